This design comes from an exercise in tuning for small area on the open sky130 flow, not from production work.
RTL that was checked went through simulation tests only; none was proved equivalent to the original.
The runs stand in the order in which they began. Some may have run side by side, so a run need not build on the results above it, and the first need not be the original design.
Some runs may be left out. An edit can pass the tests and still lose a function that they never use.
For run 1, only the layout was checked, not whether the RTL still works.
Power is estimated from default activity; no workload was simulated.

[flow/run.sh]
#!/bin/bash
# synth_recipe.tcl (not shown) runs the flow's synth.tcl, then flattens the netlist and writes it again
# the make line also repeats each setting of config.mk as NAME=value (left out here)
make -C /OpenROAD-flow-scripts/flow DESIGN_CONFIG=/design/flow/config.mk WORK_HOME=/design/flow/orfs CLKGATE_MAP_FILE= SYNTH_SCRIPT=/design/flow/synth_recipe.tcl finish
[flow/constraint.sdc]
create_clock -name core_clock -period 10.0 [get_ports {iClk}]
set_input_delay 2.0000 -clock core_clock [delete_from_list [all_inputs] [get_ports {iClk}]]
set_output_delay 2.0000 -clock core_clock [all_outputs]
set_load 0.01 [all_outputs]
[flow/config.mk]
export PLATFORM = sky130hd
export DESIGN_NAME = systolic_cube_with_mc
export DESIGN_NICKNAME = systolic_cube_with_mc
export VERILOG_FILES = /design/flow/design.v
export SDC_FILE = /design/flow/constraint.sdc
export NUM_CORES = 4
export LEC_CHECK = 0
export CAP_MARGIN = 20
export CORE_MARGIN = 2
export CORE_UTILIZATION = 45
export SLEW_MARGIN = 20
[flow/design.v]
module appr_mult_basic_unit (
  input  wire [1:0]  iData1,
  input  wire [1:0]  iData2,
  output wire [2:0]  oResult
);
assign oResult[0] = iData1[0] & iData2[0];
assign oResult[1] = (iData1[1] & iData2[0]) | (iData1[0] & iData2[1]);
assign oResult[2] = iData1[1] & iData2[1];
endmodule
module appr_mult (
  input  wire        iClk,
  input  wire        iRst,
  input  wire [7:0]  iData1,
  input  wire [7:0]  iData2,
  output reg  [19:0] oResult
);
wire [19:0] result;
wire [8:0]  partial_result   [0:3];
wire [2:0]  appr_mult_result [0:15];
always @(posedge iClk) begin
  if (iRst) begin
    oResult <= 'd0;
  end else begin
    oResult <= result;
  end
end
assign result = partial_result[0] + (partial_result[1] << 2) + (partial_result[2] << 4) + (partial_result[3] << 6);
generate
  genvar i, j;
  for (j = 0; j < 4; j = j + 1) begin
    for (i = 0; i < 4; i = i + 1) begin
      appr_mult_basic_unit appr_mult_basic_unit_i (
        .iData1(iData1[2*(i+1)-1:2*i]),
        .iData2(iData2[2*(j+1)-1:2*j]),
        .oResult(appr_mult_result[4*j+i])
      );
    end
  end
  for (i = 0; i < 4; i = i + 1) begin
  	assign partial_result[i] = appr_mult_result[4*i] + (appr_mult_result[4*i+1] << 2) + (appr_mult_result[4*i+2] << 4) + (appr_mult_result[4*i+3] << 6);
  end
endgenerate
endmodule
module pe (
  input  wire        iClk,
  input  wire        iRst,
  input  wire [7:0]  iData,
  input  wire [7:0]  iWeight,
  input  wire        iClearAcc,
  output reg  [7:0]  oWeight,
  output reg  [19:0] oAcc,
  output reg         oClearAcc
);
wire [19:0] result;
always @(posedge iClk) begin
  if (iRst) begin
    oClearAcc <= 'd0;
  end else begin
    oClearAcc <= iClearAcc;
  end
end
always @(posedge iClk) begin
  if (iRst) begin
    oWeight <= 'd0;
  end else begin
    oWeight <= iWeight;
  end
end
always @(posedge iClk) begin
  if (iRst) begin
    oAcc <= 'd0;
  end else if (iClearAcc) begin
    oAcc <= 'd0;
  end else begin
    oAcc <= oAcc + result;
  end
end
appr_mult appr_mult_i(
  .iClk(iClk),
  .iRst(iRst),
  .iData1(iData),
  .iData2(oWeight),
  .oResult(result)
);
endmodule
module pe_array #(
  parameter ARRAY_NUM = 3
)(
  input  wire                    iClk,
  input  wire                    iRst,
  input  wire                    iClearAcc,
  input  wire [ARRAY_NUM-2:0]    iCfsPassDataLeft,
  input  wire [8*ARRAY_NUM-1:0]  iData,
  input  wire [7:0]              iWeight,
  input  wire [4:0]              iCfsOutputLeftShift,
  output wire [7:0]              oWeight,
  output reg  [8*ARRAY_NUM-1:0]  oResult,
  output wire                    oClearAcc,
  output wire [ARRAY_NUM-1:0]    oResultValid
);
reg  [7:0]  data_cache     [0:ARRAY_NUM-1];
reg  [7:0]  data_cache_dly [0:ARRAY_NUM-1];
wire [7:0]  data_to_pe     [0:ARRAY_NUM-1];
wire [7:0]  weight_to_pe   [0:ARRAY_NUM-1];
wire [7:0]  weight_from_pe [0:ARRAY_NUM-1];
wire [19:0] acc            [0:ARRAY_NUM-1];
wire        clear_acc_from_pe [0:ARRAY_NUM-1];
wire        clear_acc_to_pe   [0:ARRAY_NUM-1];
assign weight_to_pe[0] = iWeight;
assign oWeight = weight_from_pe[0];
assign clear_acc_to_pe[0] = iClearAcc;
assign oClearAcc = clear_acc_from_pe[0];
assign oResultValid[0] = clear_acc_from_pe[0];
always @(posedge iClk) begin
  if (iRst) begin
    data_cache[ARRAY_NUM-1] <= 'd0;
  end else begin
    data_cache[ARRAY_NUM-1] <= iData[(ARRAY_NUM)*8-1:(ARRAY_NUM-1)*8];
  end
end
generate
  genvar i;
  for (i = 1; i < ARRAY_NUM; i = i + 1) begin
    assign weight_to_pe[i] = weight_from_pe[i-1];
    assign oResultValid[i] = clear_acc_from_pe[i];
    assign clear_acc_to_pe[i] = clear_acc_from_pe[i-1];
  end
  for (i = 0; i < ARRAY_NUM; i = i + 1) begin : pe
    assign data_to_pe[i] = data_cache[i];
    pe pe_i(
      .iClk(iClk),
      .iRst(iRst),
      .iData(data_to_pe[i]),
      .iWeight(weight_to_pe[i]),
      .iClearAcc(clear_acc_to_pe[i]),
      .oWeight(weight_from_pe[i]),
      .oAcc(acc[i]),
      .oClearAcc(clear_acc_from_pe[i])
    );
  end
  for (i = 0; i < ARRAY_NUM; i = i + 1) begin
    always @(posedge iClk) begin
      if (iRst) begin
        data_cache_dly[i] <= 'd0;
      end else begin
        data_cache_dly[i] <= data_cache[i];
      end
    end
  end
  for (i = 0; i < ARRAY_NUM-1; i = i + 1) begin
    always @(posedge iClk) begin
      if (iRst) begin
        data_cache[i] <= 'd0; 
      end else begin
        if (iCfsPassDataLeft[i]) begin
          data_cache[i] <= data_cache_dly[i+1];
        end else begin
          data_cache[i] <= iData[(i+1)*8-1:i*8];
        end
      end
    end
  end
  for (i = 0; i < ARRAY_NUM; i = i + 1) begin
    always @(posedge iClk) begin
      if (iRst) begin
        oResult[(i+1)*8-1:i*8] <= 'd0;
      end else begin
        oResult[(i+1)*8-1:i*8] <= acc[i] >> iCfsOutputLeftShift;
      end
    end
  end
endgenerate
endmodule
module pe_block #(
  parameter ARRAY_NUM = 3,
  parameter BLOCK_NUM = 3
)(
  input  wire                    iClk,
  input  wire                    iRst,
  input  wire                    iClearAcc,
  input  wire [8*ARRAY_NUM*BLOCK_NUM-1:0] iData,
  input  wire [7:0]              iWeight,
  input  wire [ARRAY_NUM-2:0]    iCfsPassDataLeft,
  input  wire [4:0]              iCfsOutputLeftShift,
  output wire [8*ARRAY_NUM*BLOCK_NUM-1:0] oResult,
  output wire [ARRAY_NUM*BLOCK_NUM-1:0] oResultValid
);
wire [7:0] weight_to_pe_block   [0:BLOCK_NUM-1];
wire [7:0] weight_from_pe_block [0:BLOCK_NUM-1];
reg  [ARRAY_NUM-2:0]   cfs_pass_data_left_dly [0:BLOCK_NUM-2];
wire       clear_acc_to_pe_block   [0:BLOCK_NUM-1];
wire       clear_acc_from_pe_block [0:BLOCK_NUM-1];
assign weight_to_pe_block[0] = iWeight;
assign clear_acc_to_pe_block[0] = iClearAcc;
always @(posedge iClk) begin
  if (iRst) begin
    cfs_pass_data_left_dly[0] <= 'd0;
  end else begin
    cfs_pass_data_left_dly[0] <= iCfsPassDataLeft;
  end
end
pe_array #(
  .ARRAY_NUM(ARRAY_NUM)
) pe_array_first (
  .iClk(iClk),
  .iRst(iRst),
  .iClearAcc(clear_acc_to_pe_block[0]),
  .iCfsPassDataLeft(iCfsPassDataLeft),
  .iData(iData[8*ARRAY_NUM-1:0]),
  .iWeight(weight_to_pe_block[0]),
  .iCfsOutputLeftShift(iCfsOutputLeftShift),
  .oWeight(weight_from_pe_block[0]),
  .oResult(oResult[8*ARRAY_NUM-1:0]),
  .oClearAcc(clear_acc_from_pe_block[0]),
  .oResultValid(oResultValid[ARRAY_NUM-1:0])
);
generate
  genvar i;
  for (i = 1; i < BLOCK_NUM-1; i = i + 1) begin
    always @(posedge iClk) begin
      if (iRst) begin
        cfs_pass_data_left_dly[i] <= 'd0;
      end else begin
        cfs_pass_data_left_dly[i] <= cfs_pass_data_left_dly[i-1];
      end
    end
  end
  for (i = 1; i < BLOCK_NUM; i = i + 1) begin
    assign weight_to_pe_block[i] = weight_from_pe_block[i-1];
    assign clear_acc_to_pe_block[i] = clear_acc_from_pe_block[i-1];
  end
  for (i = 1; i < BLOCK_NUM; i = i + 1) begin
    pe_array #(
      .ARRAY_NUM(ARRAY_NUM)
    ) pe_array_i (
      .iClk(iClk),
      .iRst(iRst),
      .iClearAcc(clear_acc_to_pe_block[i]),
      .iCfsPassDataLeft(cfs_pass_data_left_dly[i-1]),
      .iData(iData[8*ARRAY_NUM*(i+1)-1:8*ARRAY_NUM*i]),
      .iWeight(weight_to_pe_block[i]),
      .iCfsOutputLeftShift(iCfsOutputLeftShift),
      .oWeight(weight_from_pe_block[i]),
      .oResult(oResult[8*ARRAY_NUM*(i+1)-1:8*ARRAY_NUM*i]),
      .oClearAcc(clear_acc_from_pe_block[i]),
      .oResultValid(oResultValid[ARRAY_NUM*(i+1)-1:ARRAY_NUM*i])
    );
  end
endgenerate
endmodule
module pe_cube #(
  parameter CUBE_NUM  = 3,
  parameter BLOCK_NUM = 3,
  parameter ARRAY_NUM = 3
)(
  input  wire                    iClk,
  input  wire                    iRst,
  input  wire                    iClearAcc,
  input  wire [8*CUBE_NUM-1:0]   iWeight,
  input  wire [8*ARRAY_NUM-1:0]  iData1,
  input  wire [7:0]              iData2,
  input  wire [3*ARRAY_NUM-1:0]  iCfsInputPattern,  
  input  wire [ARRAY_NUM-2:0]    iCfsPassDataLeft,
  input  wire [4:0]              iCfsOutputLeftShift,
  output wire [8*ARRAY_NUM*BLOCK_NUM*CUBE_NUM-1:0] oResult,
  output wire [ARRAY_NUM*BLOCK_NUM*CUBE_NUM-1:0] oResultValid
);
localparam PATTERN_1 = 3'd0,
           PATTERN_2 = 3'd1,
           PATTERN_3 = 3'd2,
           PATTERN_4 = 3'd3,
           PATTERN_5 = 3'd4;
wire [8*BLOCK_NUM-1:0]           data_after_mux [0:ARRAY_NUM-1];
wire [8*ARRAY_NUM*BLOCK_NUM-1:0] data_to_pe_block;
wire clear_acc_to_pe_block;
reg clear_acc_dly, clear_acc_dly2;
assign clear_acc_to_pe_block = clear_acc_dly2;
always @(posedge iClk) begin
  if (iRst) begin
    clear_acc_dly  <= 'd0;
    clear_acc_dly2 <= 'd0;
  end else begin
    clear_acc_dly  <= iClearAcc;
    clear_acc_dly2 <= clear_acc_dly;
  end
end
generate
  genvar i, j;
  for (i = 0; i < ARRAY_NUM; i = i + 1) begin
    for (j = 0; j < BLOCK_NUM; j = j + 1) begin
      assign data_to_pe_block[8*ARRAY_NUM*j+8*(i+1)-1:8*ARRAY_NUM*j+8*i] = data_after_mux[i][8*(j+1)-1:8*j];
    end
  end
  for (i = 0; i < ARRAY_NUM; i = i + 1) begin
    assign data_after_mux[i] = iCfsInputPattern[3*(i+1)-1:3*i] == PATTERN_1 ? {iData2, iData2, iData1[8*(i+1)-1:8*i]} : 
                               iCfsInputPattern[3*(i+1)-1:3*i] == PATTERN_2 ? {iData2, iData1[8*(i+1)-1:8*i], iData1[8*(i+1)-1:8*i]} : 
                               iCfsInputPattern[3*(i+1)-1:3*i] == PATTERN_3 ? {iData1[8*(i+1)-1:8*i], iData1[8*(i+1)-1:8*i], iData1[8*(i+1)-1:8*i]} : 
                               iCfsInputPattern[3*(i+1)-1:3*i] == PATTERN_4 ? {iData1[8*(i+1)-1:8*i], iData1[8*(i+1)-1:8*i], iData2} : 
                               iCfsInputPattern[3*(i+1)-1:3*i] == PATTERN_5 ? {iData1[8*(i+1)-1:8*i], iData2, iData2} : 'd0;
  end
  for (i = 0; i < CUBE_NUM; i = i + 1) begin
    pe_block #(
      .ARRAY_NUM(ARRAY_NUM),
      .BLOCK_NUM(BLOCK_NUM)
    ) pe_block_i (
      .iClk(iClk),
      .iRst(iRst),
      .iClearAcc(clear_acc_to_pe_block),
      .iData(data_to_pe_block),
      .iWeight(iWeight[8*(i+1)-1:8*i]),
      .iCfsPassDataLeft(iCfsPassDataLeft),
      .iCfsOutputLeftShift(iCfsOutputLeftShift),
      .oResult(oResult[8*ARRAY_NUM*BLOCK_NUM*(i+1)-1:8*ARRAY_NUM*BLOCK_NUM*i]),
      .oResultValid(oResultValid[ARRAY_NUM*BLOCK_NUM*(i+1)-1:ARRAY_NUM*BLOCK_NUM*i])
    );
  end
endgenerate
endmodule
module result_fifo (
  input  wire       clk,
  input  wire       srst,
  input  wire [7:0] din,
  input  wire       wr_en,
  input  wire       rd_en,
  output reg  [7:0] dout,
  output wire       full,
  output wire       empty,
  output wire       wr_rst_busy,
  output wire       rd_rst_busy
);
reg [7:0] mem [0:15];
reg [3:0] wr_ptr;
reg [3:0] rd_ptr;
reg [4:0] count;
wire do_wr = wr_en & ~full;
wire do_rd = rd_en & ~empty;
assign full        = (count == 5'd16);
assign empty       = (count == 5'd0);
assign wr_rst_busy = 1'b0;
assign rd_rst_busy = 1'b0;
always @(posedge clk) begin
  if (do_wr) begin
    mem[wr_ptr] <= din;
  end
end
always @(posedge clk) begin
  if (srst) begin
    wr_ptr <= 'd0;
    rd_ptr <= 'd0;
    count  <= 'd0;
    dout   <= 'd0;
  end else begin
    if (do_wr) begin
      wr_ptr <= wr_ptr + 4'd1;
    end
    if (do_rd) begin
      rd_ptr <= rd_ptr + 4'd1;
      dout   <= mem[rd_ptr];
    end
    count <= count + {4'd0, do_wr} - {4'd0, do_rd};
  end
end
endmodule
module micro_controller #(
    parameter ARRAY_NUM     = 3,
    parameter BLOCK_NUM     = 3,
    parameter CUBE_NUM      = 3,
    parameter RAM_DEPTH     = 2048
) (
    input  wire                     iClk,
    input  wire                     iRst,
    input  wire                     iStart,
    output wire                     oReady,
    output reg                      oClearAcc,
    output reg  [3*ARRAY_NUM-1:0]   oInputPattern,
    output reg  [ARRAY_NUM-2:0]     oPassDataLeft,
    output reg                      oDataRdValid,
    output wire [$clog2(RAM_DEPTH)-1:0] oAddrRd,
    input  wire                     iAllResultFifoHasData,
    output reg  [ARRAY_NUM*BLOCK_NUM*CUBE_NUM-1:0] oResultRdEn,
    output wire                     oWriteEn,
    output reg  [$clog2(RAM_DEPTH)-1:0] oAddrWr,
    output wire [2:0]               oResultFifoSel  
);
localparam IDLE   = 'd0,
           CONFIG = 'd1;
localparam PATTERN_1 = 3'd0,
           PATTERN_2 = 3'd1,
           PATTERN_3 = 3'd2,
           PATTERN_4 = 3'd3,
           PATTERN_5 = 3'd4,
           NOT_CARE  = 3'd5;
localparam CLEAR_ACC_LATENCY = 27,
           CLEAR_CNT_LATENCY = 30;
reg       state;
reg       nxt_state;
reg [4:0] counter;
wire      one_block_finish;
wire      addr_valid;
assign one_block_finish = (counter == CLEAR_CNT_LATENCY);
assign oAddrRd = counter * 4;
assign oReady = (state == IDLE);
assign addr_valid = (state == CONFIG);
always @(posedge iClk) begin
    if (iRst) begin
        oDataRdValid <= 'd0;
    end else begin
        oDataRdValid <= addr_valid;
    end
end
always @(*) begin
    case (state)
        IDLE :
            nxt_state = iStart;
        CONFIG :
            nxt_state = ~one_block_finish;
    endcase
end
always @(posedge iClk) begin
    if (iRst) begin
        state <= IDLE;
    end else begin
        state <= nxt_state;
    end
end
always @(posedge iClk) begin
    if (iRst) begin
        counter <= 'd0;
    end else begin
        if (state == CONFIG) begin
            if (one_block_finish) begin
                counter <= 'd0;
            end else begin
                counter <= counter + 'd1;
            end
        end
    end
end
always @(posedge iClk) begin
    if (iRst) begin
        oClearAcc <= 'd0;
    end else begin
        oClearAcc <= (counter == CLEAR_ACC_LATENCY);
    end
end
always @(posedge iClk) begin 
    if (iRst) begin
        oInputPattern <= 'd0;
    end else begin
        case (counter)
            'd0 : oInputPattern <= {NOT_CARE, NOT_CARE, PATTERN_1};
            'd1 : oInputPattern <= {NOT_CARE, PATTERN_1, PATTERN_2};
            'd2 : oInputPattern <= {PATTERN_1, PATTERN_2, PATTERN_3};
            'd3 : oInputPattern <= {PATTERN_2, PATTERN_3, PATTERN_4};
            'd4 : oInputPattern <= {PATTERN_3, PATTERN_4, PATTERN_5};
            'd5 : oInputPattern <= {PATTERN_4, PATTERN_5, NOT_CARE};
            'd6 : oInputPattern <= {PATTERN_5, NOT_CARE, NOT_CARE};
            'd7 : oInputPattern <= {PATTERN_3, NOT_CARE, NOT_CARE};
            'd8 : oInputPattern <= {PATTERN_4, NOT_CARE, NOT_CARE};
            'd9 : oInputPattern <= {PATTERN_5, NOT_CARE, PATTERN_1};
            'd10 : oInputPattern <= {PATTERN_3, PATTERN_1, PATTERN_2};
            'd11 : oInputPattern <= {PATTERN_4, PATTERN_2, PATTERN_3};
            'd12 : oInputPattern <= {PATTERN_5, PATTERN_3, PATTERN_4};
            'd13 : oInputPattern <= {PATTERN_3, PATTERN_4, PATTERN_5};
            'd14 : oInputPattern <= {PATTERN_4, PATTERN_5, NOT_CARE};
            'd15 : oInputPattern <= {PATTERN_5, NOT_CARE, NOT_CARE};
            'd16 : oInputPattern <= {PATTERN_3, NOT_CARE, NOT_CARE};
            'd17 : oInputPattern <= {PATTERN_4, NOT_CARE, NOT_CARE};
            'd18 : oInputPattern <= {PATTERN_5, NOT_CARE, PATTERN_1};
            'd19 : oInputPattern <= {PATTERN_3, PATTERN_1, PATTERN_2};
            'd20 : oInputPattern <= {PATTERN_4, PATTERN_2, PATTERN_3};
            'd21 : oInputPattern <= {PATTERN_5, PATTERN_3, PATTERN_4};
            'd22 : oInputPattern <= {PATTERN_3, PATTERN_4, PATTERN_5};
            'd23 : oInputPattern <= {PATTERN_4, PATTERN_5, NOT_CARE};
            'd24 : oInputPattern <= {PATTERN_5, NOT_CARE, NOT_CARE};
            'd25 : oInputPattern <= {PATTERN_3, NOT_CARE, NOT_CARE};
            'd26 : oInputPattern <= {PATTERN_4, NOT_CARE, NOT_CARE};
            'd27 : oInputPattern <= {PATTERN_5, NOT_CARE, PATTERN_1};
            'd28 : oInputPattern <= {PATTERN_3, PATTERN_1, PATTERN_2};
            'd29 : oInputPattern <= {PATTERN_4, PATTERN_2, PATTERN_3};
            'd30 : oInputPattern <= {PATTERN_5, PATTERN_3, PATTERN_4};
            default : oInputPattern <= {NOT_CARE, NOT_CARE, NOT_CARE};
        endcase
    end
end
always @(posedge iClk) begin 
    if (iRst) begin
        oPassDataLeft <= 'd0;
    end else begin
        case (counter)
            'd0 : oPassDataLeft <= 2'd0;
            'd1 : oPassDataLeft <= 2'd0;
            'd2 : oPassDataLeft <= 2'd0;
            'd3 : oPassDataLeft <= 2'd1;
            'd4 : oPassDataLeft <= 2'd3;
            'd5 : oPassDataLeft <= 2'd3;
            'd6 : oPassDataLeft <= 2'd3;
            'd7 : oPassDataLeft <= 2'd3;
            'd8 : oPassDataLeft <= 2'd3;
            'd9 : oPassDataLeft <= 2'd2;
            'd10 : oPassDataLeft <= 2'd0;
            'd11 : oPassDataLeft <= 2'd0;
            'd12 : oPassDataLeft <= 2'd1;
            'd13 : oPassDataLeft <= 2'd3;
            'd14 : oPassDataLeft <= 2'd3;
            'd15 : oPassDataLeft <= 2'd3;
            'd16 : oPassDataLeft <= 2'd3;
            'd17 : oPassDataLeft <= 2'd3;
            'd18 : oPassDataLeft <= 2'd2;
            'd19 : oPassDataLeft <= 2'd0;
            'd20 : oPassDataLeft <= 2'd0;
            'd21 : oPassDataLeft <= 2'd1;
            'd22 : oPassDataLeft <= 2'd3;
            'd23 : oPassDataLeft <= 2'd3;
            'd24 : oPassDataLeft <= 2'd3;
            'd25 : oPassDataLeft <= 2'd3;
            'd26 : oPassDataLeft <= 2'd3;
            'd27 : oPassDataLeft <= 2'd2;
            'd28 : oPassDataLeft <= 2'd0;
            'd29 : oPassDataLeft <= 2'd0;
            'd30 : oPassDataLeft <= 2'd1;
            default : oPassDataLeft <= 2'd0;
        endcase
    end
end
reg        state_wr;
reg        nxt_state_wr;
wire       one_block_finish_wr;
reg  [3:0] counter_wr;
reg        write_en_dly, write_en_dly2;
reg  [2:0] result_fifo_dly, result_fifo_dly2;
localparam CLEAR_CNT_LATENCY_WR = 6;
assign oResultFifoSel = result_fifo_dly2;
assign oWriteEn = write_en_dly2;
assign one_block_finish_wr = (counter_wr == CLEAR_CNT_LATENCY_WR);
always @(*) begin
    case (state_wr)
        IDLE : nxt_state_wr = iAllResultFifoHasData;
        CONFIG : nxt_state_wr = ~one_block_finish_wr;
    endcase
end
always @(posedge iClk) begin
    if (iRst) begin
        state_wr <= 'd0;
    end else begin
        state_wr <= nxt_state_wr;
    end
end
always @(posedge iClk) begin
    if (iRst) begin
        counter_wr <= 'd0;
    end else begin
        if (state_wr == CONFIG) begin
            if (one_block_finish_wr) begin
                counter_wr <= 'd0;
            end else begin
                counter_wr <= counter_wr + 'd1;
            end
        end
    end
end
always @(posedge iClk) begin
    if (iRst) begin
        oResultRdEn <= 'd0;
    end else if (state_wr == CONFIG) begin
        case (counter_wr)
            'd0 : oResultRdEn <= 27'h000_000f;
            'd1 : oResultRdEn <= 27'h000_00f0;
            'd2 : oResultRdEn <= 27'h000_0f00;
            'd3 : oResultRdEn <= 27'h000_f000;
            'd4 : oResultRdEn <= 27'h00f_0000;
            'd5 : oResultRdEn <= 27'h0f0_0000;
            'd6 : oResultRdEn <= 27'h700_0000;
            default : oResultRdEn <= 27'd0;
        endcase
    end else begin
        oResultRdEn <= 27'd0;
    end
end
always @(posedge iClk) begin
    if (iRst) begin
        result_fifo_dly <= 'd0;
    end else if (state_wr == CONFIG) begin
        result_fifo_dly <= counter_wr;
    end else begin
        result_fifo_dly <= 3'd0;
    end
end
always @(posedge iClk) begin
    if (iRst) begin
        result_fifo_dly2 <= 'd0;
    end else begin
        result_fifo_dly2 <= result_fifo_dly;
    end
end
always @(posedge iClk) begin
    if (iRst) begin
        write_en_dly <= 'd0;
        write_en_dly2 <= 'd0;
    end else begin
        write_en_dly <= (state_wr == CONFIG);
        write_en_dly2 <= write_en_dly;
    end
end
always @(posedge iClk) begin
    if (iRst) begin
        oAddrWr <= 'd0;
    end else begin
        if (write_en_dly2) begin
            oAddrWr <= oAddrWr + 'd4;
        end
    end
end
endmodule
module systolic_cube_with_mc #(
    parameter ARRAY_NUM = 3,
    parameter BLOCK_NUM = 3,
    parameter CUBE_NUM  = 3,  
    parameter RAM_DEPTH = 2048
) (
    input  wire                         iClk,
    input  wire                         iRst,
    input  wire                         iStart,
    output wire                         oReady,
    output wire [$clog2(RAM_DEPTH)-1:0] oAddrForDataWeightRam,
    input  wire [31:0]                  iDataFromDataRam,
    input  wire [31:0]                  iWeightFromWeightRam,
    output wire                         oWrEnForResultRam,
    output wire [$clog2(RAM_DEPTH)-1:0] oAddrForResultRam,
    output wire [31:0]                  oDataToResultRam
);
wire                                      clear_acc;
wire [ARRAY_NUM-2:0]                      pass_data_left;
wire [3*ARRAY_NUM-1:0]                    input_pattern;
wire [8*ARRAY_NUM*BLOCK_NUM*CUBE_NUM-1:0] result;
wire [ARRAY_NUM*BLOCK_NUM*CUBE_NUM-1:0]   result_valid;
wire                                    data_from_ram_valid;
wire [ARRAY_NUM*BLOCK_NUM*CUBE_NUM-1:0] result_fifo_empty;
wire [ARRAY_NUM*BLOCK_NUM*CUBE_NUM-1:0] result_fifo_rd_en;
wire [7:0] result_from_fifo [0:ARRAY_NUM*BLOCK_NUM*CUBE_NUM-1];
wire [2:0] result_fifo_sel;
assign oDataToResultRam = (result_fifo_sel == 'd0) ? {result_from_fifo[3], result_from_fifo[2], result_from_fifo[1], result_from_fifo[0]} :
                          (result_fifo_sel == 'd1) ? {result_from_fifo[7], result_from_fifo[6], result_from_fifo[5], result_from_fifo[4]} :
                          (result_fifo_sel == 'd2) ? {result_from_fifo[11], result_from_fifo[10], result_from_fifo[9], result_from_fifo[8]} :
                          (result_fifo_sel == 'd3) ? {result_from_fifo[15], result_from_fifo[14], result_from_fifo[13], result_from_fifo[12]} :
                          (result_fifo_sel == 'd4) ? {result_from_fifo[19], result_from_fifo[18], result_from_fifo[17], result_from_fifo[16]} :
                          (result_fifo_sel == 'd5) ? {result_from_fifo[23], result_from_fifo[22], result_from_fifo[21], result_from_fifo[20]} :
                          (result_fifo_sel == 'd6) ? {7'd0, result_from_fifo[26], result_from_fifo[25], result_from_fifo[24]} : 'd0;
generate
    genvar i;
    for (i = 0; i < ARRAY_NUM*BLOCK_NUM*CUBE_NUM; i = i + 1) begin
        result_fifo result_fifo_i (
            .clk(iClk),
            .srst(iRst),
            .din(result[8*(i+1)-1:8*i]),
            .wr_en(result_valid[i]),
            .rd_en(result_fifo_rd_en[i]),
            .dout(result_from_fifo[i]),
            .full(),
            .empty(result_fifo_empty[i]),
            .wr_rst_busy(),
            .rd_rst_busy()
        );
    end
endgenerate
micro_controller #(
    .ARRAY_NUM(ARRAY_NUM),
    .BLOCK_NUM(BLOCK_NUM),
    .CUBE_NUM(CUBE_NUM),
    .RAM_DEPTH(RAM_DEPTH)
) micro_controller_i (
    .iClk(iClk),
    .iRst(iRst),
    .iStart(iStart),
    .oReady(oReady),
    .oClearAcc(clear_acc),
    .oInputPattern(input_pattern),
    .oPassDataLeft(pass_data_left),
    .oDataRdValid(data_from_ram_valid),
    .oAddrRd(oAddrForDataWeightRam),
    .iAllResultFifoHasData(~(|result_fifo_empty)),
    .oResultRdEn(result_fifo_rd_en),
    .oWriteEn(oWrEnForResultRam),
    .oAddrWr(oAddrForResultRam),
    .oResultFifoSel(result_fifo_sel)
);
pe_cube #(
    .ARRAY_NUM(ARRAY_NUM),
    .BLOCK_NUM(BLOCK_NUM),
    .CUBE_NUM(CUBE_NUM)
) pe_cube_i (
    .iClk(iClk),
    .iRst(iRst),
    .iClearAcc(clear_acc),
    .iWeight(data_from_ram_valid ? iWeightFromWeightRam[23:0] : 24'd0),
    .iData1(data_from_ram_valid ? iDataFromDataRam[23:0] : 24'd0),
    .iData2(data_from_ram_valid ? iDataFromDataRam[31:24] : 8'd0),
    .iCfsInputPattern(input_pattern),
    .iCfsPassDataLeft(pass_data_left),
    .iCfsOutputLeftShift(data_from_ram_valid ? iWeightFromWeightRam[28:24] : 5'd0),
    .oResult(result),
    .oResultValid(result_valid)
);
endmodule
==> results.yml, run 1 <==
yosys:
  synth_top_cell_by_area: "edfxtp_1"
  syn_area_mm2: 0.2836
  synth_area_per_cell_um2: 12.18
  ys_ff_latch: 5510
  synth.top_cell.area_share: 0.3659
  ys_seq_area_frac: 0.5109
  async_flop_share: 0
  yosys-top-cells-count: "3456 x edfxtp_1, 2079 x nor2_1, 2054 x dfxtp_1"
  synth.most_common_cell: "edfxtp_1"
  synthTopCellsByArea: "edfxtp_1 37%, dfxtp_1 14%, mux4_2 9.6%, ha_1 7.7%, nor2_1 2.8%"
  synth_warnings: 14
  synth_edf_count: 3456
  synth.distinct_cells: 101
  syn_inst: 23290
  synth_top_flop_cell: "edfxtp_1"
flow_run:
  cap_viol_max_count: 0
setup_path:
  slowest_stage: "o21ai_0"
  critPathLaunchType: "flop"
  r2r_slack_ns: 4.09
  worst_path_largest_cell_delay_ns: 0.78
  worstPathArrival_ns: 4.78
  cp_cell_sequence: "buf_4 > mux2i_1 > o21ai_0 > a21oi_1 > o21ai_0 > clkdlybuf4s50_1"
  reg2reg_depth: 23
  cp_num_buf_inv: 2
  crit_path_start: "micro_controller_i.result_fifo_dly2[0]"
  cp-end-kind: "output port"
  cp_top_family: "compound AO/OA/AOI/OAI gates"
  path_class: "flop to output port"
  crit_fanout: 33
  path_depth: 6
  cpMostUsedCell: "o21ai_0"
  required_ns: 8.00
  cp-endpoint: "oDataToResultRam[2]"
floorplanning:
  initial_utilization: 0.4515
  coreArea_mm2: 0.6281
  die_w_um: 797.9
  dieHeight_um: 797.9
  rows: 291
  die_area_mm2: 0.6366
  top_level_ports: 123
layout:
  areaGrowthSynthToFinish_pct: 10.38
  final_util: 0.4984
  multi_input_area_mm2: 0.1291
  stdcell_count: 31970
  final_area_mm2: 0.3130
  nFillCells: 54420
  layout.nets: 25240
  drive_gt1_frac: 0.1159
  ff_latch_area_mm2: 0.1450
power:
  p_leak_nw: 118.0
  peakVddDrop_mv: 0.1902
  finalPower_mw: 46.73
  powerDensity_mw_per_mm2: 149.3
grt:
  grt_pass1_vias: 176600
  grt_usage: 0.2324
  grt_first_pass_wirelength_um: 1129000
  grt_max_degree: 176
  grt.overflow.total: 0
  antenna_found_initial: 74
routing:
  routed_wl_um: 757300
  drc: 0
  viasPerCell: 5.662
  dr_wl_met2_um: 338900
  detail_route.wl_per_cell_um: 23.69
  ant_nets: 0
  wl_met3_um: 52730
  vias: 181000
  top_layer: "met5"
  drt_iter0_markers: 16130
  dr.pass1.iters: 9
  met1Wirelength_um: 338800
timing:
  relSlewSlack: 0.1274
  finalCritPeriodShare: 0.6777
  slew_viol_final: 0
  setup_viol: 0
  min_period_ns: 6.777
  hold_viol_final: 0
  worst_pin_slew_ns: 1.295
  rsz0062_at_grt: "false"
  fmax_mhz: 147.6
  fin_tns_setup_ns: 0
  finClkSkew_ns: 0.07265
clock_tree:
  root_buffer: "clkbuf_16"
  cts_hold_buffers: 0
  postCtsSetupRepairBufs: 0
  post_cts_resize_count: 0
  cts.sinks: 5510
  cts_buffers: 584
  clkLatencyLatePin_ns: 1.13
  cts_tree: "yes"
  clock_path_buffers: 4
  clk_pin_slew_ns: 0.06
  cts_max_level: 6
placed_design:
  place_congestion: 0.8688
  placed_cells: 30820
  io_buffers: 111
  dpl.hpwl_um: 535900
  dpl_cell_area_mm2: 0.2933
hold_path:
  hold_class: "flop to flop"
run_status:
  status: "complete, no violations"
==> cell families after synthesis <==
logic type                 synth area share
and+or+nand+nor                     0.09813
DFF                                  0.5109
AOI/OAI and AO/OA                   0.08769
buffers and inverters               0.03479
adders and majority gates            0.1035
muxes                                0.1215
xor gates and xnor gates            0.04336
other                            0.00001322
==> placed cells by master, fill, tap and decap left out, types with 378 or more instances in the layout <==
cell	instances
a21o_1	425
a21oi_1	1253
and2_1	714
buf_4	389
clkbuf_16	592
dfxtp_1	2008
edfxtp_1	3456
fa_1	378
ha_1	1742
inv_1	1198
mux2i_1	632
mux4_2	1205
nand2_1	1572
nor2_1	2072
nor2b_1	431
nor3_1	395
o21ai_0	584
xnor2_1	767
xor2_1	637
==> metal layers <==
layer / global-route usage / vias to the layer above
met3: 0.03881 / 1091
met5: 0 / -
li1: - / 84440
met1: 0.3307 / 90220
met4: 0.07606 / 26
met2: 0.3636 / 5253
==> final cells by class <==
type / count / area share
antenna: 70 / 0.0005596
tap: 8350 / 0.03337
clock buffer: 801 / 0.05201
inverter: 1202 / 0.01441
multi-input combinational: 15240 / 0.4125
timing repair buffer: 513 / 0.01374
sequential: 5510 / 0.4631
clock inverter: 282 / 0.01032
==> power by group <==
part | internal [mW] | switching, mW | total [mW]
Clock | 12.5 | 9.35 | 21.8
Sequential | 24.0 | 0.105 | 24.1
Combinational | 0.224 | 0.600 | 0.824
==> per-stage QoR <==
stage / worst slack (ns) / hold slack [ns]
after global routing: 3.144 / 0.4540
after floorplan: 4.764 / 0.4138
after CTS: 3.101 / 0.4431
after global placement: 3.483 / 0.4175
final: 3.223 / 0.4418
after detailed placement: 3.530 / 0.4338
==> worst min path at each step <==
stage | from | slack [ns] | endpoint | cells past startpoint
CTS | micro_controller_i.result_fifo_dly[1] | 0.44 | micro_controller_i.result_fifo_dly2[1] | 1
detailed placement | micro_controller_i.result_fifo_dly[1] | 0.43 | micro_controller_i.result_fifo_dly2[1] | 1
global placement | micro_controller_i.result_fifo_dly[0] | 0.42 | micro_controller_i.result_fifo_dly2[0] | 1
floorplan | micro_controller_i.result_fifo_dly[0] | 0.41 | micro_controller_i.result_fifo_dly2[0] | 1
global route | micro_controller_i.result_fifo_dly[1] | 0.45 | micro_controller_i.result_fifo_dly2[1] | 1
finish | micro_controller_i.result_fifo_dly[1] | 0.44 | micro_controller_i.result_fifo_dly2[1] | 1
==> run 2: changes to the inputs <==
==> flow/design.v (replaced) <==
module appr_mult_basic_unit (
  input  wire [1:0] iDigit,
  input  wire [7:0] iData,
  input  wire [8:0] iTimes3,
  output wire [8:0] oPartial
);
assign oPartial = (iDigit == 2'd1) ? {1'b0, iData} :
                  (iDigit == 2'd2) ? {iData, 1'b0} :
                  (iDigit == 2'd3) ? iTimes3 : 9'd0;
endmodule
module appr_mult (
  input  wire [7:0] iData,
  output wire [8:0] oTimes3
);
wire [7:0] e;
generate
  genvar i;
  for (i = 0; i < 4; i = i + 1) begin : g
    assign e[2*i]   = iData[2*i] & iData[2*i+1];
    assign e[2*i+1] = 1'b0;
  end
endgenerate
assign oTimes3 = {1'b0, iData} + {iData, 1'b0} - {e, 1'b0};
endmodule
module pe (
  input  wire        iClk,
  input  wire        iClear,      
  input  wire [7:0]  iData,
  input  wire [8:0]  iTimes3,
  input  wire [7:0]  iWeight,
  input  wire [4:0]  iShift,
  output reg  [7:0]  oResult
);
reg  [19:0] acc;
wire [8:0]  partial [0:3];
wire [15:0] product;
generate
  genvar j;
  for (j = 0; j < 4; j = j + 1) begin : digit
    appr_mult_basic_unit u (
      .iDigit(iWeight[2*j+1:2*j]),
      .iData(iData),
      .iTimes3(iTimes3),
      .oPartial(partial[j])
    );
  end
endgenerate
assign product = partial[0] + (partial[1] << 2) + (partial[2] << 4) + (partial[3] << 6);
always @(posedge iClk) begin
  if (iClear) begin
    acc <= 20'd0;
  end else begin
    acc <= acc + {4'd0, product};
  end
end
wire [19:0] shifted = acc >> iShift;
always @(posedge iClk) begin
  if (iClear) begin
    oResult <= shifted[7:0];
  end
end
endmodule
module pe_cube (
  input  wire         iClk,
  input  wire         iRst,
  input  wire         iValid,
  input  wire [31:0]  iDataRam,
  input  wire [31:0]  iWeightRam,
  input  wire [8:0]   iPattern,
  input  wire [1:0]   iPassLeft,
  input  wire         iCap0,
  input  wire [3:0]   iPost,
  output wire [215:0] oResult
);
localparam PATTERN_1 = 3'd0,
           PATTERN_2 = 3'd1,
           PATTERN_3 = 3'd2,
           PATTERN_4 = 3'd3,
           PATTERN_5 = 3'd4;
wire [7:0] d2 = iValid ? iDataRam[31:24] : 8'd0;
wire [4:0] shift_in = iValid ? iWeightRam[28:24] : 5'd0;
reg  [1:0] pass_dly [0:1];
wire [1:0] pass [0:2];
assign pass[0] = iPassLeft;
assign pass[1] = pass_dly[0];
assign pass[2] = pass_dly[1];
always @(posedge iClk) begin
  if (iRst) begin
    pass_dly[0] <= 2'd0;
    pass_dly[1] <= 2'd0;
  end else begin
    pass_dly[0] <= iPassLeft;
    pass_dly[1] <= pass_dly[0];
  end
end
wire [4:0] cap;
assign cap[0] = iCap0;
assign cap[1] = (iPost == 4'd1);
assign cap[2] = (iPost == 4'd2);
assign cap[3] = (iPost == 4'd3);
assign cap[4] = (iPost == 4'd4);
wire [4:0] shift [0:4];
assign shift[0] = iWeightRam[28:24];    
assign shift[1] = iWeightRam[28:24];
assign shift[2] = 5'd0;                 
assign shift[3] = shift_in;
assign shift[4] = shift_in;
reg  [7:0] cache [0:8];
reg  [7:0] dly   [0:8];
wire [7:0] x     [0:8];
wire [8:0] t3    [0:8];
reg  [7:0] w     [0:2][1:6];
generate
  genvar k, a, c;
  for (c = 0; c < 3; c = c + 1) begin : col
    wire [2:0] p  = iPattern[3*c+2:3*c];
    wire [7:0] d1 = iValid ? iDataRam[8*c+7:8*c] : 8'd0;
    assign x[c]   = (p == PATTERN_1 || p == PATTERN_2 || p == PATTERN_3) ? d1 :
                    (p == PATTERN_4 || p == PATTERN_5) ? d2 : 8'd0;
    assign x[3+c] = (p == PATTERN_2 || p == PATTERN_3 || p == PATTERN_4) ? d1 :
                    (p == PATTERN_1 || p == PATTERN_5) ? d2 : 8'd0;
    assign x[6+c] = (p == PATTERN_3 || p == PATTERN_4 || p == PATTERN_5) ? d1 :
                    (p == PATTERN_1 || p == PATTERN_2) ? d2 : 8'd0;
  end
  for (a = 0; a < 3; a = a + 1) begin : arr
    for (c = 0; c < 3; c = c + 1) begin : col
      always @(posedge iClk) begin
        if (c < 2 && pass[a][c % 2]) begin
          cache[3*a+c] <= dly[3*a+(c+1)%3];
        end else begin
          cache[3*a+c] <= x[3*a+c];
        end
        dly[3*a+c] <= cache[3*a+c];
      end
      appr_mult m (.iData(dly[3*a+c]), .oTimes3(t3[3*a+c]));
    end
  end
  for (k = 0; k < 3; k = k + 1) begin : blk
    always @(posedge iClk) begin
      if (iRst) begin
        w[k][1] <= 8'd0;
        w[k][2] <= 8'd0;
        w[k][3] <= 8'd0;
        w[k][4] <= 8'd0;
        w[k][5] <= 8'd0;
        w[k][6] <= 8'd0;
      end else begin
        w[k][1] <= iValid ? iWeightRam[8*k+7:8*k] : 8'd0;
        w[k][2] <= w[k][1];
        w[k][3] <= w[k][2];
        w[k][4] <= w[k][3];
        w[k][5] <= w[k][4];
        w[k][6] <= w[k][5];
      end
    end
    for (a = 0; a < 3; a = a + 1) begin : arr
      for (c = 0; c < 3; c = c + 1) begin : col
        pe u (
          .iClk(iClk),
          .iClear(iRst | cap[a+c]),
          .iData(dly[3*a+c]),
          .iTimes3(t3[3*a+c]),
          .iWeight(w[k][a+c+2]),
          .iShift(shift[a+c]),
          .oResult(oResult[8*(9*k+3*a+c)+7:8*(9*k+3*a+c)])
        );
      end
    end
  end
endgenerate
endmodule
module micro_controller (
    input  wire        iClk,
    input  wire        iRst,
    input  wire        iStart,
    output wire        oReady,
    output wire [10:0] oAddrRd,
    output reg         oDataRdValid,
    output reg  [8:0]  oInputPattern,
    output reg  [1:0]  oPassDataLeft,
    output wire        oCap0,         
    output reg  [3:0]  oPost,         
    output wire        oWriteEn,
    output wire [10:0] oAddrWr
);
localparam PATTERN_1 = 3'd0,
           PATTERN_2 = 3'd1,
           PATTERN_3 = 3'd2,
           PATTERN_4 = 3'd3,
           PATTERN_5 = 3'd4,
           NOT_CARE  = 3'd5;
reg       state;
reg [4:0] counter;
reg [8:0] addr_wr;
wire      finish = (counter == 5'd30);
assign oReady   = ~state;
assign oAddrRd  = {4'd0, counter, 2'd0};
assign oCap0    = finish;
assign oWriteEn = oPost[3] & (|oPost[2:0]);
assign oAddrWr  = {addr_wr, 2'd0};
always @(posedge iClk) begin
    if (iRst) begin
        state        <= 1'b0;
        counter      <= 5'd0;
        oDataRdValid <= 1'b0;
    end else begin
        oDataRdValid <= state;
        if (state) begin
            state   <= ~finish;
            counter <= finish ? 5'd0 : counter + 5'd1;
        end else begin
            state   <= iStart;
        end
    end
end
always @(posedge iClk) begin
    if (iRst) begin
        oPost <= 4'd0;
    end else if (finish) begin
        oPost <= 4'd1;
    end else if (oPost != 4'd0) begin
        oPost <= oPost + 4'd1;
    end
end
always @(posedge iClk) begin
    if (iRst) begin
        addr_wr <= 9'd0;
    end else if (oWriteEn) begin
        addr_wr <= addr_wr + 9'd1;
    end
end
always @(posedge iClk) begin
    if (iRst) begin
        oInputPattern <= 'd0;
    end else begin
        case (counter)
            'd0 : oInputPattern <= {NOT_CARE, NOT_CARE, PATTERN_1};
            'd1 : oInputPattern <= {NOT_CARE, PATTERN_1, PATTERN_2};
            'd2 : oInputPattern <= {PATTERN_1, PATTERN_2, PATTERN_3};
            'd3 : oInputPattern <= {PATTERN_2, PATTERN_3, PATTERN_4};
            'd4 : oInputPattern <= {PATTERN_3, PATTERN_4, PATTERN_5};
            'd5 : oInputPattern <= {PATTERN_4, PATTERN_5, NOT_CARE};
            'd6 : oInputPattern <= {PATTERN_5, NOT_CARE, NOT_CARE};
            'd7, 'd16, 'd25 : oInputPattern <= {PATTERN_3, NOT_CARE, NOT_CARE};
            'd8, 'd17, 'd26 : oInputPattern <= {PATTERN_4, NOT_CARE, NOT_CARE};
            'd9, 'd18, 'd27 : oInputPattern <= {PATTERN_5, NOT_CARE, PATTERN_1};
            'd10, 'd19, 'd28 : oInputPattern <= {PATTERN_3, PATTERN_1, PATTERN_2};
            'd11, 'd20, 'd29 : oInputPattern <= {PATTERN_4, PATTERN_2, PATTERN_3};
            'd12, 'd21, 'd30 : oInputPattern <= {PATTERN_5, PATTERN_3, PATTERN_4};
            'd13, 'd22 : oInputPattern <= {PATTERN_3, PATTERN_4, PATTERN_5};
            'd14, 'd23 : oInputPattern <= {PATTERN_4, PATTERN_5, NOT_CARE};
            'd15, 'd24 : oInputPattern <= {PATTERN_5, NOT_CARE, NOT_CARE};
            default : oInputPattern <= {NOT_CARE, NOT_CARE, NOT_CARE};
        endcase
    end
end
always @(posedge iClk) begin
    if (iRst) begin
        oPassDataLeft <= 'd0;
    end else begin
        case (counter)
            'd3, 'd12, 'd21, 'd30 : oPassDataLeft <= 2'd1;
            'd4, 'd5, 'd6, 'd7, 'd8,
            'd13, 'd14, 'd15, 'd16, 'd17,
            'd22, 'd23, 'd24, 'd25, 'd26 : oPassDataLeft <= 2'd3;
            'd9, 'd18, 'd27 : oPassDataLeft <= 2'd2;
            default : oPassDataLeft <= 2'd0;
        endcase
    end
end
endmodule
module systolic_cube_with_mc #(
    parameter ARRAY_NUM = 3,
    parameter BLOCK_NUM = 3,
    parameter CUBE_NUM  = 3,  
    parameter RAM_DEPTH = 2048
) (
    input  wire                         iClk,
    input  wire                         iRst,
    input  wire                         iStart,
    output wire                         oReady,
    output wire [$clog2(RAM_DEPTH)-1:0] oAddrForDataWeightRam,
    input  wire [31:0]                  iDataFromDataRam,
    input  wire [31:0]                  iWeightFromWeightRam,
    output wire                         oWrEnForResultRam,
    output wire [$clog2(RAM_DEPTH)-1:0] oAddrForResultRam,
    output wire [31:0]                  oDataToResultRam
);
wire         valid;
wire [8:0]   pattern;
wire [1:0]   pass_left;
wire         cap0;
wire [3:0]   post;
wire [215:0] result;
micro_controller micro_controller_i (
    .iClk(iClk),
    .iRst(iRst),
    .iStart(iStart),
    .oReady(oReady),
    .oAddrRd(oAddrForDataWeightRam),
    .oDataRdValid(valid),
    .oInputPattern(pattern),
    .oPassDataLeft(pass_left),
    .oCap0(cap0),
    .oPost(post),
    .oWriteEn(oWrEnForResultRam),
    .oAddrWr(oAddrForResultRam)
);
pe_cube pe_cube_i (
    .iClk(iClk),
    .iRst(iRst),
    .iValid(valid),
    .iDataRam(iDataFromDataRam),
    .iWeightRam(iWeightFromWeightRam),
    .iPattern(pattern),
    .iPassLeft(pass_left),
    .iCap0(cap0),
    .iPost(post),
    .oResult(result)
);
reg [31:0] word;
always @(*) begin
    case (post)
        4'd9  : word = result[31:0];
        4'd10 : word = result[63:32];
        4'd11 : word = result[95:64];
        4'd12 : word = result[127:96];
        4'd13 : word = result[159:128];
        4'd14 : word = result[191:160];
        4'd15 : word = {8'd0, result[215:192]};
        default : word = 32'd0;
    endcase
end
assign oDataToResultRam = word;
endmodule
==> results.yml, run 2 <==
run_status:
  status: "complete, no violations"
yosys:
  synth_warnings: 12
  synth.top_cell.area_share: 0.1665
  ys_ff_latch: 971
  synthTopCellsByArea: "dfxtp_1 17%, ha_1 13%, fa_1 11%, edfxtp_1 7.1%, nand2_1 5.2%"
  synth.most_common_cell: "nand2_1"
  syn_area_mm2: 0.09080
  yosys-top-cells-count: "1250 x nand2_1, 915 x ha_1, 782 x inv_1"
  synth_top_cell_by_area: "dfxtp_1"
  synth_top_flop_cell: "dfxtp_1"
  async_flop_share: 0
  syn_inst: 10770
  ys_seq_area_frac: 0.2379
  synth_area_per_cell_um2: 8.431
  synth.distinct_cells: 90
  synth_edf_count: 216
setup_path:
  path_class: "flop to flop"
  cp_top_family: "adder cells"
  worst_path_largest_cell_delay_ns: 0.82
  cp_num_buf_inv: 6
  crit_fanout: 23
  required_ns: 10.64
  slowest_stage: "ha_1"
  worstPathArrival_ns: 8.01
  critPathLaunchType: "flop"
  cp-end-kind: "flop"
timing:
  fin_tns_setup_ns: 0
  fmax_mhz: 135.7
  hold_viol_final: 0
  finalCritPeriodShare: 0.7370
  slew_viol_final: 0
  min_period_ns: 7.370
  relSlewSlack: 0.2345
  worst_pin_slew_ns: 1.146
  worst_slack_ns: 2.630
  finClkSkew_ns: 0.05935
  setup_viol: 0
  rsz0062_at_grt: "false"
placed_design:
  place_congestion: 0.9593
  io_buffers: 111
  placed_cells: 12920
  place_ws_ns: 2.855
  dpl.hpwl_um: 247000
layout:
  areaGrowthSynthToFinish_pct: 8.056
  final_cell_mix: "1248 x nand2_1, 915 x ha_1, 778 x inv_1"
  stdcell_count: 13170
  final_common_cell: "nand2_1"
  drive_gt1_frac: 0.06643
  largest_register_ffs: 432
  top_register: "pe_cube_i.blk.arr.col.u.acc"
  top_regs: "pe_cube_i.blk.arr.col.u.acc: 432 flops, pe_cube_i.blk.arr.col.u.oResult: 216 flops, pe_cube_i.w: 144 flops"
  layout.nets: 11860
routing:
  ant_nets: 0
  viasPerCell: 6.157
  drt_iter0_markers: 9063
  dr.pass1.iters: 11
  routed_wl_um: 333400
  detail_route.wl_per_cell_um: 25.32
  vias: 81070
  drc: 0
clock_tree:
  root_buffer: "clkbuf_16"
  cts_buffers: 118
  post_cts_resize_count: 0
  cts_max_level: 3
  cts.sinks: 971
  clk_pin_slew_ns: 0.07
  clock_path_buffers: 3
  cts_tree: "yes"
  clkLatencyLatePin_ns: 0.82
  cts_hold_buffers: 0
  postCtsSetupRepairBufs: 0
flow_run:
  cap_viol_max_count: 0
grt:
  antenna_found_initial: 27
  grt_usage: 0.3165
  grt.overflow.total: 0
  grt_max_degree: 102
  grt_pass1_vias: 77010
  grt_first_pass_wirelength_um: 493600
floorplanning:
  initial_utilization: 0.4538
  dieHeight_um: 453.2
  die_area_mm2: 0.2054
  rows: 164
  die_w_um: 453.2
  coreArea_mm2: 0.2001
  top_level_ports: 123
power:
  powerDensity_mw_per_mm2: 108.2
  finalPower_mw: 10.61
  p_leak_nw: 44.03
  peakVddDrop_mv: 0.1630
hold_path:
  hold_class: "flop to flop"
==> run 2: layer usage <==
layer | GRT usage | share of wire | up-vias
li1 | - | - | 37140
met4 | 0.1470 | 0.051 | 14
met1 | 0.4313 | 0.42 | 39290
met3 | 0.07067 | 0.10 | 667
met2 | 0.4754 | 0.43 | 3960
met5 | 0 | 0.00028 | -
==> run 2: cell families after synthesis <==
logic type	share of synthesized area
AOI/OAI and AO/OA	0.2108
muxes	0.05949
adders and majority gates	0.2339
DFF	0.2379
other	0.00004130
xor gates and xnor gates	0.02932
buffers and inverters	0.06977
and+or+nand+nor	0.1588
==> run 2: area by class of cell <==
class                           count  area [µm²]
Antenna cell                       18       45.04
Clock buffer                      143        3277
Clock inverter                     82        1094
Fill cell                       18830      102000
Inverter                          800        3015
Multi-Input combinational cell   8171       63010
Sequential cell                   971       21600
Tap cell                         2656        3323
Timing Repair Buffer              326        2739
==> run 2: metrics by stage <==
step	hold slack [ns]	cell area, µm²	util
after detailed placement	0.3121	93680	0.4683
after CTS	0.3268	98060	0.4901
final	0.3263	98110	0.4904
after floorplan	0.3096	90820	-
after global routing	0.3283	98070	0.4902
after global placement	0.3103	93670	0.4682
==> run 2: worst paths after layout <==
check / start / to / slack (ns) / cells past startpoint
setup / recovery: pe_cube_i.dly[1][1] / pe_cube_i.blk[2].arr[0].col[1].u.acc[17] / 2.63 / 25
hold / removal: pe_cube_i.cache[2][5] / pe_cube_i.dly[2][5] / 0.33 / 0
setup reg to reg: pe_cube_i.dly[1][1] / pe_cube_i.blk[2].arr[0].col[1].u.acc[17] / 2.63 / 25
hold reg to reg: pe_cube_i.cache[2][5] / pe_cube_i.dly[2][5] / 0.33 / 0
==> run 2: power breakdown <==
group	switching (mW)	total (mW)	internal [mW]	leakage (nW)
logic	1.08	1.52	0.431	33.6
clock network	2.01	4.84	2.83	2.10
registers	0.134	4.26	4.13	8.32
total	3.23	10.6	7.39	44.0
==> run 3: changes to the inputs <==
--- a/flow/design.v
+++ b/flow/design.v
@@ -4,9 +4,11 @@
   input  wire [8:0] iTimes3,
   output wire [8:0] oPartial
 );
-assign oPartial = (iDigit == 2'd1) ? {1'b0, iData} :
-                  (iDigit == 2'd2) ? {iData, 1'b0} :
-                  (iDigit == 2'd3) ? iTimes3 : 9'd0;
+wire s1 = iDigit[0] & ~iDigit[1];
+wire s2 = iDigit[1] & ~iDigit[0];
+wire s3 = iDigit[1] & iDigit[0];
+assign oPartial[0]   = iDigit[0] & iData[0];
+assign oPartial[8:1] = ({8{s1}} & {1'b0, iData[7:1]}) | ({8{s2}} & iData) | ({8{s3}} & iTimes3[8:1]);
 endmodule
 module appr_mult (
   input  wire [7:0] iData,
@@ -32,26 +34,202 @@
   output reg  [7:0]  oResult
 );
 reg  [19:0] acc;
-wire [8:0]  partial [0:3];
-wire [15:0] product;
-generate
-  genvar j;
-  for (j = 0; j < 4; j = j + 1) begin : digit
-    appr_mult_basic_unit u (
-      .iDigit(iWeight[2*j+1:2*j]),
-      .iData(iData),
-      .iTimes3(iTimes3),
-      .oPartial(partial[j])
-    );
-  end
-endgenerate
-assign product = partial[0] + (partial[1] << 2) + (partial[2] << 4) + (partial[3] << 6);
+wire [19:0] accg = iClear ? 20'd0 : acc;
+wire [8:0]  p0, p1, p2, p3;
+wire [19:0] sum;
+appr_mult_basic_unit u0 (.iDigit(iWeight[1:0]), .iData(iData), .iTimes3(iTimes3), .oPartial(p0));
+appr_mult_basic_unit u1 (.iDigit(iWeight[3:2]), .iData(iData), .iTimes3(iTimes3), .oPartial(p1));
+appr_mult_basic_unit u2 (.iDigit(iWeight[5:4]), .iData(iData), .iTimes3(iTimes3), .oPartial(p2));
+appr_mult_basic_unit u3 (.iDigit(iWeight[7:6]), .iData(iData), .iTimes3(iTimes3), .oPartial(p3));
+wire s1;
+wire c2;
+wire s3;
+wire c4;
+wire s5;
+wire c6;
+wire s7;
+wire c8;
+wire s9;
+wire c10;
+wire s11;
+wire c12;
+wire s13;
+wire c14;
+wire s15;
+wire c16;
+wire s17;
+wire c18;
+wire s19;
+wire c20;
+wire s21;
+wire c22;
+wire s23;
+wire c24;
+wire s25;
+wire c26;
+wire s27;
+wire c28;
+wire s29;
+wire c30;
+wire s31;
+wire c32;
+wire s33;
+wire c34;
+wire s35;
+wire c36;
+wire s37;
+wire c38;
+wire s39;
+wire c40;
+wire s41;
+wire c42;
+wire s43;
+wire c44;
+wire s45;
+wire c46;
+wire s47;
+wire c48;
+wire s49;
+wire c50;
+wire s51;
+wire c52;
+wire s53;
+wire c54;
+wire s55;
+wire c56;
+wire s57;
+wire c58;
+wire s59;
+wire c60;
+wire s61;
+wire c62;
+wire s63;
+wire c64;
+wire s65;
+wire c66;
+wire s67;
+wire c68;
+wire s69;
+wire c70;
+wire s71;
+wire c72;
+wire s73;
+wire c74;
+wire s75;
+wire c76;
+wire s77;
+wire c78;
+wire s79;
+wire c80;
+wire s81;
+wire c82;
+wire s83;
+wire c84;
+wire s85;
+wire c86;
+wire s87;
+wire c88;
+wire s89;
+wire c90;
+wire s91;
+wire c92;
+wire s93;
+assign s1 = accg[6] ^ p0[6];
+assign c2 = accg[6] & p0[6];
+assign s3 = accg[7] ^ p0[7] ^ p1[5];
+assign c4 = (accg[7] & p0[7]) | (p1[5] & (accg[7] ^ p0[7]));
+assign s5 = accg[8] ^ p0[8] ^ p1[6];
+assign c6 = (accg[8] & p0[8]) | (p1[6] & (accg[8] ^ p0[8]));
+assign s7 = accg[9] ^ p1[7];
+assign c8 = accg[9] & p1[7];
+assign s9 = accg[10] ^ p1[8];
+assign c10 = accg[10] & p1[8];
+assign s11 = accg[4] ^ p0[4];
+assign c12 = accg[4] & p0[4];
+assign s13 = accg[5] ^ p0[5] ^ p1[3];
+assign c14 = (accg[5] & p0[5]) | (p1[3] & (accg[5] ^ p0[5]));
+assign s15 = p1[4] ^ p2[2] ^ p3[0];
+assign c16 = (p1[4] & p2[2]) | (p3[0] & (p1[4] ^ p2[2]));
+assign s17 = p2[3] ^ p3[1] ^ c2;
+assign c18 = (p2[3] & p3[1]) | (c2 & (p2[3] ^ p3[1]));
+assign s19 = p2[4] ^ p3[2] ^ c4;
+assign c20 = (p2[4] & p3[2]) | (c4 & (p2[4] ^ p3[2]));
+assign s21 = p2[5] ^ p3[3] ^ c6;
+assign c22 = (p2[5] & p3[3]) | (c6 & (p2[5] ^ p3[3]));
+assign s23 = p2[6] ^ p3[4] ^ c8;
+assign c24 = (p2[6] & p3[4]) | (c8 & (p2[6] ^ p3[4]));
+assign s25 = accg[11] ^ p2[7] ^ p3[5];
+assign c26 = (accg[11] & p2[7]) | (p3[5] & (accg[11] ^ p2[7]));
+assign s27 = accg[12] ^ p2[8];
+assign c28 = accg[12] & p2[8];
+assign s29 = accg[2] ^ p0[2];
+assign c30 = accg[2] & p0[2];
+assign s31 = accg[3] ^ p0[3] ^ p1[1];
+assign c32 = (accg[3] & p0[3]) | (p1[1] & (accg[3] ^ p0[3]));
+assign s33 = p1[2] ^ p2[0] ^ s11;
+assign c34 = (p1[2] & p2[0]) | (s11 & (p1[2] ^ p2[0]));
+assign s35 = p2[1] ^ c12 ^ s13;
+assign c36 = (p2[1] & c12) | (s13 & (p2[1] ^ c12));
+assign s37 = s1 ^ c14 ^ s15;
+assign c38 = (s1 & c14) | (s15 & (s1 ^ c14));
+assign s39 = s3 ^ c16 ^ s17;
+assign c40 = (s3 & c16) | (s17 & (s3 ^ c16));
+assign s41 = s5 ^ c18 ^ s19;
+assign c42 = (s5 & c18) | (s19 & (s5 ^ c18));
+assign s43 = s7 ^ c20 ^ s21;
+assign c44 = (s7 & c20) | (s21 & (s7 ^ c20));
+assign s45 = s9 ^ c22 ^ s23;
+assign c46 = (s9 & c22) | (s23 & (s9 ^ c22));
+assign s47 = c10 ^ c24 ^ s25;
+assign c48 = (c10 & c24) | (s25 & (c10 ^ c24));
+assign s49 = p3[6] ^ c26 ^ s27;
+assign c50 = (p3[6] & c26) | (s27 & (p3[6] ^ c26));
+assign s51 = accg[13] ^ p3[7] ^ c28;
+assign c52 = (accg[13] & p3[7]) | (c28 & (accg[13] ^ p3[7]));
+assign s53 = accg[14] ^ p3[8];
+assign c54 = accg[14] & p3[8];
+assign s55 = accg[0] ^ p0[0];
+assign c56 = accg[0] & p0[0];
+assign s57 = accg[1] ^ p0[1] ^ c56;
+assign c58 = (accg[1] & p0[1]) | (c56 & (accg[1] ^ p0[1]));
+assign s59 = p1[0] ^ s29 ^ c58;
+assign c60 = (p1[0] & s29) | (c58 & (p1[0] ^ s29));
+assign s61 = c30 ^ s31 ^ c60;
+assign c62 = (c30 & s31) | (c60 & (c30 ^ s31));
+assign s63 = c32 ^ s33 ^ c62;
+assign c64 = (c32 & s33) | (c62 & (c32 ^ s33));
+assign s65 = c34 ^ s35 ^ c64;
+assign c66 = (c34 & s35) | (c64 & (c34 ^ s35));
+assign s67 = c36 ^ s37 ^ c66;
+assign c68 = (c36 & s37) | (c66 & (c36 ^ s37));
+assign s69 = c38 ^ s39 ^ c68;
+assign c70 = (c38 & s39) | (c68 & (c38 ^ s39));
+assign s71 = c40 ^ s41 ^ c70;
+assign c72 = (c40 & s41) | (c70 & (c40 ^ s41));
+assign s73 = c42 ^ s43 ^ c72;
+assign c74 = (c42 & s43) | (c72 & (c42 ^ s43));
+assign s75 = c44 ^ s45 ^ c74;
+assign c76 = (c44 & s45) | (c74 & (c44 ^ s45));
+assign s77 = c46 ^ s47 ^ c76;
+assign c78 = (c46 & s47) | (c76 & (c46 ^ s47));
+assign s79 = c48 ^ s49 ^ c78;
+assign c80 = (c48 & s49) | (c78 & (c48 ^ s49));
+assign s81 = c50 ^ s51 ^ c80;
+assign c82 = (c50 & s51) | (c80 & (c50 ^ s51));
+assign s83 = c52 ^ s53 ^ c82;
+assign c84 = (c52 & s53) | (c82 & (c52 ^ s53));
+assign s85 = accg[15] ^ c54 ^ c84;
+assign c86 = (accg[15] & c54) | (c84 & (accg[15] ^ c54));
+assign s87 = accg[16] ^ c86;
+assign c88 = accg[16] & c86;
+assign s89 = accg[17] ^ c88;
+assign c90 = accg[17] & c88;
+assign s91 = accg[18] ^ c90;
+assign c92 = accg[18] & c90;
+assign s93 = accg[19] ^ c92;
+assign sum = {s93, s91, s89, s87, s85, s83, s81, s79, s77, s75, s73, s71, s69, s67, s65, s63, s61, s59, s57, s55};
 always @(posedge iClk) begin
-  if (iClear) begin
-    acc <= 20'd0;
-  end else begin
-    acc <= acc + {4'd0, product};
-  end
+  acc <= sum;
 end
 wire [19:0] shifted = acc >> iShift;
 always @(posedge iClk) begin
@@ -68,6 +246,7 @@
   input  wire [31:0]  iWeightRam,
   input  wire [8:0]   iPattern,
   input  wire [1:0]   iPassLeft,
+  input  wire         iHold0,
   input  wire         iCap0,
   input  wire [3:0]   iPost,
   output wire [215:0] oResult
@@ -99,6 +278,9 @@
 assign cap[2] = (iPost == 4'd2);
 assign cap[3] = (iPost == 4'd3);
 assign cap[4] = (iPost == 4'd4);
+wire [4:0] hold;
+assign hold[0] = iHold0;
+assign hold[4:1] = cap[3:0];
 wire [4:0] shift [0:4];
 assign shift[0] = iWeightRam[28:24];    
 assign shift[1] = iWeightRam[28:24];
@@ -109,7 +291,7 @@
 reg  [7:0] dly   [0:8];
 wire [7:0] x     [0:8];
 wire [8:0] t3    [0:8];
-reg  [7:0] w     [0:2][1:6];
+reg  [7:0] w     [0:2][1:5];
 generate
   genvar k, a, c;
   for (c = 0; c < 3; c = c + 1) begin : col
@@ -132,7 +314,7 @@
         end
         dly[3*a+c] <= cache[3*a+c];
       end
-      appr_mult m (.iData(dly[3*a+c]), .oTimes3(t3[3*a+c]));
+      appr_mult m (.iData(cache[3*a+c]), .oTimes3(t3[3*a+c]));
     end
   end
   for (k = 0; k < 3; k = k + 1) begin : blk
@@ -143,24 +325,26 @@
         w[k][3] <= 8'd0;
         w[k][4] <= 8'd0;
         w[k][5] <= 8'd0;
-        w[k][6] <= 8'd0;
       end else begin
         w[k][1] <= iValid ? iWeightRam[8*k+7:8*k] : 8'd0;
         w[k][2] <= w[k][1];
         w[k][3] <= w[k][2];
         w[k][4] <= w[k][3];
         w[k][5] <= w[k][4];
-        w[k][6] <= w[k][5];
       end
     end
+    wire [7:0] wd [0:4];
+    for (a = 0; a < 5; a = a + 1) begin : tap
+      assign wd[a] = (iRst | hold[a]) ? 8'd0 : w[k][a+1];
+    end
     for (a = 0; a < 3; a = a + 1) begin : arr
       for (c = 0; c < 3; c = c + 1) begin : col
         pe u (
           .iClk(iClk),
           .iClear(iRst | cap[a+c]),
-          .iData(dly[3*a+c]),
+          .iData(cache[3*a+c]),
           .iTimes3(t3[3*a+c]),
-          .iWeight(w[k][a+c+2]),
+          .iWeight(wd[a+c]),
           .iShift(shift[a+c]),
           .oResult(oResult[8*(9*k+3*a+c)+7:8*(9*k+3*a+c)])
         );
@@ -178,6 +362,7 @@
     output reg         oDataRdValid,
     output reg  [8:0]  oInputPattern,
     output reg  [1:0]  oPassDataLeft,
+    output wire        oHold0,        
     output wire        oCap0,         
     output reg  [3:0]  oPost,         
     output wire        oWriteEn,
@@ -196,6 +381,7 @@
 assign oReady   = ~state;
 assign oAddrRd  = {4'd0, counter, 2'd0};
 assign oCap0    = finish;
+assign oHold0   = (counter == 5'd29);
 assign oWriteEn = oPost[3] & (|oPost[2:0]);
 assign oAddrWr  = {addr_wr, 2'd0};
 always @(posedge iClk) begin
@@ -289,6 +475,7 @@
 wire         valid;
 wire [8:0]   pattern;
 wire [1:0]   pass_left;
+wire         hold0;
 wire         cap0;
 wire [3:0]   post;
 wire [215:0] result;
@@ -301,6 +488,7 @@
     .oDataRdValid(valid),
     .oInputPattern(pattern),
     .oPassDataLeft(pass_left),
+    .oHold0(hold0),
     .oCap0(cap0),
     .oPost(post),
     .oWriteEn(oWrEnForResultRam),
@@ -314,6 +502,7 @@
     .iWeightRam(iWeightFromWeightRam),
     .iPattern(pattern),
     .iPassLeft(pass_left),
+    .iHold0(hold0),
     .iCap0(cap0),
     .iPost(post),
     .oResult(result)
--- a/flow/config.mk
+++ b/flow/config.mk
@@ -5,6 +5,7 @@
 export SDC_FILE = /design/flow/constraint.sdc
 export NUM_CORES = 4
 export LEC_CHECK = 0
+export ABC_AREA = 1
 export CAP_MARGIN = 20
 export CORE_MARGIN = 2
 export CORE_UTILIZATION = 45
==> results.yml, run 3 <==
yosys:
  synth.most_common_cell: "nand2_1"
  ys_seq_area_frac: 0.2673
  async_flop_share: 0
  synthTopCellsByArea: "fa_1 19%, dfxtp_1 18%, nand2_1 10%, inv_1 8.7%, edfxtp_1 8.4%"
  syn_inst: 10130
  synth.top_cell.area_share: 0.1921
  synth_top_flop_cell: "dfxtp_1"
  synth_area_per_cell_um2: 7.621
  synth_top_cell_by_area: "fa_1"
  yosys-top-cells-count: "2075 x nand2_1, 1786 x inv_1, 789 x nor2_1"
  synth_edf_count: 216
  ys_ff_latch: 923
  synth_warnings: 12
  syn_area_mm2: 0.07721
  synth.distinct_cells: 48
setup_path:
  worst_path_largest_cell_delay_ns: 0.56
  slowest_stage: "fa_1"
  reg2reg_depth: 27
  required_ns: 10.66
  path_depth: 27
  reg2reg_from: "micro_controller_i.oPost[0]"
  path_class: "input port to flop"
  cp-endpoint: "pe_cube_i.blk[0].arr[2].col[1].u.acc[19]"
  cpMostUsedCell: "fa_1"
  critPathLaunchType: "input port"
  cp_top_family: "adder cells"
  crit_fanout: 10
  r2r_slack_ns: 0.84
  reg2reg_to: "pe_cube_i.blk[1].arr[2].col[1].u.acc[19]"
  cp-end-kind: "flop"
  cp_num_buf_inv: 5
  crit_path_start: "iRst"
  worstPathArrival_ns: 10.27
placed_design:
  placed_cells: 12510
  io_buffers: 111
  dpl.hpwl_um: 256600
  place_congestion: 1.028
  place_ws_ns: -0.3451
routing:
  routed_wl_um: 329900
  drc: 0
  viasPerCell: 5.725
  dr_wl_met2_um: 142800
  vias: 72850
  top_layer: "met5"
  drt_iter0_markers: 8549
  wl_met3_um: 28570
  dr.pass1.iters: 7
  detail_route.wl_per_cell_um: 25.92
  ant_nets: 0
  met1Wirelength_um: 128600
floorplanning:
  top_level_ports: 123
  die_w_um: 418.2
  dieHeight_um: 418.2
  die_area_mm2: 0.1749
  coreArea_mm2: 0.1710
  rows: 152
  initial_utilization: 0.4516
clock_tree:
  clkLatencyLatePin_ns: 0.78
  root_buffer: "clkbuf_16"
  clk_pin_slew_ns: 0.07
  cts_buffers: 111
  cts.sinks: 923
  cts_max_level: 3
  postCtsSetupRepairBufs: 0
  cts_hold_buffers: 0
  cts_tree: "yes"
  clock_path_buffers: 3
  post_cts_resize_count: 0
grt:
  grt.overflow.total: 0
  grt_usage: 0.3726
  antenna_found_initial: 19
  grt_first_pass_wirelength_um: 477000
  grt_pass1_vias: 70090
  grt_max_degree: 147
power:
  p_comb_frac: 0.264
  swShare: 0.3684
  p_leak_nw: 39.29
  powerDensity_mw_per_mm2: 132.5
  peakVddDrop_mv: 0.2098
  pwr-share-clk: 0.370
  p_seq_frac: 0.366
  internal_power_mw: 7.285
  switchingPower_mw: 4.249
timing:
  finalCritPeriodShare: 0.9614
  fmax_mhz: 104.0
  worst_slack_ns: 0.3857
  slew_viol_final: 0
  fin_tns_setup_ns: 0
  whs_ns: 0.4061
  setup_viol: 0
  relSlewSlack: 0.07426
  worst_pin_slew_ns: 1.374
  hold_viol_final: 0
  rsz0062_at_grt: "false"
  finClkSkew_ns: 0.03999
  min_period_ns: 9.614
layout:
  drive_gt1_frac: 0.09627
  areaGrowthSynthToFinish_pct: 12.72
  top_regs: "pe_cube_i.blk.arr.col.u.acc: 432 flops, pe_cube_i.blk.arr.col.u.oResult: 216 flops, pe_cube_i.w: 120 flops"
  ff_latch_area_mm2: 0.02064
  final_cell_mix: "2071 x nand2_1, 1784 x inv_1, 782 x nor2_1"
  largest_register_ffs: 432
  layout.nets: 11520
  nFillCells: 16710
  stdcell_count: 12730
  final_common_cell: "nand2_1"
  multi_input_area_mm2: 0.04710
  top_register: "pe_cube_i.blk.arr.col.u.acc"
  final_util: 0.5090
run_status:
  status: "complete, no violations"
flow_run:
  cap_viol_max_count: 0
hold_path:
  hold_class: "flop to flop"
run 3: cell type report:
cell class | instances | area share
Multi-Input combinational cell | 6771 | 0.5411
Tap cell | 2233 | 0.03210
Sequential cell | 923 | 0.2372
Timing Repair Buffer | 689 | 0.06422
Clock buffer | 143 | 0.03590
Inverter | 1890 | 0.08160
Antenna cell | 11 | 0.0003163
Clock inverter | 65 | 0.007562
run 3: metrics by stage:
step	instance area, µm²	total power [mW]
global placement	83200	7.213
detailed placement	83200	7.219
global route	87020	11.87
finish	87030	11.53
CTS	86990	11.48
floorplan	77250	5.721
run 3: power by group through the flow:
stage	Sequential (mW)	Combinational [mW]	Clock, mW
after floorplan	4.16	1.56	0
after global placement	4.29	2.93	0
after detailed placement	4.28	2.93	0
after CTS	4.21	2.95	4.33
after global routing	4.22	3.19	4.46
final	4.22	3.04	4.27
run 3: logic make-up after synthesis:
family | Yosys count | share of synthesized area
mux | 50 | 0.006482
fa+ha+maj | 1069 | 0.2453
other cells | 1 | 0.00004857
xor+xnor | 70 | 0.007940
compound gates | 2140 | 0.1673
buf+inv | 2445 | 0.1241
flops | 923 | 0.2673
simple gates | 3434 | 0.1816
run 3: worst min path at each step:
stage                     slack, ns                               startpoint  cells after the start                                     endpoint
after floorplan                0.33                    pe_cube_i.cache[1][3]                      0                          pe_cube_i.dly[1][3]
after global placement         0.41                    pe_cube_i.cache[5][5]                      0                          pe_cube_i.dly[5][5]
after detailed placement       0.41                    pe_cube_i.cache[5][5]                      0                          pe_cube_i.dly[5][5]
after CTS                      0.40  pe_cube_i.blk[1].arr[0].col[2].u.acc[2]                      0  pe_cube_i.blk[1].arr[0].col[2].u.oResult[2]
after global routing           0.43                    pe_cube_i.cache[5][5]                      0                          pe_cube_i.dly[5][5]
final                          0.41  pe_cube_i.blk[1].arr[0].col[2].u.acc[2]                      0  pe_cube_i.blk[1].arr[0].col[2].u.oResult[2]
run 3: layer usage:
metal	vias up	global-route usage
li1	33180	-
met1	34840	0.4734
met2	3859	0.5691
met3	966	0.06596
met4	8	0.2752
met5	-	0
==> run 4: changes to the inputs <==
--- a/flow/design.v
+++ b/flow/design.v
@@ -278,6 +278,20 @@
 assign cap[2] = (iPost == 4'd2);
 assign cap[3] = (iPost == 4'd3);
 assign cap[4] = (iPost == 4'd4);
+reg  [2:0] since_rst;    
+always @(posedge iClk) begin
+  if (iRst) begin
+    since_rst <= 3'd1;
+  end else if (since_rst != 3'd6) begin
+    since_rst <= since_rst + 3'd1;
+  end
+end
+wire [4:0] young;
+assign young[0] = (since_rst <= 3'd1);
+assign young[1] = (since_rst <= 3'd2);
+assign young[2] = (since_rst <= 3'd3);
+assign young[3] = (since_rst <= 3'd4);
+assign young[4] = (since_rst <= 3'd5);
 wire [4:0] hold;
 assign hold[0] = iHold0;
 assign hold[4:1] = cap[3:0];
@@ -319,23 +333,15 @@
   end
   for (k = 0; k < 3; k = k + 1) begin : blk
     always @(posedge iClk) begin
-      if (iRst) begin
-        w[k][1] <= 8'd0;
-        w[k][2] <= 8'd0;
-        w[k][3] <= 8'd0;
-        w[k][4] <= 8'd0;
-        w[k][5] <= 8'd0;
-      end else begin
-        w[k][1] <= iValid ? iWeightRam[8*k+7:8*k] : 8'd0;
-        w[k][2] <= w[k][1];
-        w[k][3] <= w[k][2];
-        w[k][4] <= w[k][3];
-        w[k][5] <= w[k][4];
-      end
+      w[k][1] <= iValid ? iWeightRam[8*k+7:8*k] : 8'd0;
+      w[k][2] <= w[k][1];
+      w[k][3] <= w[k][2];
+      w[k][4] <= w[k][3];
+      w[k][5] <= w[k][4];
     end
     wire [7:0] wd [0:4];
     for (a = 0; a < 5; a = a + 1) begin : tap
-      assign wd[a] = (iRst | hold[a]) ? 8'd0 : w[k][a+1];
+      assign wd[a] = (iRst | hold[a] | young[a]) ? 8'd0 : w[k][a+1];
     end
     for (a = 0; a < 3; a = a + 1) begin : arr
       for (c = 0; c < 3; c = c + 1) begin : col
--- a/flow/config.mk
+++ b/flow/config.mk
@@ -9,4 +9,5 @@
 export CAP_MARGIN = 20
 export CORE_MARGIN = 2
 export CORE_UTILIZATION = 45
+export CTS_BUF_LIST = sky130_fd_sc_hd__clkbuf_4
 export SLEW_MARGIN = 20
==> results.yml, run 4 <==
flow_run:
  cap_viol_max_count: 0
setup_path:
  cp-end-kind: "flop"
  cpMostUsedCell: "fa_1"
  worstPathArrival_ns: 10.46
  required_ns: 11.21
  cp_top_family: "adder cells"
  reg2reg_to: "pe_cube_i.blk[2].arr[2].col[2].u.acc[19]"
  crit_fanout: 6
  cp_num_buf_inv: 8
  r2r_slack_ns: 0.77
  critPathLaunchType: "input port"
  worst_path_largest_cell_delay_ns: 0.53
  slowest_stage: "fa_1"
  reg2reg_depth: 27
  path_class: "input port to flop"
  reg2reg_from: "pe_cube_i.cache[8][4]"
timing:
  finClkSkew_ns: 0.1163
  min_period_ns: 9.250
  finalCritPeriodShare: 0.9250
  whs_ns: 0.3646
  rsz0062_at_grt: "false"
  slew_viol_final: 0
  worst_slack_ns: 0.7499
  worst_pin_slew_ns: 1.302
  relSlewSlack: 0.1227
  hold_viol_final: 0
  fmax_mhz: 108.1
  setup_viol: 0
layout:
  layout.nets: 11410
  top_regs: "pe_cube_i.blk.arr.col.u.acc: 432 flops, pe_cube_i.blk.arr.col.u.oResult: 216 flops, pe_cube_i.w: 120 flops"
  largest_register_ffs: 432
  final_cell_mix: "1758 x nand2_1, 1723 x inv_1, 814 x o21ai_0"
  stdcell_count: 12700
  nFillCells: 16350
  final_common_cell: "nand2_1"
  top_register: "pe_cube_i.blk.arr.col.u.acc"
  drive_gt1_frac: 0.1148
  ff_latch_area_mm2: 0.02070
  final_util: 0.5152
  multi_input_area_mm2: 0.04604
  areaGrowthSynthToFinish_pct: 13.97
grt:
  grt.overflow.total: 0
  antenna_found_initial: 18
  grt_usage: 0.3832
  grt_max_degree: 119
  grt_pass1_vias: 71480
  grt_first_pass_wirelength_um: 474800
clock_tree:
  cts_hold_buffers: 0
  clkLatencyLatePin_ns: 1.43
  postCtsSetupRepairBufs: 0
  cts_buffers: 291
  root_buffer: "clkbuf_4"
  clock_path_buffers: 4
  post_cts_resize_count: 0
  cts.sinks: 926
  clk_pin_slew_ns: 0.07
  cts_tree: "yes"
  cts_max_level: 5
power:
  p_seq_frac: 0.381
  swShare: 0.3961
  p_comb_frac: 0.286
  p_leak_nw: 38.86
  finalPower_mw: 11.57
  peakVddDrop_mv: 0.1656
  pwr-share-clk: 0.334
  powerDensity_mw_per_mm2: 134.6
  switchingPower_mw: 4.583
  internal_power_mw: 6.987
placed_design:
  place_ws_ns: -0.5710
  place_congestion: 1.021
  dpl.hpwl_um: 252000
  io_buffers: 111
  placed_cells: 12180
yosys:
  async_flop_share: 0
  syn_area_mm2: 0.07542
  synth_top_flop_cell: "dfxtp_1"
  ys_ff_latch: 926
  yosys-top-cells-count: "1763 x nand2_1, 1727 x inv_1, 814 x o21ai_0"
  synth.top_cell.area_share: 0.1970
  ys_seq_area_frac: 0.2745
  synth.most_common_cell: "nand2_1"
  synth.distinct_cells: 50
  synth_top_cell_by_area: "fa_1"
  synthTopCellsByArea: "fa_1 20%, dfxtp_1 19%, nand2_1 8.8%, edfxtp_1 8.6%, inv_1 8.6%"
  syn_inst: 9727
  synth_warnings: 12
  synth_area_per_cell_um2: 7.754
  synth_edf_count: 216
routing:
  drt_iter0_markers: 7901
  ant_nets: 0
  detail_route.wl_per_cell_um: 25.99
  vias: 72990
  drc: 0
  viasPerCell: 5.750
  routed_wl_um: 329900
  dr.pass1.iters: 7
floorplanning:
  top_level_ports: 123
  initial_utilization: 0.4520
  die_area_mm2: 0.1709
  dieHeight_um: 413.4
  coreArea_mm2: 0.1668
  rows: 150
  die_w_um: 413.4
hold_path:
  hold_class: "flop to flop"
  hp-start: "pe_cube_i.blk[1].arr[2].col[0].u.acc[0]"
  whs_endpoint: "pe_cube_i.blk[1].arr[2].col[0].u.oResult[0]"
  holdPathStages: 0
run_status:
  status: "complete, no violations"
[run 4: cell count changes after synthesis, moves of 64 or more]
cell      before   now
nand2_1     2075  1763
o21ai_0      681   814
buf_2        149    23
clkbuf_1     306   427
nand3_1      310   204
a21oi_1      454   550
a22oi_1       80   144
[run 4: area by class of cell]
class | instances | area share
inverters | 1810 | 0.07925
multi-input cells | 6479 | 0.5356
flip-flops and latches | 926 | 0.2408
clock buffers | 419 | 0.03660
repair buffers | 762 | 0.07067
well taps | 2204 | 0.03208
clock inverters | 73 | 0.004323
diodes | 22 | 0.0006405
[run 4: cells by family (layout without fill, tap and decap cells)]
kind of cell / after synthesis / count (layout) / share of synthesized area
mux: 50 / 50 / 0.006636
fa+ha+maj: 1074 / 1074 / 0.2520
buf+inv: 2329 / 3064 / 0.1168
other cells: 1 / 30 / 0.00004972
xor+xnor: 79 / 79 / 0.009174
compound gates: 2388 / 2388 / 0.1895
flops: 926 / 926 / 0.2745
simple gates: 2880 / 2880 / 0.1514
[run 4: metal layers]
layer | share of wire | vias to the layer above | routed length (µm) | track usage
met1 | 0.38 | 35060 | 126000 | 0.4715
met4 | 0.082 | 8 | 26950 | 0.2673
met3 | 0.093 | 1039 | 30670 | 0.08195
met5 | 0.00015 | - | 49 | 0
li1 | - | 32950 | - | -
met2 | 0.44 | 3941 | 146200 | 0.5994
[run 4: worst max path at each step]
stage,from,end,slack [ns],depth (start not counted)
after floorplan,iRst,pe_cube_i.blk[0].arr[0].col[1].u.acc[19],-0.02,27
after global placement,iRst,pe_cube_i.blk[1].arr[1].col[0].u.acc[19],-0.51,31
after detailed placement,iRst,pe_cube_i.blk[2].arr[1].col[2].u.acc[19],-0.57,35
after CTS,iRst,pe_cube_i.blk[2].arr[1].col[2].u.acc[19],0.87,35
after global routing,iRst,pe_cube_i.blk[2].arr[2].col[2].u.acc[19],0.49,32
final,iRst,pe_cube_i.blk[2].arr[2].col[2].u.acc[19],0.75,32
[run 4: worst reg2reg max path: stages, from the launching register on]
cell     delay, ns
dfxtp_1       0.51
inv_1         0.44
ha_1          0.45
inv_1         0.05
ha_1          0.34
a21oi_1       0.25
xor2_1        0.17
buf_4         0.27
o22ai_1       0.13
a21oi_1       0.22
fa_1          0.46
inv_1         0.08
fa_1          0.44
fa_1          0.43
fa_1          0.40
fa_1          0.40
fa_1          0.40
fa_1          0.41
fa_1          0.40
fa_1          0.41
fa_1          0.42
fa_1          0.42
fa_1          0.41
fa_1          0.42
ha_1          0.21
ha_1          0.19
ha_1          0.19
xnor2_1       0.12
[run 4: per-stage QoR]
step	setup TNS (ns)	cell area (µm²)
2_1_floorplan	-0.02286	75460
3_3_place_gp	-17.15	82380
3_5_place_dp	-19.60	82380
4_1_cts	0	85900
5_1_grt	0	85920
6_report	0	85950
[run 4: power groups by stage]
| stage | clock network [mW] | registers, mW | logic [mW] |
|---|---|---|---|
| floorplan | 0 | 4.29 | 1.60 |
| global placement | 0 | 4.46 | 3.16 |
| detailed placement | 0 | 4.46 | 3.17 |
| CTS | 3.94 | 4.39 | 3.18 |
| global route | 4.12 | 4.40 | 3.44 |
| finish | 3.86 | 4.41 | 3.30 |
==> run 5: changes to the inputs <==
--- a/flow/design.v
+++ b/flow/design.v
@@ -247,8 +247,7 @@
   input  wire [8:0]   iPattern,
   input  wire [1:0]   iPassLeft,
   input  wire         iHold0,
-  input  wire         iCap0,
-  input  wire [3:0]   iPost,
+  input  wire [4:0]   iCap,
   output wire [215:0] oResult
 );
 localparam PATTERN_1 = 3'd0,
@@ -272,12 +271,7 @@
     pass_dly[1] <= pass_dly[0];
   end
 end
-wire [4:0] cap;
-assign cap[0] = iCap0;
-assign cap[1] = (iPost == 4'd1);
-assign cap[2] = (iPost == 4'd2);
-assign cap[3] = (iPost == 4'd3);
-assign cap[4] = (iPost == 4'd4);
+wire [4:0] cap = iCap;
 reg  [2:0] since_rst;    
 always @(posedge iClk) begin
   if (iRst) begin
@@ -286,6 +280,10 @@
     since_rst <= since_rst + 3'd1;
   end
 end
+reg rst_q;
+always @(posedge iClk) begin
+  rst_q <= iRst;
+end
 wire [4:0] young;
 assign young[0] = (since_rst <= 3'd1);
 assign young[1] = (since_rst <= 3'd2);
@@ -341,13 +339,13 @@
     end
     wire [7:0] wd [0:4];
     for (a = 0; a < 5; a = a + 1) begin : tap
-      assign wd[a] = (iRst | hold[a] | young[a]) ? 8'd0 : w[k][a+1];
+      assign wd[a] = (hold[a] | young[a]) ? 8'd0 : w[k][a+1];
     end
     for (a = 0; a < 3; a = a + 1) begin : arr
       for (c = 0; c < 3; c = c + 1) begin : col
         pe u (
           .iClk(iClk),
-          .iClear(iRst | cap[a+c]),
+          .iClear(rst_q | cap[a+c]),
           .iData(cache[3*a+c]),
           .iTimes3(t3[3*a+c]),
           .iWeight(wd[a+c]),
@@ -368,8 +366,8 @@
     output reg         oDataRdValid,
     output reg  [8:0]  oInputPattern,
     output reg  [1:0]  oPassDataLeft,
-    output wire        oHold0,        
-    output wire        oCap0,         
+    output reg         oHold0,        
+    output reg  [4:0]  oCap,          
     output reg  [3:0]  oPost,         
     output wire        oWriteEn,
     output wire [10:0] oAddrWr
@@ -386,8 +384,6 @@
 wire      finish = (counter == 5'd30);
 assign oReady   = ~state;
 assign oAddrRd  = {4'd0, counter, 2'd0};
-assign oCap0    = finish;
-assign oHold0   = (counter == 5'd29);
 assign oWriteEn = oPost[3] & (|oPost[2:0]);
 assign oAddrWr  = {addr_wr, 2'd0};
 always @(posedge iClk) begin
@@ -407,6 +403,15 @@
 end
 always @(posedge iClk) begin
     if (iRst) begin
+        oHold0 <= 1'b0;
+        oCap   <= 5'd0;
+    end else begin
+        oHold0 <= state & (counter == 5'd28);
+        oCap   <= {oCap[3:0], state & (counter == 5'd29)};
+    end
+end
+always @(posedge iClk) begin
+    if (iRst) begin
         oPost <= 4'd0;
     end else if (finish) begin
         oPost <= 4'd1;
@@ -482,7 +487,7 @@
 wire [8:0]   pattern;
 wire [1:0]   pass_left;
 wire         hold0;
-wire         cap0;
+wire [4:0]   cap;
 wire [3:0]   post;
 wire [215:0] result;
 micro_controller micro_controller_i (
@@ -495,7 +500,7 @@
     .oInputPattern(pattern),
     .oPassDataLeft(pass_left),
     .oHold0(hold0),
-    .oCap0(cap0),
+    .oCap(cap),
     .oPost(post),
     .oWriteEn(oWrEnForResultRam),
     .oAddrWr(oAddrForResultRam)
@@ -509,8 +514,7 @@
     .iPattern(pattern),
     .iPassLeft(pass_left),
     .iHold0(hold0),
-    .iCap0(cap0),
-    .iPost(post),
+    .iCap(cap),
     .oResult(result)
 );
 reg [31:0] word;
--- a/flow/config.mk
+++ b/flow/config.mk
@@ -9,5 +9,4 @@
 export CAP_MARGIN = 20
 export CORE_MARGIN = 2
 export CORE_UTILIZATION = 45
-export CTS_BUF_LIST = sky130_fd_sc_hd__clkbuf_4
 export SLEW_MARGIN = 20
==> results.yml, run 5 <==
setup_path:
  reg2reg_from: "pe_cube_i.since_rst[0]"
  crit_fanout: 8
  r2r_slack_ns: 0.79
  reg2reg_to: "pe_cube_i.blk[1].arr[0].col[1].u.acc[19]"
  critPathLaunchType: "flop"
  required_ns: 10.63
  path_class: "flop to flop"
  cp-end-kind: "flop"
  reg2reg_depth: 27
  worstPathArrival_ns: 9.84
yosys:
  synth_top_flop_cell: "dfxtp_1"
  ys_seq_area_frac: 0.2756
  synth_warnings: 12
  synth_area_per_cell_um2: 7.741
  syn_area_mm2: 0.07562
  synth_top_cell_by_area: "fa_1"
  synth.most_common_cell: "nand2_1"
  async_flop_share: 0
  synth.distinct_cells: 46
  synth.top_cell.area_share: 0.1962
  yosys-top-cells-count: "1820 x nand2_1, 1657 x inv_1, 896 x o21ai_0"
  ys_ff_latch: 933
  syn_inst: 9769
  synthTopCellsByArea: "fa_1 20%, dfxtp_1 19%, nand2_1 9.0%, edfxtp_1 8.6%, inv_1 8.2%"
  synth_edf_count: 216
routing:
  vias: 69890
  drt_iter0_markers: 8158
  detail_route.wl_per_cell_um: 25.52
  viasPerCell: 5.821
  ant_nets: 0
  dr.pass1.iters: 8
  routed_wl_um: 306400
  drc: 0
floorplanning:
  dieHeight_um: 413.9
  initial_utilization: 0.4527
  coreArea_mm2: 0.1670
  rows: 150
  die_area_mm2: 0.1713
  die_w_um: 413.9
  top_level_ports: 123
clock_tree:
  clk_pin_slew_ns: 0.06
  cts.sinks: 933
  root_buffer: "clkbuf_16"
  clock_path_buffers: 3
  cts_tree: "yes"
  cts_buffers: 111
  post_cts_resize_count: 0
  cts_hold_buffers: 0
  postCtsSetupRepairBufs: 0
  cts_max_level: 3
  clkLatencyLatePin_ns: 0.78
hold_path:
  hp-start: "pe_cube_i.w[0][6]"
  hold_class: "flop to flop"
  holdPathStages: 0
  whs_endpoint: "pe_cube_i.w[1][6]"
placed_design:
  io_buffers: 111
  place_congestion: 1.043
  placed_cells: 11790
  dpl.hpwl_um: 232200
grt:
  antenna_found_initial: 14
  grt_pass1_vias: 66810
  grt.overflow.total: 0
  grt_max_degree: 170
  grt_usage: 0.3541
  grt_first_pass_wirelength_um: 446000
layout:
  drive_gt1_frac: 0.05430
  top_regs: "pe_cube_i.blk.arr.col.u.acc: 432 flops, pe_cube_i.blk.arr.col.u.oResult: 216 flops, pe_cube_i.w: 120 flops"
  stdcell_count: 12010
  layout.nets: 10840
  final_common_cell: "nand2_1"
  largest_register_ffs: 432
  final_cell_mix: "1814 x nand2_1, 1649 x inv_1, 896 x o21ai_0"
  nFillCells: 16440
  areaGrowthSynthToFinish_pct: 9.953
  top_register: "pe_cube_i.blk.arr.col.u.acc"
timing:
  finClkSkew_ns: 0.04564
  setup_viol: 0
  hold_viol_final: 0
  rsz0062_at_grt: "false"
  worst_pin_slew_ns: 1.075
  fin_tns_setup_ns: 0
  relSlewSlack: 0.2828
  finalCritPeriodShare: 0.9210
  min_period_ns: 9.210
  slew_viol_final: 0
  fmax_mhz: 108.6
power:
  powerDensity_mw_per_mm2: 125.4
  peakVddDrop_mv: 0.1440
  p_leak_nw: 36.51
run_status:
  status: "complete, no violations"
flow_run:
  cap_viol_max_count: 0
-- run 5: metal layers --
metal	vias up	GRT usage	wire length, µm
met5	-	0	22
met4	4	0.2011	20820
met3	741	0.06916	27710
met2	3624	0.5418	133800
met1	33710	0.4685	124000
li1	31800	-	-
-- run 5: cells by family (layout without fill, tap and decap cells) --
group,count (synthesis),count (layout),synth area share
XOR/XNOR,72,72,0.008339
AND/OR/NAND/NOR,2938,2938,0.1553
multiplexers,52,52,0.006883
other,1,12,0.00004959
flip-flops,933,933,0.2756
AO/OA/AOI/OAI,2444,2444,0.1895
adder cells (fa/ha/maj),1075,1075,0.2514
buffers and inverters,2254,2275,0.1129
-- run 5: power breakdown --
group	switching (mW)	internal, mW	leakage (nW)	total (mW)
Combinational	1.48	0.501	26.6	1.98
Clock	1.85	2.42	1.86	4.26
Sequential	0.167	4.02	8.03	4.18
Total	3.49	6.93	36.5	10.4
-- run 5: final cells by class --
class,count,area [µm²],share of cell area
Antenna cell,4,10.01,0.0001204
Clock buffer,160,3291,0.03958
Clock inverter,51,534.3,0.006426
Inverter,1731,6511,0.07831
Multi-Input combinational cell,6589,46410,0.5582
Sequential cell,933,20840,0.2507
Tap cell,2204,2758,0.03317
Timing Repair Buffer,333,2781,0.03345
-- run 5: how the worst max path moves through the flow --
stage,from,to,slack (ns),cells past startpoint
after floorplan,pe_cube_i.rst_q,pe_cube_i.blk[0].arr[1].col[2].u.acc[19],1.13,27
after global placement,pe_cube_i.since_rst[1],pe_cube_i.blk[2].arr[1].col[2].u.acc[19],0.94,29
after detailed placement,pe_cube_i.since_rst[0],pe_cube_i.blk[2].arr[1].col[2].u.acc[19],0.92,29
final,pe_cube_i.since_rst[0],pe_cube_i.blk[1].arr[0].col[1].u.acc[19],0.79,27
after CTS,pe_cube_i.since_rst[0],pe_cube_i.blk[2].arr[1].col[2].u.acc[19],0.91,29
after global routing,pe_cube_i.since_rst[0],pe_cube_i.blk[1].arr[0].col[1].u.acc[19],0.43,27
-- run 5: worst max-delay path, cell delays in order (launching register included) --
cell      delay (ns)
dfxtp_1         0.36
inv_1           0.11
ha_1            0.26
a211oi_4        0.65
nand2_1         0.28
nor2_1          0.44
inv_1           0.23
o22ai_1         0.16
a21oi_1         0.08
fa_1            0.52
inv_1           0.05
fa_1            0.40
fa_1            0.40
fa_1            0.39
fa_1            0.39
fa_1            0.39
fa_1            0.41
fa_1            0.40
fa_1            0.39
fa_1            0.39
fa_1            0.40
fa_1            0.40
fa_1            0.42
fa_1            0.45
ha_1            0.22
ha_1            0.18
ha_1            0.18
xnor2_1         0.12
-- run 5: through the flow --
step	power, mW	hold slack (ns)	utilization	cell area [µm²]	setup slack, ns
after floorplan	5.239	0.3258	-	75640	1.128
after global placement	6.136	0.3613	0.4748	79310	0.9434
after detailed placement	6.148	0.3683	0.4748	79310	0.9159
after CTS	10.40	0.3763	0.4977	83130	0.9083
after global routing	10.74	0.3894	0.4977	83130	0.4255
final	10.43	0.3709	0.4978	83140	0.7902
==> run 6: changes to the inputs <==
==> flow/flow/run.sh (new file) <==
#!/bin/bash
# The standard layout (standard.sh), with one change to synthesis: the final
# technology mapping runs ABC with flow/abc_area.script (two rounds of
# choice-based area mapping with don't-care resubstitution, and no buffering
# or sizing, which placement repairs later) instead of ORFS's ABC script.
# Everything else, including the registers, is the standard synthesis.
set -euo pipefail
W=$(pwd)
cat > "$W/synth_abc.tcl" <<EOT
proc abc {args} {
  set i [lsearch -exact \$args -script]
  if { \$i >= 0 } { set args [lreplace \$args [expr {\$i + 1}] [expr {\$i + 1}] {$W/flow/abc_area.script}] }
  yosys abc {*}\$args
}
source {$W/synth_recipe.tcl}
EOT
bash "$W/standard.sh" "SYNTH_SCRIPT=$W/synth_abc.tcl" finish > "$W/standard.log" 2>&1
==> flow/flow/abc_area.script (new file) <==
strash
&get -n
&st
&dch -f
&nf -a -R 1000
&put
mfs2
strash
&get -n
&st
&dch -f
&nf -a -R 1000
&put
topo
==> flow/standard.sh (new file) <==
#!/bin/bash
# synth_recipe.tcl (not shown) runs the flow's synth.tcl, then flattens the netlist and writes it again
# the make line also repeats each setting of config.mk as NAME=value (left out here)
make -C /OpenROAD-flow-scripts/flow DESIGN_CONFIG=/design/flow/config.mk WORK_HOME=/design/flow/orfs CLKGATE_MAP_FILE= SYNTH_SCRIPT=/design/flow/synth_recipe.tcl "${@:-finish}"
removed: flow/run.sh
==> results.yml, run 6 <==
routing:
  viasPerCell: 6.095
  dr.pass1.iters: 9
  routed_wl_um: 266800
  drc: 0
  drt_iter0_markers: 7310
  vias: 63550
  ant_nets: 0
  detail_route.wl_per_cell_um: 25.59
run_status:
  status: "complete, no violations"
setup_path:
  path_class: "flop to flop"
  slowest_stage: "xnor2_1"
  critPathLaunchType: "flop"
  cp-end-kind: "flop"
  worstPathArrival_ns: 9.95
  crit_fanout: 11
  crit_path_start: "pe_cube_i.cache[5][3]"
  required_ns: 10.64
  worst_path_largest_cell_delay_ns: 0.76
  cpMostUsedCell: "fa_1"
  reg2reg_from: "pe_cube_i.cache[5][3]"
  reg2reg_depth: 28
floorplanning:
  initial_utilization: 0.4530
  top_level_ports: 123
  rows: 146
  coreArea_mm2: 0.1582
  die_area_mm2: 0.1625
  dieHeight_um: 403.1
  die_w_um: 403.1
timing:
  fmax_mhz: 107.4
  relSlewSlack: 0.2134
  finalCritPeriodShare: 0.9307
  slew_viol_final: 0
  hold_viol_final: 0
  finClkSkew_ns: 0.03635
  fin_tns_setup_ns: 0
  setup_viol: 0
  worst_pin_slew_ns: 1.176
  min_period_ns: 9.307
  rsz0062_at_grt: "false"
power:
  p_leak_nw: 31.62
  powerDensity_mw_per_mm2: 129.0
  peakVddDrop_mv: 0.1601
yosys:
  synth_edf_count: 216
  async_flop_share: 0
  synth.most_common_cell: "nand2_1"
  synth_top_cell_by_area: "fa_1"
  syn_area_mm2: 0.07166
  synth_top_flop_cell: "dfxtp_1"
  ys_ff_latch: 933
  yosys-top-cells-count: "894 x nand2_1, 880 x clkinv_1, 802 x nor2_1"
  synth_warnings: 12
  syn_inst: 7780
  synth.distinct_cells: 57
  ys_seq_area_frac: 0.2908
  synth_area_per_cell_um2: 9.211
  synthTopCellsByArea: "fa_1 21%, dfxtp_1 20%, edfxtp_1 9.1%, ha_1 5.8%, nand2_1 4.7%"
  synth.top_cell.area_share: 0.2070
placed_design:
  dpl.hpwl_um: 197400
  place_congestion: 1.018
  placed_cells: 10210
  io_buffers: 111
grt:
  antenna_found_initial: 20
  grt_max_degree: 138
  grt_pass1_vias: 61980
  grt_first_pass_wirelength_um: 399800
  grt_usage: 0.3266
  grt.overflow.total: 0
layout:
  multi_input_area_mm2: 0.04763
  largest_register_ffs: 432
  stdcell_count: 10430
  ff_latch_area_mm2: 0.02084
  top_regs: "pe_cube_i.blk.arr.col.u.acc: 432 flops, pe_cube_i.blk.arr.col.u.oResult: 216 flops, pe_cube_i.w: 120 flops"
  layout.nets: 9392
  final_cell_mix: "890 x nand2_1, 878 x clkinv_1, 794 x nor2_1"
  top_register: "pe_cube_i.blk.arr.col.u.acc"
  areaGrowthSynthToFinish_pct: 13.68
  drive_gt1_frac: 0.05868
  final_common_cell: "nand2_1"
  nFillCells: 14830
hold_path:
  hp-start: "pe_cube_i.w[0][1]"
  hold_class: "flop to flop"
  holdPathStages: 0
clock_tree:
  cts_max_level: 3
  cts_hold_buffers: 0
  clkLatencyLatePin_ns: 0.78
  cts_buffers: 112
  cts.sinks: 933
  clock_path_buffers: 3
  cts_tree: "yes"
  postCtsSetupRepairBufs: 0
  post_cts_resize_count: 0
  clk_pin_slew_ns: 0.06
  root_buffer: "clkbuf_16"
flow_run:
  cap_viol_max_count: 0
[run 6: cell count changes in the layout (fill, tap and decap cells not counted), sizes merged, moves of 273 or more]
cell | before | now
clkinv | 71 | 911
inv | 1699 | 17
o22ai | 458 | 185
and2 | 6 | 336
nand2 | 1821 | 894
o21ai | 914 | 581
[run 6: final cells by class]
cell class              instances  area share
inverters                     880     0.04056
multi-input cells            5966      0.5847
clock buffers                 141     0.03850
repair buffers                357     0.03709
flip-flops and latches        933      0.2559
diodes                          5   0.0001536
clock inverters                73     0.01135
well taps                    2072     0.03182
[run 6: power by group]
| group | total, mW | switching [mW] | internal (mW) |
|---|---|---|---|
| registers | 4.20 | 0.190 | 4.01 |
| clock network | 4.50 | 1.86 | 2.64 |
| logic | 1.81 | 1.30 | 0.514 |
[run 6: logic make-up after synthesis]
logic type               after synthesis  share of synthesized area
flip-flops                           933                     0.2908
buffers and inverters                888                    0.04693
adder cells (fa/ha/maj)             1075                     0.2653
multiplexers                         287                    0.04304
XOR/XNOR                             143                    0.01748
AND/OR/NAND/NOR                     2323                     0.1410
AO/OA/AOI/OAI                       2130                     0.1954
other                                  1                 0.00005233
[run 6: worst paths after layout]
check / end / slack [ns]
worst min register to register: pe_cube_i.w[1][1] / 0.40
worst max register to register: pe_cube_i.blk[0].arr[1].col[2].u.acc[19] / 0.69
worst max-delay path: pe_cube_i.blk[0].arr[1].col[2].u.acc[19] / 0.69
worst min-delay path: pe_cube_i.w[1][1] / 0.40
[run 6: layer usage]
layer	share of wire	track usage	vias to the layer above
li1	-	-	28470
met1	0.41	0.4357	31020
met2	0.44	0.5019	3378
met3	0.099	0.07347	664
met4	0.058	0.1589	16
met5	0.00034	0	-
[run 6: through the flow]
stage	total power, mW	utilization	setup slack, ns	hold slack, ns	area [µm²]
detailed placement	6.013	0.4890	0.7246	0.3922	77370
global route	10.84	0.5149	0.2451	0.4097	81460
floorplan	5.098	-	0.01903	0.3560	71710
global placement	5.995	0.4890	0.8093	0.3907	77370
CTS	10.51	0.5147	0.6845	0.4013	81430
finish	10.51	0.5150	0.6928	0.3966	81470
[run 6: worst max-delay path, delay by kind of cell, from the launching register on]
kind,cells,cell delay [ns]
xor gates and xnor gates,2,0.88
DFF,1,0.59
and+or+nand+nor,1,0.05
adders and majority gates,18,6.43
AOI/OAI and AO/OA,3,0.61
buffers and inverters,4,0.59
==> run 7: changes to the inputs <==
==> flow/run.sh (new file) <==
#!/bin/bash
# synth_recipe.tcl (not shown) runs the flow's synth.tcl, then flattens the netlist and writes it again
# the make line also repeats each setting of config.mk as NAME=value (left out here)
make -C /OpenROAD-flow-scripts/flow DESIGN_CONFIG=/design/flow/config.mk WORK_HOME=/design/flow/orfs CLKGATE_MAP_FILE= SYNTH_SCRIPT=/design/flow/synth_recipe.tcl finish
--- a/flow/config.mk
+++ b/flow/config.mk
@@ -9,4 +9,6 @@
 export CAP_MARGIN = 20
 export CORE_MARGIN = 2
 export CORE_UTILIZATION = 45
+export CTS_CLUSTER_DIAMETER = 100
+export CTS_CLUSTER_SIZE = 22
 export SLEW_MARGIN = 20
removed: flow/flow/run.sh
removed: flow/flow/abc_area.script
removed: flow/standard.sh
==> results.yml, run 7 <==
yosys:
  synth_top_flop_cell: "dfxtp_1"
  yosys-top-cells-count: "1820 x nand2_1, 1657 x inv_1, 896 x o21ai_0"
  syn_area_mm2: 0.07562
  synth.most_common_cell: "nand2_1"
  synth.distinct_cells: 46
  synth_edf_count: 216
  synth_area_per_cell_um2: 7.741
  synthTopCellsByArea: "fa_1 20%, dfxtp_1 19%, nand2_1 9.0%, edfxtp_1 8.6%, inv_1 8.2%"
  synth_top_cell_by_area: "fa_1"
  synth.top_cell.area_share: 0.1962
  async_flop_share: 0
  ys_ff_latch: 933
  ys_seq_area_frac: 0.2756
  syn_inst: 9769
  synth_warnings: 12
floorplanning:
  coreArea_mm2: 0.1670
  rows: 150
  die_area_mm2: 0.1713
  dieHeight_um: 413.9
  die_w_um: 413.9
  initial_utilization: 0.4527
  top_level_ports: 123
layout:
  final_common_cell: "nand2_1"
  drive_gt1_frac: 0.04515
  top_regs: "pe_cube_i.blk.arr.col.u.acc: 432 flops, pe_cube_i.blk.arr.col.u.oResult: 216 flops, pe_cube_i.w: 120 flops"
  areaGrowthSynthToFinish_pct: 7.502
  top_register: "pe_cube_i.blk.arr.col.u.acc"
  final_cell_mix: "1814 x nand2_1, 1649 x inv_1, 896 x o21ai_0"
  final_area_mm2: 0.08129
  largest_register_ffs: 432
  layout.nets: 10790
timing:
  whs_ns: 0.3763
  min_period_ns: 9.253
  rsz0062_at_grt: "false"
  hold_viol_final: 0
  finalCritPeriodShare: 0.9253
  fin_tns_setup_ns: 0
  worst_pin_slew_ns: 1.065
  slew_viol_final: 0
  fmax_mhz: 108.1
  finClkSkew_ns: 0.03006
  relSlewSlack: 0.2900
  setup_viol: 0
setup_path:
  cpMostUsedCell: "fa_1"
  required_ns: 10.63
  worst_path_largest_cell_delay_ns: 0.53
  crit_fanout: 17
  worstPathArrival_ns: 9.89
  cp_num_buf_inv: 4
  cp-end-kind: "flop"
  cp_top_family: "adder cells"
  path_class: "flop to flop"
  critPathLaunchType: "flop"
  slowest_stage: "fa_1"
clock_tree:
  cts_max_level: 2
  cts_buffers: 60
  post_cts_resize_count: 0
  postCtsSetupRepairBufs: 0
  clk_pin_slew_ns: 0.09
  cts_hold_buffers: 0
  cts.sinks: 933
  cts_tree: "yes"
  clkLatencyLatePin_ns: 0.74
  root_buffer: "clkbuf_16"
  clock_path_buffers: 3
routing:
  dr.pass1.iters: 7
  ant_nets: 0
  vias: 69760
  drc: 0
  viasPerCell: 5.860
  routed_wl_um: 305100
  detail_route.wl_per_cell_um: 25.63
  drt_iter0_markers: 8077
power:
  powerDensity_mw_per_mm2: 110.3
  peakVddDrop_mv: 0.1465
  p_leak_nw: 35.61
  finalPower_mw: 8.965
placed_design:
  dpl_cell_area_mm2: 0.07931
  dpl.hpwl_um: 232200
  io_buffers: 111
  place_congestion: 1.043
grt:
  grt_pass1_vias: 66310
  grt_max_degree: 170
  grt_usage: 0.3517
  grt.overflow.total: 0
  antenna_found_initial: 10
  grt_first_pass_wirelength_um: 443900
run_status:
  status: "complete, no violations"
hold_path:
  hold_class: "flop to flop"
flow_run:
  cap_viol_max_count: 0
## run 7: final timing paths
path                                                                  to                   start  slack, ns  depth (start not counted)
worst max-delay path            pe_cube_i.blk[2].arr[1].col[2].u.acc[19]  pe_cube_i.since_rst[0]       0.75                         29
worst min-delay path                                   pe_cube_i.w[1][6]       pe_cube_i.w[0][6]       0.38                          0
worst max register to register  pe_cube_i.blk[2].arr[1].col[2].u.acc[19]  pe_cube_i.since_rst[0]       0.75                         29
worst min register to register                         pe_cube_i.w[1][6]       pe_cube_i.w[0][6]       0.38                          0
## run 7: stage by stage
step	setup slack, ns	instances	util
final	0.7474	11910	0.4867
after global routing	0.4297	11900	0.4867
after CTS	0.9032	11900	0.4867
after detailed placement	0.9159	11790	0.4748
after global placement	0.9434	11790	0.4748
after floorplan	1.128	9776	-
## run 7: report_power, final
group	internal [mW]	total [mW]	leakage, nW	switching (mW)
Clock	1.21	2.80	0.959	1.60
Sequential	4.01	4.18	8.03	0.167
Combinational	0.501	1.98	26.6	1.48
## run 7: final cells by class
cell class                      count  area (µm²)
Fill cell                       16640       85740
Sequential cell                   933       20840
Tap cell                         2204        2758
Multi-Input combinational cell   6589       46410
Clock buffer                       85        1627
Inverter                         1731        6511
Timing Repair Buffer              333        2781
Antenna cell                        1       2.502
Clock inverter                     29       352.8
## run 7: per-layer routing
layer  wire [µm]  track usage
met2      133200       0.5418
met3       28470      0.06334
met5          48            0
met4       20970       0.1945
met1      122500       0.4675
## run 7: kinds of logic after synthesis
group / after synthesis / synth area share
multiplexers: 52 / 0.006883
AND/OR/NAND/NOR: 2938 / 0.1553
other: 1 / 0.00004959
adder cells (fa/ha/maj): 1075 / 0.2514
flip-flops: 933 / 0.2756
AO/OA/AOI/OAI: 2444 / 0.1895
buffers and inverters: 2254 / 0.1129
XOR/XNOR: 72 / 0.008339
==> run 8: changes to the inputs <==
--- a/flow/design.v
+++ b/flow/design.v
@@ -27,6 +27,7 @@
 module pe (
   input  wire        iClk,
   input  wire        iClear,      
+  input  wire        iCapture,    
   input  wire [7:0]  iData,
   input  wire [8:0]  iTimes3,
   input  wire [7:0]  iWeight,
@@ -233,7 +234,7 @@
 end
 wire [19:0] shifted = acc >> iShift;
 always @(posedge iClk) begin
-  if (iClear) begin
+  if (iCapture) begin
     oResult <= shifted[7:0];
   end
 end
@@ -346,6 +347,7 @@
         pe u (
           .iClk(iClk),
           .iClear(rst_q | cap[a+c]),
+          .iCapture(cap[a+c]),
           .iData(cache[3*a+c]),
           .iTimes3(t3[3*a+c]),
           .iWeight(wd[a+c]),
==> flow/flow/run.sh (new file) <==
#!/bin/bash
# The standard layout (standard.sh), with two changes to synthesis, neither
# of which touches the registers:
#  - Yosys's synth skips its quick ABC pass (synth -noabc), so the full
#    adders that extract_fa finds are the ones the RTL writes, without the
#    inverters the quick mapping leaves around them;
#  - the final technology mapping runs ABC with flow/abc_area.script (two
#    rounds of choice-based area mapping with don't-care resubstitution, and
#    no buffering or sizing, which placement repairs later).
set -euo pipefail
W=$(pwd)
sed 's/yosys synth -nofsm -noshare /yosys synth -nofsm -noshare -noabc /' "$W/synth_recipe.tcl" > "$W/synth_noabc.tcl"
grep -q -- '-noabc' "$W/synth_noabc.tcl"
cat > "$W/synth_abc.tcl" <<EOT
proc abc {args} {
  set i [lsearch -exact \$args -script]
  if { \$i >= 0 } { set args [lreplace \$args [expr {\$i + 1}] [expr {\$i + 1}] {$W/flow/abc_area.script}] }
  yosys abc {*}\$args
}
source {$W/synth_noabc.tcl}
EOT
bash "$W/standard.sh" "SYNTH_SCRIPT=$W/synth_abc.tcl" finish > "$W/standard.log" 2>&1
==> flow/flow/abc_area.script (new file) <==
strash
&get -n
&st
&dch -f
&nf -a -R 1000
&put
mfs2
strash
&get -n
&st
&dch -f
&nf -a -R 1000
&put
topo
==> flow/standard.sh (new file) <==
#!/bin/bash
# synth_recipe.tcl (not shown) runs the flow's synth.tcl, then flattens the netlist and writes it again
# the make line also repeats each setting of config.mk as NAME=value (left out here)
make -C /OpenROAD-flow-scripts/flow DESIGN_CONFIG=/design/flow/config.mk WORK_HOME=/design/flow/orfs CLKGATE_MAP_FILE= SYNTH_SCRIPT=/design/flow/synth_recipe.tcl "${@:-finish}"
--- a/flow/config.mk
+++ b/flow/config.mk
@@ -9,6 +9,4 @@
 export CAP_MARGIN = 20
 export CORE_MARGIN = 2
 export CORE_UTILIZATION = 45
-export CTS_CLUSTER_DIAMETER = 100
-export CTS_CLUSTER_SIZE = 22
 export SLEW_MARGIN = 20
removed: flow/run.sh
==> results.yml, run 8 <==
run_status:
  status: "complete, no violations"
clock_tree:
  cts_tree: "yes"
  clkLatencyLatePin_ns: 0.77
  root_buffer: "clkbuf_16"
  cts_max_level: 3
  cts_hold_buffers: 0
  post_cts_resize_count: 0
  clk_pin_slew_ns: 0.06
  cts.sinks: 933
  clock_path_buffers: 3
  cts_buffers: 110
  postCtsSetupRepairBufs: 0
layout:
  nFillCells: 14690
  layout.nets: 9079
  final_cell_mix: "1273 x nand2_1, 780 x fa_1, 713 x dfxtp_1"
  largest_register_ffs: 432
  top_register: "pe_cube_i.blk.arr.col.u.acc"
  multi_input_area_mm2: 0.04945
  areaGrowthSynthToFinish_pct: 13.87
  ff_latch_area_mm2: 0.02085
  drive_gt1_frac: 0.06536
  final_common_cell: "nand2_1"
  top_regs: "pe_cube_i.blk.arr.col.u.acc: 432 flops, pe_cube_i.blk.arr.col.u.oResult: 216 flops, pe_cube_i.w: 120 flops"
yosys:
  synth_top_cell_by_area: "fa_1"
  synth.top_cell.area_share: 0.2191
  syn_inst: 7411
  async_flop_share: 0
  yosys-top-cells-count: "1279 x nand2_1, 780 x fa_1, 717 x dfxtp_1"
  synthTopCellsByArea: "fa_1 22%, dfxtp_1 20%, edfxtp_1 9.1%, nand2_1 6.7%, a22oi_1 6.0%"
  synth_edf_count: 216
  ys_ff_latch: 933
  syn_area_mm2: 0.07127
  ys_seq_area_frac: 0.2924
  synth.distinct_cells: 52
  synth.most_common_cell: "nand2_1"
  synth_top_flop_cell: "dfxtp_1"
  synth_area_per_cell_um2: 9.616
  synth_warnings: 12
placed_design:
  place_congestion: 0.9966
  place_ws_ns: 0.5150
  io_buffers: 111
  dpl.hpwl_um: 199800
setup_path:
  cp-end-kind: "flop"
  crit_path_start: "pe_cube_i.since_rst[1]"
  path_depth: 25
  critPathLaunchType: "flop"
  crit_fanout: 16
  worstPathArrival_ns: 10.31
  reg2reg_from: "pe_cube_i.since_rst[1]"
  reg2reg_to: "pe_cube_i.blk[1].arr[2].col[1].u.acc[19]"
  r2r_slack_ns: 0.33
  cp_num_buf_inv: 2
  cp_top_family: "adder cells"
  slowest_stage: "o21ai_0"
  path_class: "flop to flop"
  reg2reg_depth: 25
  required_ns: 10.64
  cp-endpoint: "pe_cube_i.blk[1].arr[2].col[1].u.acc[19]"
  cpMostUsedCell: "fa_1"
  worst_path_largest_cell_delay_ns: 0.86
grt:
  antenna_found_initial: 17
  grt_max_degree: 169
  grt_first_pass_wirelength_um: 403100
  grt.overflow.total: 0
  grt_usage: 0.3317
  grt_pass1_vias: 61900
timing:
  worst_pin_slew_ns: 1.287
  finClkSkew_ns: 0.02943
  rsz0062_at_grt: "false"
  setup_viol: 0
  min_period_ns: 9.670
  worst_slack_ns: 0.3303
  fin_tns_setup_ns: 0
  slew_viol_final: 0
  whs_ns: 0.3763
  relSlewSlack: 0.1385
  finalCritPeriodShare: 0.9670
  hold_viol_final: 0
  fmax_mhz: 103.4
power:
  peakVddDrop_mv: 0.1400
  p_comb_frac: 0.202
  p_leak_nw: 36.10
  pwr-share-clk: 0.414
  p_seq_frac: 0.384
  internal_power_mw: 7.095
  switchingPower_mw: 3.525
  swShare: 0.3320
  powerDensity_mw_per_mm2: 130.9
routing:
  wl_met3_um: 27360
  top_layer: "met5"
  routed_wl_um: 272500
  ant_nets: 0
  viasPerCell: 6.312
  drt_iter0_markers: 8506
  drc: 0
  vias: 63640
  detail_route.wl_per_cell_um: 27.03
  dr.pass1.iters: 9
  dr_wl_met2_um: 119700
  met1Wirelength_um: 110300
floorplanning:
  dieHeight_um: 402.0
  top_level_ports: 123
  die_area_mm2: 0.1616
  initial_utilization: 0.4515
  die_w_um: 402.0
  coreArea_mm2: 0.1578
  rows: 146
hold_path:
  hold_class: "flop to flop"
flow_run:
  cap_viol_max_count: 0
==> run 8: changes by cell type after synthesis, moves of 142 or more <==
cell,before,now
inv_1,1657,0
and2_0,0,438
nand3_1,256,78
o221ai_1,152,10
nor2_1,715,554
mux2i_1,52,196
o22ai_1,458,135
a222oi_1,0,143
a21oi_1,544,391
nand2_1,1820,1279
o21ai_0,896,503
clkbuf_1,434,0
a22oi_1,198,574
clkinv_1,45,293
==> run 8: cell type report <==
type,count,area share
Antenna cell,9,0.0002775
Clock buffer,139,0.03859
Clock inverter,71,0.009914
Inverter,293,0.01355
Multi-Input combinational cell,6184,0.6094
Sequential cell,933,0.2569
Tap cell,2072,0.03195
Timing Repair Buffer,382,0.03939
==> run 8: power by group through the flow <==
| stage | combinational (mW) | clock [mW] | sequential, mW |
|---|---|---|---|
| 6_report | 2.14 | 4.39 | 4.08 |
| 5_1_grt | 2.25 | 4.60 | 4.09 |
| 4_1_cts | 2.06 | 4.46 | 4.08 |
| 3_5_place_dp | 2.05 | 0 | 4.16 |
| 3_3_place_gp | 2.04 | 0 | 4.15 |
| 2_1_floorplan | 1.00 | 0 | 4.13 |
==> run 8: routing by layer <==
layer | up-vias | GRT usage
met3 | 670 | 0.07440
met2 | 3674 | 0.5057
li1 | 27940 | -
met1 | 31340 | 0.4470
met5 | - | 0
met4 | 16 | 0.1588
==> run 8: worst min-delay path by stage <==
| stage | from | endpoint | slack [ns] | depth (start not counted) |
|---|---|---|---|---|
| floorplan | pe_cube_i.w[12][6] | pe_cube_i.w[13][6] | 0.33 | 0 |
| global placement | pe_cube_i.w[10][4] | pe_cube_i.w[11][4] | 0.38 | 0 |
| detailed placement | pe_cube_i.w[5][7] | pe_cube_i.w[6][7] | 0.37 | 0 |
| CTS | pe_cube_i.w[5][7] | pe_cube_i.w[6][7] | 0.38 | 0 |
| global route | pe_cube_i.w[10][2] | pe_cube_i.w[11][2] | 0.40 | 0 |
| finish | pe_cube_i.w[6][4] | pe_cube_i.w[7][4] | 0.38 | 0 |
==> run 8: cell families after synthesis <==
| kind of cell | Yosys count | synth area share |
|---|---|---|
| compound gates | 2087 | 0.1948 |
| buf+inv | 301 | 0.01628 |
| mux | 276 | 0.04286 |
| other cells | 1 | 0.00005262 |
| fa+ha+maj | 1108 | 0.2767 |
| simple gates | 2549 | 0.1577 |
| flops | 933 | 0.2924 |
| xor+xnor | 156 | 0.01917 |
==> run 8: stage by stage <==
stage / power (mW) / cells / utilization / area (µm²)
after global routing: 10.93 / 10070 / 0.5140 / 81130
final: 10.62 / 10080 / 0.5142 / 81150
after detailed placement: 6.209 / 9863 / 0.4888 / 77160
after CTS: 10.59 / 10070 / 0.5138 / 81090
after global placement: 6.194 / 9863 / 0.4888 / 77150
after floorplan: 5.136 / 7418 / - / 71300
==> run 9: changes to the inputs <==
--- a/flow/design.v
+++ b/flow/design.v
@@ -429,9 +429,7 @@
     end
 end
 always @(posedge iClk) begin
-    if (iRst) begin
-        oInputPattern <= 'd0;
-    end else begin
+    begin
         case (counter)
             'd0 : oInputPattern <= {NOT_CARE, NOT_CARE, PATTERN_1};
             'd1 : oInputPattern <= {NOT_CARE, PATTERN_1, PATTERN_2};
@@ -521,15 +519,14 @@
 );
 reg [31:0] word;
 always @(*) begin
-    case (post)
-        4'd9  : word = result[31:0];
-        4'd10 : word = result[63:32];
-        4'd11 : word = result[95:64];
-        4'd12 : word = result[127:96];
-        4'd13 : word = result[159:128];
-        4'd14 : word = result[191:160];
-        4'd15 : word = {8'd0, result[215:192]};
-        default : word = 32'd0;
+    case (post[2:0])
+        3'd2 : word = result[63:32];
+        3'd3 : word = result[95:64];
+        3'd4 : word = result[127:96];
+        3'd5 : word = result[159:128];
+        3'd6 : word = result[191:160];
+        3'd7 : word = {8'd0, result[215:192]};
+        default : word = result[31:0];
     endcase
 end
 assign oDataToResultRam = word;
--- a/flow/config.mk
+++ b/flow/config.mk
@@ -9,4 +9,6 @@
 export CAP_MARGIN = 20
 export CORE_MARGIN = 2
 export CORE_UTILIZATION = 45
+export CTS_CLUSTER_DIAMETER = 100
+export CTS_CLUSTER_SIZE = 22
 export SLEW_MARGIN = 20
==> results.yml, run 9 <==
run_status:
  status: "complete, no violations"
clock_tree:
  clkLatencyLatePin_ns: 0.74
  post_cts_resize_count: 0
  clock_path_buffers: 3
  clk_pin_slew_ns: 0.09
  root_buffer: "clkbuf_16"
  cts_hold_buffers: 0
  cts_tree: "yes"
  cts_max_level: 2
  cts_buffers: 58
  postCtsSetupRepairBufs: 0
  cts.sinks: 933
yosys:
  synth.most_common_cell: "nand2_1"
  ys_seq_area_frac: 0.2916
  yosys-top-cells-count: "1416 x nand2_1, 780 x fa_1, 717 x dfxtp_1"
  synth.distinct_cells: 57
  syn_area_mm2: 0.07147
  synth.top_cell.area_share: 0.2185
  synth_edf_count: 216
  synthTopCellsByArea: "fa_1 22%, dfxtp_1 20%, edfxtp_1 9.1%, nand2_1 7.4%, ha_1 5.7%"
  synth_warnings: 12
  ys_ff_latch: 933
  synth_area_per_cell_um2: 9.526
  synth_top_flop_cell: "dfxtp_1"
  syn_inst: 7502
  synth_top_cell_by_area: "fa_1"
  async_flop_share: 0
floorplanning:
  top_level_ports: 123
  coreArea_mm2: 0.1580
  dieHeight_um: 402.5
  die_w_um: 402.5
  initial_utilization: 0.4523
  die_area_mm2: 0.1620
  rows: 146
timing:
  finalCritPeriodShare: 0.9462
  worst_slack_ns: 0.5380
  slew_viol_final: 0
  worst_pin_slew_ns: 1.170
  fin_tns_setup_ns: 0
  hold_viol_final: 0
  fmax_mhz: 105.7
  finClkSkew_ns: 0.02970
  min_period_ns: 9.462
  rsz0062_at_grt: "false"
  relSlewSlack: 0.2172
  setup_viol: 0
layout:
  layout.nets: 9087
  drive_gt1_frac: 0.04839
  stdcell_count: 10040
  top_register: "pe_cube_i.blk.arr.col.u.acc"
  final_area_mm2: 0.07906
  areaGrowthSynthToFinish_pct: 10.63
  final_cell_mix: "1410 x nand2_1, 780 x fa_1, 713 x dfxtp_1"
  largest_register_ffs: 432
  top_regs: "pe_cube_i.blk.arr.col.u.acc: 432 flops, pe_cube_i.blk.arr.col.u.oResult: 216 flops, pe_cube_i.w: 120 flops"
  final_common_cell: "nand2_1"
routing:
  top_layer: "met5"
  drc: 0
  vias: 62560
  drt_iter0_markers: 7557
  viasPerCell: 6.234
  dr_wl_met2_um: 117600
  wl_met3_um: 26220
  dr.pass1.iters: 10
  detail_route.wl_per_cell_um: 26.39
  ant_nets: 0
  routed_wl_um: 264800
  met1Wirelength_um: 107300
power:
  p_leak_nw: 35.16
  p_comb_frac: 0.260
  switchingPower_mw: 3.300
  powerDensity_mw_per_mm2: 115.1
  pwr-share-clk: 0.295
  internal_power_mw: 5.798
  swShare: 0.3627
  p_seq_frac: 0.444
  peakVddDrop_mv: 0.1553
placed_design:
  placed_cells: 9923
  place_congestion: 0.9755
  place_ws_ns: 0.6241
  io_buffers: 111
  dpl.hpwl_um: 194100
  dpl_cell_area_mm2: 0.07713
setup_path:
  critPathLaunchType: "flop"
  path_class: "flop to flop"
  cp-end-kind: "flop"
  worstPathArrival_ns: 10.09
  crit_fanout: 16
  required_ns: 10.63
grt:
  grt_max_degree: 97
  grt_pass1_vias: 61140
  grt.overflow.total: 0
  antenna_found_initial: 14
  grt_usage: 0.3216
  grt_first_pass_wirelength_um: 393400
flow_run:
  cap_viol_max_count: 0
hold_path:
  hold_class: "flop to flop"
-- run 9: path summary, 6_finish.rpt --
check / from / end / slack [ns] / depth (start not counted)
worst min-delay path: pe_cube_i.w[0][3] / pe_cube_i.w[1][3] / 0.37 / 0
worst max-delay path: pe_cube_i.since_rst[0] / pe_cube_i.blk[0].arr[1].col[0].u.acc[19] / 0.54 / 27
worst max register to register: pe_cube_i.since_rst[0] / pe_cube_i.blk[0].arr[1].col[0].u.acc[19] / 0.54 / 27
worst min register to register: pe_cube_i.w[0][3] / pe_cube_i.w[1][3] / 0.37 / 0
-- run 9: layer usage --
metal  vias to the layer above  track usage
li1                      27870            -
met1                     30640       0.4350
met2                      3445       0.4994
met3                       603      0.06329
met4                         6       0.1457
met5                         -            0
-- run 9: critical path, cell delays in order, from the launching register on --
cell and delay (ns):
dfxtp_1 0.47, clkinv_1 0.15, ha_1 0.22, nand2b_1 0.18, a21oi_4 0.51, nand2_1 0.13, nor2_1 0.83, a22oi_1 0.21
nand2_1 0.12, ha_1 0.24, fa_1 0.41, fa_1 0.40, fa_1 0.41, fa_1 0.39, fa_1 0.41, fa_1 0.41
fa_1 0.40, fa_1 0.39, fa_1 0.40, fa_1 0.40, fa_1 0.40, fa_1 0.40, fa_1 0.40, fa_1 0.38
ha_1 0.19, ha_1 0.18, ha_1 0.18, xnor2_1 0.12
-- run 9: cell type report --
cell class              count  area [µm²]
diodes                      6       15.01
clock buffers              80        1575
clock inverters            25       310.3
fillers                 14790       78950
inverters                 298        1119
multi-input cells        6270       49650
flip-flops and latches    933       20850
well taps                2072        2592
repair buffers            351        2949
-- run 9: cell families (layout without fill, tap and decap cells) --
family          after synthesis  in the layout  share of synthesized area
simple gates               2719           2719                     0.1671
mux                         289            289                    0.04384
xor+xnor                    159            159                    0.01949
fa+ha+maj                  1108           1108                     0.2759
other cells                   1             14                 0.00005247
flops                       933            933                     0.2916
compound gates             1987           1987                     0.1855
buf+inv                     306            754                    0.01649
-- run 9: metrics by stage --
step / hold WS [ns] / power, mW / util
global route: 0.3819 / 9.401 / 0.5003
detailed placement: 0.3566 / 6.416 / 0.4881
CTS: 0.3692 / 9.083 / 0.5001
finish: 0.3712 / 9.098 / 0.5004
floorplan: 0.3306 / 5.172 / -
global placement: 0.3584 / 6.402 / 0.4881
-- run 9: power groups by stage --
stage               clock network [mW]  logic, mW  registers (mW)
detailed placement                   0       2.29            4.12
CTS                               2.74       2.30            4.04
global placement                     0       2.28            4.12
floorplan                            0       1.07            4.10
finish                            2.69       2.37            4.04
global route                      2.87       2.48            4.05
==> run 10: changes to the inputs <==
==> flow/run.sh (new file) <==
#!/bin/bash
# synth_recipe.tcl (not shown) runs the flow's synth.tcl, then flattens the netlist and writes it again
# the make line also repeats each setting of config.mk as NAME=value (left out here)
make -C /OpenROAD-flow-scripts/flow DESIGN_CONFIG=/design/flow/config.mk WORK_HOME=/design/flow/orfs CLKGATE_MAP_FILE= SYNTH_SCRIPT=/design/flow/synth_recipe.tcl finish
removed: flow/flow/run.sh
removed: flow/flow/abc_area.script
removed: flow/standard.sh
==> results.yml, run 10 <==
clock_tree:
  cts_max_level: 2
  postCtsSetupRepairBufs: 0
  post_cts_resize_count: 0
  clock_path_buffers: 3
  root_buffer: "clkbuf_16"
  cts_tree: "yes"
  cts_buffers: 60
  cts.sinks: 933
  clk_pin_slew_ns: 0.10
  cts_hold_buffers: 0
  clkLatencyLatePin_ns: 0.76
timing:
  setup_viol: 0
  fmax_mhz: 107.0
  finClkSkew_ns: 0.03229
  fin_tns_setup_ns: 0
  worst_pin_slew_ns: 1.139
  worst_slack_ns: 0.6566
  rsz0062_at_grt: "false"
  slew_viol_final: 0
  relSlewSlack: 0.2328
  finalCritPeriodShare: 0.9343
  min_period_ns: 9.343
  hold_viol_final: 0
placed_design:
  io_buffers: 111
  place_congestion: 1.055
  dpl.hpwl_um: 236400
  place_ws_ns: 0.8342
setup_path:
  worst_path_largest_cell_delay_ns: 0.81
  slowest_stage: "nor3_4"
  crit_path_start: "pe_cube_i.since_rst[2]"
  required_ns: 10.64
  path_class: "flop to flop"
  reg2reg_to: "pe_cube_i.blk[2].arr[2].col[1].u.acc[19]"
  reg2reg_from: "pe_cube_i.since_rst[2]"
  cp-endpoint: "pe_cube_i.blk[2].arr[2].col[1].u.acc[19]"
  cpMostUsedCell: "fa_1"
  crit_fanout: 8
  cp-end-kind: "flop"
  r2r_slack_ns: 0.66
  worstPathArrival_ns: 9.98
  reg2reg_depth: 28
  critPathLaunchType: "flop"
routing:
  routed_wl_um: 311100
  vias: 70680
  viasPerCell: 5.798
  ant_nets: 0
  dr.pass1.iters: 8
  drc: 0
  detail_route.wl_per_cell_um: 25.52
  drt_iter0_markers: 8688
power:
  peakVddDrop_mv: 0.1702
  powerDensity_mw_per_mm2: 112.1
  p_leak_nw: 35.90
floorplanning:
  coreArea_mm2: 0.1691
  die_area_mm2: 0.1733
  dieHeight_um: 416.3
  die_w_um: 416.3
  top_level_ports: 123
  initial_utilization: 0.4523
  rows: 151
yosys:
  syn_inst: 9989
  synth_warnings: 12
  syn_area_mm2: 0.07649
  ys_seq_area_frac: 0.2725
  synth.top_cell.area_share: 0.1939
  synth.distinct_cells: 48
  synthTopCellsByArea: "fa_1 19%, dfxtp_1 19%, nand2_1 9.7%, inv_1 9.0%, edfxtp_1 8.5%"
  synth_edf_count: 216
  synth_top_flop_cell: "dfxtp_1"
  ys_ff_latch: 933
  synth.most_common_cell: "nand2_1"
  synth_top_cell_by_area: "fa_1"
  synth_area_per_cell_um2: 7.657
  async_flop_share: 0
  yosys-top-cells-count: "1981 x nand2_1, 1832 x inv_1, 868 x o21ai_0"
flow_run:
  cap_viol_max_count: 0
layout:
  top_regs: "pe_cube_i.blk.arr.col.u.acc: 432 flops, pe_cube_i.blk.arr.col.u.oResult: 216 flops, pe_cube_i.w: 120 flops"
  drive_gt1_frac: 0.04963
  layout.nets: 11050
  areaGrowthSynthToFinish_pct: 7.744
  final_common_cell: "nand2_1"
  final_cell_mix: "1978 x nand2_1, 1823 x inv_1, 868 x o21ai_0"
  largest_register_ffs: 432
  top_register: "pe_cube_i.blk.arr.col.u.acc"
grt:
  grt_first_pass_wirelength_um: 449500
  antenna_found_initial: 22
  grt_usage: 0.3524
  grt.overflow.total: 0
  grt_max_degree: 95
  grt_pass1_vias: 67560
hold_path:
  hold_class: "flop to flop"
run_status:
  status: "complete, no violations"
==> run 10: worst min-delay path by stage <==
stage / end / slack (ns) / start / cells after the start
6_report: pe_cube_i.dly[4][0] / 0.36 / pe_cube_i.cache[4][0] / 0
5_1_grt: pe_cube_i.w[1][4] / 0.37 / pe_cube_i.w[0][4] / 0
4_1_cts: pe_cube_i.dly[4][0] / 0.36 / pe_cube_i.cache[4][0] / 0
3_5_place_dp: pe_cube_i.dly[4][0] / 0.35 / pe_cube_i.cache[4][0] / 0
3_3_place_gp: pe_cube_i.dly[4][0] / 0.34 / pe_cube_i.cache[4][0] / 0
2_1_floorplan: pe_cube_i.dly[1][0] / 0.33 / pe_cube_i.cache[1][0] / 0
==> run 10: cells by family after synthesis <==
kind of cell | count (synthesis) | share of synthesized area
AND/OR/NAND/NOR | 3119 | 0.1636
buffers and inverters | 2431 | 0.1210
AO/OA/AOI/OAI | 2315 | 0.1804
adder cells (fa/ha/maj) | 1076 | 0.2487
flip-flops | 933 | 0.2725
XOR/XNOR | 72 | 0.008244
multiplexers | 42 | 0.005496
other | 1 | 0.00004903
==> run 10: power by group <==
group	total [mW]	internal, mW	switching, mW
Combinational	2.41	0.675	1.73
Clock	2.78	1.18	1.61
Sequential	4.04	3.93	0.114
==> run 10: critical path: cells and delay by family (launching register included) <==
family | cells | cell delay (ns)
AO/OA/AOI/OAI | 2 | 0.28
XOR/XNOR | 1 | 0.12
adder cells (fa/ha/maj) | 17 | 6.57
buffers and inverters | 5 | 0.64
flip-flops | 1 | 0.40
AND/OR/NAND/NOR | 3 | 1.17
==> run 10: per-stage QoR <==
step                instance area (µm²)    util  hold slack [ns]  cells  power, mW
CTS                               82300  0.4867           0.3626  12170      9.183
detailed placement                80370  0.4753           0.3467  12060      6.436
floorplan                         76510       -           0.3258   9996      5.259
global route                      82380  0.4872           0.3734  12180      9.494
finish                            82410  0.4874           0.3643  12190      9.235
global placement                  80360  0.4753           0.3443  12060      6.418
==> run 10: final cells by class <==
cell class / instances / area (µm²)
sequential: 933 / 20850
antenna: 19 / 47.55
multi-input combinational: 6632 / 46530
inverter: 1913 / 7189
fill: 16810 / 86680
clock inverter: 28 / 350.3
tap: 2218 / 2775
timing repair buffer: 367 / 3089
clock buffer: 80 / 1577
==> run 10: metal layers <==
| metal | vias to the layer above | wire, µm | global-route usage |
|---|---|---|---|
| li1 | 32090 | - | - |
| met1 | 33870 | 117500 | 0.4376 |
| met2 | 3791 | 135400 | 0.5421 |
| met3 | 930 | 30080 | 0.06966 |
| met4 | 8 | 28130 | 0.2667 |
| met5 | - | 46 | 0 |
==> run 11: changes to the inputs <==
--- a/flow/design.v
+++ b/flow/design.v
@@ -35,7 +35,10 @@
   output reg  [7:0]  oResult
 );
 reg  [19:0] acc;
+reg         cdef;
+wire        cnext;
 wire [19:0] accg = iClear ? 20'd0 : acc;
+wire        cdefg = iClear ? 1'b0 : cdef;
 wire [8:0]  p0, p1, p2, p3;
 wire [19:0] sum;
 appr_mult_basic_unit u0 (.iDigit(iWeight[1:0]), .iData(iData), .iTimes3(iTimes3), .oPartial(p0));
@@ -209,8 +212,9 @@
 assign c72 = (c40 & s41) | (c70 & (c40 ^ s41));
 assign s73 = c42 ^ s43 ^ c72;
 assign c74 = (c42 & s43) | (c72 & (c42 ^ s43));
-assign s75 = c44 ^ s45 ^ c74;
-assign c76 = (c44 & s45) | (c74 & (c44 ^ s45));
+assign cnext = c74;
+assign s75 = c44 ^ s45 ^ cdefg;
+assign c76 = (c44 & s45) | (cdefg & (c44 ^ s45));
 assign s77 = c46 ^ s47 ^ c76;
 assign c78 = (c46 & s47) | (c76 & (c46 ^ s47));
 assign s79 = c48 ^ s49 ^ c78;
@@ -230,7 +234,8 @@
 assign s93 = accg[19] ^ c92;
 assign sum = {s93, s91, s89, s87, s85, s83, s81, s79, s77, s75, s73, s71, s69, s67, s65, s63, s61, s59, s57, s55};
 always @(posedge iClk) begin
-  acc <= sum;
+  acc  <= sum;
+  cdef <= cnext;
 end
 wire [19:0] shifted = acc >> iShift;
 always @(posedge iClk) begin
@@ -273,24 +278,15 @@
   end
 end
 wire [4:0] cap = iCap;
-reg  [2:0] since_rst;    
+reg  [4:0] young;
 always @(posedge iClk) begin
   if (iRst) begin
-    since_rst <= 3'd1;
-  end else if (since_rst != 3'd6) begin
-    since_rst <= since_rst + 3'd1;
+    young <= 5'b11111;
+  end else begin
+    young <= {young[3:0], 1'b0};
   end
 end
-reg rst_q;
-always @(posedge iClk) begin
-  rst_q <= iRst;
-end
-wire [4:0] young;
-assign young[0] = (since_rst <= 3'd1);
-assign young[1] = (since_rst <= 3'd2);
-assign young[2] = (since_rst <= 3'd3);
-assign young[3] = (since_rst <= 3'd4);
-assign young[4] = (since_rst <= 3'd5);
+wire rst_q = young[0];
 wire [4:0] hold;
 assign hold[0] = iHold0;
 assign hold[4:1] = cap[3:0];
==> flow/flow/run.sh (new file) <==
#!/bin/bash
# The standard layout (standard.sh), with two changes to synthesis, neither
# of which touches the registers:
#  - Yosys's synth skips its quick ABC pass (synth -noabc), so the full
#    adders that extract_fa finds are the ones the RTL writes, without the
#    inverters the quick mapping leaves around them;
#  - the final technology mapping runs ABC with flow/abc_area.script (two
#    rounds of choice-based area mapping with don't-care resubstitution, and
#    no buffering or sizing, which placement repairs later).
set -euo pipefail
W=$(pwd)
sed 's/yosys synth -nofsm -noshare /yosys synth -nofsm -noshare -noabc /' "$W/synth_recipe.tcl" > "$W/synth_noabc.tcl"
grep -q -- '-noabc' "$W/synth_noabc.tcl"
cat > "$W/synth_abc.tcl" <<EOT
proc abc {args} {
  set i [lsearch -exact \$args -script]
  if { \$i >= 0 } { set args [lreplace \$args [expr {\$i + 1}] [expr {\$i + 1}] {$W/flow/abc_area.script}] }
  yosys abc {*}\$args
}
source {$W/synth_noabc.tcl}
EOT
bash "$W/standard.sh" "SYNTH_SCRIPT=$W/synth_abc.tcl" finish > "$W/standard.log" 2>&1
==> flow/flow/abc_area.script (new file) <==
strash
&get -n
&st
&dch -f
&nf -a -R 1000
&put
mfs2
strash
&get -n
&st
&dch -f
&nf -a -R 1000
&put
topo
==> flow/standard.sh (new file) <==
#!/bin/bash
# synth_recipe.tcl (not shown) runs the flow's synth.tcl, then flattens the netlist and writes it again
# the make line also repeats each setting of config.mk as NAME=value (left out here)
make -C /OpenROAD-flow-scripts/flow DESIGN_CONFIG=/design/flow/config.mk WORK_HOME=/design/flow/orfs CLKGATE_MAP_FILE= SYNTH_SCRIPT=/design/flow/synth_recipe.tcl "${@:-finish}"
removed: flow/run.sh
==> results.yml, run 11 <==
clock_tree:
  cts_hold_buffers: 0
  clkLatencyLatePin_ns: 0.74
  cts_tree: "yes"
  cts.sinks: 952
  cts_max_level: 2
  postCtsSetupRepairBufs: 0
  cts_buffers: 55
  post_cts_resize_count: 0
  root_buffer: "clkbuf_16"
  clock_path_buffers: 3
  clk_pin_slew_ns: 0.09
layout:
  final_cell_mix: "1011 x nand2_1, 780 x fa_1, 756 x o21ai_0"
  areaGrowthSynthToFinish_pct: 10.17
  top_regs: "pe_cube_i.blk.arr.col.u.acc: 432 flops, pe_cube_i.blk.arr.col.u.oResult: 216 flops, pe_cube_i.w: 120 flops"
  drive_gt1_frac: 0.04357
  final_common_cell: "nand2_1"
  largest_register_ffs: 432
  layout.nets: 8954
  top_register: "pe_cube_i.blk.arr.col.u.acc"
timing:
  rsz0062_at_grt: "false"
  relSlewSlack: 0.1902
  setup_viol: 0
  fin_tns_setup_ns: 0
  worst_pin_slew_ns: 1.202
  slew_viol_final: 0
  fmax_mhz: 122.0
  min_period_ns: 8.196
  hold_viol_final: 0
  finClkSkew_ns: 0.02909
  finalCritPeriodShare: 0.8196
grt:
  grt_usage: 0.3190
  grt_pass1_vias: 60240
  grt_first_pass_wirelength_um: 391500
  grt.overflow.total: 0
  grt_max_degree: 147
  antenna_found_initial: 25
yosys:
  synth_xor_area_frac: 0.01937
  synth_warnings: 12
  synth_top_flop_cell: "dfxtp_1"
  syn_area_mm2: 0.07142
  synth.distinct_cells: 53
  yosys-top-cells-count: "1016 x nand2_1, 780 x fa_1, 757 x o21ai_0"
  synthTopCellsByArea: "fa_1 22%, dfxtp_1 21%, edfxtp_1 9.1%, a22oi_1 5.7%, ha_1 5.7%"
  synth_compound_area_frac: 0.1992
  async_flop_share: 0
  synth_top_family_by_area: "adder cells"
  synth_top_cell_by_area: "fa_1"
  synth_area_per_cell_um2: 9.647
  synth_edf_count: 216
  synth-simple-area-share: 0.1510
  synth.most_common_cell: "nand2_1"
  ys_seq_area_frac: 0.2971
  ys_ff_latch: 952
  synth.top_cell.area_share: 0.2186
  muxShareOfSynthArea: 0.04273
  syn_inst: 7404
  synth_fa_ha_area_frac: 0.2752
run_status:
  status: "complete, no violations"
setup_path:
  cp-end-kind: "flop"
  slowest_stage: "fa_1"
  critPathLaunchType: "flop"
  required_ns: 10.63
  crit_fanout: 25
  cpMostUsedCell: "fa_1"
  worstPathArrival_ns: 8.83
  reg2reg_depth: 27
  path_class: "flop to flop"
  worst_path_largest_cell_delay_ns: 0.54
power:
  p_comb_frac: 0.237
  powerDensity_mw_per_mm2: 111.4
  finalPower_mw: 8.764
  internal_power_mw: 5.749
  switchingPower_mw: 3.015
  p_leak_nw: 33.62
  pwr-share-clk: 0.297
  swShare: 0.3440
  peakVddDrop_mv: 0.1561
  p_seq_frac: 0.466
flow_run:
  cap_viol_max_count: 0
routing:
  dr.pass1.iters: 10
  viasPerCell: 6.243
  drt_iter0_markers: 8106
  ant_nets: 0
  detail_route.wl_per_cell_um: 26.44
  drc: 0
  vias: 61850
  routed_wl_um: 261900
floorplanning:
  rows: 146
  die_w_um: 402.4
  dieHeight_um: 402.4
  die_area_mm2: 0.1619
  top_level_ports: 123
  initial_utilization: 0.4520
  coreArea_mm2: 0.1580
placed_design:
  dpl.hpwl_um: 193600
  io_buffers: 111
  place_congestion: 0.9933
hold_path:
  holdPathStages: 0
  hold_class: "flop to flop"
run 11: through the flow:
stage | std cells | hold WS (ns) | worst slack (ns) | utilization | area [µm²]
after floorplan | 7411 | 0.3445 | 1.780 | - | 71450
after global placement | 9799 | 0.3713 | 1.911 | 0.4866 | 76890
after detailed placement | 9799 | 0.3785 | 1.857 | 0.4867 | 76900
after CTS | 9899 | 0.3898 | 1.808 | 0.4979 | 78670
after global routing | 9899 | 0.4087 | 1.411 | 0.4979 | 78670
final | 9906 | 0.3984 | 1.804 | 0.4980 | 78690
run 11: cells by family (layout without fill, tap and decap cells):
kind of cell	after synthesis	count (layout)
AOI/OAI and AO/OA	2224	2224
xor gates and xnor gates	158	158
adders and majority gates	1103	1103
buffers and inverters	284	700
DFF	952	952
muxes	288	288
other	1	15
and+or+nand+nor	2394	2394
run 11: path summary, 6_finish.rpt:
| kind | start | endpoint | slack, ns |
|---|---|---|---|
| hold / removal | pe_cube_i.w[6][4] | pe_cube_i.w[7][4] | 0.40 |
| setup reg to reg | pe_cube_i.cache[3][3] | pe_cube_i.blk[2].arr[1].col[0].u.acc[19] | 1.80 |
| setup / recovery | pe_cube_i.cache[3][3] | pe_cube_i.blk[2].arr[1].col[0].u.acc[19] | 1.80 |
| hold reg to reg | pe_cube_i.w[6][4] | pe_cube_i.w[7][4] | 0.40 |
run 11: area by class of cell:
cell class	instances	area, µm²
clock inverter	19	261.5
inverter	276	1036
multi-input combinational	6175	49310
sequential	952	21230
fill	14820	79320
timing repair buffer	324	2731
tap	2072	2592
clock buffer	81	1506
antenna	7	17.52
run 11: power groups by stage:
stage	logic (mW)	registers, mW	clock network, mW
final	2.08	4.08	2.61
after CTS	2.04	4.07	2.66
after global placement	2.03	4.16	0
after floorplan	0.925	4.15	0
after detailed placement	2.03	4.16	0
after global routing	2.19	4.08	2.78
run 11: metal layers:
| metal | GRT usage | vias to the layer above | wire (µm) |
|---|---|---|---|
| met1 | 0.4338 | 30360 | 107000 |
| met3 | 0.07566 | 541 | 27010 |
| li1 | - | 27730 | - |
| met2 | 0.4822 | 3202 | 114400 |
| met5 | 0 | - | 88 |
| met4 | 0.1456 | 12 | 13390 |
run 11: critical path, delay by kind of cell, from the launching register on:
| kind | cells | cell delay, ns |
|---|---|---|
| compound gates | 6 | 0.98 |
| xor+xnor | 2 | 0.58 |
| fa+ha+maj | 14 | 5.20 |
| buf+inv | 4 | 0.89 |
| flops | 1 | 0.32 |
| simple gates | 1 | 0.06 |
==> run 12: changes to the inputs <==
--- a/flow/config.mk
+++ b/flow/config.mk
@@ -11,4 +11,5 @@
 export CORE_UTILIZATION = 45
 export CTS_CLUSTER_DIAMETER = 100
 export CTS_CLUSTER_SIZE = 22
+export GPL_TIMING_DRIVEN = 0
 export SLEW_MARGIN = 20
==> results.yml, run 12 <==
run_status:
  status: "complete, no violations"
floorplanning:
  die_w_um: 402.4
  dieHeight_um: 402.4
  rows: 146
  initial_utilization: 0.4520
  top_level_ports: 123
  coreArea_mm2: 0.1580
  die_area_mm2: 0.1619
yosys:
  yosys-top-cells-count: "1016 x nand2_1, 780 x fa_1, 757 x o21ai_0"
  syn_inst: 7404
  synth_warnings: 12
  synth_edf_count: 216
  ys_seq_area_frac: 0.2971
  synth_top_cell_by_area: "fa_1"
  synth_top_flop_cell: "dfxtp_1"
  synth_area_per_cell_um2: 9.647
  ys_ff_latch: 952
  synth.top_cell.area_share: 0.2186
  syn_area_mm2: 0.07142
  synth.most_common_cell: "nand2_1"
  synth.distinct_cells: 53
  synthTopCellsByArea: "fa_1 22%, dfxtp_1 21%, edfxtp_1 9.1%, a22oi_1 5.7%, ha_1 5.7%"
  async_flop_share: 0
routing:
  detail_route.wl_per_cell_um: 26.51
  routed_wl_um: 259400
  dr_wl_met2_um: 113800
  top_layer: "met5"
  drc: 0
  wl_met3_um: 26660
  drt_iter0_markers: 8291
  vias: 62110
  ant_nets: 0
  dr.pass1.iters: 14
  met1Wirelength_um: 106200
  viasPerCell: 6.349
timing:
  slew_viol_final: 0
  worst_slack_ns: 0.3586
  setup_viol: 0
  worst_pin_slew_ns: 1.248
  fmax_mhz: 103.7
  rsz0062_at_grt: "false"
  min_period_ns: 9.641
  finalCritPeriodShare: 0.9641
  finClkSkew_ns: 0.03100
  relSlewSlack: 0.1650
  hold_viol_final: 0
clock_tree:
  clk_pin_slew_ns: 0.09
  cts_hold_buffers: 0
  clkLatencyLatePin_ns: 0.73
  clock_path_buffers: 3
  cts_max_level: 2
  postCtsSetupRepairBufs: 0
  cts.sinks: 952
  cts_buffers: 55
  root_buffer: "clkbuf_16"
  cts_tree: "yes"
placed_design:
  place_congestion: 0.9811
  io_buffers: 111
  placed_cells: 9672
  place_ws_ns: -0.07307
  dpl.hpwl_um: 191300
grt:
  grt_first_pass_wirelength_um: 386700
  grt_max_degree: 144
  grt_pass1_vias: 60400
  antenna_found_initial: 16
  grt.overflow.total: 0
  grt_usage: 0.3139
layout:
  top_register: "pe_cube_i.blk.arr.col.u.acc"
  areaGrowthSynthToFinish_pct: 10.63
  stdcell_count: 9783
  top_regs: "pe_cube_i.blk.arr.col.u.acc: 432 flops, pe_cube_i.blk.arr.col.u.oResult: 216 flops, pe_cube_i.w: 120 flops"
  largest_register_ffs: 432
  nFillCells: 14690
  final_util: 0.5001
  drive_gt1_frac: 0.04102
  final_common_cell: "nand2_1"
  final_cell_mix: "1007 x nand2_1, 780 x fa_1, 756 x o21ai_0"
  layout.nets: 8829
setup_path:
  path_class: "flop to flop"
  crit_fanout: 14
  critPathLaunchType: "flop"
  worstPathArrival_ns: 10.25
  cp-end-kind: "flop"
  required_ns: 10.61
hold_path:
  hold_class: "flop to flop"
power:
  peakVddDrop_mv: 0.1602
  p_leak_nw: 33.44
  finalPower_mw: 8.794
  powerDensity_mw_per_mm2: 111.3
flow_run:
  cap_viol_max_count: 0
[run 12: changes by cell type in the layout (fill, tap and decap cells not counted), moves of 18 or more]
cell	delta
xnor2_2	+18
buf_4	-193
dfxtp_1	-44
dfxtp_2	+42
buf_16	+26
xnor2_1	-18
buf_12	+25
[run 12: repair_timing]
item,in CTS,in global routing
endpoints found under the hold margin,0,0
pin swaps,0,0
endpoints found under the setup margin,6,30
gates resized for setup,1,8
[run 12: worst paths after layout]
check                        start                                        to  slack [ns]  depth (start not counted)
min reg2reg      pe_cube_i.w[0][5]                         pe_cube_i.w[1][5]        0.39                          0
max          pe_cube_i.cache[8][0]  pe_cube_i.blk[0].arr[2].col[2].u.acc[19]        0.36                         23
max reg2reg  pe_cube_i.cache[8][0]  pe_cube_i.blk[0].arr[2].col[2].u.acc[19]        0.36                         23
min              pe_cube_i.w[0][5]                         pe_cube_i.w[1][5]        0.39                          0
[run 12: worst max-delay path, stage by stage (launching register included)]
cell and delay [ns]:
dfxtp_1 0.99, clkinvlp_4 0.72, fa_1 0.72, clkinv_1 0.46, fa_1 0.66, nand3_1 0.09, nand2_1 0.10, a21o_1 0.19
a21oi_1 0.23, xor2_2 0.64, o21ai_0 0.33, fa_1 0.48, fa_1 0.40, fa_1 0.42, fa_1 0.43, fa_1 0.40
fa_1 0.39, fa_1 0.39, fa_1 0.40, fa_1 0.38, ha_1 0.20, ha_1 0.19, ha_1 0.19, xnor2_1 0.12
[run 12: layout make-up]
cell class,count,area (µm²),share of cell area
antenna,7,17.52,0.0002217
buffer,8,60.06,0.0007601
clock buffer,83,1524,0.01929
clock inverter,19,207.7,0.002629
inverter,276,1057,0.01338
multi-input combinational,6175,49640,0.6282
sequential,952,21290,0.2694
tap,2072,2592,0.03281
timing repair buffer,191,2629,0.03327
[run 12: kinds of logic after synthesis]
group                    Yosys count  share of synthesized area
AO/OA/AOI/OAI                   2224                     0.1992
XOR/XNOR                         158                    0.01937
adder cells (fa/ha/maj)         1103                     0.2752
buffers and inverters            284                    0.01535
flip-flops                       952                     0.2971
multiplexers                     288                    0.04273
other                              1                 0.00005250
AND/OR/NAND/NOR                 2394                     0.1510
[run 12: report_power, final]
| part | switching [mW] | internal [mW] |
|---|---|---|
| combinational | 1.40 | 0.663 |
| clock | 1.47 | 1.09 |
| sequential | 0.183 | 3.98 |
[run 12: stage by stage]
stage | instance area, µm² | TNS, ns | hold WS, ns
2_1_floorplan | 71450 | 0 | 0.3445
3_3_place_gp | 75150 | -1420.32 | 0.3700
3_5_place_dp | 77190 | -0.1876 | 0.3750
4_1_cts | 78930 | 0 | 0.3895
5_1_grt | 79000 | 0 | 0.4006
6_report | 79020 | 0 | 0.3903
[run 12: metal layers]
metal	up-vias	track usage
li1	27470	-
met1	30560	0.4263
met2	3491	0.4783
met3	579	0.07510
met4	12	0.1359
met5	-	0
==> run 13: changes to the inputs <==
--- a/flow/design.v
+++ b/flow/design.v
@@ -27,12 +27,10 @@
 module pe (
   input  wire        iClk,
   input  wire        iClear,      
-  input  wire        iCapture,    
   input  wire [7:0]  iData,
   input  wire [8:0]  iTimes3,
   input  wire [7:0]  iWeight,
-  input  wire [4:0]  iShift,
-  output reg  [7:0]  oResult
+  output wire [19:0] oAcc
 );
 reg  [19:0] acc;
 reg         cdef;
@@ -237,12 +235,7 @@
   acc  <= sum;
   cdef <= cnext;
 end
-wire [19:0] shifted = acc >> iShift;
-always @(posedge iClk) begin
-  if (iCapture) begin
-    oResult <= shifted[7:0];
-  end
-end
+assign oAcc = acc;
 endmodule
 module pe_cube (
   input  wire         iClk,
@@ -290,12 +283,6 @@
 wire [4:0] hold;
 assign hold[0] = iHold0;
 assign hold[4:1] = cap[3:0];
-wire [4:0] shift [0:4];
-assign shift[0] = iWeightRam[28:24];    
-assign shift[1] = iWeightRam[28:24];
-assign shift[2] = 5'd0;                 
-assign shift[3] = shift_in;
-assign shift[4] = shift_in;
 reg  [7:0] cache [0:8];
 reg  [7:0] dly   [0:8];
 wire [7:0] x     [0:8];
@@ -338,20 +325,39 @@
     for (a = 0; a < 5; a = a + 1) begin : tap
       assign wd[a] = (hold[a] | young[a]) ? 8'd0 : w[k][a+1];
     end
+    wire [19:0] acc [0:8];
     for (a = 0; a < 3; a = a + 1) begin : arr
       for (c = 0; c < 3; c = c + 1) begin : col
         pe u (
           .iClk(iClk),
           .iClear(rst_q | cap[a+c]),
-          .iCapture(cap[a+c]),
           .iData(cache[3*a+c]),
           .iTimes3(t3[3*a+c]),
           .iWeight(wd[a+c]),
-          .iShift(shift[a+c]),
-          .oResult(oResult[8*(9*k+3*a+c)+7:8*(9*k+3*a+c)])
+          .oAcc(acc[3*a+c])
         );
       end
     end
+    wire [19:0] sh0_in = ({20{cap[0]}} & acc[0]) | ({20{cap[1]}} & acc[1]) |
+                         ({20{cap[3]}} & acc[5]) | ({20{cap[4]}} & acc[8]);
+    wire [19:0] sh1_in = ({20{cap[1]}} & acc[3]) | ({20{cap[3]}} & acc[7]);
+    wire [19:0] sh0    = sh0_in >> shift_in;
+    wire [19:0] sh1    = sh1_in >> shift_in;
+    reg  [7:0] res [0:8];
+    always @(posedge iClk) begin
+      if (cap[0]) res[0] <= sh0[7:0];
+      if (cap[1]) res[1] <= sh0[7:0];
+      if (cap[2]) res[2] <= acc[2][7:0];
+      if (cap[1]) res[3] <= sh1[7:0];
+      if (cap[2]) res[4] <= acc[4][7:0];
+      if (cap[3]) res[5] <= sh0[7:0];
+      if (cap[2]) res[6] <= acc[6][7:0];
+      if (cap[3]) res[7] <= sh1[7:0];
+      if (cap[4]) res[8] <= sh0[7:0];
+    end
+    for (a = 0; a < 9; a = a + 1) begin : out
+      assign oResult[8*(9*k+a)+7:8*(9*k+a)] = res[a];
+    end
   end
 endgenerate
 endmodule
--- a/flow/config.mk
+++ b/flow/config.mk
@@ -11,5 +11,4 @@
 export CORE_UTILIZATION = 45
 export CTS_CLUSTER_DIAMETER = 100
 export CTS_CLUSTER_SIZE = 22
-export GPL_TIMING_DRIVEN = 0
 export SLEW_MARGIN = 20
==> results.yml, run 13 <==
floorplanning:
  coreArea_mm2: 0.1452
  top_level_ports: 123
  dieHeight_um: 386.1
  die_area_mm2: 0.1491
  die_w_um: 386.1
  rows: 140
  initial_utilization: 0.4524
setup_path:
  worstPathArrival_ns: 9.16
  path_class: "flop to flop"
  cp-end-kind: "flop"
  required_ns: 10.64
  crit_fanout: 9
  critPathLaunchType: "flop"
yosys:
  synth_top_flop_cell: "dfxtp_1"
  synthTopCellsByArea: "fa_1 24%, dfxtp_1 22%, edfxtp_1 9.9%, a22oi_1 6.6%, ha_1 6.2%"
  async_flop_share: 0
  synth_top_cell_by_area: "fa_1"
  synth.distinct_cells: 52
  yosys-top-cells-count: "841 x nand2_1, 780 x fa_1, 736 x dfxtp_1"
  synth_edf_count: 216
  synth_warnings: 18
  synth.most_common_cell: "nand2_1"
  synth_area_per_cell_um2: 10.18
  synth.top_cell.area_share: 0.2377
  syn_area_mm2: 0.06569
  ys_seq_area_frac: 0.3230
  ys_ff_latch: 952
  syn_inst: 6451
timing:
  relSlewSlack: 0.1097
  fin_tns_setup_ns: 0
  worst_slack_ns: 1.476
  fmax_mhz: 117.3
  finClkSkew_ns: 0.07346
  min_period_ns: 8.524
  rsz0062_at_grt: "false"
  hold_viol_final: 0
  worst_pin_slew_ns: 1.336
  setup_viol: 0
  finalCritPeriodShare: 0.8524
  slew_viol_final: 0
layout:
  top_regs: "pe_cube_i.blk.arr.col.u.acc: 432 flops, pe_cube_i.blk.res: 216 flops, pe_cube_i.w: 120 flops"
  drive_gt1_frac: 0.04833
  layout.nets: 8000
  areaGrowthSynthToFinish_pct: 10.93
  nFillCells: 13470
  top_register: "pe_cube_i.blk.arr.col.u.acc"
  final_common_cell: "nand2_1"
  largest_register_ffs: 432
  final_cell_mix: "839 x nand2_1, 780 x fa_1, 727 x dfxtp_1"
clock_tree:
  clkLatencyLatePin_ns: 0.75
  cts.sinks: 952
  post_cts_resize_count: 0
  clk_pin_slew_ns: 0.10
  cts_hold_buffers: 0
  cts_buffers: 57
  root_buffer: "clkbuf_16"
  clock_path_buffers: 3
  cts_max_level: 2
  cts_tree: "yes"
  postCtsSetupRepairBufs: 0
hold_path:
  hold_class: "flop to flop"
grt:
  grt.overflow.total: 0
  grt_pass1_vias: 53210
  grt_max_degree: 127
  antenna_found_initial: 16
  grt_usage: 0.3621
  grt_first_pass_wirelength_um: 388900
placed_design:
  dpl.hpwl_um: 204700
  place_ws_ns: 1.670
  io_buffers: 111
  place_congestion: 1.024
power:
  p_leak_nw: 31.51
  powerDensity_mw_per_mm2: 121.2
  peakVddDrop_mv: 0.1779
routing:
  ant_nets: 0
  dr.pass1.iters: 12
  dr_wl_met2_um: 110800
  met1Wirelength_um: 111200
  vias: 56550
  drc: 0
  wl_met3_um: 35900
  viasPerCell: 6.428
  routed_wl_um: 273100
  top_layer: "met5"
  detail_route.wl_per_cell_um: 31.04
  drt_iter0_markers: 9238
flow_run:
  cap_viol_max_count: 0
run_status:
  status: "complete, no violations"
==> run 13: power breakdown <==
group / total [mW] / internal, mW / switching (mW)
clock network: 2.72 / 1.18 / 1.54
registers: 4.12 / 3.99 / 0.130
logic: 1.99 / 0.596 / 1.39
==> run 13: metrics by stage <==
stage / instance area [µm²] / util / power [mW] / instances / hold WS, ns
2_1_floorplan: 65720 / - / 5.022 / 6458 / 0.3509
3_3_place_gp: 70980 / 0.4888 / 6.115 / 8688 / 0.3729
3_5_place_dp: 70980 / 0.4888 / 6.126 / 8688 / 0.3740
4_1_cts: 72840 / 0.5016 / 8.798 / 8786 / 0.3803
5_1_grt: 72850 / 0.5017 / 9.069 / 8787 / 0.3900
6_report: 72870 / 0.5018 / 8.831 / 8798 / 0.3863
==> run 13: area by class of cell <==
cell class	instances	area, µm²	share of cell area
flip-flops and latches	952	21240	0.2915
well taps	1917	2399	0.03291
multi-input cells	5228	43590	0.5981
clock inverters	25	371.6	0.005099
repair buffers	321	2745	0.03767
inverters	270	1013	0.01391
clock buffers	73	1486	0.02040
diodes	12	30.03	0.0004121
==> run 13: per-layer routing <==
layer	GRT usage	vias to the layer above
li1	-	24210
met1	0.5107	28100
met2	0.5039	3681
met3	0.1174	559
met4	0.1579	6
met5	0.01332	-
==> run 13: cell families (layout without fill, tap and decap cells) <==
kind of cell,after synthesis,count (layout),synth area share
AOI/OAI and AO/OA,1878,1878,0.1909
other,1,20,0.00005708
and+or+nand+nor,2044,2044,0.1436
muxes,35,35,0.005542
adders and majority gates,1103,1103,0.2992
xor gates and xnor gates,160,160,0.02133
buffers and inverters,278,689,0.01634
DFF,952,952,0.3230
==> run 13: final timing paths <==
check,from,endpoint,slack [ns],cells past startpoint
max,pe_cube_i.cache[8][2],pe_cube_i.blk[2].arr[2].col[2].u.acc[19],1.48,25
min,pe_cube_i.w[3][3],pe_cube_i.w[4][3],0.39,0
max reg2reg,pe_cube_i.cache[8][2],pe_cube_i.blk[2].arr[2].col[2].u.acc[19],1.48,25
min reg2reg,pe_cube_i.w[3][3],pe_cube_i.w[4][3],0.39,0
==> run 13: worst max-delay path, cell delays in order, from the launching register on <==
cell      delay (ns)
dfxtp_1         0.34
clkinv_1        0.13
fa_1            0.55
clkinv_1        0.06
ha_1            0.34
nand2_1         0.06
o21ai_0         0.29
a21o_1          0.17
a21o_1          0.14
a21o_1          0.11
a21oi_1         0.07
xnor2_1         0.94
o21ai_0         0.32
fa_1            0.50
fa_1            0.46
fa_1            0.40
fa_1            0.42
fa_1            0.40
fa_1            0.41
fa_1            0.42
fa_1            0.42
fa_1            0.65
ha_1            0.31
ha_1            0.18
ha_1            0.19
xnor2_1         0.12
==> run 14: changes to the inputs <==
--- a/flow/config.mk
+++ b/flow/config.mk
@@ -6,9 +6,9 @@
 export NUM_CORES = 4
 export LEC_CHECK = 0
 export ABC_AREA = 1
-export CAP_MARGIN = 20
+export CAP_MARGIN = 5
 export CORE_MARGIN = 2
 export CORE_UTILIZATION = 45
 export CTS_CLUSTER_DIAMETER = 100
 export CTS_CLUSTER_SIZE = 22
-export SLEW_MARGIN = 20
+export SLEW_MARGIN = 5
==> results.yml, run 14 <==
setup_path:
  path_class: "flop to flop"
  reg2reg_to: "pe_cube_i.blk[2].arr[0].col[1].u.acc[19]"
  r2r_slack_ns: 1.53
  worstPathArrival_ns: 9.06
  reg2reg_depth: 26
  critPathLaunchType: "flop"
  required_ns: 10.60
  cp-end-kind: "flop"
  crit_fanout: 12
  reg2reg_from: "pe_cube_i.cache[1][0]"
timing:
  hold_viol_final: 0
  rsz0062_at_grt: "false"
  worst_pin_slew_ns: 1.341
  relSlewSlack: 0.09622
  finClkSkew_ns: 0.07436
  fin_tns_setup_ns: 0
  min_period_ns: 8.468
  slew_viol_final: 0
  finalCritPeriodShare: 0.8468
  fmax_mhz: 118.1
  setup_viol: 0
routing:
  drc: 0
  vias: 56700
  dr.pass1.iters: 12
  viasPerCell: 6.447
  drt_iter0_markers: 9214
  detail_route.wl_per_cell_um: 31.06
  ant_nets: 0
  routed_wl_um: 273200
power:
  switchingPower_mw: 3.072
  finalPower_mw: 8.836
  p_comb_frac: 0.225
  pwr-share-clk: 0.308
  peakVddDrop_mv: 0.1833
  p_seq_frac: 0.466
  internal_power_mw: 5.764
  p_leak_nw: 31.51
  powerDensity_mw_per_mm2: 121.3
  swShare: 0.3477
flow_run:
  cap_viol_max_count: 0
layout:
  nFillCells: 13470
  largest_register_ffs: 432
  top_regs: "pe_cube_i.blk.arr.col.u.acc: 432 flops, pe_cube_i.blk.res: 216 flops, pe_cube_i.w: 120 flops"
  final_cell_mix: "839 x nand2_1, 780 x fa_1, 727 x dfxtp_1"
  final_common_cell: "nand2_1"
  layout.nets: 8001
  top_register: "pe_cube_i.blk.arr.col.u.acc"
  drive_gt1_frac: 0.04833
  areaGrowthSynthToFinish_pct: 10.92
floorplanning:
  die_area_mm2: 0.1491
  coreArea_mm2: 0.1452
  rows: 140
  top_level_ports: 123
  initial_utilization: 0.4524
  die_w_um: 386.1
  dieHeight_um: 386.1
hold_path:
  whs_endpoint: "pe_cube_i.w[4][3]"
  holdPathStages: 0
  hold_class: "flop to flop"
  hp-start: "pe_cube_i.w[3][3]"
clock_tree:
  clkLatencyLatePin_ns: 0.76
  clock_path_buffers: 3
  cts_max_level: 2
  cts.sinks: 952
  postCtsSetupRepairBufs: 0
  clk_pin_slew_ns: 0.10
  cts_tree: "yes"
  cts_hold_buffers: 0
  cts_buffers: 57
  root_buffer: "clkbuf_16"
  post_cts_resize_count: 0
yosys:
  synth_area_per_cell_um2: 10.18
  yosys-top-cells-count: "841 x nand2_1, 780 x fa_1, 736 x dfxtp_1"
  synth.distinct_cells: 52
  ys_seq_area_frac: 0.3230
  synthTopCellsByArea: "fa_1 24%, dfxtp_1 22%, edfxtp_1 9.9%, a22oi_1 6.6%, ha_1 6.2%"
  synth_warnings: 18
  synth_top_cell_by_area: "fa_1"
  async_flop_share: 0
  ys_ff_latch: 952
  syn_inst: 6451
  synth.top_cell.area_share: 0.2377
  syn_area_mm2: 0.06569
  synth_edf_count: 216
  synth.most_common_cell: "nand2_1"
  synth_top_flop_cell: "dfxtp_1"
placed_design:
  dpl.hpwl_um: 204700
  place_congestion: 1.024
  io_buffers: 111
grt:
  grt_usage: 0.3621
  grt.overflow.total: 0
  antenna_found_initial: 16
  grt_max_degree: 127
  grt_pass1_vias: 53210
  grt_first_pass_wirelength_um: 388900
run_status:
  status: "complete, no violations"
-- run 14: changes by cell type in the layout (fill, tap and decap cells not counted) --
cell,change
o21ai_0,+4
diode_2,-4
nor2_1,+1
nor2_2,-1
o21ai_1,-4
clkbuf_4,+1
-- run 14: cell type report --
| cell class | count | area [µm²] | share of cell area |
|---|---|---|---|
| Inverter | 270 | 1013 | 0.01391 |
| Antenna cell | 8 | 20.02 | 0.0002747 |
| Clock inverter | 25 | 371.6 | 0.005100 |
| Timing Repair Buffer | 322 | 2753 | 0.03777 |
| Multi-Input combinational cell | 5228 | 43580 | 0.5981 |
| Tap cell | 1917 | 2399 | 0.03292 |
| Clock buffer | 73 | 1486 | 0.02040 |
| Sequential cell | 952 | 21240 | 0.2915 |
-- run 14: logic make-up after synthesis --
group | Yosys count | synth area share
buf+inv | 278 | 0.01634
xor+xnor | 160 | 0.02133
other cells | 1 | 0.00005708
compound gates | 1878 | 0.1909
mux | 35 | 0.005542
simple gates | 2044 | 0.1436
flops | 952 | 0.3230
fa+ha+maj | 1103 | 0.2992
-- run 14: metal layers --
metal | wire, µm | vias to the layer above | track usage
met4 | 14730 | 8 | 0.1579
met1 | 111000 | 28170 | 0.5107
met3 | 36060 | 534 | 0.1174
met2 | 111100 | 3770 | 0.5039
li1 | - | 24220 | -
met5 | 319 | - | 0.01332
-- run 14: worst max path at each step --
stage / start / to / slack, ns / cells past startpoint
after floorplan: micro_controller_i.oCap[1] / pe_cube_i.blk[0].arr[0].col[1].u.acc[19] / 1.17 / 15
after global placement: pe_cube_i.cache[8][2] / pe_cube_i.blk[2].arr[2].col[2].u.acc[19] / 1.75 / 25
after detailed placement: pe_cube_i.cache[8][2] / pe_cube_i.blk[0].arr[2].col[2].u.acc[19] / 1.67 / 25
after CTS: pe_cube_i.cache[8][2] / pe_cube_i.blk[0].arr[2].col[2].u.acc[19] / 1.65 / 25
after global routing: pe_cube_i.cache[8][2] / pe_cube_i.blk[2].arr[2].col[2].u.acc[19] / 1.23 / 25
final: pe_cube_i.cache[1][0] / pe_cube_i.blk[2].arr[0].col[1].u.acc[19] / 1.53 / 26
-- run 14: per-stage QoR --
step / cells / util / instance area (µm²) / worst slack, ns / hold slack (ns)
6_report: 8795 / 0.5018 / 72870 / 1.532 / 0.3831
4_1_cts: 8786 / 0.5016 / 72840 / 1.655 / 0.3803
3_3_place_gp: 8688 / 0.4888 / 70980 / 1.751 / 0.3729
5_1_grt: 8788 / 0.5017 / 72850 / 1.227 / 0.3900
2_1_floorplan: 6458 / - / 65720 / 1.173 / 0.3509
3_5_place_dp: 8688 / 0.4888 / 70980 / 1.670 / 0.3740
-- run 14: worst max-delay path, stage by stage, from the launching register on --
cell and delay (ns):
dfxtp_1 0.33, clkinv_1 0.13, buf_4 0.21, nor2_1 0.07, fa_1 0.53, clkinv_1 0.49, fa_1 0.64, a21o_1 0.19
a21oi_1 0.26, o21bai_1 0.10, a21oi_1 0.18, xor2_1 0.15, buf_4 0.26, o21ai_0 0.15, fa_1 0.44, fa_1 0.41
fa_1 0.43, fa_1 0.44, fa_1 0.40, fa_1 0.39, fa_1 0.39, fa_1 0.39, fa_1 0.57, ha_1 0.27
ha_1 0.18, ha_1 0.18, xnor2_1 0.12
-- run 14: power by group through the flow --
stage                     clock network (mW)  registers, mW  logic [mW]
after floorplan                            0           4.17       0.854
after global placement                     0           4.20        1.91
after detailed placement                   0           4.20        1.92
after CTS                               2.75           4.11        1.93
after global routing                    2.87           4.12        2.08
final                                   2.72           4.12        1.99
==> run 15: changes to the inputs <==
--- a/flow/config.mk
+++ b/flow/config.mk
@@ -6,9 +6,10 @@
 export NUM_CORES = 4
 export LEC_CHECK = 0
 export ABC_AREA = 1
-export CAP_MARGIN = 5
+export CAP_MARGIN = 20
 export CORE_MARGIN = 2
 export CORE_UTILIZATION = 45
 export CTS_CLUSTER_DIAMETER = 100
 export CTS_CLUSTER_SIZE = 22
-export SLEW_MARGIN = 5
+export PLACE_DENSITY = 0.75
+export SLEW_MARGIN = 20
==> results.yml, run 15 <==
layout:
  nFillCells: 13090
  layout.nets: 8005
  final_cell_mix: "839 x nand2_1, 780 x fa_1, 730 x dfxtp_1"
  multi_input_area_mm2: 0.04363
  top_regs: "pe_cube_i.blk.arr.col.u.acc: 432 flops, pe_cube_i.blk.res: 216 flops, pe_cube_i.w: 120 flops"
  drive_gt1_frac: 0.04948
  top_register: "pe_cube_i.blk.arr.col.u.acc"
  final_common_cell: "nand2_1"
  areaGrowthSynthToFinish_pct: 10.91
  ff_latch_area_mm2: 0.02124
  stdcell_count: 8802
  largest_register_ffs: 432
clock_tree:
  cts.sinks: 952
  clkLatencyLatePin_ns: 0.75
  cts_tree: "yes"
  cts_buffers: 56
  cts_hold_buffers: 0
  clk_pin_slew_ns: 0.09
  postCtsSetupRepairBufs: 0
  cts_max_level: 2
  post_cts_resize_count: 0
  clock_path_buffers: 3
  root_buffer: "clkbuf_16"
floorplanning:
  die_area_mm2: 0.1491
  rows: 140
  coreArea_mm2: 0.1452
  die_w_um: 386.1
  initial_utilization: 0.4524
  dieHeight_um: 386.1
  top_level_ports: 123
power:
  p_seq_frac: 0.467
  switchingPower_mw: 3.097
  pwr-share-clk: 0.295
  internal_power_mw: 5.692
  p_leak_nw: 31.50
  powerDensity_mw_per_mm2: 120.6
  finalPower_mw: 8.789
  swShare: 0.3524
  p_comb_frac: 0.238
  peakVddDrop_mv: 0.1493
yosys:
  synth_area_per_cell_um2: 10.18
  async_flop_share: 0
  ys_ff_latch: 952
  synth.distinct_cells: 52
  yosys-top-cells-count: "841 x nand2_1, 780 x fa_1, 736 x dfxtp_1"
  synth_edf_count: 216
  synth_top_flop_cell: "dfxtp_1"
  ys_seq_area_frac: 0.3230
  synth.top_cell.area_share: 0.2377
  synth_warnings: 18
  synth.most_common_cell: "nand2_1"
  synthTopCellsByArea: "fa_1 24%, dfxtp_1 22%, edfxtp_1 9.9%, a22oi_1 6.6%, ha_1 6.2%"
  syn_area_mm2: 0.06569
  syn_inst: 6451
  synth_top_cell_by_area: "fa_1"
grt:
  grt.overflow.total: 0
  met2_usage: 0.5062
  grt_usage: 0.3524
  grt_most_used_layer: "met2"
  grt_util_met3: 0.1199
  grt_first_pass_wirelength_um: 380900
  grtUsageMet1: 0.4656
  antenna_found_initial: 24
  grt_pass1_vias: 54310
  grt_max_degree: 127
setup_path:
  reg2reg_depth: 26
  required_ns: 10.58
  worstPathArrival_ns: 9.19
  r2r_slack_ns: 1.39
  reg2reg_from: "pe_cube_i.cache[5][0]"
  cp-end-kind: "flop"
  reg2reg_to: "pe_cube_i.blk[1].arr[1].col[2].u.acc[19]"
  path_class: "flop to flop"
  crit_fanout: 12
  cp-endpoint: "pe_cube_i.blk[1].arr[1].col[2].u.acc[19]"
  crit_path_start: "pe_cube_i.cache[5][0]"
  critPathLaunchType: "flop"
routing:
  routed_wl_um: 265900
  viasPerCell: 6.507
  vias: 57270
  drc: 0
  dr.pass1.iters: 11
  ant_nets: 0
  detail_route.wl_per_cell_um: 30.21
  drt_iter0_markers: 10210
flow_run:
  cap_viol_max_count: 0
timing:
  finalCritPeriodShare: 0.8606
  slew_viol_final: 0
  rsz0062_at_grt: "false"
  fmax_mhz: 116.2
  worst_pin_slew_ns: 1.336
  worst_slack_ns: 1.394
  fin_tns_setup_ns: 0
  hold_viol_final: 0
  setup_viol: 0
  finClkSkew_ns: 0.09367
  relSlewSlack: 0.1094
  min_period_ns: 8.606
hold_path:
  hold_class: "flop to flop"
run_status:
  status: "complete, no violations"
placed_design:
  place_congestion: 1.067
  io_buffers: 111
  placed_cells: 8685
  dpl.hpwl_um: 198700
  place_ws_ns: 1.584
[run 15: cell counts after synthesis]
No cell type changed its count.
[run 15: per-layer routing]
metal | part of all wire | vias up | wire length [µm]
met2 | 0.41 | 4133 | 110300
met3 | 0.14 | 783 | 36150
li1 | - | 24250 | -
met4 | 0.073 | 18 | 19440
met5 | 0.0012 | - | 309
met1 | 0.37 | 28090 | 99670
[run 15: through the flow]
step	hold WS, ns	utilization	area, µm²
after floorplan	0.3509	-	65720
after global placement	0.3771	0.4885	70930
after detailed placement	0.3782	0.4885	70940
after CTS	0.3842	0.5008	72720
after global routing	0.3943	0.5015	72830
final	0.3901	0.5017	72860
[run 15: worst min-delay path by stage]
stage | startpoint | endpoint | depth (start not counted)
floorplan | pe_cube_i.w[12][6] | pe_cube_i.w[13][6] | 0
global placement | pe_cube_i.w[2][3] | pe_cube_i.w[3][3] | 0
detailed placement | pe_cube_i.w[2][2] | pe_cube_i.w[3][2] | 0
CTS | pe_cube_i.w[0][2] | pe_cube_i.w[1][2] | 0
global route | pe_cube_i.w[0][2] | pe_cube_i.w[1][2] | 0
finish | pe_cube_i.w[0][1] | pe_cube_i.w[1][1] | 0
[run 15: logic make-up after synthesis]
| family | synth area share |
|---|---|
| simple gates | 0.1436 |
| compound gates | 0.1909 |
| fa+ha+maj | 0.2992 |
| flops | 0.3230 |
| buf+inv | 0.01634 |
| xor+xnor | 0.02133 |
| mux | 0.005542 |
| other cells | 0.00005708 |
[run 15: worst max-delay path, stage by stage (launching register included)]
cell and delay (ns):
dfxtp_1 0.32, clkinv_1 0.07, buf_4 0.22, nor2_1 0.08, fa_1 0.76, clkinv_1 0.52
fa_1 0.59, nand3_1 0.10, nand2_1 0.08, a21o_1 0.18, a21oi_1 0.16, xor2_1 0.17
buf_4 0.28, o21ai_0 0.17, fa_1 0.44, fa_1 0.45, fa_1 0.45, fa_1 0.43
fa_1 0.40, fa_1 0.39, fa_1 0.47, fa_1 0.53, fa_1 0.47, ha_1 0.21
ha_1 0.18, ha_1 0.19, xnor2_1 0.12
[run 15: cell type report]
class / instances / share of cell area
multi-input combinational: 5228 / 0.5988
sequential: 952 / 0.2915
timing repair buffer: 327 / 0.03805
tap: 1917 / 0.03292
clock buffer: 73 / 0.02025
inverter: 270 / 0.01391
clock inverter: 22 / 0.004121
antenna: 13 / 0.0004465
[run 15: power groups by stage]
stage / logic [mW] / clock network [mW] / registers [mW]
2_1_floorplan: 0.854 / 0 / 4.17
3_3_place_gp: 1.96 / 0 / 4.18
3_5_place_dp: 1.98 / 0 / 4.19
4_1_cts: 1.99 / 2.62 / 4.10
5_1_grt: 2.15 / 2.74 / 4.11
6_report: 2.09 / 2.60 / 4.10
==> run 16: changes to the inputs <==
==> flow/run.sh (new file) <==
#!/bin/bash
# synth_recipe.tcl (not shown) runs the flow's synth.tcl, then flattens the netlist and writes it again
# the make line also repeats each setting of config.mk as NAME=value (left out here)
make -C /OpenROAD-flow-scripts/flow DESIGN_CONFIG=/design/flow/config.mk WORK_HOME=/design/flow/orfs CLKGATE_MAP_FILE= SYNTH_SCRIPT=/design/flow/synth_recipe.tcl finish
--- a/flow/config.mk
+++ b/flow/config.mk
@@ -11,5 +11,4 @@
 export CORE_UTILIZATION = 45
 export CTS_CLUSTER_DIAMETER = 100
 export CTS_CLUSTER_SIZE = 22
-export PLACE_DENSITY = 0.75
 export SLEW_MARGIN = 20
removed: flow/flow/run.sh
removed: flow/flow/abc_area.script
removed: flow/standard.sh
==> results.yml, run 16 <==
yosys:
  synth_area_per_cell_um2: 7.901
  synth_top_cell_by_area: "fa_1"
  synth.top_cell.area_share: 0.2036
  syn_area_mm2: 0.07267
  ys_seq_area_frac: 0.2920
  async_flop_share: 0
  syn_inst: 9198
  yosys-top-cells-count: "2103 x inv_1, 1685 x nand2_1, 799 x nor2_1"
  synth_top_flop_cell: "dfxtp_1"
  synth.most_common_cell: "inv_1"
  synth_warnings: 18
  synth_edf_count: 216
  synth.distinct_cells: 48
  synthTopCellsByArea: "fa_1 20%, dfxtp_1 20%, inv_1 11%, edfxtp_1 8.9%, nand2_1 8.7%"
  ys_ff_latch: 952
clock_tree:
  post_cts_resize_count: 0
  cts_hold_buffers: 0
  cts_buffers: 57
  cts_tree: "yes"
  clk_pin_slew_ns: 0.10
  clkLatencyLatePin_ns: 0.77
  root_buffer: "clkbuf_16"
  cts.sinks: 952
  postCtsSetupRepairBufs: 0
  clock_path_buffers: 3
  cts_max_level: 2
placed_design:
  dpl.hpwl_um: 225000
  place_congestion: 1.037
  io_buffers: 111
  dpl_cell_area_mm2: 0.07603
setup_path:
  worstPathArrival_ns: 8.82
  reg2reg_to: "pe_cube_i.blk[1].arr[0].col[1].u.acc[19]"
  reg2reg_from: "micro_controller_i.oCap[0]"
  path_class: "flop to flop"
  required_ns: 10.58
  r2r_slack_ns: 1.76
  reg2reg_depth: 21
  crit_fanout: 24
  cp-end-kind: "flop"
  critPathLaunchType: "flop"
hold_path:
  holdPathStages: 0
  whs_endpoint: "pe_cube_i.w[13][7]"
  hold_class: "flop to flop"
  hp-start: "pe_cube_i.w[12][7]"
layout:
  final_area_mm2: 0.07794
  final_cell_mix: "2098 x inv_1, 1682 x nand2_1, 794 x nor2_1"
  top_register: "pe_cube_i.blk.arr.col.u.acc"
  largest_register_ffs: 432
  drive_gt1_frac: 0.03403
  layout.nets: 10240
  areaGrowthSynthToFinish_pct: 7.248
  top_regs: "pe_cube_i.blk.arr.col.u.acc: 432 flops, pe_cube_i.blk.res: 216 flops, pe_cube_i.w: 120 flops"
  final_common_cell: "inv_1"
floorplanning:
  rows: 147
  dieHeight_um: 405.9
  coreArea_mm2: 0.1604
  top_level_ports: 123
  die_area_mm2: 0.1647
  die_w_um: 405.9
  initial_utilization: 0.4531
grt:
  grt_usage: 0.3465
  grt_max_degree: 93
  grt_pass1_vias: 60990
  grt.overflow.total: 0
  grt_first_pass_wirelength_um: 415300
  antenna_found_initial: 26
timing:
  min_period_ns: 8.242
  finalCritPeriodShare: 0.8242
  finClkSkew_ns: 0.09426
  hold_viol_final: 0
  slew_viol_final: 0
  relSlewSlack: 0.2142
  worst_pin_slew_ns: 1.166
  setup_viol: 0
  fin_tns_setup_ns: 0
  rsz0062_at_grt: "false"
  fmax_mhz: 121.3
power:
  peakVddDrop_mv: 0.1596
  powerDensity_mw_per_mm2: 106.3
  p_leak_nw: 33.75
routing:
  vias: 63820
  routed_wl_um: 286400
  ant_nets: 0
  drc: 0
  detail_route.wl_per_cell_um: 25.30
  viasPerCell: 5.638
  drt_iter0_markers: 7308
  dr.pass1.iters: 9
run_status:
  status: "complete, no violations"
flow_run:
  cap_viol_max_count: 0
[run 16: cell types whose count changed after synthesis, moves of 217 or more]
cell,change
o221ai_1,+317
inv_1,+2103
clkbuf_1,+312
nand3_1,+378
o21ai_0,-395
o22ai_1,+425
nand2_1,+844
and2_0,-462
clkinv_1,-217
a22oi_1,-570
nor2_1,+357
[run 16: final cells by class]
| cell class | instances | area, µm² |
|---|---|---|
| Clock inverter | 24 | 367.9 |
| Sequential cell | 952 | 21240 |
| Antenna cell | 20 | 50.05 |
| Clock buffer | 73 | 1496 |
| Fill cell | 15800 | 82440 |
| Multi-Input combinational cell | 5662 | 41700 |
| Inverter | 2168 | 8142 |
| Timing Repair Buffer | 261 | 2250 |
| Tap cell | 2160 | 2703 |
[run 16: cell families (layout without fill, tap and decap cells)]
family	after synthesis	in the layout	share of synthesized area
compound gates	1439	1439	0.1318
xor+xnor	79	79	0.009521
fa+ha+maj	1071	1071	0.2607
buf+inv	2591	2526	0.1354
flops	952	952	0.2920
other cells	1	28	0.00005160
simple gates	3065	3065	0.1705
[run 16: how the worst max path moves through the flow]
| stage | start | to | slack [ns] | depth (start not counted) |
|---|---|---|---|---|
| after floorplan | micro_controller_i.oCap[2] | pe_cube_i.blk[2].arr[1].col[2].u.acc[19] | 2.85 | 24 |
| after global placement | pe_cube_i.cache[1][2] | pe_cube_i.blk[2].arr[0].col[1].u.acc[19] | 2.22 | 26 |
| after detailed placement | pe_cube_i.cache[3][3] | pe_cube_i.blk[0].arr[1].col[0].u.acc[19] | 2.19 | 25 |
| after CTS | pe_cube_i.cache[3][3] | pe_cube_i.blk[0].arr[1].col[0].u.acc[19] | 2.11 | 25 |
| after global routing | micro_controller_i.oCap[0] | pe_cube_i.blk[2].arr[0].col[1].u.acc[19] | 1.61 | 23 |
| final | micro_controller_i.oCap[0] | pe_cube_i.blk[1].arr[0].col[1].u.acc[19] | 1.76 | 21 |
[run 16: power by group]
group / switching [mW] / leakage [nW] / total, mW / internal [mW]
combinational: 1.09 / 24.9 / 1.52 / 0.430
sequential: 0.0862 / 7.93 / 4.07 / 3.98
clock: 1.53 / 0.899 / 2.69 / 1.16
[run 16: worst max-delay path, stage by stage, from the launching register on]
cell and delay, ns:
dfxtp_2 0.39, nor2_1 0.61, inv_1 0.57, nor2_1 0.35, inv_1 0.13, nor2_1 0.66, clkinv_1 0.68, o22ai_1 0.28
a21oi_1 0.10, fa_1 0.47, fa_1 0.57, fa_1 0.19, inv_1 0.05, fa_1 0.40, fa_1 0.41, fa_1 0.40
fa_1 0.41, fa_1 0.59, ha_1 0.29, ha_1 0.19, ha_1 0.19, xnor2_1 0.12
[run 16: per-stage QoR]
step	setup WS (ns)	hold WS [ns]	power, mW	utilization	cells
floorplan	2.854	0.3258	4.946	-	9205
global route	1.607	0.3784	8.550	0.4859	11310
global placement	2.219	0.3659	5.616	0.4740	11200
detailed placement	2.193	0.3668	5.627	0.4740	11200
CTS	2.111	0.3540	8.277	0.4856	11300
finish	1.758	0.3485	8.282	0.4860	11320
[run 16: routing by layer]
metal / share of wire / vias up / track usage
met5: 0.00028 / - / 0
met4: 0.066 / 12 / 0.1920
met3: 0.10 / 602 / 0.07812
met2: 0.42 / 3281 / 0.5131
met1: 0.41 / 31070 / 0.4683
li1: - / 28860 / -
==> run 17: changes to the inputs <==
--- a/flow/design.v
+++ b/flow/design.v
@@ -14,15 +14,31 @@
   input  wire [7:0] iData,
   output wire [8:0] oTimes3
 );
-wire [7:0] e;
+wire [7:0] lo;
+wire [8:2] hi;
 generate
   genvar i;
   for (i = 0; i < 4; i = i + 1) begin : g
-    assign e[2*i]   = iData[2*i] & iData[2*i+1];
-    assign e[2*i+1] = 1'b0;
+    assign lo[2*i]   = iData[2*i];
+    assign lo[2*i+1] = iData[2*i] | iData[2*i+1];
+    assign hi[2*i+2] = iData[2*i+1];
   end
 endgenerate
-assign oTimes3 = {1'b0, iData} + {iData, 1'b0} - {e, 1'b0};
+wire c3 = lo[2] & hi[2];
+wire c4 = lo[3] & c3;
+wire c5 = (lo[4] & hi[4]) | (c4 & (lo[4] ^ hi[4]));
+wire c6 = lo[5] & c5;
+wire c7 = (lo[6] & hi[6]) | (c6 & (lo[6] ^ hi[6]));
+wire c8 = lo[7] & c7;
+assign oTimes3 = {hi[8] ^ c8,
+                  lo[7] ^ c7,
+                  lo[6] ^ hi[6] ^ c6,
+                  lo[5] ^ c5,
+                  lo[4] ^ hi[4] ^ c4,
+                  lo[3] ^ c3,
+                  lo[2] ^ hi[2],
+                  lo[1],
+                  lo[0]};
 endmodule
 module pe (
   input  wire        iClk,
@@ -341,8 +357,9 @@
     wire [19:0] sh0_in = ({20{cap[0]}} & acc[0]) | ({20{cap[1]}} & acc[1]) |
                          ({20{cap[3]}} & acc[5]) | ({20{cap[4]}} & acc[8]);
     wire [19:0] sh1_in = ({20{cap[1]}} & acc[3]) | ({20{cap[3]}} & acc[7]);
-    wire [19:0] sh0    = sh0_in >> shift_in;
-    wire [19:0] sh1    = sh1_in >> shift_in;
+    wire [7:0]  sh0, sh1;
+    result_shift rs0 (.iAcc(sh0_in), .iShift(shift_in), .oResult(sh0));
+    result_shift rs1 (.iAcc(sh1_in), .iShift(shift_in), .oResult(sh1));
     reg  [7:0] res [0:8];
     always @(posedge iClk) begin
       if (cap[0]) res[0] <= sh0[7:0];
@@ -361,6 +378,17 @@
   end
 endgenerate
 endmodule
+module result_shift (
+  input  wire [19:0] iAcc,
+  input  wire [4:0]  iShift,
+  output wire [7:0]  oResult
+);
+wire [19:0] z1 = iShift[4] ? {16'd0, iAcc[19:16]} : iAcc;    
+wire [14:0] z2 = iShift[3] ? {3'd0, z1[19:8]} : z1[14:0];     
+wire [10:0] z3 = iShift[2] ? z2[14:4] : z2[10:0];
+wire [8:0]  z4 = iShift[1] ? z3[10:2] : z3[8:0];
+assign oResult = iShift[0] ? z4[8:1] : z4[7:0];
+endmodule
 module micro_controller (
     input  wire        iClk,
     input  wire        iRst,
==> flow/flow/run.sh (new file) <==
#!/bin/bash
# The standard layout (standard.sh), with two changes to synthesis, neither
# of which touches the registers:
#  - Yosys's synth skips its quick ABC pass (synth -noabc), so the full
#    adders that extract_fa finds are the ones the RTL writes, without the
#    inverters the quick mapping leaves around them;
#  - the final technology mapping runs ABC with flow/abc_area.script (two
#    rounds of choice-based area mapping with don't-care resubstitution, and
#    no buffering or sizing, which placement repairs later).
set -euo pipefail
W=$(pwd)
sed 's/yosys synth -nofsm -noshare /yosys synth -nofsm -noshare -noabc /' "$W/synth_recipe.tcl" > "$W/synth_noabc.tcl"
grep -q -- '-noabc' "$W/synth_noabc.tcl"
cat > "$W/synth_abc.tcl" <<EOT
proc abc {args} {
  set i [lsearch -exact \$args -script]
  if { \$i >= 0 } { set args [lreplace \$args [expr {\$i + 1}] [expr {\$i + 1}] {$W/flow/abc_area.script}] }
  yosys abc {*}\$args
}
source {$W/synth_noabc.tcl}
EOT
bash "$W/standard.sh" "SYNTH_SCRIPT=$W/synth_abc.tcl" finish > "$W/standard.log" 2>&1
==> flow/flow/abc_area.script (new file) <==
strash
&get -n
&st
&dch -f
&nf -a -R 1000
&put
mfs2
strash
&get -n
&st
&dch -f
&nf -a -R 1000
&put
topo
==> flow/standard.sh (new file) <==
#!/bin/bash
# synth_recipe.tcl (not shown) runs the flow's synth.tcl, then flattens the netlist and writes it again
# the make line also repeats each setting of config.mk as NAME=value (left out here)
make -C /OpenROAD-flow-scripts/flow DESIGN_CONFIG=/design/flow/config.mk WORK_HOME=/design/flow/orfs CLKGATE_MAP_FILE= SYNTH_SCRIPT=/design/flow/synth_recipe.tcl "${@:-finish}"
removed: flow/run.sh
==> results.yml, run 17 <==
run_status:
  status: "complete, no violations"
layout:
  final_common_cell: "nand2_1"
  final_util: 0.5013
  layout.nets: 7371
  final_cell_mix: "1394 x nand2_1, 756 x fa_1, 730 x dfxtp_1"
  areaGrowthSynthToFinish_pct: 10.46
  top_regs: "pe_cube_i.blk.arr.col.u.acc: 432 flops, pe_cube_i.blk.res: 216 flops, pe_cube_i.w: 120 flops"
  final_area_mm2: 0.06892
  drive_gt1_frac: 0.04552
  top_register: "pe_cube_i.blk.arr.col.u.acc"
  largest_register_ffs: 432
  nFillCells: 12530
yosys:
  synth_top_cell_by_area: "fa_1"
  synth_area_per_cell_um2: 10.53
  synth.distinct_cells: 50
  synth.most_common_cell: "nand2_1"
  synth.top_cell.area_share: 0.2426
  synth_top_flop_cell: "dfxtp_1"
  synth_edf_count: 216
  synthTopCellsByArea: "fa_1 24%, dfxtp_1 24%, edfxtp_1 10%, nand2_1 8.4%, a22oi_1 6.9%"
  ys_seq_area_frac: 0.3401
  syn_area_mm2: 0.06239
  async_flop_share: 0
  synth_warnings: 18
  syn_inst: 5924
  ys_ff_latch: 952
  yosys-top-cells-count: "1395 x nand2_1, 756 x fa_1, 736 x dfxtp_1"
setup_path:
  reg2reg_depth: 22
  worstPathArrival_ns: 8.37
  reg2reg_from: "pe_cube_i.cache[1][3]"
  critPathLaunchType: "flop"
  r2r_slack_ns: 2.25
  crit_fanout: 27
  crit_path_start: "pe_cube_i.cache[1][3]"
  cp-endpoint: "pe_cube_i.blk[1].arr[0].col[1].u.acc[19]"
  reg2reg_to: "pe_cube_i.blk[1].arr[0].col[1].u.acc[19]"
  path_class: "flop to flop"
  required_ns: 10.61
  cp-end-kind: "flop"
routing:
  detail_route.wl_per_cell_um: 29.13
  dr.pass1.iters: 9
  vias: 51430
  drc: 0
  viasPerCell: 6.345
  drt_iter0_markers: 7518
  ant_nets: 0
  routed_wl_um: 236200
power:
  pwr-share-clk: 0.335
  finalPower_mw: 7.604
  powerDensity_mw_per_mm2: 110.3
  swShare: 0.2958
  peakVddDrop_mv: 0.1623
  p_comb_frac: 0.128
  p_leak_nw: 31.89
  p_seq_frac: 0.537
  switchingPower_mw: 2.250
  internal_power_mw: 5.354
grt:
  antenna_found_initial: 26
  grt_first_pass_wirelength_um: 343100
  grt_pass1_vias: 49580
  grt_usage: 0.3297
  grt_max_degree: 127
  grt.overflow.total: 0
floorplanning:
  initial_utilization: 0.4538
  dieHeight_um: 376.4
  die_w_um: 376.4
  top_level_ports: 123
  rows: 136
  coreArea_mm2: 0.1375
  die_area_mm2: 0.1416
clock_tree:
  cts_hold_buffers: 0
  cts_max_level: 2
  clkLatencyLatePin_ns: 0.74
  clock_path_buffers: 3
  post_cts_resize_count: 0
  postCtsSetupRepairBufs: 0
  cts.sinks: 952
  cts_tree: "yes"
  root_buffer: "clkbuf_16"
  clk_pin_slew_ns: 0.09
  cts_buffers: 55
placed_design:
  dpl.hpwl_um: 172400
  place_congestion: 0.9983
  dpl_cell_area_mm2: 0.06715
  io_buffers: 111
timing:
  slew_viol_final: 0
  min_period_ns: 7.755
  worst_pin_slew_ns: 1.199
  relSlewSlack: 0.1778
  setup_viol: 0
  fmax_mhz: 129.0
  fin_tns_setup_ns: 0
  rsz0062_at_grt: "false"
  finClkSkew_ns: 0.05459
  finalCritPeriodShare: 0.7755
  hold_viol_final: 0
flow_run:
  cap_viol_max_count: 0
hold_path:
  hold_class: "flop to flop"
-- run 17: cell count changes after synthesis, sizes merged, moves of 95 or more --
cell and delta:
inv -2115, nor2 -609, a22oi +563, and2 +494, nand3 -450, o22ai -420
o221ai -318, clkbuf -312, nand2 -299, and3 +178, a222oi +122, buf -103
a22o +95
-- run 17: through the flow --
stage	instances	hold slack [ns]	setup WS, ns
3_5_place_dp	7999	0.3926	2.334
4_1_cts	8091	0.4042	2.311
6_report	8106	0.3912	2.245
3_3_place_gp	7998	0.4004	2.379
2_1_floorplan	5931	0.3596	1.260
5_1_grt	8101	0.4012	2.018
-- run 17: area by class of cell --
type	count	area [µm²]	area share
antenna	7	17.52	0.0002542
clock buffer	73	1448	0.02100
clock inverter	19	231.5	0.003359
inverter	5	18.77	0.0002723
multi-input combinational	4966	41230	0.5983
sequential	952	21240	0.3082
tap	1794	2245	0.03257
timing repair buffer	290	2485	0.03605
-- run 17: power groups by stage --
stage / Combinational [mW] / Sequential [mW] / Clock (mW)
final: 0.972 / 4.09 / 2.55
after detailed placement: 0.952 / 4.17 / 0
after CTS: 0.956 / 4.08 / 2.59
after global placement: 0.947 / 4.17 / 0
after floorplan: 0.406 / 4.15 / 0
after global routing: 1.02 / 4.09 / 2.71
-- run 17: metal layers --
metal  track usage  wire, µm  share of wire  vias up
li1              -         -              -    22140
met1        0.4542     94530           0.40    25760
met2        0.4802    100100           0.42     3007
met3       0.09447     29060           0.12      503
met4        0.1496     12360          0.052       16
met5             0       108        0.00046        -
-- run 17: how the worst min path moves through the flow --
stage | start | end | slack [ns] | depth (start not counted)
2_1_floorplan | pe_cube_i.w[0][1] | pe_cube_i.w[1][1] | 0.36 | 0
3_3_place_gp | pe_cube_i.w[10][7] | pe_cube_i.w[11][7] | 0.40 | 0
3_5_place_dp | pe_cube_i.w[0][1] | pe_cube_i.w[1][1] | 0.39 | 0
4_1_cts | pe_cube_i.w[0][7] | pe_cube_i.w[1][7] | 0.40 | 0
5_1_grt | pe_cube_i.w[0][7] | pe_cube_i.w[1][7] | 0.40 | 0
6_report | pe_cube_i.w[0][7] | pe_cube_i.w[1][7] | 0.39 | 0
-- run 17: cell families after synthesis --
kind of cell / after synthesis / share of synthesized area
buffers and inverters: 13 / 0.001263
AND/OR/NAND/NOR: 2414 / 0.1771
multiplexers: 54 / 0.008703
other: 1 / 0.00006010
adder cells (fa/ha/maj): 1034 / 0.2983
flip-flops: 952 / 0.3401
XOR/XNOR: 109 / 0.01530
AO/OA/AOI/OAI: 1347 / 0.1592
-- run 17: critical path, cell delays in order, from the launching register on --
cell	delay (ns)
dfxtp_1	0.31
buf_4	0.24
or2_0	0.27
ha_1	0.27
fa_1	0.40
ha_1	0.20
fa_1	0.37
ha_1	0.52
a22oi_1	0.26
nand2_1	0.10
fa_1	0.41
fa_1	0.41
fa_1	0.44
fa_1	0.42
fa_1	0.39
fa_1	0.43
fa_1	0.44
fa_1	0.58
fa_1	0.47
ha_1	0.20
ha_1	0.19
ha_1	0.19
xnor2_1	0.12
==> run 18: changes to the inputs <==
==> flow/run.sh (new file) <==
#!/bin/bash
# synth_recipe.tcl (not shown) runs the flow's synth.tcl, then flattens the netlist and writes it again
# the make line also repeats each setting of config.mk as NAME=value (left out here)
make -C /OpenROAD-flow-scripts/flow DESIGN_CONFIG=/design/flow/config.mk WORK_HOME=/design/flow/orfs CLKGATE_MAP_FILE= SYNTH_SCRIPT=/design/flow/synth_recipe.tcl finish
removed: flow/flow/run.sh
removed: flow/flow/abc_area.script
removed: flow/standard.sh
==> results.yml, run 18 <==
run_status:
  status: "complete, no violations"
yosys:
  synth_xor_area_frac: 0.005766
  yosys-top-cells-count: "1685 x inv_1, 1466 x nand2_1, 756 x fa_1"
  synth.top_cell.area_share: 0.2214
  muxShareOfSynthArea: 0
  syn_area_mm2: 0.06835
  synth_top_family_by_area: "adder cells"
  synth-simple-area-share: 0.1552
  synthTopCellsByArea: "fa_1 22%, dfxtp_1 22%, edfxtp_1 9.5%, inv_1 9.3%, nand2_1 8.1%"
  synth_area_per_cell_um2: 8.306
  synth_warnings: 18
  synth_compound_area_frac: 0.1361
  synth_edf_count: 216
  async_flop_share: 0
  synth.distinct_cells: 50
  ys_ff_latch: 952
  synth_fa_ha_area_frac: 0.2734
  synth_top_flop_cell: "dfxtp_1"
  ys_seq_area_frac: 0.3104
  synth_top_cell_by_area: "fa_1"
  synth.most_common_cell: "inv_1"
  syn_inst: 8230
layout:
  drive_gt1_frac: 0.03581
  largest_register_ffs: 432
  final_area_mm2: 0.07329
  final_cell_mix: "1682 x inv_1, 1463 x nand2_1, 756 x fa_1"
  top_regs: "pe_cube_i.blk.arr.col.u.acc: 432 flops, pe_cube_i.blk.res: 216 flops, pe_cube_i.w: 120 flops"
  nFillCells: 14840
  top_register: "pe_cube_i.blk.arr.col.u.acc"
  layout.nets: 9251
  final_common_cell: "inv_1"
  multi_input_area_mm2: 0.03906
  areaGrowthSynthToFinish_pct: 7.216
  ff_latch_area_mm2: 0.02124
clock_tree:
  clock_path_buffers: 3
  clk_pin_slew_ns: 0.09
  post_cts_resize_count: 0
  cts.sinks: 952
  cts_buffers: 58
  root_buffer: "clkbuf_16"
  cts_hold_buffers: 0
  postCtsSetupRepairBufs: 0
  cts_tree: "yes"
  clkLatencyLatePin_ns: 0.77
  cts_max_level: 2
placed_design:
  dpl.hpwl_um: 217900
  place_congestion: 1.052
  dpl_cell_area_mm2: 0.07137
  io_buffers: 111
setup_path:
  required_ns: 10.65
  reg2reg_from: "pe_cube_i.cache[8][2]"
  reg2reg_to: "pe_cube_i.blk[1].arr[2].col[2].u.acc[19]"
  cp-end-kind: "flop"
  critPathLaunchType: "flop"
  path_class: "flop to flop"
  reg2reg_depth: 24
  r2r_slack_ns: 2.16
  crit_fanout: 10
  worstPathArrival_ns: 8.48
floorplanning:
  rows: 143
  top_level_ports: 123
  dieHeight_um: 393.7
  die_area_mm2: 0.1550
  initial_utilization: 0.4516
  die_w_um: 393.7
  coreArea_mm2: 0.1514
routing:
  ant_nets: 0
  dr.pass1.iters: 6
  drt_iter0_markers: 8594
  detail_route.wl_per_cell_um: 27.57
  routed_wl_um: 281800
  drc: 0
  vias: 59510
  viasPerCell: 5.824
timing:
  hold_viol_final: 0
  finClkSkew_ns: 0.06046
  worst_pin_slew_ns: 1.213
  min_period_ns: 7.835
  relSlewSlack: 0.1883
  fin_tns_setup_ns: 0
  setup_viol: 0
  rsz0062_at_grt: "false"
  finalCritPeriodShare: 0.7835
  whs_ns: 0.3558
  slew_viol_final: 0
  fmax_mhz: 127.6
hold_path:
  hp-start: "pe_cube_i.w[0][0]"
  whs_endpoint: "pe_cube_i.w[1][0]"
  holdPathStages: 0
  hold_class: "flop to flop"
grt:
  grt_pass1_vias: 56720
  grt_usage: 0.3586
  grt_first_pass_wirelength_um: 403200
  antenna_found_initial: 20
  grt.overflow.total: 0
  grt_max_degree: 67
power:
  finalPower_mw: 7.804
  p_leak_nw: 31.16
  powerDensity_mw_per_mm2: 106.5
  peakVddDrop_mv: 0.1442
flow_run:
  cap_viol_max_count: 0
## run 18: cell count changes after synthesis, moves of 178 or more
cell	before	now
and2_0	496	0
o22ai_1	58	461
o221ai_1	3	236
inv_1	0	1685
nand3_1	34	281
clkbuf_1	0	257
nor2_1	199	738
and3_1	178	0
a22oi_1	574	29
## run 18: cells by family (layout without fill, tap and decap cells)
family                   after synthesis  in the layout
AO/OA/AOI/OAI                       1442           1442
AND/OR/NAND/NOR                     2624           2624
other                                  1             14
flip-flops                           952            952
buffers and inverters               2126           2072
adder cells (fa/ha/maj)             1040           1040
XOR/XNOR                              45             45
## run 18: how the worst max path moves through the flow
stage / from / end
4_1_cts: pe_cube_i.cache[8][2] / pe_cube_i.blk[1].arr[2].col[2].u.acc[19]
3_5_place_dp: pe_cube_i.cache[8][2] / pe_cube_i.blk[1].arr[2].col[2].u.acc[19]
6_report: pe_cube_i.cache[8][2] / pe_cube_i.blk[1].arr[2].col[2].u.acc[19]
5_1_grt: pe_cube_i.cache[8][2] / pe_cube_i.blk[1].arr[2].col[2].u.acc[19]
3_3_place_gp: pe_cube_i.cache[8][2] / pe_cube_i.blk[1].arr[2].col[2].u.acc[19]
2_1_floorplan: micro_controller_i.oCap[2] / pe_cube_i.blk[2].arr[2].col[1].u.acc[19]
## run 18: layer usage
metal / routed length, µm / GRT usage / up-vias
li1: - / - / 26150
met1: 116000 / 0.5124 / 29050
met2: 111800 / 0.4945 / 3708
met3: 37280 / 0.1041 / 595
met4: 16620 / 0.1729 / 8
met5: 53 / 0 / -
## run 18: final cells by class
cell class | instances | share of cell area
antenna | 6 | 0.0002049
tap | 2030 | 0.03466
clock buffer | 70 | 0.02042
inverter | 1748 | 0.08953
multi-input combinational | 5159 | 0.5330
timing repair buffer | 225 | 0.02684
sequential | 952 | 0.2898
clock inverter | 29 | 0.005514
## run 18: power by group
| part | leakage [nW] | total (mW) | internal (mW) | switching (mW) |
|---|---|---|---|---|
| logic | 22.3 | 0.991 | 0.291 | 0.700 |
| clock network | 0.918 | 2.75 | 1.17 | 1.57 |
| registers | 7.95 | 4.07 | 3.97 | 0.0965 |
## run 18: per-stage QoR
step                      worst slack [ns]  cells    util
final                                2.165  10220  0.4842
after global routing                 1.967  10210  0.4841
after CTS                            2.267  10210  0.4841
after detailed placement             2.287  10110  0.4715
after global placement               2.305  10110  0.4715
after floorplan                      2.952   8237       -
## run 18: critical path, stage by stage, from the launching register on
cell and delay (ns):
dfxtp_1 0.58, buf_4 0.34, ha_1 0.19, inv_1 0.05, nor2_1 0.05, fa_1 0.44
ha_1 0.23, fa_1 0.47, ha_1 0.21, xor2_1 0.54, a21oi_1 0.22, fa_1 0.44
fa_1 0.42, fa_1 0.54, fa_1 0.17, inv_1 0.05, fa_1 0.38, fa_1 0.39
fa_1 0.39, fa_1 0.39, fa_1 0.46, ha_1 0.23, ha_1 0.20, ha_1 0.19
xnor2_1 0.12
==> run 19: changes to the inputs <==
==> flow/flow/run.sh (new file) <==
#!/bin/bash
# The standard layout (standard.sh), with two changes to synthesis, neither
# of which touches the registers:
#  - Yosys's synth skips its quick ABC pass (synth -noabc), so the full
#    adders that extract_fa finds are the ones the RTL writes, without the
#    inverters the quick mapping leaves around them;
#  - the final technology mapping runs ABC with flow/abc_area.script (two
#    rounds of choice-based area mapping with don't-care resubstitution, and
#    no buffering or sizing, which placement repairs later).
set -euo pipefail
W=$(pwd)
sed 's/yosys synth -nofsm -noshare /yosys synth -nofsm -noshare -noabc /' "$W/synth_recipe.tcl" > "$W/synth_noabc.tcl"
grep -q -- '-noabc' "$W/synth_noabc.tcl"
cat > "$W/synth_abc.tcl" <<EOT
proc abc {args} {
  set i [lsearch -exact \$args -script]
  if { \$i >= 0 } { set args [lreplace \$args [expr {\$i + 1}] [expr {\$i + 1}] {$W/flow/abc_area.script}] }
  yosys abc {*}\$args
}
source {$W/synth_noabc.tcl}
EOT
bash "$W/standard.sh" "SYNTH_SCRIPT=$W/synth_abc.tcl" finish > "$W/standard.log" 2>&1
==> flow/flow/abc_area.script (new file) <==
strash
&get -n
&st
&dch -f
&nf -a -R 1000
&put
mfs2
strash
&get -n
&st
&dch -f
&nf -a -R 1000
&put
topo
==> flow/standard.sh (new file) <==
#!/bin/bash
# synth_recipe.tcl (not shown) runs the flow's synth.tcl, then flattens the netlist and writes it again
# the make line also repeats each setting of config.mk as NAME=value (left out here)
make -C /OpenROAD-flow-scripts/flow DESIGN_CONFIG=/design/flow/config.mk WORK_HOME=/design/flow/orfs CLKGATE_MAP_FILE= SYNTH_SCRIPT=/design/flow/synth_recipe.tcl "${@:-finish}"
--- a/flow/config.mk
+++ b/flow/config.mk
@@ -9,6 +9,6 @@
 export CAP_MARGIN = 20
 export CORE_MARGIN = 2
 export CORE_UTILIZATION = 45
-export CTS_CLUSTER_DIAMETER = 100
-export CTS_CLUSTER_SIZE = 22
+export CTS_CLUSTER_DIAMETER = 110
+export CTS_CLUSTER_SIZE = 26
 export SLEW_MARGIN = 20
removed: flow/run.sh
==> results.yml, run 19 <==
grt:
  grt_max_degree: 127
  antenna_found_initial: 26
  grt_util_met3: 0.09894
  grt_pass1_vias: 49560
  grt.overflow.total: 0
  met2_usage: 0.4833
  grt_usage: 0.3294
  grt_most_used_layer: "met2"
  grtUsageMet1: 0.4513
  grt_first_pass_wirelength_um: 343000
routing:
  drc: 0
  dr.pass1.iters: 9
  drt_iter0_markers: 7398
  ant_nets: 0
  routed_wl_um: 235700
  detail_route.wl_per_cell_um: 29.09
  vias: 51330
  viasPerCell: 6.333
floorplanning:
  top_level_ports: 123
  die_w_um: 376.4
  die_area_mm2: 0.1416
  coreArea_mm2: 0.1375
  rows: 136
  initial_utilization: 0.4538
  dieHeight_um: 376.4
timing:
  finClkSkew_ns: 0.03765
  fin_tns_setup_ns: 0
  slew_viol_final: 0
  hold_viol_final: 0
  whs_ns: 0.3937
  worst_pin_slew_ns: 1.185
  setup_viol: 0
  fmax_mhz: 129.4
  finalCritPeriodShare: 0.7728
  worst_slack_ns: 2.272
  min_period_ns: 7.728
  rsz0062_at_grt: "false"
  relSlewSlack: 0.1877
placed_design:
  place_ws_ns: 2.334
  io_buffers: 111
  dpl.hpwl_um: 172400
  place_congestion: 0.9983
  placed_cells: 7999
clock_tree:
  post_cts_resize_count: 0
  clkLatencyLatePin_ns: 0.72
  cts_hold_buffers: 0
  cts.sinks: 952
  cts_buffers: 48
  cts_max_level: 2
  cts_tree: "yes"
  clock_path_buffers: 3
  postCtsSetupRepairBufs: 0
  root_buffer: "clkbuf_16"
  clk_pin_slew_ns: 0.11
setup_path:
  cp-end-kind: "flop"
  crit_fanout: 27
  path_class: "flop to flop"
  cp_num_buf_inv: 1
  critPathLaunchType: "flop"
  required_ns: 10.60
  cp_cell_sequence: "buf_4 > or2_0 > ha_1 > fa_1 > ha_1 > fa_1 > ha_1 > a22oi_1 > nand2_1 > fa_1 > fa_1 > fa_1 > fa_1 > fa_1 > fa_1 > fa_1 > fa_1 > fa_1 > ha_1 > ha_1 > ha_1 > xnor2_1"
  cp_top_family: "adder cells"
  cpMostUsedCell: "fa_1"
  r2r_slack_ns: 2.27
  worst_path_largest_cell_delay_ns: 0.58
  slowest_stage: "fa_1"
  worstPathArrival_ns: 8.32
layout:
  final_cell_mix: "1394 x nand2_1, 756 x fa_1, 730 x dfxtp_1"
  top_register: "pe_cube_i.blk.arr.col.u.acc"
  largest_register_ffs: 432
  drive_gt1_frac: 0.04463
  final_common_cell: "nand2_1"
  areaGrowthSynthToFinish_pct: 10.29
  stdcell_count: 8104
  layout.nets: 7364
  top_regs: "pe_cube_i.blk.arr.col.u.acc: 432 flops, pe_cube_i.blk.res: 216 flops, pe_cube_i.w: 120 flops"
yosys:
  synth.distinct_cells: 50
  synth.most_common_cell: "nand2_1"
  yosys-top-cells-count: "1395 x nand2_1, 756 x fa_1, 736 x dfxtp_1"
  synth_top_cell_by_area: "fa_1"
  ys_ff_latch: 952
  async_flop_share: 0
  synthTopCellsByArea: "fa_1 24%, dfxtp_1 24%, edfxtp_1 10%, nand2_1 8.4%, a22oi_1 6.9%"
  ys_seq_area_frac: 0.3401
  synth_top_flop_cell: "dfxtp_1"
  syn_inst: 5924
  synth.top_cell.area_share: 0.2426
  synth_edf_count: 216
  synth_warnings: 18
  syn_area_mm2: 0.06239
  synth_area_per_cell_um2: 10.53
hold_path:
  hold_class: "flop to flop"
run_status:
  status: "complete, no violations"
power:
  finalPower_mw: 7.493
  p_leak_nw: 31.81
  powerDensity_mw_per_mm2: 108.9
  peakVddDrop_mv: 0.1301
flow_run:
  cap_viol_max_count: 0
run 19: cell types whose count changed after synthesis, moves of 73 or more:
cell,delta
a21oi_1,-169
a222oi_1,+122
a22o_1,+81
a22oi_1,+545
a32o_1,+73
and2_0,+496
and3_1,+178
clkbuf_1,-257
inv_1,-1685
nand3_1,-247
nor2_1,-539
o221ai_1,-233
o22ai_1,-403
run 19: final timing paths:
check,start,end,cells after the start
setup / recovery,pe_cube_i.cache[1][3],pe_cube_i.blk[1].arr[0].col[1].u.acc[19],22
hold / removal,pe_cube_i.w[0][5],pe_cube_i.w[1][5],0
setup reg to reg,pe_cube_i.cache[1][3],pe_cube_i.blk[1].arr[0].col[1].u.acc[19],22
hold reg to reg,pe_cube_i.w[0][5],pe_cube_i.w[1][5],0
run 19: layer usage:
| layer | vias to the layer above | part of all wire |
|---|---|---|
| li1 | 22130 | - |
| met1 | 25630 | 0.41 |
| met2 | 3065 | 0.43 |
| met3 | 484 | 0.12 |
| met4 | 14 | 0.048 |
| met5 | - | 0.00042 |
run 19: kinds of logic (layout without fill, tap and decap cells):
kind of cell,after synthesis,after routing,synth area share
multiplexers,54,54,0.008703
buffers and inverters,13,378,0.001263
XOR/XNOR,109,109,0.01530
AND/OR/NAND/NOR,2414,2414,0.1771
AO/OA/AOI/OAI,1347,1347,0.1592
other,1,22,0.00006010
flip-flops,952,952,0.3401
adder cells (fa/ha/maj),1034,1034,0.2983
run 19: area by class of cell:
type | count | area (µm²)
Antenna cell | 14 | 35.03
Clock buffer | 64 | 1292
Clock inverter | 19 | 262.8
Fill cell | 12540 | 68680
Inverter | 5 | 18.77
Multi-Input combinational cell | 4966 | 41230
Sequential cell | 952 | 21240
Tap cell | 1794 | 2245
Timing Repair Buffer | 290 | 2485
run 19: power breakdown:
part	leakage, nW	internal, mW	total [mW]	switching [mW]
sequential	7.93	3.98	4.09	0.109
combinational	23.1	0.315	0.968	0.653
clock	0.744	0.990	2.44	1.45
total	31.8	5.28	7.49	2.21
run 19: worst register-to-register path, cell delays in order (launching register included):
cell,delay [ns]
dfxtp_1,0.31
buf_4,0.24
or2_0,0.29
ha_1,0.26
fa_1,0.40
ha_1,0.20
fa_1,0.37
ha_1,0.52
a22oi_1,0.25
nand2_1,0.10
fa_1,0.40
fa_1,0.41
fa_1,0.44
fa_1,0.42
fa_1,0.39
fa_1,0.44
fa_1,0.44
fa_1,0.58
fa_1,0.47
ha_1,0.21
ha_1,0.19
ha_1,0.19
xnor2_1,0.12
run 19: through the flow:
step                utilization  cell area (µm²)
floorplan                     -            62420
global placement         0.4882            67130
detailed placement       0.4884            67150
CTS                      0.4997            68710
global route             0.5003            68780
finish                   0.5005            68810
==> run 20: changes to the inputs <==
--- a/flow/config.mk
+++ b/flow/config.mk
@@ -9,6 +9,7 @@
 export CAP_MARGIN = 20
 export CORE_MARGIN = 2
 export CORE_UTILIZATION = 45
-export CTS_CLUSTER_DIAMETER = 110
-export CTS_CLUSTER_SIZE = 26
+export CTS_CLUSTER_DIAMETER = 100
+export CTS_CLUSTER_SIZE = 22
+export GPL_TIMING_DRIVEN = 0
 export SLEW_MARGIN = 20
==> results.yml, run 20 <==
run_status:
  status: "complete, no violations"
power:
  finalPower_mw: 7.660
  peakVddDrop_mv: 0.1540
  internal_power_mw: 5.403
  switchingPower_mw: 2.257
  p_leak_nw: 31.59
  p_comb_frac: 0.118
  swShare: 0.2947
  powerDensity_mw_per_mm2: 110.7
  pwr-share-clk: 0.335
  p_seq_frac: 0.547
yosys:
  syn_inst: 5924
  synth_warnings: 18
  ys_seq_area_frac: 0.3401
  synth.distinct_cells: 50
  ys_ff_latch: 952
  synth_area_per_cell_um2: 10.53
  synthTopCellsByArea: "fa_1 24%, dfxtp_1 24%, edfxtp_1 10%, nand2_1 8.4%, a22oi_1 6.9%"
  syn_area_mm2: 0.06239
  synth.most_common_cell: "nand2_1"
  synth_top_flop_cell: "dfxtp_1"
  synth.top_cell.area_share: 0.2426
  yosys-top-cells-count: "1395 x nand2_1, 756 x fa_1, 736 x dfxtp_1"
  async_flop_share: 0
  synth_top_cell_by_area: "fa_1"
  synth_edf_count: 216
placed_design:
  place_congestion: 0.9726
  place_ws_ns: 2.082
  dpl.hpwl_um: 176000
  placed_cells: 7896
  io_buffers: 111
  dpl_cell_area_mm2: 0.06733
hold_path:
  hold_class: "flop to flop"
  whs_endpoint: "pe_cube_i.dly[8][1]"
  hp-start: "pe_cube_i.cache[8][1]"
  holdPathStages: 0
routing:
  routed_wl_um: 235700
  ant_nets: 0
  dr.pass1.iters: 10
  detail_route.wl_per_cell_um: 29.43
  vias: 50850
  viasPerCell: 6.349
  drt_iter0_markers: 6873
  drc: 0
setup_path:
  reg2reg_to: "pe_cube_i.blk[0].arr[1].col[2].u.acc[19]"
  worstPathArrival_ns: 8.43
  reg2reg_depth: 21
  crit_fanout: 27
  required_ns: 10.59
  path_class: "flop to flop"
  cp-end-kind: "flop"
  reg2reg_from: "pe_cube_i.cache[5][3]"
  r2r_slack_ns: 2.16
  critPathLaunchType: "flop"
clock_tree:
  post_cts_resize_count: 0
  clock_path_buffers: 3
  postCtsSetupRepairBufs: 0
  clkLatencyLatePin_ns: 0.74
  clk_pin_slew_ns: 0.09
  cts_tree: "yes"
  cts_hold_buffers: 0
  root_buffer: "clkbuf_16"
  cts_max_level: 2
  cts.sinks: 952
  cts_buffers: 55
grt:
  grt.overflow.total: 0
  grt_first_pass_wirelength_um: 342800
  grt_usage: 0.3300
  grt_pass1_vias: 49070
  grt_max_degree: 59
  grt_util_met3: 0.1007
  grtUsageMet1: 0.4581
  antenna_found_initial: 28
  grt_most_used_layer: "met2"
  met2_usage: 0.4728
floorplanning:
  dieHeight_um: 376.4
  die_w_um: 376.4
  coreArea_mm2: 0.1375
  top_level_ports: 123
  rows: 136
  initial_utilization: 0.4538
  die_area_mm2: 0.1416
layout:
  top_register: "pe_cube_i.blk.arr.col.u.acc"
  multi_input_area_mm2: 0.04140
  layout.nets: 7265
  largest_register_ffs: 432
  ff_latch_area_mm2: 0.02131
  final_common_cell: "nand2_1"
  areaGrowthSynthToFinish_pct: 10.88
  final_area_mm2: 0.06919
  drive_gt1_frac: 0.04452
  stdcell_count: 8010
  nFillCells: 12420
  final_cell_mix: "1390 x nand2_1, 756 x fa_1, 680 x dfxtp_1"
  top_regs: "pe_cube_i.blk.arr.col.u.acc: 432 flops, pe_cube_i.blk.res: 216 flops, pe_cube_i.w: 120 flops"
flow_run:
  cap_viol_max_count: 0
timing:
  relSlewSlack: 0.1723
  finClkSkew_ns: 0.05720
  hold_viol_final: 0
  worst_pin_slew_ns: 1.239
  finalCritPeriodShare: 0.7844
  whs_ns: 0.4021
  setup_viol: 0
  worst_slack_ns: 2.156
  rsz0062_at_grt: "false"
  slew_viol_final: 0
  fmax_mhz: 127.5
  min_period_ns: 7.844
[run 20: worst max path at each step]
stage / startpoint / to / slack, ns / cells past startpoint
finish: pe_cube_i.cache[5][3] / pe_cube_i.blk[0].arr[1].col[2].u.acc[19] / 2.16 / 21
global route: pe_cube_i.cache[0][1] / pe_cube_i.blk[0].arr[0].col[0].u.acc[19] / 2.02 / 21
CTS: pe_cube_i.cache[1][3] / pe_cube_i.blk[2].arr[0].col[1].u.acc[19] / 1.96 / 21
detailed placement: pe_cube_i.cache[1][3] / pe_cube_i.blk[2].arr[0].col[1].u.acc[19] / 2.08 / 21
global placement: micro_controller_i.oCap[1] / pe_cube_i.blk[1].arr[1].col[0].u.acc[19] / -6.08 / 15
floorplan: micro_controller_i.oCap[1] / pe_cube_i.blk[0].arr[0].col[1].u.acc[19] / 1.26 / 15
[run 20: cells by family after synthesis]
group                      synth area share
muxes                              0.008703
buffers and inverters              0.001263
and+or+nand+nor                      0.1771
DFF                                  0.3401
adders and majority gates            0.2983
AOI/OAI and AO/OA                    0.1592
xor gates and xnor gates            0.01530
other                            0.00006010
[run 20: cell type report]
type | instances | share of cell area
inverters | 5 | 0.0002713
clock buffers | 72 | 0.02096
multi-input cells | 4966 | 0.5984
well taps | 1794 | 0.03244
clock inverters | 21 | 0.003888
flip-flops and latches | 952 | 0.3079
plain buffers | 8 | 0.0008681
diodes | 16 | 0.0005787
repair buffers | 176 | 0.03461
[run 20: critical path, stage by stage, from the launching register on]
cell,delay [ns]
dfxtp_2,0.56
or2_0,0.33
ha_1,0.21
fa_1,0.36
ha_1,0.20
fa_1,0.36
ha_1,0.22
xor2_2,0.79
a22o_1,0.28
fa_1,0.19
fa_1,0.43
fa_1,0.41
fa_1,0.42
fa_1,0.39
fa_1,0.39
fa_1,0.41
fa_1,0.42
fa_1,0.53
ha_1,0.25
ha_1,0.18
ha_1,0.19
xnor2_1,0.12
[run 20: per-stage QoR]
stage | TNS [ns] | util
after floorplan | 0 | -
after global placement | -1378.19 | 0.4784
after detailed placement | 0 | 0.4897
after CTS | 0 | 0.5022
after global routing | 0 | 0.5030
final | 0 | 0.5032
[run 20: per-layer routing]
layer	part of all wire	up-vias
met1	0.41	25540
met5	0.00032	-
met4	0.052	10
met3	0.12	472
met2	0.42	2880
li1	-	21950
[run 20: power groups by stage]
stage	clock network [mW]	registers, mW	logic [mW]
2_1_floorplan	0	4.15	0.406
3_3_place_gp	0	4.27	0.838
3_5_place_dp	0	4.26	0.889
4_1_cts	2.60	4.18	0.893
5_1_grt	2.73	4.19	0.957
6_report	2.57	4.19	0.903
==> run 21: changes to the inputs <==
--- a/flow/design.v
+++ b/flow/design.v
@@ -49,10 +49,7 @@
   output wire [19:0] oAcc
 );
 reg  [19:0] acc;
-reg         cdef;
-wire        cnext;
 wire [19:0] accg = iClear ? 20'd0 : acc;
-wire        cdefg = iClear ? 1'b0 : cdef;
 wire [8:0]  p0, p1, p2, p3;
 wire [19:0] sum;
 appr_mult_basic_unit u0 (.iDigit(iWeight[1:0]), .iData(iData), .iTimes3(iTimes3), .oPartial(p0));
@@ -226,9 +223,8 @@
 assign c72 = (c40 & s41) | (c70 & (c40 ^ s41));
 assign s73 = c42 ^ s43 ^ c72;
 assign c74 = (c42 & s43) | (c72 & (c42 ^ s43));
-assign cnext = c74;
-assign s75 = c44 ^ s45 ^ cdefg;
-assign c76 = (c44 & s45) | (cdefg & (c44 ^ s45));
+assign s75 = c44 ^ s45 ^ c74;
+assign c76 = (c44 & s45) | (c74 & (c44 ^ s45));
 assign s77 = c46 ^ s47 ^ c76;
 assign c78 = (c46 & s47) | (c76 & (c46 ^ s47));
 assign s79 = c48 ^ s49 ^ c78;
@@ -249,7 +245,6 @@
 assign sum = {s93, s91, s89, s87, s85, s83, s81, s79, s77, s75, s73, s71, s69, s67, s65, s63, s61, s59, s57, s55};
 always @(posedge iClk) begin
   acc  <= sum;
-  cdef <= cnext;
 end
 assign oAcc = acc;
 endmodule
--- a/flow/config.mk
+++ b/flow/config.mk
@@ -11,5 +11,4 @@
 export CORE_UTILIZATION = 45
 export CTS_CLUSTER_DIAMETER = 100
 export CTS_CLUSTER_SIZE = 22
-export GPL_TIMING_DRIVEN = 0
 export SLEW_MARGIN = 20
==> results.yml, run 21 <==
run_status:
  status: "complete, no violations"
power:
  p_seq_frac: 0.534
  swShare: 0.2940
  peakVddDrop_mv: 0.1441
  powerDensity_mw_per_mm2: 109.8
  switchingPower_mw: 2.219
  p_leak_nw: 31.76
  pwr-share-clk: 0.338
  internal_power_mw: 5.329
  p_comb_frac: 0.128
floorplanning:
  die_area_mm2: 0.1406
  initial_utilization: 0.4522
  die_w_um: 375.0
  top_level_ports: 123
  coreArea_mm2: 0.1370
  dieHeight_um: 375.0
  rows: 136
setup_path:
  reg2reg_to: "pe_cube_i.blk[2].arr[1].col[2].u.acc[19]"
  required_ns: 10.60
  crit_fanout: 12
  path_class: "flop to flop"
  reg2reg_depth: 23
  worstPathArrival_ns: 9.59
  crit_path_start: "pe_cube_i.cache[5][2]"
  critPathLaunchType: "flop"
  r2r_slack_ns: 1.01
  reg2reg_from: "pe_cube_i.cache[5][2]"
  cp-endpoint: "pe_cube_i.blk[2].arr[1].col[2].u.acc[19]"
  cp-end-kind: "flop"
routing:
  viasPerCell: 6.323
  detail_route.wl_per_cell_um: 30.15
  drc: 0
  drt_iter0_markers: 7035
  dr.pass1.iters: 9
  wl_met3_um: 28590
  top_layer: "met5"
  met1Wirelength_um: 99030
  routed_wl_um: 244500
  dr_wl_met2_um: 103000
  ant_nets: 0
  vias: 51270
yosys:
  ys_seq_area_frac: 0.3367
  synthTopCellsByArea: "fa_1 24%, dfxtp_1 23%, edfxtp_1 10%, nand2_1 8.5%, a22oi_1 7.0%"
  synth.distinct_cells: 51
  synth.top_cell.area_share: 0.2443
  syn_inst: 5890
  synth_edf_count: 216
  async_flop_share: 0
  synth_area_per_cell_um2: 10.52
  syn_area_mm2: 0.06195
  ys_ff_latch: 934
  yosys-top-cells-count: "1408 x nand2_1, 756 x fa_1, 718 x dfxtp_1"
  synth_top_flop_cell: "dfxtp_1"
  synth.most_common_cell: "nand2_1"
  synth_top_cell_by_area: "fa_1"
  synth_warnings: 18
layout:
  final_common_cell: "nand2_1"
  drive_gt1_frac: 0.04971
  areaGrowthSynthToFinish_pct: 10.97
  final_area_mm2: 0.06874
  top_regs: "pe_cube_i.blk.arr.col.u.acc: 432 flops, pe_cube_i.blk.res: 216 flops, pe_cube_i.w: 120 flops"
  final_cell_mix: "1406 x nand2_1, 756 x fa_1, 712 x dfxtp_1"
  top_register: "pe_cube_i.blk.arr.col.u.acc"
  largest_register_ffs: 432
  layout.nets: 7362
timing:
  setup_viol: 0
  min_period_ns: 8.988
  rsz0062_at_grt: "false"
  slew_viol_final: 0
  finClkSkew_ns: 0.05643
  whs_ns: 0.3685
  finalCritPeriodShare: 0.8988
  relSlewSlack: 0.1697
  hold_viol_final: 0
  fmax_mhz: 111.3
  worst_pin_slew_ns: 1.245
  fin_tns_setup_ns: 0
grt:
  grt_pass1_vias: 49770
  grt_usage: 0.3446
  grt.overflow.total: 0
  antenna_found_initial: 18
  grt_max_degree: 75
  grt_first_pass_wirelength_um: 353500
clock_tree:
  cts_max_level: 2
  postCtsSetupRepairBufs: 0
  clkLatencyLatePin_ns: 0.74
  cts_tree: "yes"
  root_buffer: "clkbuf_16"
  post_cts_resize_count: 0
  clk_pin_slew_ns: 0.09
  clock_path_buffers: 3
  cts_buffers: 55
  cts_hold_buffers: 0
  cts.sinks: 934
placed_design:
  dpl.hpwl_um: 181900
  dpl_cell_area_mm2: 0.06691
  io_buffers: 111
  place_congestion: 1.003
flow_run:
  cap_viol_max_count: 0
hold_path:
  hold_class: "flop to flop"
==> run 21: cell count changes in the layout (fill, tap and decap cells not counted), moves of 6 or more <==
| cell | previous run | this run |
|---|---|---|
| buf_12 | 20 | 1 |
| nor2_1 | 168 | 176 |
| nor2b_2 | 11 | 5 |
| and2_0 | 489 | 472 |
| xor2_2 | 6 | 0 |
| nor2_2 | 20 | 3 |
| nor2b_1 | 31 | 39 |
| buf_4 | 15 | 200 |
| nand2_1 | 1390 | 1406 |
| dfxtp_1 | 680 | 712 |
| dfxtp_2 | 50 | 0 |
| buf_16 | 26 | 1 |
| nand3_1 | 34 | 44 |
| a21oi_1 | 192 | 178 |
==> run 21: worst min path at each step <==
stage	from	endpoint	slack (ns)	depth (start not counted)
after floorplan	pe_cube_i.w[0][3]	pe_cube_i.w[1][3]	0.36	0
after CTS	pe_cube_i.cache[7][4]	pe_cube_i.dly[7][4]	0.37	0
after detailed placement	pe_cube_i.cache[7][4]	pe_cube_i.dly[7][4]	0.36	0
final	pe_cube_i.cache[7][4]	pe_cube_i.dly[7][4]	0.37	0
after global placement	pe_cube_i.cache[7][4]	pe_cube_i.dly[7][4]	0.34	0
after global routing	pe_cube_i.cache[7][4]	pe_cube_i.dly[7][4]	0.38	0
==> run 21: through the flow <==
stage	worst slack (ns)	total power, mW	cells	util
5_1_grt	0.7470	7.772	8092	0.5016
4_1_cts	1.113	7.569	8088	0.5012
6_report	1.012	7.547	8108	0.5019
2_1_floorplan	0.1656	4.480	5897	-
3_5_place_dp	1.168	5.052	7995	0.4885
3_3_place_gp	1.204	5.043	7995	0.4884
==> run 21: cell families (layout without fill, tap and decap cells) <==
| family | after synthesis | in the layout | synth area share |
|---|---|---|---|
| fa+ha+maj | 1034 | 1034 | 0.3005 |
| flops | 934 | 934 | 0.3367 |
| xor+xnor | 107 | 107 | 0.01513 |
| mux | 54 | 54 | 0.008726 |
| other cells | 1 | 25 | 0.00006054 |
| compound gates | 1344 | 1344 | 0.1605 |
| buf+inv | 15 | 415 | 0.001394 |
| simple gates | 2401 | 2401 | 0.1770 |
==> run 21: power by group through the flow <==
stage          Sequential [mW]  Combinational [mW]  Clock, mW
4_1_cts                   4.02               0.945       2.60
3_3_place_gp              4.11               0.935          0
3_5_place_dp              4.11               0.943          0
2_1_floorplan             4.07               0.410          0
6_report                  4.03               0.962       2.55
5_1_grt                   4.03                1.02       2.72
==> run 21: final cells by class <==
| class | instances | area [µm²] |
|---|---|---|
| Antenna cell | 17 | 42.54 |
| Clock buffer | 74 | 1499 |
| Clock inverter | 19 | 241.5 |
| Fill cell | 12410 | 68240 |
| Inverter | 7 | 26.28 |
| Multi-Input combinational cell | 4948 | 41130 |
| Sequential cell | 934 | 20880 |
| Tap cell | 1794 | 2245 |
| Timing Repair Buffer | 315 | 2675 |
==> run 21: critical path, stage by stage (launching register included) <==
cell	delay, ns
dfxtp_1	0.58
or2_0	0.33
ha_1	0.21
fa_1	1.12
nand2_1	0.10
nand2_1	0.11
ha_1	0.23
fa_1	0.47
fa_1	0.43
fa_1	0.39
fa_1	0.40
fa_1	0.39
fa_1	0.39
fa_1	0.40
fa_1	0.40
fa_1	0.39
fa_1	0.42
fa_1	0.43
fa_1	0.41
fa_1	0.53
ha_1	0.26
ha_1	0.19
ha_1	0.19
xnor2_1	0.12
==> run 21: metal layers <==
layer	up-vias	track usage
met1	25710	0.4757
met5	-	0
met3	492	0.09630
li1	22130	-
met2	2922	0.4977
met4	12	0.1672
==> run 22: changes to the inputs <==
--- a/flow/design.v
+++ b/flow/design.v
@@ -49,7 +49,10 @@
   output wire [19:0] oAcc
 );
 reg  [19:0] acc;
+reg         cdef;
+wire        cnext;
 wire [19:0] accg = iClear ? 20'd0 : acc;
+wire        cdefg = iClear ? 1'b0 : cdef;
 wire [8:0]  p0, p1, p2, p3;
 wire [19:0] sum;
 appr_mult_basic_unit u0 (.iDigit(iWeight[1:0]), .iData(iData), .iTimes3(iTimes3), .oPartial(p0));
@@ -223,8 +226,9 @@
 assign c72 = (c40 & s41) | (c70 & (c40 ^ s41));
 assign s73 = c42 ^ s43 ^ c72;
 assign c74 = (c42 & s43) | (c72 & (c42 ^ s43));
-assign s75 = c44 ^ s45 ^ c74;
-assign c76 = (c44 & s45) | (c74 & (c44 ^ s45));
+assign cnext = c74;
+assign s75 = c44 ^ s45 ^ cdefg;
+assign c76 = (c44 & s45) | (cdefg & (c44 ^ s45));
 assign s77 = c46 ^ s47 ^ c76;
 assign c78 = (c46 & s47) | (c76 & (c46 ^ s47));
 assign s79 = c48 ^ s49 ^ c78;
@@ -245,6 +249,7 @@
 assign sum = {s93, s91, s89, s87, s85, s83, s81, s79, s77, s75, s73, s71, s69, s67, s65, s63, s61, s59, s57, s55};
 always @(posedge iClk) begin
   acc  <= sum;
+  cdef <= cnext;
 end
 assign oAcc = acc;
 endmodule
--- a/flow/flow/run.sh
+++ b/flow/flow/run.sh
@@ -5,7 +5,7 @@
 #    adders that extract_fa finds are the ones the RTL writes, without the
 #    inverters the quick mapping leaves around them;
 #  - the final technology mapping runs ABC with flow/abc_area.script (two
-#    rounds of choice-based area mapping with don't-care resubstitution, and
+#    rounds of choice-based area mapping (amap) with resubstitution, and
 #    no buffering or sizing, which placement repairs later).
 set -euo pipefail
 W=$(pwd)
==> flow/flow/abc_area.script (replaced) <==
strash
dch -f
amap
mfs2
strash
dch -f
amap
topo
==> results.yml, run 22 <==
timing:
  fin_tns_setup_ns: 0
  min_period_ns: 7.982
  relSlewSlack: 0.2122
  worst_pin_slew_ns: 1.182
  fmax_mhz: 125.3
  whs_ns: 0.3748
  hold_viol_final: 0
  slew_viol_final: 0
  finalCritPeriodShare: 0.7982
  finClkSkew_ns: 0.04221
  setup_viol: 0
  rsz0062_at_grt: "false"
clock_tree:
  root_buffer: "clkbuf_16"
  cts_buffers: 55
  cts_max_level: 2
  postCtsSetupRepairBufs: 0
  cts_tree: "yes"
  clock_path_buffers: 3
  cts_hold_buffers: 0
  clkLatencyLatePin_ns: 0.74
  cts.sinks: 952
  post_cts_resize_count: 0
  clk_pin_slew_ns: 0.10
routing:
  drt_iter0_markers: 8138
  drc: 0
  viasPerCell: 6.377
  detail_route.wl_per_cell_um: 30.14
  vias: 49900
  ant_nets: 0
  dr.pass1.iters: 15
  routed_wl_um: 235900
layout:
  layout.nets: 7104
  top_regs: "pe_cube_i.blk.arr.col.u.acc: 432 flops, pe_cube_i.blk.res: 216 flops, pe_cube_i.w: 120 flops"
  top_register: "pe_cube_i.blk.arr.col.u.acc"
  areaGrowthSynthToFinish_pct: 9.935
  final_common_cell: "fa_1"
  final_cell_mix: "756 x fa_1, 730 x dfxtp_1, 722 x nor2_1"
  final_area_mm2: 0.06760
  stdcell_count: 7826
  largest_register_ffs: 432
  drive_gt1_frac: 0.03893
floorplanning:
  initial_utilization: 0.4539
  dieHeight_um: 373.7
  die_area_mm2: 0.1396
  die_w_um: 373.7
  top_level_ports: 123
  rows: 135
  coreArea_mm2: 0.1355
grt:
  grt_first_pass_wirelength_um: 342800
  antenna_found_initial: 10
  grt_usage: 0.3353
  grt.overflow.total: 0
  grt_pass1_vias: 48530
  grt_max_degree: 100
yosys:
  synth.most_common_cell: "fa_1"
  syn_inst: 5704
  synth_top_flop_cell: "dfxtp_1"
  synth.distinct_cells: 39
  syn_area_mm2: 0.06149
  synth_area_per_cell_um2: 10.78
  ys_ff_latch: 952
  synth.top_cell.area_share: 0.2461
  yosys-top-cells-count: "756 x fa_1, 736 x dfxtp_1, 727 x nor2_1"
  async_flop_share: 0
  ys_seq_area_frac: 0.3451
  synthTopCellsByArea: "fa_1 25%, dfxtp_1 24%, edfxtp_1 11%, a222oi_1 6.4%, ha_1 5.7%"
  synth_warnings: 18
  synth_edf_count: 216
  synth_top_cell_by_area: "fa_1"
setup_path:
  r2r_slack_ns: 2.02
  crit_fanout: 13
  cpMostUsedCell: "fa_1"
  worstPathArrival_ns: 8.62
  worst_path_largest_cell_delay_ns: 0.66
  critPathLaunchType: "flop"
  path_depth: 21
  reg2reg_to: "pe_cube_i.blk[2].arr[0].col[1].u.acc[19]"
  cp-endpoint: "pe_cube_i.blk[2].arr[0].col[1].u.acc[19]"
  slowest_stage: "dfxtp_1"
  cp-end-kind: "flop"
  cp_num_buf_inv: 1
  reg2reg_depth: 21
  cp_top_family: "adder cells"
  crit_path_start: "pe_cube_i.cache[1][2]"
  required_ns: 10.64
  path_class: "flop to flop"
  reg2reg_from: "pe_cube_i.cache[1][2]"
  cp_cell_sequence: "or2_0 > ha_1 > fa_1 > ha_1 > fa_1 > ha_1 > a222oi_1 > clkinv_1 > fa_1 > fa_1 > fa_1 > fa_1 > fa_1 > fa_1 > fa_1 > fa_1 > fa_1 > ha_1 > ha_1 > ha_1 > o31ai_1"
power:
  switchingPower_mw: 2.227
  swShare: 0.2917
  p_seq_frac: 0.535
  internal_power_mw: 5.407
  pwr-share-clk: 0.331
  peakVddDrop_mv: 0.1355
  powerDensity_mw_per_mm2: 112.9
  p_leak_nw: 27.54
  p_comb_frac: 0.133
placed_design:
  io_buffers: 111
  place_congestion: 1.048
  dpl.hpwl_um: 181000
  placed_cells: 7727
  dpl_cell_area_mm2: 0.06587
flow_run:
  cap_viol_max_count: 0
hold_path:
  hold_class: "flop to flop"
run_status:
  status: "complete, no violations"
[run 22: metal layers]
| metal | vias up | track usage | part of all wire |
|---|---|---|---|
| met5 | - | 0.002401 | 0.00026 |
| met1 | 24720 | 0.4549 | 0.40 |
| met4 | 4 | 0.1760 | 0.068 |
| met2 | 3005 | 0.4927 | 0.42 |
| li1 | 21650 | - | - |
| met3 | 528 | 0.08649 | 0.11 |
[run 22: logic make-up after synthesis]
family                     share of synthesized area
adders and majority gates                     0.3027
xor gates and xnor gates                    0.003846
and+or+nand+nor                               0.1051
buffers and inverters                        0.04352
DFF                                           0.3451
other                                     0.00006098
AOI/OAI and AO/OA                             0.1997
[run 22: stage by stage]
step	worst slack (ns)	utilization	power (mW)
after floorplan	0.1859	-	4.603
after global placement	2.200	0.4861	5.153
after detailed placement	2.091	0.4862	5.162
after CTS	2.086	0.4989	7.664
after global routing	1.711	0.4989	7.875
final	2.018	0.4990	7.634
[run 22: cell type report]
class / count / area, µm²
Inverter: 697 / 2616
Multi-Input combinational cell: 4054 / 37660
Sequential cell: 952 / 21240
Tap cell: 1781 / 2228
Antenna cell: 8 / 20.02
Timing Repair Buffer: 243 / 2122
Clock inverter: 21 / 241.5
Clock buffer: 70 / 1475
Fill cell: 12460 / 67860
[run 22: worst min-delay path by stage]
| stage | from | endpoint | slack [ns] | cells past startpoint |
|---|---|---|---|---|
| 6_report | pe_cube_i.cache[4][0] | pe_cube_i.dly[4][0] | 0.37 | 0 |
| 5_1_grt | pe_cube_i.cache[4][0] | pe_cube_i.dly[4][0] | 0.39 | 0 |
| 4_1_cts | pe_cube_i.cache[4][0] | pe_cube_i.dly[4][0] | 0.38 | 0 |
| 3_5_place_dp | pe_cube_i.cache[4][0] | pe_cube_i.dly[4][0] | 0.37 | 0 |
| 3_3_place_gp | pe_cube_i.cache[4][0] | pe_cube_i.dly[4][0] | 0.35 | 0 |
| 2_1_floorplan | pe_cube_i.w[12][6] | pe_cube_i.w[13][6] | 0.33 | 0 |
[run 22: power by group through the flow]
| stage | Combinational (mW) | Clock, mW | Sequential (mW) |
|---|---|---|---|
| 2_1_floorplan | 0.467 | 0 | 4.14 |
| 3_3_place_gp | 0.987 | 0 | 4.17 |
| 3_5_place_dp | 0.995 | 0 | 4.17 |
| 4_1_cts | 0.999 | 2.59 | 4.08 |
| 5_1_grt | 1.07 | 2.72 | 4.09 |
| 6_report | 1.02 | 2.53 | 4.09 |
==> run 23: changes to the inputs <==
--- a/flow/design.v
+++ b/flow/design.v
@@ -49,10 +49,7 @@
   output wire [19:0] oAcc
 );
 reg  [19:0] acc;
-reg         cdef;
-wire        cnext;
 wire [19:0] accg = iClear ? 20'd0 : acc;
-wire        cdefg = iClear ? 1'b0 : cdef;
 wire [8:0]  p0, p1, p2, p3;
 wire [19:0] sum;
 appr_mult_basic_unit u0 (.iDigit(iWeight[1:0]), .iData(iData), .iTimes3(iTimes3), .oPartial(p0));
@@ -226,9 +223,8 @@
 assign c72 = (c40 & s41) | (c70 & (c40 ^ s41));
 assign s73 = c42 ^ s43 ^ c72;
 assign c74 = (c42 & s43) | (c72 & (c42 ^ s43));
-assign cnext = c74;
-assign s75 = c44 ^ s45 ^ cdefg;
-assign c76 = (c44 & s45) | (cdefg & (c44 ^ s45));
+assign s75 = c44 ^ s45 ^ c74;
+assign c76 = (c44 & s45) | (c74 & (c44 ^ s45));
 assign s77 = c46 ^ s47 ^ c76;
 assign c78 = (c46 & s47) | (c76 & (c46 ^ s47));
 assign s79 = c48 ^ s49 ^ c78;
@@ -249,7 +245,6 @@
 assign sum = {s93, s91, s89, s87, s85, s83, s81, s79, s77, s75, s73, s71, s69, s67, s65, s63, s61, s59, s57, s55};
 always @(posedge iClk) begin
   acc  <= sum;
-  cdef <= cnext;
 end
 assign oAcc = acc;
 endmodule
==> results.yml, run 23 <==
grt:
  grt_pass1_vias: 48000
  grt_first_pass_wirelength_um: 349000
  grt_max_degree: 80
  grt.overflow.total: 0
  grtUsageMet1: 0.5198
  grt_usage: 0.3519
  met2_usage: 0.4869
  grt_util_met3: 0.09721
  grt_most_used_layer: "met1"
  antenna_found_initial: 16
layout:
  largest_register_ffs: 432
  top_regs: "pe_cube_i.blk.arr.col.u.acc: 432 flops, pe_cube_i.blk.res: 216 flops, pe_cube_i.w: 120 flops"
  areaGrowthSynthToFinish_pct: 10.59
  layout.nets: 7093
  stdcell_count: 7820
  nFillCells: 12410
  final_common_cell: "fa_1"
  final_util: 0.4992
  drive_gt1_frac: 0.04580
  top_register: "pe_cube_i.blk.arr.col.u.acc"
  final_cell_mix: "756 x fa_1, 712 x dfxtp_1, 694 x nor2_1"
floorplanning:
  top_level_ports: 123
  initial_utilization: 0.4514
  coreArea_mm2: 0.1350
  dieHeight_um: 371.9
  rows: 135
  die_w_um: 371.9
  die_area_mm2: 0.1383
routing:
  vias: 50590
  dr.pass1.iters: 14
  drt_iter0_markers: 9046
  viasPerCell: 6.469
  routed_wl_um: 245800
  drc: 0
  ant_nets: 0
  detail_route.wl_per_cell_um: 31.43
setup_path:
  reg2reg_depth: 24
  cp_cell_sequence: "or2_0 > nand2b_1 > nor2_1 > clkinv_1 > o21ai_0 > ha_1 > fa_1 > fa_1 > fa_1 > fa_1 > fa_1 > fa_1 > fa_1 > fa_1 > fa_1 > fa_1 > fa_1 > fa_1 > fa_1 > fa_1 > ha_1 > ha_1 > ha_1 > xor2_1"
  cp-end-kind: "flop"
  cp_num_buf_inv: 1
  crit_fanout: 14
  cp_top_family: "adder cells"
  path_depth: 24
  cpMostUsedCell: "fa_1"
  slowest_stage: "or2_0"
  worstPathArrival_ns: 10.10
  path_class: "flop to flop"
  worst_path_largest_cell_delay_ns: 0.64
  required_ns: 10.58
  critPathLaunchType: "flop"
yosys:
  synth_edf_count: 216
  ys_ff_latch: 934
  synth_fa_ha_area_frac: 0.3056
  syn_inst: 5651
  synthTopCellsByArea: "fa_1 25%, dfxtp_1 24%, edfxtp_1 11%, a222oi_1 6.4%, ha_1 5.7%"
  yosys-top-cells-count: "756 x fa_1, 718 x dfxtp_1, 702 x nor2_1"
  synth_top_family_by_area: "adder cells"
  synth_warnings: 18
  synth_compound_area_frac: 0.2000
  syn_area_mm2: 0.06091
  muxShareOfSynthArea: 0
  synth_xor_area_frac: 0.003019
  synth.distinct_cells: 40
  async_flop_share: 0
  synth_area_per_cell_um2: 10.78
  synth-simple-area-share: 0.1072
  synth.top_cell.area_share: 0.2485
  synth.most_common_cell: "fa_1"
  synth_top_cell_by_area: "fa_1"
  ys_seq_area_frac: 0.3424
  synth_top_flop_cell: "dfxtp_1"
clock_tree:
  cts_max_level: 2
  clk_pin_slew_ns: 0.09
  cts_tree: "yes"
  cts_buffers: 55
  root_buffer: "clkbuf_16"
  post_cts_resize_count: 0
  clock_path_buffers: 3
  clkLatencyLatePin_ns: 0.73
  postCtsSetupRepairBufs: 0
  cts_hold_buffers: 0
  cts.sinks: 934
placed_design:
  placed_cells: 7716
  place_congestion: 1.013
  place_ws_ns: 0.6107
  dpl.hpwl_um: 190500
  io_buffers: 111
timing:
  fmax_mhz: 105.1
  setup_viol: 0
  rsz0062_at_grt: "false"
  fin_tns_setup_ns: 0
  slew_viol_final: 0
  worst_pin_slew_ns: 1.177
  hold_viol_final: 0
  finClkSkew_ns: 0.06341
  relSlewSlack: 0.2152
  worst_slack_ns: 0.4845
  finalCritPeriodShare: 0.9515
  min_period_ns: 9.515
power:
  p_comb_frac: 0.190
  switchingPower_mw: 2.756
  pwr-share-clk: 0.305
  internal_power_mw: 5.550
  swShare: 0.3318
  p_seq_frac: 0.505
  peakVddDrop_mv: 0.1565
  p_leak_nw: 27.67
  powerDensity_mw_per_mm2: 123.3
hold_path:
  holdPathStages: 0
  hold_class: "flop to flop"
run_status:
  status: "complete, no violations"
flow_run:
  cap_viol_max_count: 0
-- run 23: cell types whose count changed after synthesis, sizes merged, moves of 18 or more --
cell,delta
a22oi,+22
nand2,+18
o211ai,-21
clkinv,-35
nor2,-25
dfxtp,-18
-- run 23: per-layer routing --
layer	vias to the layer above	wire length [µm]	part of all wire
met4	4	10940	0.044
met3	374	31300	0.13
met1	25330	103200	0.42
li1	21590	-	-
met2	3282	100300	0.41
met5	-	23	0.000094
-- run 23: path summary, 6_finish.rpt --
path | slack, ns | endpoint | startpoint
worst min-delay path | 0.36 | pe_cube_i.dly[2][0] | pe_cube_i.cache[2][0]
worst min register to register | 0.36 | pe_cube_i.dly[2][0] | pe_cube_i.cache[2][0]
worst max register to register | 0.48 | pe_cube_i.blk[1].arr[2].col[1].u.acc[19] | micro_controller_i.oCap[2]
worst max-delay path | 0.48 | pe_cube_i.blk[1].arr[2].col[1].u.acc[19] | micro_controller_i.oCap[2]
-- run 23: final cells by class --
cell class,count,area (µm²),area share
antenna,13,32.53,0.0004829
inverter,662,2485,0.03689
multi-input combinational,4054,37580,0.5579
timing repair buffer,285,2442,0.03625
clock inverter,20,274.0,0.004068
sequential,934,20880,0.3099
tap,1781,2228,0.03308
clock buffer,71,1446,0.02147
-- run 23: metrics by stage --
stage | area (µm²) | power, mW | hold slack [ns]
3_3_place_gp | 65610 | 5.791 | 0.3422
3_5_place_dp | 65610 | 5.799 | 0.3464
2_1_floorplan | 60940 | 4.901 | 0.3318
6_report | 67370 | 8.305 | 0.3585
5_1_grt | 67330 | 8.529 | 0.3672
4_1_cts | 67330 | 8.291 | 0.3618
-- run 23: cell families after synthesis --
family	after synthesis
AOI/OAI and AO/OA	1603
buffers and inverters	670
other	1
xor gates and xnor gates	21
DFF	934
and+or+nand+nor	1388
adders and majority gates	1034
-- run 23: power by group through the flow --
stage | combinational, mW | clock, mW | sequential [mW]
finish | 1.58 | 2.53 | 4.20
global route | 1.65 | 2.69 | 4.19
CTS | 1.53 | 2.57 | 4.18
detailed placement | 1.53 | 0 | 4.27
global placement | 1.52 | 0 | 4.27
floorplan | 0.713 | 0 | 4.19
==> run 24: changes to the inputs <==
--- a/flow/config.mk
+++ b/flow/config.mk
@@ -8,7 +8,7 @@
 export ABC_AREA = 1
 export CAP_MARGIN = 20
 export CORE_MARGIN = 2
-export CORE_UTILIZATION = 45
+export CORE_UTILIZATION = 55
 export CTS_CLUSTER_DIAMETER = 100
 export CTS_CLUSTER_SIZE = 22
 export SLEW_MARGIN = 20
==> results.yml, run 24 <==
run_status:
  status: "complete, no violations"
grt:
  grt_usage: 0.4153
  grt.overflow.total: 0
  grt_pass1_vias: 48460
  antenna_found_initial: 9
  grt_first_pass_wirelength_um: 338400
  grt_max_degree: 100
setup_path:
  critPathLaunchType: "flop"
  worstPathArrival_ns: 10.04
  path_class: "flop to flop"
  reg2reg_to: "pe_cube_i.blk[2].arr[2].col[1].u.acc[19]"
  slowest_stage: "nor2_1"
  cpMostUsedCell: "fa_1"
  reg2reg_depth: 24
  cp_cell_sequence: "or2_0 > nand2b_1 > nor2_1 > clkinv_1 > o21ai_0 > ha_1 > fa_1 > fa_1 > fa_1 > fa_1 > fa_1 > fa_1 > fa_1 > fa_1 > fa_1 > fa_1 > fa_1 > fa_1 > fa_1 > fa_1 > ha_1 > ha_1 > ha_1 > xor2_1"
  cp-end-kind: "flop"
  r2r_slack_ns: 0.56
  reg2reg_from: "micro_controller_i.oCap[2]"
  worst_path_largest_cell_delay_ns: 0.61
  required_ns: 10.60
  crit_fanout: 14
power:
  peakVddDrop_mv: 0.1268
  p_seq_frac: 0.512
  finalPower_mw: 8.175
  pwr-share-clk: 0.295
  swShare: 0.3303
  powerDensity_mw_per_mm2: 122.1
  p_leak_nw: 27.68
  internal_power_mw: 5.475
  switchingPower_mw: 2.700
  p_comb_frac: 0.193
layout:
  top_register: "pe_cube_i.blk.arr.col.u.acc"
  final_common_cell: "fa_1"
  areaGrowthSynthToFinish_pct: 9.933
  final_cell_mix: "756 x fa_1, 712 x dfxtp_1, 693 x nor2_1"
  stdcell_count: 7531
  top_regs: "pe_cube_i.blk.arr.col.u.acc: 432 flops, pe_cube_i.blk.res: 216 flops, pe_cube_i.w: 120 flops"
  layout.nets: 7103
  drive_gt1_frac: 0.04707
  largest_register_ffs: 432
yosys:
  synth_warnings: 18
  synth_fa_ha_area_frac: 0.3056
  synth_area_per_cell_um2: 10.78
  synth.top_cell.area_share: 0.2485
  synthTopCellsByArea: "fa_1 25%, dfxtp_1 24%, edfxtp_1 11%, a222oi_1 6.4%, ha_1 5.7%"
  synth_top_cell_by_area: "fa_1"
  synth-simple-area-share: 0.1072
  muxShareOfSynthArea: 0
  synth_edf_count: 216
  synth.most_common_cell: "fa_1"
  ys_seq_area_frac: 0.3424
  synth_top_family_by_area: "adder cells"
  synth_xor_area_frac: 0.003019
  async_flop_share: 0
  synth.distinct_cells: 40
  syn_inst: 5651
  synth_compound_area_frac: 0.2000
  syn_area_mm2: 0.06091
  synth_top_flop_cell: "dfxtp_1"
  ys_ff_latch: 934
  yosys-top-cells-count: "756 x fa_1, 718 x dfxtp_1, 702 x nor2_1"
routing:
  viasPerCell: 6.760
  detail_route.wl_per_cell_um: 31.53
  ant_nets: 0
  drc: 0
  vias: 50910
  drt_iter0_markers: 8891
  dr.pass1.iters: 17
  routed_wl_um: 237500
timing:
  setup_viol: 0
  rsz0062_at_grt: "false"
  slew_viol_final: 0
  finClkSkew_ns: 0.03006
  hold_viol_final: 0
  relSlewSlack: 0.1628
  min_period_ns: 9.441
  worst_pin_slew_ns: 1.251
  worst_slack_ns: 0.5588
  fmax_mhz: 105.9
  finalCritPeriodShare: 0.9441
clock_tree:
  cts_hold_buffers: 0
  cts_buffers: 53
  clkLatencyLatePin_ns: 0.72
  cts_tree: "yes"
  clk_pin_slew_ns: 0.09
  cts_max_level: 2
  clock_path_buffers: 3
  root_buffer: "clkbuf_16"
  postCtsSetupRepairBufs: 0
  post_cts_resize_count: 0
  cts.sinks: 934
placed_design:
  place_ws_ns: 0.7343
  io_buffers: 111
  place_congestion: 1.034
  placed_cells: 7433
  dpl.hpwl_um: 182400
hold_path:
  hold_class: "flop to flop"
  holdPathStages: 0
  whs_endpoint: "pe_cube_i.w[3][6]"
  hp-start: "pe_cube_i.w[2][6]"
floorplanning:
  dieHeight_um: 336.8
  top_level_ports: 123
  initial_utilization: 0.5527
  rows: 122
  die_area_mm2: 0.1134
  coreArea_mm2: 0.1102
  die_w_um: 336.8
flow_run:
  cap_viol_max_count: 0
==> run 24: cell counts after synthesis <==
No cell type changed its count.
==> run 24: final cells by class <==
| type | count | area [µm²] |
|---|---|---|
| multi-input cells | 4054 | 37580 |
| clock buffers | 68 | 1383 |
| diodes | 10 | 25.02 |
| clock inverters | 18 | 209.0 |
| fillers | 9534 | 43250 |
| well taps | 1488 | 1862 |
| flip-flops and latches | 934 | 20880 |
| inverters | 662 | 2485 |
| repair buffers | 297 | 2542 |
==> run 24: routing by layer <==
metal / GRT usage / vias up / share of wire
met1: 0.5729 / 25170 / 0.39
met3: 0.1576 / 523 / 0.14
met4: 0.1816 / 4 / 0.054
met2: 0.5813 / 3629 / 0.41
met5: 0 / - / 0.00011
li1: - / 21590 / -
==> run 24: power by group through the flow <==
stage / Clock, mW / Combinational [mW] / Sequential, mW
floorplan: 0 / 0.713 / 4.19
global placement: 0 / 1.51 / 4.25
detailed placement: 0 / 1.51 / 4.25
CTS: 2.44 / 1.52 / 4.17
global route: 2.56 / 1.64 / 4.18
finish: 2.41 / 1.58 / 4.18
==> run 24: through the flow <==
step	TNS, ns	instance area, µm²	utilization	hold slack [ns]
2_1_floorplan	-0.03133	60940	-	0.3318
3_3_place_gp	0	65330	0.5927	0.3397
3_5_place_dp	0	65330	0.5927	0.3421
4_1_cts	0	66920	0.6072	0.3579
5_1_grt	0	66940	0.6074	0.3697
6_report	0	66970	0.6076	0.3619
==> run 24: cell families after synthesis <==
| logic type | count (synthesis) |
|---|---|
| other | 1 |
| xor gates and xnor gates | 21 |
| adders and majority gates | 1034 |
| AOI/OAI and AO/OA | 1603 |
| and+or+nand+nor | 1388 |
| buffers and inverters | 670 |
| DFF | 934 |
==> run 24: worst max-delay path, delay by kind of cell (launching register included) <==
| family | cells | cell delay [ns] |
|---|---|---|
| buffers and inverters | 1 | 0.28 |
| adder cells (fa/ha/maj) | 18 | 6.60 |
| flip-flops | 1 | 0.43 |
| AO/OA/AOI/OAI | 1 | 0.28 |
| AND/OR/NAND/NOR | 3 | 1.59 |
| XOR/XNOR | 1 | 0.16 |
==> run 24: worst max-delay path by stage <==
| stage | from | end | slack [ns] | depth (start not counted) |
|---|---|---|---|---|
| finish | micro_controller_i.oCap[2] | pe_cube_i.blk[2].arr[2].col[1].u.acc[19] | 0.56 | 24 |
| CTS | micro_controller_i.oCap[2] | pe_cube_i.blk[2].arr[2].col[1].u.acc[19] | 0.72 | 24 |
| global route | micro_controller_i.oCap[2] | pe_cube_i.blk[2].arr[2].col[1].u.acc[19] | 0.26 | 24 |
| detailed placement | micro_controller_i.oCap[2] | pe_cube_i.blk[2].arr[2].col[1].u.acc[19] | 0.73 | 24 |
| global placement | micro_controller_i.oCap[2] | pe_cube_i.blk[2].arr[2].col[1].u.acc[19] | 0.83 | 24 |
| floorplan | micro_controller_i.oCap[3] | pe_cube_i.blk[0].arr[1].col[2].u.acc[19] | -0.03 | 23 |
==> run 25: changes to the inputs <==
--- a/flow/config.mk
+++ b/flow/config.mk
@@ -8,7 +8,7 @@
 export ABC_AREA = 1
 export CAP_MARGIN = 20
 export CORE_MARGIN = 2
-export CORE_UTILIZATION = 55
+export CORE_UTILIZATION = 45
 export CTS_CLUSTER_DIAMETER = 100
-export CTS_CLUSTER_SIZE = 22
+export CTS_CLUSTER_SIZE = 24
 export SLEW_MARGIN = 20
==> results.yml, run 25 <==
floorplanning:
  initial_utilization: 0.4514
  die_area_mm2: 0.1383
  dieHeight_um: 371.9
  die_w_um: 371.9
  top_level_ports: 123
  rows: 135
  coreArea_mm2: 0.1350
layout:
  largest_register_ffs: 432
  final_area_mm2: 0.06738
  final_cell_mix: "756 x fa_1, 712 x dfxtp_1, 694 x nor2_1"
  layout.nets: 7090
  drive_gt1_frac: 0.04598
  final_util: 0.4992
  final_common_cell: "fa_1"
  areaGrowthSynthToFinish_pct: 10.61
  top_register: "pe_cube_i.blk.arr.col.u.acc"
  stdcell_count: 7812
  top_regs: "pe_cube_i.blk.arr.col.u.acc: 432 flops, pe_cube_i.blk.res: 216 flops, pe_cube_i.w: 120 flops"
placed_design:
  place_congestion: 1.013
  dpl.hpwl_um: 190500
  dpl_cell_area_mm2: 0.06561
  placed_cells: 7716
  io_buffers: 111
  place_ws_ns: 0.6107
yosys:
  synth_edf_count: 216
  synth.most_common_cell: "fa_1"
  synth_warnings: 18
  syn_inst: 5651
  synth_top_cell_by_area: "fa_1"
  ys_seq_area_frac: 0.3424
  syn_area_mm2: 0.06091
  synthTopCellsByArea: "fa_1 25%, dfxtp_1 24%, edfxtp_1 11%, a222oi_1 6.4%, ha_1 5.7%"
  ys_ff_latch: 934
  synth.distinct_cells: 40
  async_flop_share: 0
  synth_area_per_cell_um2: 10.78
  synth.top_cell.area_share: 0.2485
  yosys-top-cells-count: "756 x fa_1, 718 x dfxtp_1, 702 x nor2_1"
  synth_top_flop_cell: "dfxtp_1"
clock_tree:
  cts_max_level: 2
  cts_hold_buffers: 0
  clk_pin_slew_ns: 0.10
  root_buffer: "clkbuf_16"
  cts_tree: "yes"
  post_cts_resize_count: 0
  clkLatencyLatePin_ns: 0.73
  clock_path_buffers: 3
  cts.sinks: 934
  postCtsSetupRepairBufs: 0
  cts_buffers: 52
timing:
  fin_tns_setup_ns: 0
  finClkSkew_ns: 0.05117
  slew_viol_final: 0
  rsz0062_at_grt: "false"
  fmax_mhz: 104.3
  whs_ns: 0.3629
  setup_viol: 0
  worst_pin_slew_ns: 1.189
  finalCritPeriodShare: 0.9587
  hold_viol_final: 0
  worst_slack_ns: 0.4129
  min_period_ns: 9.587
  relSlewSlack: 0.2076
setup_path:
  reg2reg_depth: 24
  slowest_stage: "or2_0"
  worstPathArrival_ns: 10.18
  required_ns: 10.59
  worst_path_largest_cell_delay_ns: 0.64
  reg2reg_from: "micro_controller_i.oCap[2]"
  path_class: "flop to flop"
  reg2reg_to: "pe_cube_i.blk[1].arr[2].col[1].u.acc[19]"
  cp-end-kind: "flop"
  cp_cell_sequence: "or2_0 > nand2b_1 > nor2_1 > clkinv_1 > o21ai_0 > ha_1 > fa_1 > fa_1 > fa_1 > fa_1 > fa_1 > fa_1 > fa_1 > fa_1 > fa_1 > fa_1 > fa_1 > fa_1 > fa_1 > fa_1 > ha_1 > ha_1 > ha_1 > xor2_1"
  cpMostUsedCell: "fa_1"
  critPathLaunchType: "flop"
  r2r_slack_ns: 0.41
  crit_fanout: 14
hold_path:
  whs_endpoint: "pe_cube_i.dly[4][0]"
  holdPathStages: 0
  hp-start: "pe_cube_i.cache[4][0]"
  hold_class: "flop to flop"
grt:
  grt_first_pass_wirelength_um: 349000
  grt_usage: 0.3521
  antenna_found_initial: 16
  grt_pass1_vias: 47950
  grt.overflow.total: 0
  grt_max_degree: 80
flow_run:
  cap_viol_max_count: 0
power:
  internal_power_mw: 5.569
  peakVddDrop_mv: 0.1529
  finalPower_mw: 8.333
  swShare: 0.3317
  powerDensity_mw_per_mm2: 123.7
  p_seq_frac: 0.504
  pwr-share-clk: 0.307
  switchingPower_mw: 2.764
  p_leak_nw: 27.69
  p_comb_frac: 0.189
routing:
  drc: 0
  vias: 50550
  detail_route.wl_per_cell_um: 31.50
  dr.pass1.iters: 15
  routed_wl_um: 246100
  drt_iter0_markers: 9394
  ant_nets: 0
  viasPerCell: 6.471
run_status:
  status: "complete, no violations"
==> run 25: power by group through the flow <==
| stage | Clock [mW] | Sequential (mW) | Combinational, mW |
|---|---|---|---|
| after floorplan | 0 | 4.19 | 0.713 |
| after global placement | 0 | 4.27 | 1.52 |
| after detailed placement | 0 | 4.27 | 1.53 |
| after CTS | 2.61 | 4.18 | 1.53 |
| after global routing | 2.72 | 4.19 | 1.65 |
| final | 2.56 | 4.20 | 1.58 |
==> run 25: how the worst max path moves through the flow <==
stage	startpoint	to	slack, ns	cells after the start
5_1_grt	micro_controller_i.oCap[2]	pe_cube_i.blk[0].arr[2].col[1].u.acc[19]	0.25	24
2_1_floorplan	micro_controller_i.oCap[3]	pe_cube_i.blk[0].arr[1].col[2].u.acc[19]	-0.03	23
3_3_place_gp	micro_controller_i.oCap[2]	pe_cube_i.blk[1].arr[2].col[1].u.acc[19]	0.69	24
6_report	micro_controller_i.oCap[2]	pe_cube_i.blk[1].arr[2].col[1].u.acc[19]	0.41	24
3_5_place_dp	micro_controller_i.oCap[2]	pe_cube_i.blk[1].arr[1].col[2].u.acc[19]	0.61	24
4_1_cts	micro_controller_i.oCap[2]	pe_cube_i.blk[1].arr[2].col[1].u.acc[19]	0.62	24
==> run 25: critical path: cells and delay by family, from the launching register on <==
kind / cells / cell delay, ns
buf+inv: 1 / 0.27
flops: 1 / 0.43
fa+ha+maj: 18 / 6.56
simple gates: 3 / 1.67
xor+xnor: 1 / 0.16
compound gates: 1 / 0.34
==> run 25: cell type report <==
cell class                 count  area [µm²]
multi-input combinational   4054       37580
clock inverter                21       322.8
tap                         1781        2228
fill                       12410       67580
antenna                        6       15.01
sequential                   934       20880
clock buffer                  69        1426
timing repair buffer         285        2442
inverter                     662        2485
==> run 25: layer usage <==
metal,wire length (µm),share of wire,vias up,track usage
li1,-,-,21550,-
met1,103800,0.42,25380,0.5210
met2,99850,0.41,3262,0.4842
met3,30810,0.13,353,0.09420
met4,11590,0.047,8,0.1422
met5,57,0.00023,-,0.001049
==> run 25: cells by family after synthesis <==
| group | Yosys count | share of synthesized area |
|---|---|---|
| compound gates | 1603 | 0.2000 |
| xor+xnor | 21 | 0.003019 |
| fa+ha+maj | 1034 | 0.3056 |
| buf+inv | 670 | 0.04178 |
| flops | 934 | 0.3424 |
| other cells | 1 | 0.00006156 |
| simple gates | 1388 | 0.1072 |

==> separate check: timing with driven ports <==
Ports are ideal in the flow. The routed layouts listed here were re-timed in OpenROAD.
Step 1 (the two cells are an assumption about what drives the block):
set clk [get_ports {iClk}]
set_driving_cell -lib_cell sky130_fd_sc_hd__clkbuf_16 $clk
set_driving_cell -lib_cell sky130_fd_sc_hd__buf_2 [delete_from_list [all_inputs] $clk]
Step 2, shift: input delay + t, output delay - t, t = (earliest + latest rising clock arrival at the registers) / 2. This alone moves slack from input paths to output paths.
a / b / c = ideal / step 1 / step 2; a / b = the first two.
| run | t (ns) | setup slack, ns | hold WS [ns] | worst setup path after step 2 | worst slew at a driven data input, ns |
|---|---|---|---|---|---|
| run 1 | 1.224 | 3.223 / 3.094 / 3.355 | 0.442 / 0.442 / 0.442 | input to register | 0.21 |
| run 2 | 0.876 | 2.630 / 2.630 / 2.630 | 0.326 / 0.326 / 0.326 | register to register | 0.25 |
| run 3 | 0.843 | 0.386 / 0.450 / -0.393 | 0.406 / 0.406 / 0.406 | input to register | 0.11 |
| run 4 | 1.450 | 0.750 / 0.768 / -0.665 | 0.365 / 0.365 / 0.365 | input to register | 0.08 |
| run 5 | 0.849 | 0.790 / 0.790 / 0.790 | 0.371 / 0.371 / 0.371 | register to register | 0.10 |
| run 6 | 0.837 | 0.693 / 0.693 / 0.693 | 0.397 / 0.397 / 0.397 | register to register | 0.16 |
| run 7 | 0.819 | 0.747 / 0.747 / 0.747 | 0.376 / 0.376 / 0.376 | register to register | 0.10 |
| run 8 | 0.833 | 0.330 / 0.330 / 0.330 | 0.376 / 0.376 / 0.376 | register to register | 0.05 |
| run 9 | 0.810 | 0.538 / 0.538 / 0.538 | 0.371 / 0.371 / 0.371 | register to register | 0.06 |
| run 10 | 0.837 | 0.657 / 0.657 / 0.657 | 0.364 / 0.364 / 0.364 | register to register | 0.06 |
| run 11 | 0.811 | 1.804 / 1.804 / 1.804 | 0.398 / 0.398 / 0.398 | register to register | 0.05 |
| run 12 | 0.802 | 0.359 / 0.359 / 0.359 | 0.390 / 0.390 / 0.390 | register to register | 0.05 |
| run 13 | 0.800 | 1.476 / 1.476 / 1.476 | 0.386 / 0.386 / 0.386 | register to register | 0.05 |
| run 14 | 0.803 | 1.532 / 1.532 / 1.532 | 0.383 / 0.383 / 0.383 | register to register | 0.05 |
| run 15 | 0.795 | 1.394 / 1.394 / 1.394 | 0.390 / 0.390 / 0.390 | register to register | 0.06 |
| run 16 | 0.805 | 1.758 / 1.758 / 1.758 | 0.348 / 0.348 / 0.348 | register to register | 0.08 |
| run 17 | 0.792 | 2.245 / 2.245 / 2.245 | 0.391 / 0.391 / 0.391 | register to register | 0.04 |
| run 18 | 0.830 | 2.165 / 2.165 / 2.165 | 0.356 / 0.356 / 0.356 | register to register | 0.06 |
| run 19 | 0.786 | 2.272 / 2.272 / 2.272 | 0.394 / 0.394 / 0.394 | register to register | 0.05 |
| run 20 | 0.788 | 2.156 / 2.156 / 2.156 | 0.402 / 0.402 / 0.402 | register to register | 0.06 |
| run 21 | 0.799 | 1.012 / 1.012 / 1.012 | 0.369 / 0.369 / 0.369 | register to register | 0.05 |
| run 22 | 0.797 | 2.018 / 2.018 / 2.018 | 0.375 / 0.375 / 0.375 | register to register | 0.04 |
| run 23 | 0.786 | 0.485 / 0.485 / 0.485 | 0.358 / 0.358 / 0.358 | register to register | 0.10 |
| run 24 | 0.786 | 0.559 / 0.559 / 0.559 | 0.362 / 0.362 / 0.362 | register to register | 0.05 |
| run 25 | 0.785 | 0.413 / 0.413 / 0.413 | 0.363 / 0.363 / 0.363 | register to register | 0.10 |
Met with ideal ports but missed after step 2: setup timing in run 3 and run 4. The setup slack of run 4, which loses most, moves by +0.018 ns with the drivers and by -1.415 ns with both steps.
